Background: an optimization exercise with open tools, aiming at small area. Do not read the settings as production practice. At most, simulation tests tie the RTL to the original design; equivalence was not proved. The runs stand in the order in which they began. Some may have run side by side, so a run need not build on the results above it, and the first need not be the original design. Not every run is shown, and edits may drop behaviour that the tests do not exercise. Only the layout flow was run in runs 1, 2 and 13 to 17; the RTL was not checked for function there. Power and IR drop assume default switching activity.

[flow/config.mk]
export PLATFORM = sky130hd
export DESIGN_NAME = apb_slave
export DESIGN_NICKNAME = apb_slave
export VERILOG_FILES = /design/flow/design.v
export SDC_FILE = /design/flow/constraint.sdc
export NUM_CORES = 4
export LEC_CHECK = 0
export CAP_MARGIN = 20
export CORE_MARGIN = 2
export CORE_UTILIZATION = 40
export SLEW_MARGIN = 20
[flow/constraint.sdc]
create_clock -name core_clock -period 5.0 [get_ports {PCLK}]
set_input_delay 1.0000 -clock core_clock [delete_from_list [all_inputs] [get_ports {PCLK}]]
set_output_delay 1.0000 -clock core_clock [all_outputs]
set_load 0.01 [all_outputs]
[flow/design.v]
`timescale 1ns / 1ps
module apb_slave (
    input wire PCLK,         
    input wire PRESETn,      
    input wire PSEL,         
    input wire PENABLE,      
    input wire PWRITE,       
    input wire [31:0] PADDR,  
    input wire [31:0] PWDATA,  
    output reg [31:0] PRDATA,  
    output reg PREADY        
);
    reg [31:0] mem [0:15];   
    always @(posedge PCLK or negedge PRESETn) begin
        if (~PRESETn)
            PREADY <= 0;
        else
            PREADY <= 1;   
    end
    always @(posedge PCLK) begin
        if (PSEL && PENABLE) begin
            if (PWRITE) begin
                mem[PADDR[3:0]] <= PWDATA;  
            end else begin
                PRDATA <= mem[PADDR[3:0]];  
            end
        end
    end
endmodule
[flow/run.sh]
#!/bin/bash
# synth_recipe.tcl (not shown) runs the flow's synth.tcl, then flattens the netlist and writes it again
# the make line also repeats each setting of config.mk as NAME=value (left out here)
make -C /OpenROAD-flow-scripts/flow DESIGN_CONFIG=/design/flow/config.mk WORK_HOME=/design/flow/orfs CLKGATE_MAP_FILE= SYNTH_SCRIPT=/design/flow/synth_recipe.tcl finish
==> flow_summary.yaml, run 1 <==
sta:
  finalCriticalPeriod_ns: 3.07
  tightest_slew_ns: 0.962
  slew_headroom: 0.358
  fin_tns_setup_ns: 0
  setup_ws_ns: 1.93
  period_share: 0.614
  setup_viol: 0
  skew_ns: 0.0220
  final-hold-violation-count: 0
  fmax_mhz: 326
  slew_viol_final: 0
  rsz0062_at_grt: "no"
setup_path:
  crit_fanout: 20
  reg2reg_from: "mem[11][26]$_DFFE_PP_"
  start_kind: "primary input"
  rr_worst_depth: 3
  cp_slowest_cell: "clkdlybuf4s50_1"
  timing.rr.end: "PRDATA[26]$_DFFE_PP_"
  critical_path.max_stage_delay_ns: 0.87
  path_class: "primary input to register"
  r2r_slack_ns: 3.40
  cp-startpoint: "PADDR[3]"
  end_kind: "register"
  crit_chain: "clkdlybuf4s50_1, nand2_1, nor2_4, buf_4"
  critPathArrivalTime_ns: 3.37
  cp.required_ns: 5.30
  endpoint: "mem[14][1]$_DFFE_PP_"
place:
  io_buffer_count: 73
  gp_congestion: 0.686
  place_ws_ns: 1.24
  dp_hpwl_um: 23200
detailed_routing:
  drtAntennaViolNets: 0
  m1WireLength_um: 18200
  avgRoutedWirePerCell_um: 24.9
  wl_met3_um: 2640
  via_per_inst: 5.34
  wl_met2_um: 20300
  top_layer: "met4"
  wirelength_um: 41800
  drt-initial-drc-count: 851
  drc: 0
  vias: 8972
  drt_first_pass_iters: 5
grt:
  grt_max_degree: 110
  grt_pass1_vias: 9479
  antenna_found_initial: 0
  grt.total_usage: 0.162
  grt_overflow: 0
  grt_pass1_wl_um: 62700
power_and_ir_drop:
  irDropWorstVdd_mv: 0.289
  p_leak_nw: 7.44
  fin_total_pwr_mw: 9.67
  power.density_nw_per_um2: 405
clock_network:
  ctsHtreeMaxLevel: 2
  cts_sinks: 545
  clockBufferDepth: 3
  clk_pin_slew_ns: 0.06
  cts-resized-gates: 0
  cts_buffers: 55
  clk_latency_ns: 0.62
  holdBufCountCts: 0
  post-cts-setup-buffers: 0
  tritoncts: "yes"
  cts_root_buf: "clkbuf_16"
logic_synthesis:
  yosysUniqueCellTypes: 20
  ys_ff_latch: 545
  syn_avg_cell_area_sq_um: 23.9
  syn-cell-area_sq_um: 20200
  yosysTopAreaCell: "edfxtp_1"
  ys_top_cells_by_area: "edfxtp_1, mux4_2, a22oi_1"
  syn_inst: 847
  ys_warn_count: 1
  seq_area_frac_synth: 0.808
  synth_fp_nets: 916
  synth_top_cell_area_share: 0.807
layout:
  syn_to_final_growth_pct: 17.8
  drive_gt1_frac: 0.258
  nets: 1030
  final_common_cell: "edfxtp_1"
  num_antenna_cells: 0
  layout_common_cells: "edfxtp_1, mux4_2, clkdlybuf4s50_1, a22oi_1, clkbuf_16"
floorplan:
  chipWidth_um: 229
  core.rowCount: 82
  fp.dieH_um: 229
  io_pins: 102
  die_area_sq_um: 52400
  core_area_sq_um: 50100
  start_util: 0.404
outcome:
  status: "complete, no violations"
worst_hold_path:
  min_path_type: "primary input to asynchronous set/reset pin"
job:
  drv_cap: 0
[logic make-up (layout without fill, tap and decap cells)]
logic type	Yosys count	after routing	share of synthesized area
buffers and inverters	47	207	0.0126
other	1	1	0.000185
muxes	128	128	0.142
DFF	545	545	0.808
AOI/OAI and AO/OA	64	64	0.0237
and+or+nand+nor	62	62	0.0132
[worst max-delay path, delay by kind of cell]
family	cells	cell delay, ns
simple gates	2	1.15
buf+inv	2	1.20
[worst min path at each step]
stage / from / cells after the start / endpoint / slack, ns
after detailed placement: mem[14][31]$_DFFE_PP_ / 3 / PRDATA[31]$_DFFE_PP_ / 0.74
after global placement: mem[12][31]$_DFFE_PP_ / 3 / PRDATA[31]$_DFFE_PP_ / 0.73
final: PRESETn / 1 / PREADY$_DFF_PN0_ / 0.52
after floorplan: PRESETn / 0 / PREADY$_DFF_PN0_ / 0.70
after CTS: PRESETn / 1 / PREADY$_DFF_PN0_ / 0.49
after global routing: PRESETn / 1 / PREADY$_DFF_PN0_ / 0.49
[sequential cells by signal (all words and copies together), names as in the netlist]
register	count
PREADY	1
PRDATA	32
mem	512
[layout make-up]
type                            count  area [sq um]
Sequential cell                   545         16400
Timing Repair Buffer              104          1030
Clock buffer                       66          1420
Fill cell                        4146         26200
Multi-Input combinational cell    255          3770
Tap cell                          672           841
Clock inverter                     37           438
[cells in the mapped netlist]
master    instances
edfxtp_1        544
mux4_2          128
a22oi_1          64
nand2_1          34
clkbuf_1         25
nor2_1           14
buf_2            12
buf_6             8
nor3_1            4
nand2b_1          2
nand3b_1          2
nor2b_1           2
and2_1            1
and3_1            1
buf_1             1
buf_4             1
conb_1            1
dfrtp_1           1
nand3_1           1
or3b_1            1
[metrics by stage]
| step | cell area, sq um | hold WS [ns] | cells | utilization |
|---|---|---|---|---|
| 3_5_place_dp | 22000 | 0.744 | 1576 | 0.439 |
| 4_1_cts | 23900 | 0.486 | 1679 | 0.477 |
| 2_1_floorplan | 20200 | 0.704 | 847 | - |
| 6_report | 23900 | 0.523 | 1679 | 0.477 |
| 5_1_grt | 23900 | 0.486 | 1679 | 0.477 |
| 3_3_place_gp | 22000 | 0.733 | 1576 | 0.439 |
[power by group]
group          switching [mW]  total (mW)  internal, mW
Sequential            0.00741        5.08          5.07
Clock                    1.71        4.21          2.50
Combinational           0.222       0.386         0.163
Total                    1.94        9.67          7.73
[per-layer routing]
layer | GRT usage | vias up
met1 | 0.227 | 4807
met3 | 0.0391 | 54
met5 | 0 | -
li1 | - | 3868
met4 | 0.0331 | 0
met2 | 0.262 | 243
==> run 2, diff against run 1 <==
==> flow/design.v (replaced) <==
`timescale 1ns / 1ps
module apb_slave (
    input wire PCLK,
    input wire PRESETn,
    input wire PSEL,
    input wire PENABLE,
    input wire PWRITE,
    input wire [31:0] PADDR,
    input wire [31:0] PWDATA,
    output wire [31:0] PRDATA,
    output reg PREADY
);
    reg [31:0] mem [0:15];
    reg [3:0] raddr;
    always @(posedge PCLK or negedge PRESETn) begin
        if (~PRESETn)
            PREADY <= 0;
        else
            PREADY <= 1;
    end
    always @(posedge PCLK) begin
        raddr <= PADDR[3:0];
        if (PSEL && PENABLE && PWRITE)
            mem[PADDR[3:0]] <= PWDATA;
    end
    assign PRDATA = mem[raddr];
endmodule
==> flow_summary.yaml, run 2 <==
outcome:
  status: "complete, no violations"
sta:
  final-hold-violation-count: 0
  tightest_slew_ns: 1.09
  slew_viol_final: 0
  period_share: 0.848
  setup_viol: 0
  rsz0062_at_grt: "no"
  setup_ws_ns: 0.758
  fmax_mhz: 236
  worst_hold_slack_ns: 0.561
  finalCriticalPeriod_ns: 4.24
  slew_headroom: 0.271
  fin_tns_setup_ns: 0
detailed_routing:
  via_per_inst: 5.49
  drt_first_pass_iters: 5
  drtAntennaViolNets: 0
  avgRoutedWirePerCell_um: 25.7
  drc: 0
  wirelength_um: 40500
  drt-initial-drc-count: 917
  vias: 8633
logic_synthesis:
  synth_top_cell_area_share: 0.796
  yosysTopAreaCell: "edfxtp_1"
  ys_ff_latch: 517
  yosys.area_share.simple: 0.0134
  synth_fp_nets: 882
  synthAdderAreaFrac: 0
  synth_mux_area_frac: 0.149
  yosysMostFrequentCell: "edfxtp_1"
  async_flop_share: 0.00193
  ys_warn_count: 1
  ys_top_cells_by_area: "edfxtp_1, mux4_2, a22oi_1"
  syn_avg_cell_area_sq_um: 23.8
  synth_edf_count: 512
  seq_area_frac_synth: 0.802
  ys.flop_type: "edfxtp_1"
  synth_common_cells: "edfxtp_1, mux4_2, a22oi_1, nand2_1, clkbuf_1"
  synth_top_family_by_area: "multiplexers"
  syn-cell-area_sq_um: 19300
  syn_inst: 813
  synth_compound_area_frac: 0.0249
  synth_xor_area_frac: 0
  yosysUniqueCellTypes: 20
setup_path:
  crit_fanout: 32
  cp_slowest_cell: "dfxtp_4"
  path_delay_family: "buffers and inverters"
  crit_chain: "buf_12, mux4_2, a22oi_1, nand2_1, clkdlybuf4s50_1"
  critical_path.max_stage_delay_ns: 0.83
  cp.required_ns: 4.00
  end_kind: "primary output"
  start_kind: "register"
  path_class: "register to primary output"
  critPathArrivalTime_ns: 3.24
  crit_buf_inv: 2
clock_network:
  cts_root_buf: "clkbuf_16"
  cts-resized-gates: 0
  holdBufCountCts: 0
  clk_pin_slew_ns: 0.06
  cts_sinks: 517
  clockBufferDepth: 3
  tritoncts: "yes"
  cts_buffers: 51
  post-cts-setup-buffers: 0
  ctsHtreeMaxLevel: 2
floorplan:
  io_pins: 102
  die_area_sq_um: 50000
  chipWidth_um: 224
  core_area_sq_um: 47600
  start_util: 0.405
  core.rowCount: 80
  fp.dieH_um: 224
place:
  place_ws_ns: 1.32
  post-place-cells: 1486
  gp_congestion: 0.688
  dp_hpwl_um: 20300
  io_buffer_count: 73
power_and_ir_drop:
  p_clk_frac: 0.396
  power.density_nw_per_um2: 385
  p_leak_nw: 6.96
  seqPwrFrac: 0.555
  irDropWorstVdd_mv: 0.224
  switching_share: 0.202
  power.internal_mw: 6.92
  power.share.combinational: 0.050
  p_switching_mw: 1.75
grt:
  grt_max_degree: 129
  grt_pass1_vias: 8975
  grt_pass1_wl_um: 59300
  antenna_found_initial: 2
  grt_overflow: 0
  grt.total_usage: 0.165
job:
  drv_cap: 0
layout:
  largest_reg_flops: 512
  syn_to_final_growth_pct: 16.6
  nets: 993
  layout_common_cells: "edfxtp_1, mux4_2, clkdlybuf4s50_1, a22oi_1, clkbuf_16"
  drive_gt1_frac: 0.248
  instances_no_fill: 1573
  final_common_cell: "edfxtp_1"
  num_antenna_cells: 0
worst_hold_path:
  min_path_type: "primary input to asynchronous set/reset pin"
==> run 2: cell types whose count changed in the layout (fill, tap and decap cells not counted), sizes merged, moves of 2 or more <==
| cell | before | now |
|---|---|---|
| edfxtp | 544 | 512 |
| bufinv | 9 | 0 |
| clkinv | 24 | 18 |
| buf | 32 | 28 |
| dfxtp | 0 | 4 |
| inv | 4 | 0 |
| clkbuf | 67 | 69 |
| clkdlybuf4s50 | 71 | 73 |
==> run 2: logic make-up after synthesis <==
group	count (synthesis)
buf+inv	43
other cells	1
compound gates	64
flops	517
mux	128
simple gates	60
==> run 2: cell type report <==
cell class | count | area, sq um
Fill cell | 3842 | 25100
Sequential cell | 517 | 15500
Multi-Input combinational cell | 253 | 3760
Clock buffer | 69 | 1390
Timing Repair Buffer | 101 | 1040
Tap cell | 615 | 769
Clock inverter | 18 | 75.1
==> run 2: worst max-delay path by stage <==
| stage | startpoint | end | cells past startpoint | slack (ns) |
|---|---|---|---|---|
| floorplan | PWRITE | mem[0][0]$_DFFE_PP_ | 3 | 0.64 |
| global placement | register | PRDATA[1] | 5 | 1.31 |
| detailed placement | register | PRDATA[22] | 5 | 1.32 |
| CTS | register | PRDATA[22] | 5 | 0.68 |
| global route | register | PRDATA[22] | 5 | 0.57 |
| finish | register | PRDATA[22] | 5 | 0.76 |
==> run 2: stage by stage <==
stage               area, sq um  power [mW]   util
floorplan                 19300        5.12      -
global placement          21100        5.34  0.442
detailed placement        21100        5.34  0.442
CTS                       22500        8.77  0.473
global route              22500        8.95  0.473
finish                    22500        8.67  0.473
==> run 2: metal layers <==
metal,global-route usage,vias to the layer above,share of wire
met4,0.0452,4,0.019
met5,0,-,0.00054
met3,0.0278,63,0.049
met2,0.259,214,0.47
li1,-,3714,-
met1,0.240,4638,0.46
==> run 2: power by group through the flow <==
stage          Clock (mW)  Combinational (mW)  Sequential, mW
2_1_floorplan           0               0.227            4.89
3_3_place_gp            0               0.434            4.90
3_5_place_dp            0               0.439            4.90
4_1_cts              3.52               0.441            4.81
5_1_grt              3.67               0.465            4.81
6_report             3.43               0.431            4.81
==> run 3, diff against run 2 <==
==> flow/design.v (replaced) <==
`timescale 1ns / 1ps
module apb_bit (
    input wire clk,
    input wire we,
    input wire web,
    input wire d,
    output reg q
);
    always @(posedge clk)
        q <= (q & web) | (d & we);
endmodule
module apb_aoi3 (
    input wire a0, input wire s0,
    input wire a1, input wire s1,
    input wire a2, input wire s2,
    output wire y
);
    assign y = ~((a0 & s0) | (a1 & s1) | (a2 & s2));
endmodule
module apb_nand2 (
    input wire a, input wire s,
    output wire y
);
    assign y = ~(a & s);
endmodule
module apb_nand6 (
    input wire [5:0] x,
    output wire y
);
    assign y = ~&x;
endmodule
module apb_slave (
    input wire PCLK,
    input wire PRESETn,
    input wire PSEL,
    input wire PENABLE,
    input wire PWRITE,
    input wire [31:0] PADDR,
    input wire [31:0] PWDATA,
    output wire [31:0] PRDATA,
    output reg PREADY
);
    reg [3:0] raddr;
    wire [15:0] we;
    wire [15:0] web;
    wire [15:0] sel;
    wire [31:0] q [0:15];
    always @(posedge PCLK or negedge PRESETn) begin
        if (~PRESETn)
            PREADY <= 0;
        else
            PREADY <= 1;
    end
    always @(posedge PCLK)
        raddr <= PADDR[3:0];
    wire wr = PSEL & PENABLE & PWRITE;
    genvar w, b;
    generate
        for (w = 0; w < 16; w = w + 1) begin : word
            assign we[w] = wr & (PADDR[3:0] == w);
            assign web[w] = ~we[w];
            assign sel[w] = (raddr == w);
            for (b = 0; b < 32; b = b + 1) begin : bits
                apb_bit u (.clk(PCLK), .we(we[w]), .web(web[w]), .d(PWDATA[b]), .q(q[w][b]));
            end
        end
        for (b = 0; b < 32; b = b + 1) begin : rd
            wire [5:0] x;
            apb_aoi3 g0 (.a0(q[0][b]),  .s0(sel[0]),  .a1(q[1][b]),  .s1(sel[1]),  .a2(q[2][b]),  .s2(sel[2]),  .y(x[0]));
            apb_aoi3 g1 (.a0(q[3][b]),  .s0(sel[3]),  .a1(q[4][b]),  .s1(sel[4]),  .a2(q[5][b]),  .s2(sel[5]),  .y(x[1]));
            apb_aoi3 g2 (.a0(q[6][b]),  .s0(sel[6]),  .a1(q[7][b]),  .s1(sel[7]),  .a2(q[8][b]),  .s2(sel[8]),  .y(x[2]));
            apb_aoi3 g3 (.a0(q[9][b]),  .s0(sel[9]),  .a1(q[10][b]), .s1(sel[10]), .a2(q[11][b]), .s2(sel[11]), .y(x[3]));
            apb_aoi3 g4 (.a0(q[12][b]), .s0(sel[12]), .a1(q[13][b]), .s1(sel[13]), .a2(q[14][b]), .s2(sel[14]), .y(x[4]));
            apb_nand2 g5 (.a(q[15][b]), .s(sel[15]), .y(x[5]));
            apb_nand6 g6 (.x(x), .y(PRDATA[b]));
        end
    endgenerate
endmodule
--- a/flow/config.mk
+++ b/flow/config.mk
@@ -11 +11,3 @@
 export SLEW_MARGIN = 20
+export SYNTH_HIERARCHICAL = 1
+export SYNTH_MINIMUM_KEEP_SIZE = 0
==> flow_summary.yaml, run 3 <==
floorplan:
  chipWidth_um: 213
  die_area_sq_um: 45200
  io_pins: 102
  core.rowCount: 76
  core_area_sq_um: 43100
  start_util: 0.405
  fp.dieH_um: 213
logic_synthesis:
  ys.flop_type: "dfxtp_1"
  syn_inst: 1362
  seq_area_frac_synth: 0.594
  async_flop_share: 0.00193
  synth_common_cells: "dfxtp_1, a22o_1, a222oi_1, nand2_1, nand3_1"
  synth_fp_nets: 1431
  ys_top_cells_by_area: "dfxtp_1, a22o_1, a222oi_1"
  ys_ff_latch: 517
  syn_avg_cell_area_sq_um: 12.8
  ys_warn_count: 8
  synth_top_family_by_area: "compound AO/OA/AOI/OAI gates"
  synth_mux_area_frac: 0
  synth_top_cell_area_share: 0.593
  synth_xor_area_frac: 0
  synth_edf_count: 0
  yosys.area_share.simple: 0.0546
  yosysMostFrequentCell: "dfxtp_1"
  yosysUniqueCellTypes: 24
  synth_compound_area_frac: 0.349
  yosysTopAreaCell: "dfxtp_1"
  synthAdderAreaFrac: 0
  syn-cell-area_sq_um: 17400
job:
  drv_cap: 0
detailed_routing:
  drc: 0
  wirelength_um: 59400
  via_per_inst: 6.66
  avgRoutedWirePerCell_um: 27.5
  drt-initial-drc-count: 2063
  drtAntennaViolNets: 0
  drt_first_pass_iters: 11
  vias: 14390
setup_path:
  crit_fanout: 18
  cp.required_ns: 4.00
  path_delay_family: "simple AND/OR/NAND/NOR gates"
  start_kind: "register"
  path_class: "register to primary output"
  crit_buf_inv: 2
  critPathArrivalTime_ns: 3.50
  cp_slowest_cell: "nor2_4"
  end_kind: "primary output"
  crit_chain: "nand2b_1, nor2_4, buf_4, a222oi_1, and4_1, nand3_1, clkdlybuf4s50_1"
  critical_path.max_stage_delay_ns: 0.61
sta:
  slew_viol_final: 0
  rsz0062_at_grt: "no"
  setup_viol: 0
  fmax_mhz: 222
  slew_headroom: 0.172
  finalCriticalPeriod_ns: 4.50
  tightest_slew_ns: 1.24
  period_share: 0.899
  fin_tns_setup_ns: 0
  final-hold-violation-count: 0
  skew_ns: 0
grt:
  grt_pass1_wl_um: 88500
  grt_overflow: 0
  antenna_found_initial: 1
  grt_pass1_vias: 14259
  grt_max_degree: 33
  grt.total_usage: 0.259
clock_network:
  cts_sinks: 517
  tritoncts: "yes"
  ctsHtreeMaxLevel: 2
  clk_latency_ns: 0.60
  clockBufferDepth: 3
  cts-resized-gates: 0
  holdBufCountCts: 0
  post-cts-setup-buffers: 0
  cts_root_buf: "clkbuf_16"
  cts_buffers: 52
  clk_pin_slew_ns: 0.06
layout:
  largest_reg_flops: 512
  syn_to_final_growth_pct: 22.9
  layout_common_cells: "dfxtp_1, a22o_1, a222oi_1, clkdlybuf4s50_1, clkbuf_16"
  instances_no_fill: 2162
  final_common_cell: "dfxtp_1"
  drive_gt1_frac: 0.115
  design_area_sq_um: 21400
  nets: 1604
place:
  placed_area_sq_um: 19500
  io_buffer_count: 73
  dp_hpwl_um: 33400
  gp_congestion: 0.783
  post-place-cells: 2066
power_and_ir_drop:
  power.density_nw_per_um2: 483
  irDropWorstVdd_mv: 0.268
  p_leak_nw: 8.00
worst_hold_path:
  min_path_type: "register to register"
outcome:
  status: "complete, no violations"
-- run 3: path summary, 6_finish.rpt --
| kind | startpoint | end | slack [ns] | depth (start not counted) |
|---|---|---|---|---|
| min in group asynchronous | PRESETn | PREADY$_DFF_PN0_ | 0.54 | 1 |
| max | raddr[0]$_DFF_P_ | PRDATA[1] | 0.50 | 7 |
| min | word[14].bits[27].u.q$_DFF_P_ | word[14].bits[27].u.q$_DFF_P_ | 0.48 | 1 |
| max in group asynchronous | PRESETn | PREADY$_DFF_PN0_ | 4.36 | 1 |
| min reg2reg | word[14].bits[27].u.q$_DFF_P_ | word[14].bits[27].u.q$_DFF_P_ | 0.48 | 1 |
| max reg2reg | word[9].bits[5].u.q$_DFF_P_ | word[9].bits[5].u.q$_DFF_P_ | 4.33 | 1 |
-- run 3: cell type report --
cell class	instances	area (sq um)
diodes	1	2.50
fillers	3787	21700
well taps	585	732
multi-input cells	839	7250
repair buffers	125	1130
clock buffers	72	1540
clock inverters	23	398
flip-flops and latches	517	10400
-- run 3: report_power, final --
group	total [mW]	switching [mW]	internal [mW]
registers	5.00	0.307	4.69
clock network	4.36	1.69	2.67
logic	0.983	0.362	0.620
total	10.3	2.35	7.98
-- run 3: metrics by stage --
stage / hold WS [ns] / setup slack [ns] / total power, mW / util
final: 0.483 / 0.504 / 10.3 / 0.497
after global routing: 0.495 / 0.439 / 10.7 / 0.497
after CTS: 0.486 / 0.546 / 10.4 / 0.497
after detailed placement: 0.470 / 1.20 / 6.05 / 0.452
after global placement: 0.465 / 1.23 / 6.00 / 0.452
after floorplan: 0.455 / 0.832 / 5.65 / -
-- run 3: kinds of logic (layout without fill, tap and decap cells) --
group,Yosys count,in the layout
AOI/OAI and AO/OA,672,672
DFF,517,517
and+or+nand+nor,166,166
buffers and inverters,6,220
other,1,2
-- run 3: metal layers --
metal,vias up,part of all wire,GRT usage
li1,6304,-,-
met3,139,0.083,0.0509
met5,-,0,0
met2,679,0.46,0.416
met4,0,0.033,0.0996
met1,7268,0.43,0.345
-- run 3: per-module statistics from Yosys, one instance, submodules excluded --
| module | times used | area, sq um | cells inside | flops+latches |
|---|---|---|---|---|
| apb_slave | 1 | 529 | 82 | 5 |
| apb_bit | 512 | 28.8 | 2 | 1 |
| apb_nand6 | 32 | 13.8 | 2 | 0 |
| apb_aoi3 | 160 | 10.0 | 1 | 0 |
| apb_nand2 | 32 | 3.75 | 1 | 0 |
==> run 4, diff against run 3 <==
--- a/flow/config.mk
+++ b/flow/config.mk
@@ -10,2 +10,4 @@
 export CORE_UTILIZATION = 40
+export CTS_BUF_LIST = sky130_fd_sc_hd__clkbuf_8
+export CTS_CLUSTER_SIZE = 30
 export SLEW_MARGIN = 20
==> flow_summary.yaml, run 4 <==
detailed_routing:
  wirelength_um: 59600
  vias: 14604
  drtAntennaViolNets: 0
  drt_first_pass_iters: 11
  via_per_inst: 6.58
  drt-initial-drc-count: 2081
  avgRoutedWirePerCell_um: 26.9
  drc: 0
logic_synthesis:
  ys_top_cells_by_area: "dfxtp_1, a22o_1, a222oi_1"
  seq_area_frac_synth: 0.594
  ys_warn_count: 8
  synth_top_cell_area_share: 0.593
  async_flop_share: 0.00193
  yosysUniqueCellTypes: 24
  synth_fp_nets: 1431
  synth_edf_count: 0
  yosysTopAreaCell: "dfxtp_1"
  synth_common_cells: "dfxtp_1, a22o_1, a222oi_1, nand2_1, nand3_1"
  ys.flop_type: "dfxtp_1"
  ys_ff_latch: 517
  syn-cell-area_sq_um: 17400
  syn_inst: 1362
  syn_avg_cell_area_sq_um: 12.8
  yosysMostFrequentCell: "dfxtp_1"
grt:
  grt_pass1_vias: 14602
  grt_max_degree: 33
  grt.total_usage: 0.262
  grt_pass1_wl_um: 89500
  antenna_found_initial: 1
  grt_overflow: 0
sta:
  tightest_slew_ns: 1.24
  rsz0062_at_grt: "no"
  skew_ns: 0
  slew_headroom: 0.173
  slew_viol_final: 0
  setup_viol: 0
  period_share: 0.904
  finalCriticalPeriod_ns: 4.52
  fin_tns_setup_ns: 0
  final-hold-violation-count: 0
  fmax_mhz: 221
layout:
  drive_gt1_frac: 0.134
  nets: 1636
  design_area_sq_um: 21300
  final_common_cell: "dfxtp_1"
  largest_reg_flops: 512
  layout_common_cells: "dfxtp_1, a22o_1, a222oi_1, clkbuf_8, clkdlybuf4s50_1"
  syn_to_final_growth_pct: 22.1
setup_path:
  cp.required_ns: 4.00
  crit_fanout: 18
  critPathArrivalTime_ns: 3.52
  cp_slowest_cell: "nor2_4"
  end_kind: "primary output"
  crit_buf_inv: 2
  start_kind: "register"
  crit_chain: "nand2b_1, nor2_4, buf_4, a222oi_1, and4_1, nand3_1, clkdlybuf4s50_1"
  path_class: "register to primary output"
  path_delay_family: "simple AND/OR/NAND/NOR gates"
  critical_path.max_stage_delay_ns: 0.61
power_and_ir_drop:
  power.share.combinational: 0.100
  p_clk_frac: 0.392
  seqPwrFrac: 0.509
  p_switching_mw: 2.38
  switching_share: 0.242
  power.density_nw_per_um2: 462
  power.internal_mw: 7.45
  p_leak_nw: 8.07
  irDropWorstVdd_mv: 0.218
place:
  io_buffer_count: 73
  placed_area_sq_um: 19500
  dp_hpwl_um: 33400
  gp_congestion: 0.783
clock_network:
  clk_latency_ns: 0.64
  ctsHtreeMaxLevel: 3
  clk_pin_slew_ns: 0.06
  cts_buffers: 84
  tritoncts: "yes"
  holdBufCountCts: 0
  post-cts-setup-buffers: 0
  cts_sinks: 517
  cts-resized-gates: 0
  clockBufferDepth: 3
  cts_root_buf: "clkbuf_8"
floorplan:
  chipWidth_um: 213
  core.rowCount: 76
  start_util: 0.405
  io_pins: 102
  die_area_sq_um: 45200
  core_area_sq_um: 43100
  fp.dieH_um: 213
outcome:
  status: "complete, no violations"
job:
  drv_cap: 0
worst_hold_path:
  min_path_type: "register to register"
[run 4: cell counts after synthesis]
Identical to the previous run, type by type.
[run 4: path summary, 6_finish.rpt]
| path | startpoint | depth (start not counted) | slack, ns | end |
|---|---|---|---|---|
| setup / recovery | raddr[0]$_DFF_P_ | 7 | 0.48 | PRDATA[1] |
| hold / removal | word[15].bits[12].u.q$_DFF_P_ | 1 | 0.48 | word[15].bits[12].u.q$_DFF_P_ |
| setup reg to reg | word[9].bits[5].u.q$_DFF_P_ | 1 | 4.33 | word[9].bits[5].u.q$_DFF_P_ |
| min in group asynchronous | PRESETn | 1 | 0.49 | PREADY$_DFF_PN0_ |
| max in group asynchronous | PRESETn | 1 | 4.41 | PREADY$_DFF_PN0_ |
| hold reg to reg | word[15].bits[12].u.q$_DFF_P_ | 1 | 0.48 | word[15].bits[12].u.q$_DFF_P_ |
[run 4: logic make-up (layout without fill, tap and decap cells)]
logic type | Yosys count | in the layout | synth area share
AOI/OAI and AO/OA | 672 | 672 | 0.349
buffers and inverters | 6 | 278 | 0.00172
DFF | 517 | 517 | 0.594
other | 1 | 2 | 0.000215
and+or+nand+nor | 166 | 166 | 0.0546
[run 4: layout make-up]
| cell class | count | area, sq um |
|---|---|---|
| diodes | 1 | 2.50 |
| clock buffers | 113 | 1560 |
| clock inverters | 40 | 246 |
| fillers | 3826 | 21800 |
| multi-input cells | 839 | 7250 |
| flip-flops and latches | 517 | 10400 |
| well taps | 585 | 732 |
| repair buffers | 125 | 1130 |
[run 4: layer usage]
| layer | track usage | vias to the layer above | share of wire |
|---|---|---|---|
| met5 | 0 | - | 0 |
| met4 | 0.106 | 0 | 0.034 |
| met3 | 0.0525 | 148 | 0.087 |
| met2 | 0.418 | 756 | 0.46 |
| met1 | 0.348 | 7306 | 0.42 |
| li1 | - | 6394 | - |
[run 4: power by group through the flow]
stage | combinational, mW | clock (mW) | sequential (mW)
after floorplan | 0.663 | 0 | 4.99
final | 0.982 | 3.85 | 5.00
after detailed placement | 0.981 | 0 | 5.07
after global routing | 1.06 | 4.10 | 5.05
after CTS | 0.984 | 3.91 | 4.99
after global placement | 0.956 | 0 | 5.05
[run 4: metrics by stage]
stage / setup WS (ns) / instances / power, mW / utilization / hold slack [ns]
4_1_cts: 0.494 / 2219 / 9.88 / 0.494 / 0.458
2_1_floorplan: 0.832 / 1362 / 5.65 / - / 0.455
5_1_grt: 0.388 / 2220 / 10.2 / 0.494 / 0.467
3_3_place_gp: 1.23 / 2066 / 6.00 / 0.452 / 0.465
3_5_place_dp: 1.20 / 2066 / 6.05 / 0.452 / 0.470
6_report: 0.480 / 2220 / 9.83 / 0.494 / 0.483
[run 4: per-module statistics from Yosys (local to each module, per instance)]
module,cell area [sq um],flip-flops and latches,times used,cells
apb_bit,28.8,1,512,2
apb_aoi3,10.0,0,160,1
apb_nand6,13.8,0,32,2
apb_slave,529,5,1,82
apb_nand2,3.75,0,32,1
==> run 5, diff against run 4 <==
--- a/flow/config.mk
+++ b/flow/config.mk
@@ -10,4 +10,3 @@
 export CORE_UTILIZATION = 40
-export CTS_BUF_LIST = sky130_fd_sc_hd__clkbuf_8
-export CTS_CLUSTER_SIZE = 30
+export CTS_BUF_LIST = sky130_fd_sc_hd__clkbuf_4
 export SLEW_MARGIN = 20
==> flow_summary.yaml, run 5 <==
outcome:
  status: "complete, no violations"
setup_path:
  cp-startpoint: "raddr[0]$_DFF_P_"
  crit_chain: "nand2b_1, nor2_4, buf_4, a222oi_1, and4_1, nand3_1, clkdlybuf4s50_1"
  start_kind: "register"
  path_delay_family: "simple AND/OR/NAND/NOR gates"
  critical_path.max_stage_delay_ns: 0.61
  end_kind: "primary output"
  path_class: "register to primary output"
  reg2reg_from: "word[9].bits[5].u.q$_DFF_P_"
  cp.required_ns: 4.00
  crit_buf_inv: 2
  critPathArrivalTime_ns: 3.83
  cp_slowest_cell: "nor2_4"
  crit_fanout: 18
power_and_ir_drop:
  p_leak_nw: 8.06
  fin_total_pwr_mw: 9.74
  irDropWorstVdd_mv: 0.238
  power.density_nw_per_um2: 459
detailed_routing:
  drc: 0
  drt_first_pass_iters: 9
  via_per_inst: 6.49
  avgRoutedWirePerCell_um: 26.1
  drt-initial-drc-count: 2115
  drtAntennaViolNets: 0
  wirelength_um: 60100
  vias: 14940
clock_network:
  clk_pin_slew_ns: 0.06
  ctsHtreeMaxLevel: 4
  cts_root_buf: "clkbuf_4"
  clk_latency_ns: 0.96
  holdBufCountCts: 0
  post-cts-setup-buffers: 0
  cts-resized-gates: 0
  cts_buffers: 136
  clockBufferDepth: 3
  tritoncts: "yes"
  cts_sinks: 517
sta:
  fin_tns_setup_ns: 0
  tightest_slew_ns: 1.23
  setup_viol: 0
  slew_headroom: 0.181
  rsz0062_at_grt: "no"
  skew_ns: 0
  final-hold-violation-count: 0
  finalCriticalPeriod_ns: 4.83
  period_share: 0.965
  slew_viol_final: 0
  fmax_mhz: 207
logic_synthesis:
  synth_xor_area_frac: 0
  synth_top_cell_area_share: 0.593
  synth_mux_area_frac: 0
  synthAdderAreaFrac: 0
  yosys.area_share.simple: 0.0546
  ys_warn_count: 8
  ys_ff_latch: 517
  synth_fp_nets: 1431
  synth_compound_area_frac: 0.349
  syn_inst: 1362
  syn-cell-area_sq_um: 17400
  ys.flop_type: "dfxtp_1"
  syn_avg_cell_area_sq_um: 12.8
  synth_edf_count: 0
  yosysMostFrequentCell: "dfxtp_1"
  seq_area_frac_synth: 0.594
  yosysTopAreaCell: "dfxtp_1"
  synth_top_family_by_area: "compound AO/OA/AOI/OAI gates"
  synth_common_cells: "dfxtp_1, a22o_1, a222oi_1, nand2_1, nand3_1"
  ys_top_cells_by_area: "dfxtp_1, a22o_1, a222oi_1"
  yosysUniqueCellTypes: 24
  async_flop_share: 0.00193
grt:
  grt_max_degree: 33
  antenna_found_initial: 2
  grt_pass1_wl_um: 90200
  grt_overflow: 0
  grt_pass1_vias: 15048
  grt.total_usage: 0.267
layout:
  design_area_sq_um: 21200
  nets: 1688
  layout_common_cells: "dfxtp_1, a22o_1, clkbuf_4, a222oi_1, clkdlybuf4s50_1"
  syn_to_final_growth_pct: 21.7
  final_common_cell: "dfxtp_1"
  nFillCells: 3906
  largest_reg_flops: 512
  drive_gt1_frac: 0.175
  final_util: 0.492
floorplan:
  core_area_sq_um: 43100
  core.rowCount: 76
  io_pins: 102
  die_area_sq_um: 45200
  fp.dieH_um: 213
  chipWidth_um: 213
  start_util: 0.405
job:
  drv_cap: 0
place:
  dp_hpwl_um: 33400
  gp_congestion: 0.783
  io_buffer_count: 73
  placed_area_sq_um: 19500
worst_hold_path:
  min_path_type: "primary input to asynchronous set/reset pin"
## run 5: cell types whose count changed in the layout (fill, tap and decap cells not counted), sizes merged
cell	change
clkbuf	+78
clkinvlp	+2
clkinv	+18
bufinv	+3
diode	+5
inv	-25
## run 5: per-module statistics from Yosys, one instance, submodules excluded
module / area (sq um) / copies in the design / cells inside
apb_aoi3: 10.0 / 160 / 1
apb_bit: 28.8 / 512 / 2
apb_nand2: 3.75 / 32 / 1
apb_nand6: 13.8 / 32 / 2
apb_slave: 529 / 1 / 82
## run 5: cell type report
class / count / area (sq um) / share of cell area
flip-flops and latches: 517 / 10400 / 0.488
multi-input cells: 839 / 7250 / 0.342
clock buffers: 191 / 1430 / 0.0676
repair buffers: 125 / 1130 / 0.0534
well taps: 585 / 732 / 0.0345
clock inverters: 38 / 292 / 0.0137
diodes: 6 / 15.0 / 0.000708
## run 5: cells by family (layout without fill, tap and decap cells)
| group | Yosys count | after routing |
|---|---|---|
| flops | 517 | 517 |
| compound gates | 672 | 672 |
| other cells | 1 | 7 |
| buf+inv | 6 | 354 |
| simple gates | 166 | 166 |
## run 5: where the power goes
group	switching, mW	internal, mW	total (mW)
Clock	1.75	2.02	3.76
Sequential	0.305	4.69	5.00
Combinational	0.362	0.620	0.982
## run 5: final timing paths
kind / to / slack, ns / depth (start not counted)
hold reg to reg: word[15].bits[3].u.q$_DFF_P_ / 0.48 / 1
setup / recovery: PRDATA[1] / 0.17 / 7
hold / removal: PREADY$_DFF_PN0_ / 0.19 / 1
min in group core_clock: word[15].bits[3].u.q$_DFF_P_ / 0.48 / 1
max in group asynchronous: PREADY$_DFF_PN0_ / 4.71 / 1
setup reg to reg: word[9].bits[5].u.q$_DFF_P_ / 4.33 / 1
## run 5: metal layers
layer | up-vias | track usage | share of wire
met3 | 119 | 0.0619 | 0.088
li1 | 6552 | - | -
met5 | - | 0 | 0
met4 | 0 | 0.120 | 0.026
met1 | 7471 | 0.346 | 0.42
met2 | 798 | 0.423 | 0.46
## run 5: metrics by stage
step	instances	hold WS, ns	setup WS, ns
after floorplan	1362	0.455	0.832
after global placement	2066	0.465	1.23
after detailed placement	2066	0.470	1.20
after CTS	2295	0.111	0.171
after global routing	2299	0.125	0.0843
final	2301	0.189	0.175
==> run 6, diff against run 5 <==
--- a/flow/config.mk
+++ b/flow/config.mk
@@ -11,2 +11,4 @@
 export CTS_BUF_LIST = sky130_fd_sc_hd__clkbuf_4
+export CTS_CLUSTER_DIAMETER = 40
+export CTS_CLUSTER_SIZE = 10
 export SLEW_MARGIN = 20
==> flow_summary.yaml, run 6 <==
layout:
  instances_no_fill: 2181
  nets: 1623
  syn_to_final_growth_pct: 17.2
  largest_reg_flops: 512
  ff_latch_area_sq_um: 10400
  drive_gt1_frac: 0.124
  layout_common_cells: "dfxtp_1, a22o_1, a222oi_1, clkbuf_4, clkdlybuf4s50_1"
  multi_input_area_sq_um: 7250
  final_common_cell: "dfxtp_1"
  design_area_sq_um: 20400
  nFillCells: 3894
logic_synthesis:
  synth_edf_count: 0
  synth_common_cells: "dfxtp_1, a22o_1, a222oi_1, nand2_1, nand3_1"
  ys_top_cells_by_area: "dfxtp_1, a22o_1, a222oi_1"
  ys_ff_latch: 517
  ys.flop_type: "dfxtp_1"
  ys_warn_count: 8
  yosysMostFrequentCell: "dfxtp_1"
  async_flop_share: 0.00193
  syn_avg_cell_area_sq_um: 12.8
  seq_area_frac_synth: 0.594
  yosysUniqueCellTypes: 24
  syn-cell-area_sq_um: 17400
  yosysTopAreaCell: "dfxtp_1"
  synth_top_cell_area_share: 0.593
  syn_inst: 1362
  synth_fp_nets: 1431
sta:
  period_share: 0.937
  final-hold-violation-count: 0
  slew_viol_final: 0
  slew_headroom: 0.184
  setup_viol: 0
  fin_tns_setup_ns: 0
  fmax_mhz: 213
  setup_ws_ns: 0.313
  rsz0062_at_grt: "no"
  tightest_slew_ns: 1.22
  skew_ns: 0
  finalCriticalPeriod_ns: 4.69
detailed_routing:
  drt-initial-drc-count: 1972
  drt_first_pass_iters: 9
  drtAntennaViolNets: 0
  via_per_inst: 6.64
  avgRoutedWirePerCell_um: 27.1
  drc: 0
  vias: 14484
  wirelength_um: 59200
setup_path:
  start_kind: "register"
  crit_chain: "nand2b_1, nor2_4, buf_4, a222oi_1, and4_1, nand3_1, clkdlybuf4s50_1"
  critPathArrivalTime_ns: 3.69
  path_delay_family: "simple AND/OR/NAND/NOR gates"
  path_class: "register to primary output"
  end_kind: "primary output"
  cp_slowest_cell: "nor2_4"
  cp.required_ns: 4.00
  crit_buf_inv: 2
  crit_fanout: 18
  critical_path.max_stage_delay_ns: 0.62
clock_network:
  tritoncts: "yes"
  clockBufferDepth: 3
  clk_latency_ns: 0.77
  post-cts-setup-buffers: 0
  holdBufCountCts: 0
  cts_sinks: 517
  cts_buffers: 71
  cts_root_buf: "clkbuf_4"
  ctsHtreeMaxLevel: 3
  clk_pin_slew_ns: 0.11
  cts-resized-gates: 0
place:
  place_ws_ns: 1.20
  io_buffer_count: 73
  placed_area_sq_um: 19500
  post-place-cells: 2066
  gp_congestion: 0.783
  dp_hpwl_um: 33400
grt:
  grt_max_degree: 33
  antenna_found_initial: 2
  grt.total_usage: 0.259
  grt_pass1_wl_um: 88400
  grt_pass1_vias: 14332
  grt_overflow: 0
power_and_ir_drop:
  power.density_nw_per_um2: 421
  p_leak_nw: 7.57
  irDropWorstVdd_mv: 0.214
  fin_total_pwr_mw: 8.60
floorplan:
  chipWidth_um: 213
  core_area_sq_um: 43100
  io_pins: 102
  core.rowCount: 76
  fp.dieH_um: 213
  start_util: 0.405
  die_area_sq_um: 45200
outcome:
  status: "complete, no violations"
job:
  drv_cap: 0
worst_hold_path:
  min_path_type: "primary input to asynchronous set/reset pin"
-- run 6: changes by cell type in the layout (fill, tap and decap cells not counted) --
cell / before / now
bufinv_16: 5 / 6
clkbuf_4: 191 / 83
clkinv_1: 20 / 7
clkinv_2: 4 / 5
clkinv_4: 1 / 3
clkinvlp_4: 2 / 3
diode_2: 6 / 2
inv_2: 6 / 3
inv_6: 0 / 3
-- run 6: path summary, 6_finish.rpt --
kind                                              from                     endpoint  slack [ns]  cells after the start
min in group core_clock    word[5].bits[5].u.q$_DFF_P_  word[5].bits[5].u.q$_DFF_P_        0.49                      1
min                                            PRESETn             PREADY$_DFF_PN0_        0.34                      1
max                                   raddr[0]$_DFF_P_                    PRDATA[1]        0.31                      7
max in group asynchronous                      PRESETn             PREADY$_DFF_PN0_        4.57                      1
max reg2reg                word[9].bits[5].u.q$_DFF_P_  word[9].bits[5].u.q$_DFF_P_        4.32                      1
min reg2reg                word[5].bits[5].u.q$_DFF_P_  word[5].bits[5].u.q$_DFF_P_        0.49                      1
-- run 6: cell families (layout without fill, tap and decap cells) --
kind of cell           count (synthesis)  count (layout)  synth area share
DFF                                  517             517             0.594
and+or+nand+nor                      166             166            0.0546
other                                  1               3          0.000215
AOI/OAI and AO/OA                    672             672             0.349
buffers and inverters                  6             238           0.00172
-- run 6: metal layers --
metal  vias to the layer above  track usage  part of all wire
li1                       6362            -                 -
met1                      7271        0.346              0.43
met2                       693        0.412              0.46
met3                       158       0.0513             0.082
met4                         0        0.102             0.035
met5                         -            0                 0
-- run 6: power breakdown --
group	internal, mW	switching, mW	total, mW
logic	0.620	0.361	0.981
registers	4.69	0.304	4.99
clock network	1.12	1.50	2.63
-- run 6: metrics by stage --
stage / utilization / hold WS (ns)
CTS: 0.474 / 0.271
global placement: 0.452 / 0.465
floorplan: - / 0.455
global route: 0.474 / 0.296
detailed placement: 0.452 / 0.470
finish: 0.474 / 0.339
-- run 6: final cells by class --
| class | instances | area share |
|---|---|---|
| sequential | 517 | 0.507 |
| clock buffer | 83 | 0.0305 |
| timing repair buffer | 125 | 0.0555 |
| antenna | 2 | 0.000245 |
| tap | 585 | 0.0358 |
| clock inverter | 30 | 0.0156 |
| multi-input combinational | 839 | 0.355 |
-- run 6: per-module statistics from Yosys, one instance, submodules excluded --
module     cell area, sq um  times used  cells inside
apb_bit                28.8         512             2
apb_nand2              3.75          32             1
apb_aoi3               10.0         160             1
apb_nand6              13.8          32             2
apb_slave               529           1            82
==> run 7, diff against run 6 <==
--- a/flow/config.mk
+++ b/flow/config.mk
@@ -10,5 +10,5 @@
 export CORE_UTILIZATION = 40
-export CTS_BUF_LIST = sky130_fd_sc_hd__clkbuf_4
-export CTS_CLUSTER_DIAMETER = 40
-export CTS_CLUSTER_SIZE = 10
+export CTS_BUF_LIST = sky130_fd_sc_hd__clkbuf_8
+export CTS_CLUSTER_DIAMETER = 50
+export CTS_CLUSTER_SIZE = 20
 export SLEW_MARGIN = 20
==> flow_summary.yaml, run 7 <==
layout:
  final_common_cell: "dfxtp_1"
  drive_gt1_frac: 0.105
  multi_input_area_sq_um: 7250
  syn_to_final_growth_pct: 17.0
  nFillCells: 3904
  ff_latch_area_sq_um: 10400
  layout_common_cells: "dfxtp_1, a22o_1, a222oi_1, clkdlybuf4s50_1, buf_4"
  nets: 1595
  design_area_sq_um: 20400
  largest_reg_flops: 512
grt:
  antenna_found_initial: 1
  grt_max_degree: 33
  grt_overflow: 0
  grt_pass1_wl_um: 88000
  grt.total_usage: 0.258
  grt_pass1_vias: 14130
sta:
  slew_headroom: 0.175
  skew_ns: 0
  setup_viol: 0
  period_share: 0.908
  slew_viol_final: 0
  finalCriticalPeriod_ns: 4.54
  tightest_slew_ns: 1.23
  fmax_mhz: 220
  fin_tns_setup_ns: 0
  final-hold-violation-count: 0
  worst_hold_slack_ns: 0.476
  rsz0062_at_grt: "no"
floorplan:
  core.rowCount: 76
  io_pins: 102
  die_area_sq_um: 45200
  start_util: 0.405
  core_area_sq_um: 43100
  fp.dieH_um: 213
  chipWidth_um: 213
logic_synthesis:
  synth_common_cells: "dfxtp_1, a22o_1, a222oi_1, nand2_1, nand3_1"
  seq_area_frac_synth: 0.594
  yosysUniqueCellTypes: 24
  synth_edf_count: 0
  syn-cell-area_sq_um: 17400
  ys_warn_count: 8
  syn_avg_cell_area_sq_um: 12.8
  synth_top_cell_area_share: 0.593
  syn_inst: 1362
  yosysMostFrequentCell: "dfxtp_1"
  synth_fp_nets: 1431
  async_flop_share: 0.00193
  ys_top_cells_by_area: "dfxtp_1, a22o_1, a222oi_1"
  ys.flop_type: "dfxtp_1"
  yosysTopAreaCell: "dfxtp_1"
  ys_ff_latch: 517
setup_path:
  reg2reg_from: "word[9].bits[5].u.q$_DFF_P_"
  cp_slowest_cell: "nor2_4"
  path_class: "register to primary output"
  crit_fanout: 19
  crit_chain: "nand2b_1, nor2_4, buf_4, a222oi_1, and4_1, nand3_1, clkdlybuf4s50_1"
  critPathArrivalTime_ns: 3.54
  end_kind: "primary output"
  critical_path.max_stage_delay_ns: 0.76
  rr_worst_depth: 1
  start_kind: "register"
  r2r_slack_ns: 4.32
  cp.required_ns: 4.00
  timing.rr.end: "word[9].bits[5].u.q$_DFF_P_"
  path_delay_family: "simple AND/OR/NAND/NOR gates"
  crit_buf_inv: 2
power_and_ir_drop:
  irDropWorstVdd_mv: 0.238
  p_leak_nw: 7.51
  power.density_nw_per_um2: 418
  fin_total_pwr_mw: 8.53
detailed_routing:
  drtAntennaViolNets: 0
  vias: 14309
  via_per_inst: 6.68
  avgRoutedWirePerCell_um: 27.4
  drc: 0
  drt-initial-drc-count: 2121
  wirelength_um: 58800
  drt_first_pass_iters: 8
place:
  gp_congestion: 0.783
  placed_area_sq_um: 19500
  dp_hpwl_um: 33400
  io_buffer_count: 73
clock_network:
  ctsHtreeMaxLevel: 2
  cts_buffers: 43
  post-cts-setup-buffers: 0
  tritoncts: "yes"
  clk_pin_slew_ns: 0.11
  clockBufferDepth: 3
  holdBufCountCts: 0
  clk_latency_ns: 0.65
  cts-resized-gates: 0
  cts_root_buf: "clkbuf_8"
  cts_sinks: 517
worst_hold_path:
  min_path_type: "primary input to asynchronous set/reset pin"
job:
  drv_cap: 0
outcome:
  status: "complete, no violations"
[run 7: cell types whose count changed in the layout (fill, tap and decap cells not counted), moves of 5 or more]
cell / change
bufinv_16: -6
clkbuf_4: -83
clkbuf_8: +45
clkinv_1: -7
clkinv_2: -5
inv_6: +6
inv_8: +8
[run 7: cells by family (layout without fill, tap and decap cells)]
logic type	Yosys count	in the layout	share of synthesized area
and+or+nand+nor	166	166	0.0546
DFF	517	517	0.594
AOI/OAI and AO/OA	672	672	0.349
buffers and inverters	6	201	0.00172
other	1	2	0.000215
[run 7: cell type report]
class	instances	share of cell area
flip-flops and latches	517	0.508
multi-input cells	839	0.356
repair buffers	125	0.0556
well taps	585	0.0359
clock buffers	45	0.0304
clock inverters	31	0.0148
diodes	1	0.000123
[run 7: how the worst max path moves through the flow]
stage                           startpoint  depth (start not counted)         end  slack [ns]
after floorplan           raddr[1]$_DFF_P_                          3   PRDATA[0]        0.83
after detailed placement  raddr[0]$_DFF_P_                          7   PRDATA[1]        1.20
after CTS                 raddr[0]$_DFF_P_                          7   PRDATA[1]        0.48
after global placement    raddr[0]$_DFF_P_                          7   PRDATA[1]        1.23
after global routing      raddr[0]$_DFF_P_                          7   PRDATA[1]        0.37
final                     raddr[0]$_DFF_P_                          7  PRDATA[24]        0.46
[run 7: per-stage QoR]
stage	std cells	setup WS, ns	util
3_3_place_gp	2066	1.23	0.452
3_5_place_dp	2066	1.20	0.452
2_1_floorplan	1362	0.832	-
4_1_cts	2142	0.476	0.473
5_1_grt	2143	0.370	0.473
6_report	2143	0.462	0.473
[run 7: power breakdown]
group | internal, mW | switching, mW
clock network | 0.947 | 1.62
registers | 4.69 | 0.305
logic | 0.620 | 0.361
total | 6.25 | 2.28
[run 7: per-layer routing]
metal	up-vias	global-route usage	part of all wire
met5	-	0	0
met4	0	0.0933	0.032
met3	126	0.0522	0.087
met2	703	0.413	0.46
met1	7200	0.345	0.42
li1	6280	-	-
[run 7: per-module statistics from Yosys, one instance, submodules excluded]
module / flip-flops and latches / times used
apb_bit: 1 / 512
apb_aoi3: 0 / 160
apb_nand2: 0 / 32
apb_nand6: 0 / 32
apb_slave: 5 / 1
==> run 8, diff against run 7 <==
--- a/flow/config.mk
+++ b/flow/config.mk
@@ -10,5 +10,5 @@
 export CORE_UTILIZATION = 40
-export CTS_BUF_LIST = sky130_fd_sc_hd__clkbuf_8
-export CTS_CLUSTER_DIAMETER = 50
-export CTS_CLUSTER_SIZE = 20
+export CTS_BUF_LIST = sky130_fd_sc_hd__clkbuf_16
+export CTS_CLUSTER_DIAMETER = 80
+export CTS_CLUSTER_SIZE = 40
 export SLEW_MARGIN = 20
==> flow_summary.yaml, run 8 <==
outcome:
  status: "complete, no violations"
setup_path:
  crit_chain: "nand2b_1, nor2_4, buf_4, a222oi_1, and4_1, nand3_1, clkdlybuf4s50_1"
  path_class: "register to primary output"
  cp_slowest_cell: "nor2_4"
  critical_path.max_stage_delay_ns: 0.61
  critPathArrivalTime_ns: 3.51
  crit_buf_inv: 2
  path_delay_family: "simple AND/OR/NAND/NOR gates"
  cp.required_ns: 4.00
  crit_fanout: 18
  end_kind: "primary output"
  start_kind: "register"
logic_synthesis:
  syn_inst: 1362
  synth_fp_nets: 1431
  synth_edf_count: 0
  syn_avg_cell_area_sq_um: 12.8
  ys.flop_type: "dfxtp_1"
  ys_top_cells_by_area: "dfxtp_1, a22o_1, a222oi_1"
  yosysMostFrequentCell: "dfxtp_1"
  synth_top_cell_area_share: 0.593
  syn-cell-area_sq_um: 17400
  yosysUniqueCellTypes: 24
  seq_area_frac_synth: 0.594
  yosysTopAreaCell: "dfxtp_1"
  ys_warn_count: 8
  async_flop_share: 0.00193
  ys_ff_latch: 517
  synth_common_cells: "dfxtp_1, a22o_1, a222oi_1, nand2_1, nand3_1"
sta:
  period_share: 0.903
  setup_viol: 0
  fin_tns_setup_ns: 0
  slew_viol_final: 0
  fmax_mhz: 222
  finalCriticalPeriod_ns: 4.51
  final-hold-violation-count: 0
  skew_ns: 0
  rsz0062_at_grt: "no"
  slew_headroom: 0.170
  tightest_slew_ns: 1.24
detailed_routing:
  vias: 14215
  drt_first_pass_iters: 9
  drc: 0
  drtAntennaViolNets: 0
  via_per_inst: 6.71
  avgRoutedWirePerCell_um: 27.5
  drt-initial-drc-count: 2026
  wirelength_um: 58300
layout:
  largest_reg_flops: 512
  nets: 1580
  final_common_cell: "dfxtp_1"
  ff_latch_area_sq_um: 10400
  syn_to_final_growth_pct: 17.9
  final_util: 0.477
  drive_gt1_frac: 0.0926
  num_antenna_cells: 0
  nFillCells: 3855
  layout_common_cells: "dfxtp_1, a22o_1, a222oi_1, clkdlybuf4s50_1, buf_4"
  multi_input_area_sq_um: 7250
grt:
  antenna_found_initial: 0
  grt.total_usage: 0.254
  grt_max_degree: 35
  grt_overflow: 0
  grt_pass1_vias: 13994
  grt_pass1_wl_um: 87300
clock_network:
  cts_sinks: 517
  cts_buffers: 28
  cts-resized-gates: 0
  holdBufCountCts: 0
  tritoncts: "yes"
  cts_root_buf: "clkbuf_16"
  ctsHtreeMaxLevel: 1
  clk_latency_ns: 0.60
  post-cts-setup-buffers: 0
  clk_pin_slew_ns: 0.11
  clockBufferDepth: 3
floorplan:
  die_area_sq_um: 45200
  fp.dieH_um: 213
  start_util: 0.405
  io_pins: 102
  chipWidth_um: 213
  core_area_sq_um: 43100
  core.rowCount: 76
place:
  io_buffer_count: 73
  gp_congestion: 0.783
  dp_hpwl_um: 33400
power_and_ir_drop:
  irDropWorstVdd_mv: 0.270
  p_leak_nw: 7.55
  power.density_nw_per_um2: 429
job:
  drv_cap: 0
worst_hold_path:
  min_path_type: "register to register"
run 8: cell counts after synthesis:
Identical to the previous run, type by type.
run 8: layout make-up:
class | instances | area share
clock buffer | 29 | 0.0353
multi-input combinational | 839 | 0.353
sequential | 517 | 0.504
clock inverter | 23 | 0.0170
tap | 585 | 0.0356
timing repair buffer | 125 | 0.0552
run 8: routing by layer:
metal  vias to the layer above  part of all wire  global-route usage
li1                       6248                 -                   -
met3                       106             0.083              0.0382
met4                         0             0.027              0.0745
met2                       698              0.47               0.416
met1                      7163              0.42               0.347
met5                         -                 0                   0
run 8: final timing paths:
path	end	from	slack (ns)	depth (start not counted)
worst max-delay path	PRDATA[1]	raddr[0]$_DFF_P_	0.49	7
max in group asynchronous	PREADY$_DFF_PN0_	PRESETn	4.38	1
worst max register to register	word[9].bits[5].u.q$_DFF_P_	word[9].bits[5].u.q$_DFF_P_	4.33	1
min in group asynchronous	PREADY$_DFF_PN0_	PRESETn	0.53	1
worst min-delay path	word[11].bits[31].u.q$_DFF_P_	word[11].bits[31].u.q$_DFF_P_	0.49	1
worst min register to register	word[11].bits[31].u.q$_DFF_P_	word[11].bits[31].u.q$_DFF_P_	0.49	1
run 8: per-module statistics from Yosys, one instance, submodules excluded:
module	flip-flops and latches	cell area [sq um]
apb_aoi3	0	10.0
apb_bit	1	28.8
apb_nand2	0	3.75
apb_nand6	0	13.8
apb_slave	5	529
run 8: cell families after synthesis:
| group | count (synthesis) | synth area share |
|---|---|---|
| AOI/OAI and AO/OA | 672 | 0.349 |
| DFF | 517 | 0.594 |
| and+or+nand+nor | 166 | 0.0546 |
| buffers and inverters | 6 | 0.00172 |
| other | 1 | 0.000215 |
run 8: stage by stage:
step	std cells	hold WS [ns]	instance area, sq um	setup slack, ns	power, mW
6_report	2118	0.494	20500	0.487	8.81
5_1_grt	2118	0.506	20500	0.423	9.14
4_1_cts	2118	0.495	20500	0.525	8.85
3_5_place_dp	2066	0.470	19500	1.20	6.05
3_3_place_gp	2066	0.465	19500	1.23	6.00
2_1_floorplan	1362	0.455	17400	0.832	5.65
run 8: where the power goes:
group	total, mW	switching, mW	internal, mW
Combinational	0.982	0.361	0.620
Clock	2.84	1.64	1.20
Sequential	4.99	0.303	4.69
==> run 9, diff against run 8 <==
==> flow/flow/run.sh (new file) <==
#!/bin/bash
# Own layout flow: the standard synthesis and layout, with
#  - port buffers of the smallest buffer cell (every port still gets one),
#  - clock tree of clkbuf_8 leaf clusters without dummy balancing loads.
# Each step's full output goes to a log of its own in this folder.
set -euo pipefail
bash standard.sh synth > synth.log 2>&1
CTS="-sink_clustering_enable -repair_clock_nets -dont_use_dummy_load -buf_list sky130_fd_sc_hd__clkbuf_8 -sink_clustering_size 20 -sink_clustering_max_diameter 50"
bash standard.sh \
  "BUFFER_PORTS_ARGS=-buffer_cell sky130_fd_sc_hd__buf_1" \
  "CTS_ARGS=$CTS" \
  finish > layout.log 2>&1
==> flow/standard.sh (new file) <==
#!/bin/bash
# synth_recipe.tcl (not shown) runs the flow's synth.tcl, then flattens the netlist and writes it again
# the make line also repeats each setting of config.mk as NAME=value (left out here)
make -C /OpenROAD-flow-scripts/flow DESIGN_CONFIG=/design/flow/config.mk WORK_HOME=/design/flow/orfs CLKGATE_MAP_FILE= SYNTH_SCRIPT=/design/flow/synth_recipe.tcl "${@:-finish}"
--- a/flow/config.mk
+++ b/flow/config.mk
@@ -10,5 +10,3 @@
 export CORE_UTILIZATION = 40
-export CTS_BUF_LIST = sky130_fd_sc_hd__clkbuf_16
-export CTS_CLUSTER_DIAMETER = 80
-export CTS_CLUSTER_SIZE = 40
+export GPL_TIMING_DRIVEN = 0
 export SLEW_MARGIN = 20
removed: flow/run.sh
==> flow_summary.yaml, run 9 <==
outcome:
  status: "complete, no violations"
setup_path:
  critical_path.max_stage_delay_ns: 0.75
  crit_fanout: 9
  critPathArrivalTime_ns: 3.11
  cp.required_ns: 4.00
  crit_chain: "nand2_1, nor3_2, buf_4, buf_4, a222oi_1, nand3_1, buf_1"
  cp_slowest_cell: "nor3_2"
  path_class: "register to primary output"
  end_kind: "primary output"
  start_kind: "register"
  critPathMostFrequentCell: "buf_4"
grt:
  grt_overflow: 0
  grtUsageMet1: 0.346
  grt.total_usage: 0.263
  gr-usage-met2: 0.433
  grt_busiest_layer: "met2"
  grt_pass1_wl_um: 91000
  grt_use_met3: 0.0488
  antenna_found_initial: 1
  grt_max_degree: 23
  grt_pass1_vias: 14612
clock_network:
  cts_root_buf: "clkbuf_8"
  cts_sinks: 517
  ctsHtreeMaxLevel: 2
  post-cts-setup-buffers: 0
  clockBufferDepth: 3
  clk_latency_ns: 0.61
  tritoncts: "yes"
  cts_buffers: 45
  clk_pin_slew_ns: 0.08
  cts-resized-gates: 0
  holdBufCountCts: 0
logic_synthesis:
  synth_edf_count: 0
  synth_fp_nets: 1431
  ys_warn_count: 8
  syn_inst: 1362
  ys_top_cells_by_area: "dfxtp_1, a22o_1, a222oi_1"
  yosysMostFrequentCell: "dfxtp_1"
  async_flop_share: 0.00193
  synth_common_cells: "dfxtp_1, a22o_1, a222oi_1, nand2_1, nand3_1"
  yosysTopAreaCell: "dfxtp_1"
  seq_area_frac_synth: 0.594
  syn-cell-area_sq_um: 17400
  ys.flop_type: "dfxtp_1"
  ys_ff_latch: 517
  syn_avg_cell_area_sq_um: 12.8
  synth_top_cell_area_share: 0.593
  yosysUniqueCellTypes: 24
sta:
  slew_viol_final: 0
  fmax_mhz: 243
  final-hold-violation-count: 0
  rsz0062_at_grt: "no"
  setup_ws_ns: 0.891
  setup_viol: 0
  tightest_slew_ns: 0.889
  finalCriticalPeriod_ns: 4.11
  slew_headroom: 0.404
  period_share: 0.822
  skew_ns: 0
detailed_routing:
  vias: 14533
  drt-initial-drc-count: 1904
  drtAntennaViolNets: 0
  wirelength_um: 60000
  drt_first_pass_iters: 7
  drc: 0
  via_per_inst: 6.75
  avgRoutedWirePerCell_um: 27.8
layout:
  syn_to_final_growth_pct: 18.3
  multi_input_area_sq_um: 7270
  largest_reg_flops: 512
  final_common_cell: "dfxtp_1"
  layout_common_cells: "dfxtp_1, a22o_1, a222oi_1, buf_1, buf_4"
  nets: 1639
  nFillCells: 3802
  ff_latch_area_sq_um: 10400
  instances_no_fill: 2154
  drive_gt1_frac: 0.121
power_and_ir_drop:
  power.density_nw_per_um2: 391
  p_leak_nw: 7.66
  irDropWorstVdd_mv: 0.201
floorplan:
  start_util: 0.405
  io_pins: 102
  die_area_sq_um: 45200
  core.rowCount: 76
  chipWidth_um: 213
  core_area_sq_um: 43100
  fp.dieH_um: 213
place:
  dp_hpwl_um: 40800
  post-place-cells: 2108
  place_ws_ns: 1.56
  io_buffer_count: 73
  gp_congestion: 0.794
job:
  drv_cap: 0
worst_hold_path:
  min_path_type: "primary input to asynchronous set/reset pin"
[run 9: final cells by class]
| type | count | share of cell area |
|---|---|---|
| flip-flops and latches | 517 | 0.502 |
| plain buffers | 6 | 0.00146 |
| well taps | 585 | 0.0355 |
| clock buffers | 45 | 0.0300 |
| multi-input cells | 839 | 0.353 |
| diodes | 1 | 0.000121 |
| repair buffers | 161 | 0.0781 |
[run 9: logic make-up after synthesis]
group | share of synthesized area
flip-flops | 0.594
AO/OA/AOI/OAI | 0.349
buffers and inverters | 0.00172
AND/OR/NAND/NOR | 0.0546
other | 0.000215
[run 9: stage by stage]
| step | area (sq um) | setup TNS (ns) | power, mW | hold WS (ns) | utilization |
|---|---|---|---|---|---|
| after detailed placement | 20000 | 0 | 6.00 | 0.470 | 0.464 |
| after floorplan | 17400 | 0 | 5.65 | 0.455 | - |
| after CTS | 20600 | 0 | 8.11 | 0.0847 | 0.479 |
| after global routing | 20600 | 0 | 8.39 | 0.0882 | 0.479 |
| after global placement | 18400 | -321.79 | 5.91 | 0.465 | 0.428 |
| final | 20600 | 0 | 8.06 | 0.128 | 0.479 |
[run 9: worst paths after layout]
check	slack [ns]	start	end	cells past startpoint
max	0.89	raddr[1]$_DFF_P_	PRDATA[29]	7
min	0.13	PRESETn	PREADY$_DFF_PN0_	1
max reg2reg	4.32	word[7].bits[15].u.q$_DFF_P_	word[7].bits[15].u.q$_DFF_P_	1
min reg2reg	0.48	word[2].bits[26].u.q$_DFF_P_	word[2].bits[26].u.q$_DFF_P_	1
max in group asynchronous	4.77	PRESETn	PREADY$_DFF_PN0_	1
min in group core_clock	0.48	word[2].bits[26].u.q$_DFF_P_	word[2].bits[26].u.q$_DFF_P_	1
[run 9: power by group]
| group | internal [mW] | leakage, nW | switching (mW) | total [mW] |
|---|---|---|---|---|
| clock | 0.805 | 0.324 | 1.33 | 2.14 |
| sequential | 4.69 | 4.27 | 0.308 | 4.99 |
| combinational | 0.562 | 3.07 | 0.368 | 0.930 |
[run 9: worst max-delay path, delay by kind of cell, from the launching register on]
| family | cells | cell delay, ns |
|---|---|---|
| and+or+nand+nor | 3 | 1.15 |
| buffers and inverters | 3 | 0.71 |
| DFF | 1 | 0.49 |
| AOI/OAI and AO/OA | 1 | 0.13 |
[run 9: per-module statistics from Yosys, one instance, submodules excluded]
module     area [sq um]  cells inside  flops+latches  times used
apb_nand2          3.75             1              0          32
apb_slave           529            82              5           1
apb_nand6          13.8             2              0          32
apb_aoi3           10.0             1              0         160
apb_bit            28.8             2              1         512
[run 9: routing by layer]
metal  wire [um]  up-vias  share of wire
met4        1940        0          0.032
met3        4440      140          0.074
met5           0        -              0
met2       28200      655           0.47
li1            -     6331              -
met1       25400     7407           0.42
==> run 10, diff against run 9 <==
==> flow/run.sh (new file) <==
#!/bin/bash
# synth_recipe.tcl (not shown) runs the flow's synth.tcl, then flattens the netlist and writes it again
# the make line also repeats each setting of config.mk as NAME=value (left out here)
make -C /OpenROAD-flow-scripts/flow DESIGN_CONFIG=/design/flow/config.mk WORK_HOME=/design/flow/orfs CLKGATE_MAP_FILE= SYNTH_SCRIPT=/design/flow/synth_recipe.tcl finish
--- a/flow/config.mk
+++ b/flow/config.mk
@@ -10,2 +10,5 @@
 export CORE_UTILIZATION = 40
+export CTS_BUF_LIST = sky130_fd_sc_hd__clkbuf_8
+export CTS_CLUSTER_DIAMETER = 50
+export CTS_CLUSTER_SIZE = 20
 export GPL_TIMING_DRIVEN = 0
removed: flow/flow/run.sh
removed: flow/standard.sh
==> flow_summary.yaml, run 10 <==
outcome:
  status: "complete, no violations"
logic_synthesis:
  synth_top_cell_area_share: 0.593
  ys.flop_type: "dfxtp_1"
  syn_avg_cell_area_sq_um: 12.8
  synth_edf_count: 0
  synthAdderAreaFrac: 0
  ys_warn_count: 8
  synth_common_cells: "dfxtp_1, a22o_1, a222oi_1, nand2_1, nand3_1"
  seq_area_frac_synth: 0.594
  yosysUniqueCellTypes: 24
  synth_compound_area_frac: 0.349
  async_flop_share: 0.00193
  yosysTopAreaCell: "dfxtp_1"
  synth_xor_area_frac: 0
  ys_ff_latch: 517
  synth_mux_area_frac: 0
  ys_top_cells_by_area: "dfxtp_1, a22o_1, a222oi_1"
  syn_inst: 1362
  synth_top_family_by_area: "compound AO/OA/AOI/OAI gates"
  synth_fp_nets: 1431
  yosys.area_share.simple: 0.0546
  syn-cell-area_sq_um: 17400
  yosysMostFrequentCell: "dfxtp_1"
setup_path:
  end_kind: "primary output"
  cp_slowest_cell: "nor3_2"
  critPathMostFrequentCell: "buf_4"
  crit_fanout: 8
  crit_chain: "nand2b_1, nor3_2, buf_4, buf_4, buf_4, a222oi_1, and4_1, nand3_1, clkdlybuf4s50_1"
  start_kind: "register"
  critical_path.max_stage_delay_ns: 0.59
  critPathArrivalTime_ns: 3.79
  path_class: "register to primary output"
  cp.required_ns: 4.00
place:
  placed_area_sq_um: 20400
  post-place-cells: 2107
  gp_congestion: 0.797
  io_buffer_count: 73
  dp_hpwl_um: 40400
detailed_routing:
  drc: 0
  wl_met3_um: 4620
  m1WireLength_um: 25500
  via_per_inst: 6.71
  drt_first_pass_iters: 8
  vias: 14694
  wirelength_um: 60300
  top_layer: "met4"
  wl_met2_um: 28300
  avgRoutedWirePerCell_um: 27.5
  drtAntennaViolNets: 0
  drt-initial-drc-count: 1978
sta:
  setup_viol: 0
  final-hold-violation-count: 0
  tightest_slew_ns: 0.934
  worst_hold_slack_ns: 0.463
  skew_ns: 0
  finalCriticalPeriod_ns: 4.79
  rsz0062_at_grt: "no"
  slew_viol_final: 0
  slew_headroom: 0.374
  period_share: 0.959
  fmax_mhz: 209
clock_network:
  cts-resized-gates: 0
  clk_pin_slew_ns: 0.11
  clk_latency_ns: 0.66
  tritoncts: "yes"
  holdBufCountCts: 0
  cts_sinks: 517
  cts_buffers: 45
  post-cts-setup-buffers: 0
  cts_root_buf: "clkbuf_8"
  ctsHtreeMaxLevel: 2
  clockBufferDepth: 3
floorplan:
  io_pins: 102
  die_area_sq_um: 45200
  core.rowCount: 76
  core_area_sq_um: 43100
  start_util: 0.405
  fp.dieH_um: 213
  chipWidth_um: 213
layout:
  drive_gt1_frac: 0.137
  largest_reg_flops: 512
  final_util: 0.498
  multi_input_area_sq_um: 7270
  nFillCells: 3737
  design_area_sq_um: 21400
  final_common_cell: "dfxtp_1"
  ff_latch_area_sq_um: 10400
  syn_to_final_growth_pct: 23.1
  nets: 1638
  instances_no_fill: 2190
  layout_common_cells: "dfxtp_1, a22o_1, a222oi_1, clkdlybuf4s50_1, clkbuf_8"
grt:
  grt_overflow: 0
  grt_max_degree: 24
  antenna_found_initial: 1
  grt.total_usage: 0.266
  grt_pass1_vias: 14580
  grt_pass1_wl_um: 92100
job:
  drv_cap: 0
power_and_ir_drop:
  p_leak_nw: 8.03
  power.density_nw_per_um2: 408
  fin_total_pwr_mw: 8.75
  irDropWorstVdd_mv: 0.162
worst_hold_path:
  min_path_type: "primary input to asynchronous set/reset pin"
-- run 10: cell counts after synthesis --
No cell type changed its count.
-- run 10: cell type report --
type	count	area share
sequential	517	0.483
multi-input combinational	839	0.339
timing repair buffer	160	0.0937
tap	585	0.0341
clock buffer	48	0.0308
clock inverter	34	0.0180
buffer	6	0.00140
antenna	1	0.000117
-- run 10: worst paths after layout --
check | from | end | slack [ns] | cells after the start
setup / recovery | raddr[3]$_DFF_P_ | PRDATA[28] | 0.21 | 9
setup reg to reg | word[9].bits[15].u.q$_DFF_P_ | word[9].bits[15].u.q$_DFF_P_ | 4.31 | 1
hold reg to reg | word[1].bits[18].u.q$_DFF_P_ | word[1].bits[18].u.q$_DFF_P_ | 0.49 | 1
min in group core_clock | word[1].bits[18].u.q$_DFF_P_ | word[1].bits[18].u.q$_DFF_P_ | 0.49 | 1
max in group asynchronous | PRESETn | PREADY$_DFF_PN0_ | 4.44 | 1
hold / removal | PRESETn | PREADY$_DFF_PN0_ | 0.46 | 1
-- run 10: report_power, final --
| group | internal, mW | total (mW) | leakage, nW | switching [mW] |
|---|---|---|---|---|
| combinational | 0.635 | 1.00 | 3.23 | 0.368 |
| clock | 1.14 | 2.76 | 0.537 | 1.62 |
| sequential | 4.69 | 4.99 | 4.27 | 0.305 |
| total | 6.46 | 8.75 | 8.03 | 2.29 |
-- run 10: worst max-delay path, delay by kind of cell, from the launching register on --
family	cells	cell delay, ns
AND/OR/NAND/NOR	4	1.31
buffers and inverters	4	1.21
flip-flops	1	0.50
AO/OA/AOI/OAI	1	0.13
-- run 10: layer usage --
layer  global-route usage  up-vias
li1                     -     6375
met1                0.355     7469
met2                0.437      724
met3               0.0369      126
met4                0.103        0
met5                    0        -
-- run 10: per-stage QoR --
step / setup TNS [ns] / setup WS, ns
finish: 0 / 0.207
global route: 0 / 0.115
CTS: 0 / 0.277
detailed placement: 0 / 1.00
global placement: -395.36 / -3.85
floorplan: 0 / 0.832
-- run 10: modules after synthesis (local to each module, per instance) --
module,times used,flip-flops and latches,area [sq um],cells inside
apb_aoi3,160,0,10.0,1
apb_nand2,32,0,3.75,1
apb_bit,512,1,28.8,2
apb_slave,1,5,529,82
apb_nand6,32,0,13.8,2
-- run 10: cells by family (layout without fill, tap and decap cells) --
kind of cell	count (synthesis)	count (layout)
AOI/OAI and AO/OA	672	672
buffers and inverters	6	248
and+or+nand+nor	166	166
DFF	517	517
other	1	2
==> run 11, diff against run 10 <==
==> flow/flow/run.sh (new file) <==
#!/bin/bash
# Own layout flow: the standard synthesis and layout, with
#  - port buffers of the smallest buffer cell (every port still gets one),
#  - clock tree of clkbuf_8 leaf clusters without dummy balancing loads.
# Each step's full output goes to a log of its own in this folder.
set -euo pipefail
bash standard.sh synth > synth.log 2>&1
CTS="-sink_clustering_enable -repair_clock_nets -dont_use_dummy_load -buf_list sky130_fd_sc_hd__clkbuf_8 -sink_clustering_size 20 -sink_clustering_max_diameter 50"
bash standard.sh \
  "BUFFER_PORTS_ARGS=-buffer_cell sky130_fd_sc_hd__buf_1" \
  "CTS_ARGS=$CTS" \
  finish > layout.log 2>&1
==> flow/standard.sh (new file) <==
#!/bin/bash
# synth_recipe.tcl (not shown) runs the flow's synth.tcl, then flattens the netlist and writes it again
# the make line also repeats each setting of config.mk as NAME=value (left out here)
make -C /OpenROAD-flow-scripts/flow DESIGN_CONFIG=/design/flow/config.mk WORK_HOME=/design/flow/orfs CLKGATE_MAP_FILE= SYNTH_SCRIPT=/design/flow/synth_recipe.tcl "${@:-finish}"
--- a/flow/config.mk
+++ b/flow/config.mk
@@ -10,6 +10,2 @@
 export CORE_UTILIZATION = 40
-export CTS_BUF_LIST = sky130_fd_sc_hd__clkbuf_8
-export CTS_CLUSTER_DIAMETER = 50
-export CTS_CLUSTER_SIZE = 20
-export GPL_TIMING_DRIVEN = 0
 export SLEW_MARGIN = 20
removed: flow/run.sh
==> flow_summary.yaml, run 11 <==
sta:
  tightest_slew_ns: 1.17
  fin_tns_setup_ns: 0
  slew_headroom: 0.218
  setup_ws_ns: 0.731
  slew_viol_final: 0
  final-hold-violation-count: 0
  skew_ns: 0
  rsz0062_at_grt: "no"
  fmax_mhz: 234
  period_share: 0.854
  setup_viol: 0
  finalCriticalPeriod_ns: 4.27
setup_path:
  reg2reg_from: "word[0].bits[0].u.q$_DFF_P_"
  start_kind: "register"
  rr_worst_depth: 1
  cp-startpoint: "raddr[2]$_DFF_P_"
  timing.rr.end: "word[0].bits[0].u.q$_DFF_P_"
  crit_chain: "nand2_1, nor3_2, buf_12, a222oi_1, and4_1, nand3_1, buf_1"
  cp.required_ns: 4.00
  critical_path.max_stage_delay_ns: 0.81
  cp_slowest_cell: "nor3_2"
  r2r_slack_ns: 4.34
  critPathArrivalTime_ns: 3.27
  path_class: "register to primary output"
  end_kind: "primary output"
  endpoint: "PRDATA[7]"
  crit_fanout: 24
place:
  gp_congestion: 0.816
  place_ws_ns: 1.43
  post-place-cells: 2062
  io_buffer_count: 73
  dp_hpwl_um: 33600
floorplan:
  core.rowCount: 76
  die_area_sq_um: 45200
  start_util: 0.405
  chipWidth_um: 213
  io_pins: 102
  fp.dieH_um: 213
  core_area_sq_um: 43100
logic_synthesis:
  yosysTopAreaCell: "dfxtp_1"
  synth_fp_nets: 1431
  yosysMostFrequentCell: "dfxtp_1"
  seq_area_frac_synth: 0.594
  ys_ff_latch: 517
  ys_top_cells_by_area: "dfxtp_1, a22o_1, a222oi_1"
  syn-cell-area_sq_um: 17400
  yosysUniqueCellTypes: 24
  ys_warn_count: 8
  synth_top_cell_area_share: 0.593
  syn_avg_cell_area_sq_um: 12.8
  synth_edf_count: 0
  async_flop_share: 0.00193
  synth_common_cells: "dfxtp_1, a22o_1, a222oi_1, nand2_1, nand3_1"
  ys.flop_type: "dfxtp_1"
  syn_inst: 1362
layout:
  drive_gt1_frac: 0.0894
  instances_no_fill: 2107
  num_antenna_cells: 0
  layout_common_cells: "dfxtp_1, a22o_1, a222oi_1, buf_1, buf_4"
  final_common_cell: "dfxtp_1"
  nets: 1593
  syn_to_final_growth_pct: 12.7
  largest_reg_flops: 512
grt:
  grt_max_degree: 33
  grt_pass1_wl_um: 89000
  grt.total_usage: 0.262
  antenna_found_initial: 0
  grt_pass1_vias: 13893
  grt_overflow: 0
power_and_ir_drop:
  irDropWorstVdd_mv: 0.219
  power.density_nw_per_um2: 408
  p_leak_nw: 7.16
clock_network:
  cts_sinks: 517
  clk_pin_slew_ns: 0.10
  cts-resized-gates: 0
  ctsHtreeMaxLevel: 2
  tritoncts: "yes"
  clockBufferDepth: 3
  post-cts-setup-buffers: 0
  cts_buffers: 44
  holdBufCountCts: 0
  cts_root_buf: "clkbuf_8"
  clk_latency_ns: 0.61
detailed_routing:
  vias: 14444
  drc: 0
  drt-initial-drc-count: 1986
  avgRoutedWirePerCell_um: 28.5
  drtAntennaViolNets: 0
  wirelength_um: 60000
  drt_first_pass_iters: 10
  via_per_inst: 6.86
job:
  drv_cap: 0
worst_hold_path:
  min_path_type: "primary input to asynchronous set/reset pin"
outcome:
  status: "complete, no violations"
run 11: cell counts after synthesis:
Identical to the previous run, type by type.
run 11: cells by family after synthesis:
family,count (synthesis),share of synthesized area
DFF,517,0.594
other,1,0.000215
buffers and inverters,6,0.00172
and+or+nand+nor,166,0.0546
AOI/OAI and AO/OA,672,0.349
run 11: routing by layer:
metal | part of all wire | track usage
met1 | 0.43 | 0.360
met2 | 0.45 | 0.422
met3 | 0.093 | 0.0475
met4 | 0.022 | 0.0719
met5 | 0 | 0
run 11: modules after synthesis (local to each module, per instance):
module,cells inside,copies in the design,flip-flops and latches,area [sq um]
apb_aoi3,1,160,0,10.0
apb_bit,2,512,1,28.8
apb_nand2,1,32,0,3.75
apb_nand6,2,32,0,13.8
apb_slave,82,1,5,529
run 11: worst min-delay path by stage:
stage	cells past startpoint	slack, ns	start	endpoint
6_report	1	0.09	PRESETn	PREADY$_DFF_PN0_
3_5_place_dp	1	0.47	word[12].bits[7].u.q$_DFF_P_	word[12].bits[7].u.q$_DFF_P_
4_1_cts	1	0.07	PRESETn	PREADY$_DFF_PN0_
2_1_floorplan	1	0.46	word[0].bits[0].u.q$_DFF_P_	word[0].bits[0].u.q$_DFF_P_
5_1_grt	1	0.08	PRESETn	PREADY$_DFF_PN0_
3_3_place_gp	1	0.46	word[6].bits[21].u.q$_DFF_P_	word[6].bits[21].u.q$_DFF_P_
run 11: final cells by class:
class | count | area, sq um
Multi-Input combinational cell | 839 | 7250
Clock buffer | 44 | 606
Sequential cell | 517 | 10400
Tap cell | 585 | 732
Fill cell | 3948 | 23400
Timing Repair Buffer | 122 | 687
run 11: critical path: cells and delay by family, from the launching register on:
| family | cells | cell delay (ns) |
|---|---|---|
| simple gates | 4 | 1.53 |
| flops | 1 | 0.51 |
| buf+inv | 2 | 0.45 |
| compound gates | 1 | 0.14 |
run 11: power by group:
| part | switching [mW] | total, mW | internal [mW] |
|---|---|---|---|
| combinational | 0.365 | 0.910 | 0.545 |
| clock | 1.32 | 2.10 | 0.788 |
| sequential | 0.304 | 4.99 | 4.69 |
| total | 1.98 | 8.00 | 6.02 |
run 11: per-stage QoR:
stage	cell area [sq um]	hold slack [ns]	util	power, mW
6_report	19600	0.0943	0.456	8.00
5_1_grt	19600	0.0764	0.456	8.34
4_1_cts	19600	0.0653	0.455	8.04
3_5_place_dp	19000	0.470	0.441	5.97
3_3_place_gp	19000	0.465	0.441	5.93
2_1_floorplan	17400	0.455	-	5.65
==> run 12, diff against run 11 <==
--- a/flow/config.mk
+++ b/flow/config.mk
@@ -9,3 +9,4 @@
 export CORE_MARGIN = 2
-export CORE_UTILIZATION = 40
+export CORE_UTILIZATION = 65
+export PLACE_DENSITY = 0.75
 export SLEW_MARGIN = 20
==> flow_summary.yaml, run 12 <==
outcome:
  status: "complete, no violations"
sta:
  slew_viol_final: 0
  fmax_mhz: 236
  final-hold-violation-count: 0
  rsz0062_at_grt: "no"
  skew_ns: 0
  fin_tns_setup_ns: 0
  setup_viol: 0
  setup_ws_ns: 0.755
  finalCriticalPeriod_ns: 4.25
  period_share: 0.849
  tightest_slew_ns: 1.29
  slew_headroom: 0.136
clock_network:
  ctsHtreeMaxLevel: 2
  tritoncts: "yes"
  cts_sinks: 517
  cts_root_buf: "clkbuf_8"
  clk_latency_ns: 0.57
  clk_pin_slew_ns: 0.08
  clockBufferDepth: 3
  post-cts-setup-buffers: 0
  cts_buffers: 40
  holdBufCountCts: 0
  cts-resized-gates: 0
detailed_routing:
  avgRoutedWirePerCell_um: 31.2
  via_per_inst: 8.07
  drt_first_pass_iters: 7
  vias: 14913
  drtAntennaViolNets: 0
  wirelength_um: 57600
  drc: 0
  drt-initial-drc-count: 2532
floorplan:
  die_area_sq_um: 28100
  io_pins: 102
  core_area_sq_um: 26200
  start_util: 0.665
  fp.dieH_um: 168
  chipWidth_um: 168
  core.rowCount: 59
layout:
  nets: 1584
  nFillCells: 1934
  layout_common_cells: "dfxtp_1, a22o_1, a222oi_1, buf_1, nand2_1"
  drive_gt1_frac: 0.0813
  largest_reg_flops: 512
  ff_latch_area_sq_um: 10400
  design_area_sq_um: 19300
  final_common_cell: "dfxtp_1"
  multi_input_area_sq_um: 7250
  syn_to_final_growth_pct: 10.5
logic_synthesis:
  synth_top_cell_area_share: 0.593
  ys_warn_count: 8
  seq_area_frac_synth: 0.594
  synth_common_cells: "dfxtp_1, a22o_1, a222oi_1, nand2_1, nand3_1"
  ys.flop_type: "dfxtp_1"
  ys_ff_latch: 517
  ys_top_cells_by_area: "dfxtp_1, a22o_1, a222oi_1"
  synth_fp_nets: 1431
  yosysUniqueCellTypes: 24
  syn_inst: 1362
  syn-cell-area_sq_um: 17400
  synth_edf_count: 0
  async_flop_share: 0.00193
  yosysTopAreaCell: "dfxtp_1"
  syn_avg_cell_area_sq_um: 12.8
  yosysMostFrequentCell: "dfxtp_1"
power_and_ir_drop:
  p_leak_nw: 7.10
  irDropWorstVdd_mv: 0.300
  power.density_nw_per_um2: 409
setup_path:
  critPathArrivalTime_ns: 3.25
  crit_chain: "nand2b_1, nor2_4, a222oi_1, and4_1, nand3_1, buf_1"
  cp.required_ns: 4.00
  critical_path.max_stage_delay_ns: 1.00
  cp_slowest_cell: "nor2_4"
  start_kind: "register"
  r2r_slack_ns: 4.32
  path_class: "register to primary output"
  crit_fanout: 32
  end_kind: "primary output"
grt:
  antenna_found_initial: 1
  grt_pass1_vias: 14351
  grt_max_degree: 33
  grt.total_usage: 0.398
  grt_overflow: 0
  grt_pass1_wl_um: 86000
worst_hold_path:
  min_path_type: "primary input to asynchronous set/reset pin"
place:
  place_ws_ns: 1.47
  gp_congestion: 0.808
  placed_area_sq_um: 18600
  io_buffer_count: 73
  dp_hpwl_um: 29500
job:
  drv_cap: 0
==> run 12: cell counts after synthesis <==
No cell type changed its count.
==> run 12: cells by family after synthesis <==
family          count (synthesis)  synth area share
simple gates                  166            0.0546
compound gates                672             0.349
buf+inv                         6           0.00172
other cells                     1          0.000215
flops                         517             0.594
==> run 12: path summary, 6_finish.rpt <==
check | from | to | cells after the start
max reg2reg | word[3].bits[0].u.q$_DFF_P_ | word[3].bits[0].u.q$_DFF_P_ | 1
max | raddr[1]$_DFF_P_ | PRDATA[1] | 6
min reg2reg | word[10].bits[19].u.q$_DFF_P_ | word[10].bits[19].u.q$_DFF_P_ | 1
min | PRESETn | PREADY$_DFF_PN0_ | 1
min in group core_clock | word[10].bits[19].u.q$_DFF_P_ | word[10].bits[19].u.q$_DFF_P_ | 1
max in group asynchronous | PRESETn | PREADY$_DFF_PN0_ | 1
==> run 12: critical path, delay by kind of cell, from the launching register on <==
kind	cells	cell delay [ns]
AOI/OAI and AO/OA	1	0.27
buffers and inverters	1	0.19
DFF	1	0.51
and+or+nand+nor	4	1.73
==> run 12: routing by layer <==
| layer | global-route usage | part of all wire | wire, um |
|---|---|---|---|
| met1 | 0.535 | 0.38 | 22100 |
| met2 | 0.616 | 0.44 | 25400 |
| met3 | 0.0891 | 0.13 | 7670 |
| met4 | 0.185 | 0.043 | 2450 |
| met5 | 0 | 0 | 0 |
==> run 12: per-stage QoR <==
step | total power [mW] | hold WS, ns | util | std cells
floorplan | 5.65 | 0.455 | - | 1362
global placement | 5.91 | 0.465 | 0.710 | 1804
detailed placement | 5.97 | 0.470 | 0.710 | 1804
CTS | 7.86 | 0.161 | 0.731 | 1844
global route | 8.16 | 0.164 | 0.735 | 1848
finish | 7.87 | 0.182 | 0.735 | 1849
==> run 12: area by class of cell <==
type	instances	share of cell area
clock buffers	40	0.0286
flip-flops and latches	517	0.538
diodes	1	0.000130
repair buffers	117	0.0350
multi-input cells	839	0.377
well taps	335	0.0218
==> run 12: Yosys stat by module (local to each module, per instance) <==
module     area [sq um]  flops+latches  copies in the design
apb_nand2          3.75              0                    32
apb_bit            28.8              1                   512
apb_nand6          13.8              0                    32
apb_aoi3           10.0              0                   160
apb_slave           529              5                     1
==> run 12: report_power, final <==
group          internal (mW)  leakage (nW)  total, mW  switching (mW)
Clock                  0.720         0.288       1.97            1.25
Sequential              4.69          4.27       5.00           0.314
Combinational          0.544          2.55      0.908           0.364
==> run 13, diff against run 12 <==
--- a/flow/design.v
+++ b/flow/design.v
@@ -20,12 +20,24 @@
 module apb_nand2 (
-    input wire a, input wire s,
+    input wire a, input wire b,
     output wire y
 );
-    assign y = ~(a & s);
+    assign y = ~(a & b);
 endmodule
-module apb_nand6 (
-    input wire [5:0] x,
+module apb_and3 (
+    input wire a, input wire b, input wire c,
     output wire y
 );
-    assign y = ~&x;
+    assign y = a & b & c;
+endmodule
+module apb_nand4 (
+    input wire a, input wire b, input wire c, input wire d,
+    output wire y
+);
+    assign y = ~(a & b & c & d);
+endmodule
+module apb_inv (
+    input wire a,
+    output wire y
+);
+    assign y = ~a;
 endmodule
@@ -46,2 +58,3 @@
     wire [15:0] sel;
+    wire [15:0] seln;
     wire [31:0] q [0:15];
@@ -56,8 +69,16 @@
     wire wr = PSEL & PENABLE & PWRITE;
-    genvar w, b;
+    wire [3:0] wlo, whi, rlo, rhi;
+    genvar i, w, b;
     generate
+        for (i = 0; i < 4; i = i + 1) begin : pre
+            assign wlo[i] = wr & (PADDR[1:0] == i);
+            assign whi[i] = (PADDR[3:2] == i);
+            assign rlo[i] = (raddr[1:0] == i);
+            assign rhi[i] = (raddr[3:2] == i);
+        end
         for (w = 0; w < 16; w = w + 1) begin : word
-            assign we[w] = wr & (PADDR[3:0] == w);
-            assign web[w] = ~we[w];
-            assign sel[w] = (raddr == w);
+            apb_nand2 wn (.a(whi[w / 4]), .b(wlo[w % 4]), .y(web[w]));
+            apb_inv   wi (.a(web[w]), .y(we[w]));
+            apb_nand2 rn (.a(rhi[w / 4]), .b(rlo[w % 4]), .y(seln[w]));
+            apb_inv   ri (.a(seln[w]), .y(sel[w]));
             for (b = 0; b < 32; b = b + 1) begin : bits
@@ -68,2 +89,3 @@
             wire [5:0] x;
+            wire x012;
             apb_aoi3 g0 (.a0(q[0][b]),  .s0(sel[0]),  .a1(q[1][b]),  .s1(sel[1]),  .a2(q[2][b]),  .s2(sel[2]),  .y(x[0]));
@@ -73,4 +95,5 @@
             apb_aoi3 g4 (.a0(q[12][b]), .s0(sel[12]), .a1(q[13][b]), .s1(sel[13]), .a2(q[14][b]), .s2(sel[14]), .y(x[4]));
-            apb_nand2 g5 (.a(q[15][b]), .s(sel[15]), .y(x[5]));
-            apb_nand6 g6 (.x(x), .y(PRDATA[b]));
+            apb_nand2 g5 (.a(q[15][b]), .b(sel[15]), .y(x[5]));
+            apb_and3  g6 (.a(x[0]), .b(x[1]), .c(x[2]), .y(x012));
+            apb_nand4 g7 (.a(x012), .b(x[3]), .c(x[4]), .d(x[5]), .y(PRDATA[b]));
         end
==> flow_summary.yaml, run 13 <==
sta:
  rsz0062_at_grt: "no"
  fmax_mhz: 239
  tightest_slew_ns: 1.23
  final-hold-violation-count: 0
  slew_viol_final: 0
  setup_viol: 0
  skew_ns: 0
  fin_tns_setup_ns: 0
  slew_headroom: 0.180
  finalCriticalPeriod_ns: 4.18
  period_share: 0.835
setup_path:
  crit_cells: 7
  r2r_slack_ns: 4.31
  crit_fanout: 17
  timing.rr.end: "word[4].bits[23].u.q$_DFF_P_"
  critical_path.max_stage_delay_ns: 0.62
  critPathArrivalTime_ns: 3.18
  cp_slowest_cell: "clkinv_1"
  start_kind: "register"
  crit_buf_inv: 3
  crit_chain: "and2_1, nand2_1, clkinv_1, buf_4, a222oi_1, nand4_1, buf_1"
  cp.required_ns: 4.00
  end_kind: "primary output"
  path_delay_family: "buffers and inverters"
  rr_worst_depth: 1
  reg2reg_from: "word[4].bits[23].u.q$_DFF_P_"
  path_class: "register to primary output"
floorplan:
  fp.dieH_um: 167
  io_pins: 102
  chipWidth_um: 167
  start_util: 0.663
  die_area_sq_um: 28000
  core_area_sq_um: 26100
  core.rowCount: 59
layout:
  design_area_sq_um: 18900
  syn_to_final_growth_pct: 9.19
  drive_gt1_frac: 0.0588
  num_antenna_cells: 0
  nFillCells: 1928
  nets: 1601
  instances_no_fill: 1865
  layout_common_cells: "dfxtp_1, a22o_1, a222oi_1, buf_1, nand2_1"
  largest_reg_flops: 512
  final_common_cell: "dfxtp_1"
logic_synthesis:
  synth_xor_area_frac: 0
  ys_ff_latch: 517
  yosys.area_share.simple: 0.0431
  synth_mux_area_frac: 0
  syn_inst: 1369
  synth_compound_area_frac: 0.351
  async_flop_share: 0.00193
  syn-cell-area_sq_um: 17300
  ys.flop_type: "dfxtp_1"
  yosysUniqueCellTypes: 15
  synth_fp_nets: 1438
  synth_top_family_by_area: "compound AO/OA/AOI/OAI gates"
  synth_common_cells: "dfxtp_1, a22o_1, a222oi_1, nand2_1"
  seq_area_frac_synth: 0.598
  synth_top_cell_area_share: 0.597
  synthAdderAreaFrac: 0
  syn_avg_cell_area_sq_um: 12.6
  yosysMostFrequentCell: "dfxtp_1"
  yosysTopAreaCell: "dfxtp_1"
  ys_top_cells_by_area: "dfxtp_1, a22o_1, a222oi_1"
  ys_warn_count: 8
  synth_edf_count: 0
detailed_routing:
  avgRoutedWirePerCell_um: 30.2
  drt-initial-drc-count: 2417
  wirelength_um: 56300
  drtAntennaViolNets: 0
  vias: 14656
  via_per_inst: 7.86
  drc: 0
  drt_first_pass_iters: 21
grt:
  gr-usage-met2: 0.640
  grt_busiest_layer: "met2"
  grtUsageMet1: 0.500
  grt_max_degree: 34
  grt.total_usage: 0.390
  grt_use_met3: 0.0823
  grt_pass1_wl_um: 84500
  grt_pass1_vias: 14162
  antenna_found_initial: 0
  grt_overflow: 0
clock_network:
  post-cts-setup-buffers: 0
  clk_pin_slew_ns: 0.10
  cts_buffers: 38
  cts-resized-gates: 0
  clockBufferDepth: 3
  clk_latency_ns: 0.55
  tritoncts: "yes"
  cts_root_buf: "clkbuf_8"
  ctsHtreeMaxLevel: 2
  cts_sinks: 517
  holdBufCountCts: 0
power_and_ir_drop:
  power.density_nw_per_um2: 414
  irDropWorstVdd_mv: 0.318
  p_leak_nw: 7.32
place:
  gp_congestion: 0.812
  post-place-cells: 1827
  dp_hpwl_um: 29900
  io_buffer_count: 73
  placed_area_sq_um: 18400
worst_hold_path:
  min_path_type: "primary input to asynchronous set/reset pin"
outcome:
  status: "complete, no violations"
job:
  drv_cap: 0
[run 13: layer usage]
metal	routed length [um]	vias to the layer above	share of wire
met5	0	-	0
met4	2450	0	0.044
met3	6360	189	0.11
met2	26000	997	0.46
met1	21500	7276	0.38
li1	-	6194	-
[run 13: worst max path at each step]
stage | from | to | slack (ns)
floorplan | PWRITE | word[0].bits[0].u.q$_DFF_P_ | 2.20
global placement | raddr[3]$_DFF_P_ | PRDATA[19] | 1.58
detailed placement | raddr[3]$_DFF_P_ | PRDATA[10] | 1.55
CTS | raddr[3]$_DFF_P_ | PRDATA[10] | 0.94
global route | raddr[3]$_DFF_P_ | PRDATA[10] | 0.79
finish | raddr[3]$_DFF_P_ | PRDATA[10] | 0.82
[run 13: layout make-up]
cell class                 instances  area, sq um  share of cell area
clock buffer                      38          523              0.0277
inverter                          33          124             0.00655
multi-input combinational        819         6840               0.362
timing repair buffer             123          649              0.0343
sequential                       517        10400               0.548
tap                              335          419              0.0222
[run 13: logic make-up after synthesis]
group | count (synthesis)
flip-flops | 517
other | 1
AND/OR/NAND/NOR | 146
buffers and inverters | 33
AO/OA/AOI/OAI | 672
[run 13: Yosys stat by module, one instance, submodules excluded]
module / flops+latches / times used
apb_slave: 5 / 1
apb_bit: 1 / 512
apb_aoi3: 0 / 160
apb_and3: 0 / 32
apb_nand4: 0 / 32
apb_inv: 0 / 32
apb_nand2: 0 / 64
[run 13: per-stage QoR]
stage,util,power [mW],hold slack [ns],setup slack (ns)
after floorplan,-,5.64,0.455,2.20
after global placement,0.703,5.89,0.465,1.58
after detailed placement,0.703,5.94,0.470,1.55
after CTS,0.723,7.80,0.193,0.942
after global routing,0.723,8.09,0.189,0.789
final,0.723,7.82,0.205,0.823
[run 13: report_power, final]
| part | switching [mW] | internal, mW | total (mW) |
|---|---|---|---|
| Sequential | 0.311 | 4.69 | 5.00 |
| Clock | 1.25 | 0.687 | 1.94 |
| Combinational | 0.351 | 0.536 | 0.887 |
==> run 14, diff against run 13 <==
--- a/flow/config.mk
+++ b/flow/config.mk
@@ -10,2 +10,3 @@
 export CORE_UTILIZATION = 65
+export GPL_TIMING_DRIVEN = 0
 export PLACE_DENSITY = 0.75
==> flow_summary.yaml, run 14 <==
logic_synthesis:
  synth_common_cells: "dfxtp_1, a22o_1, a222oi_1, nand2_1"
  yosysMostFrequentCell: "dfxtp_1"
  seq_area_frac_synth: 0.598
  synth_edf_count: 0
  synth_top_cell_area_share: 0.597
  ys.flop_type: "dfxtp_1"
  syn_inst: 1369
  ys_warn_count: 8
  syn_avg_cell_area_sq_um: 12.6
  ys_top_cells_by_area: "dfxtp_1, a22o_1, a222oi_1"
  yosysUniqueCellTypes: 15
  synth_fp_nets: 1438
  ys_ff_latch: 517
  syn-cell-area_sq_um: 17300
  async_flop_share: 0.00193
  yosysTopAreaCell: "dfxtp_1"
sta:
  rsz0062_at_grt: "no"
  slew_viol_final: 0
  final-hold-violation-count: 0
  skew_ns: 0
  tightest_slew_ns: 0.888
  finalCriticalPeriod_ns: 3.81
  worst_hold_slack_ns: 0.171
  setup_ws_ns: 1.19
  setup_viol: 0
  period_share: 0.762
  fmax_mhz: 262
  slew_headroom: 0.407
  fin_tns_setup_ns: 0
setup_path:
  path_class: "register to primary output"
  endpoint: "PRDATA[18]"
  r2r_slack_ns: 4.31
  end_kind: "primary output"
  rr_worst_depth: 1
  crit_fanout: 32
  start_kind: "register"
  cp.required_ns: 4.00
  reg2reg_from: "word[13].bits[15].u.q$_DFF_P_"
  critPathArrivalTime_ns: 2.81
  timing.rr.end: "word[13].bits[15].u.q$_DFF_P_"
  cp-startpoint: "raddr[1]$_DFF_P_"
clock_network:
  cts_sinks: 517
  tritoncts: "yes"
  clockBufferDepth: 3
  holdBufCountCts: 0
  clk_latency_ns: 0.58
  ctsHtreeMaxLevel: 2
  cts_root_buf: "clkbuf_8"
  clk_pin_slew_ns: 0.09
  cts_buffers: 39
  cts-resized-gates: 0
  post-cts-setup-buffers: 0
layout:
  final_common_cell: "dfxtp_1"
  nets: 1583
  instances_no_fill: 1848
  largest_reg_flops: 512
  layout_common_cells: "dfxtp_1, a22o_1, a222oi_1, buf_1, nand2_1"
  drive_gt1_frac: 0.0794
  design_area_sq_um: 19300
  syn_to_final_growth_pct: 11.7
power_and_ir_drop:
  switching_share: 0.243
  seqPwrFrac: 0.638
  p_switching_mw: 1.90
  p_leak_nw: 7.39
  irDropWorstVdd_mv: 0.312
  power.density_nw_per_um2: 405
  power.internal_mw: 5.93
  p_clk_frac: 0.248
  power.share.combinational: 0.115
floorplan:
  core_area_sq_um: 26100
  start_util: 0.663
  fp.dieH_um: 167
  chipWidth_um: 167
  core.rowCount: 59
  die_area_sq_um: 28000
  io_pins: 102
outcome:
  status: "complete, no violations"
place:
  io_buffer_count: 73
  placed_area_sq_um: 18800
  place_ws_ns: 1.45
  gp_congestion: 0.780
  dp_hpwl_um: 32500
  post-place-cells: 1808
detailed_routing:
  wirelength_um: 56000
  drt_first_pass_iters: 19
  vias: 14655
  drt-initial-drc-count: 2179
  drc: 0
  drtAntennaViolNets: 0
  avgRoutedWirePerCell_um: 30.3
  via_per_inst: 7.93
grt:
  grt_max_degree: 33
  grt_overflow: 0
  grt_pass1_vias: 14089
  grt_pass1_wl_um: 84300
  grt.total_usage: 0.391
  antenna_found_initial: 2
job:
  drv_cap: 0
worst_hold_path:
  min_path_type: "primary input to asynchronous set/reset pin"
-- run 14: final cells by class --
cell class	count	area, sq um
multi-input combinational	819	6880
inverter	33	124
sequential	517	10400
fill	1823	6790
clock buffer	39	537
tap	335	419
antenna	1	2.50
timing repair buffer	104	1030
-- run 14: cells by family after synthesis --
| logic type | count (synthesis) | synth area share |
|---|---|---|
| AOI/OAI and AO/OA | 672 | 0.351 |
| DFF | 517 | 0.598 |
| and+or+nand+nor | 146 | 0.0431 |
| buffers and inverters | 33 | 0.00715 |
| other | 1 | 0.000217 |
-- run 14: per-stage QoR --
stage / power, mW / utilization
2_1_floorplan: 5.64 / -
3_3_place_gp: 5.87 / 0.689
3_5_place_dp: 5.96 / 0.720
4_1_cts: 7.83 / 0.740
5_1_grt: 8.12 / 0.740
6_report: 7.84 / 0.740
-- run 14: worst min path at each step --
stage                                        startpoint                             to
after floorplan             word[0].bits[0].u.q$_DFF_P_    word[0].bits[0].u.q$_DFF_P_
after global placement    word[12].bits[18].u.q$_DFF_P_  word[12].bits[18].u.q$_DFF_P_
after detailed placement    word[3].bits[4].u.q$_DFF_P_    word[3].bits[4].u.q$_DFF_P_
after CTS                                       PRESETn               PREADY$_DFF_PN0_
after global routing                            PRESETn               PREADY$_DFF_PN0_
final                                           PRESETn               PREADY$_DFF_PN0_
-- run 14: worst max-delay path, cell delays in order (launching register included) --
cell and delay, ns:
dfxtp_1 0.37, nor2b_1 0.29, nand2_1 0.14, inv_2 0.56, a222oi_1 0.25, and3_1 0.27, nand4_1 0.12, buf_1 0.19
-- run 14: routing by layer --
| layer | part of all wire | track usage | vias to the layer above |
|---|---|---|---|
| li1 | - | - | 6156 |
| met1 | 0.38 | 0.506 | 7249 |
| met2 | 0.46 | 0.620 | 1042 |
| met3 | 0.12 | 0.0882 | 206 |
| met4 | 0.047 | 0.199 | 2 |
| met5 | 0.00023 | 0 | - |
-- run 14: modules after synthesis (local to each module, per instance) --
| module | area (sq um) | cells inside |
|---|---|---|
| apb_inv | 3.75 | 1 |
| apb_nand4 | 6.26 | 1 |
| apb_nand2 | 3.75 | 1 |
| apb_bit | 28.8 | 2 |
| apb_aoi3 | 10.0 | 1 |
| apb_slave | 219 | 25 |
| apb_and3 | 6.26 | 1 |
-- run 14: power groups by stage --
stage,clock (mW),combinational (mW),sequential (mW)
after global placement,0,0.833,5.04
after floorplan,0,0.654,4.99
after CTS,1.95,0.891,4.98
after global routing,2.10,0.967,5.05
final,1.94,0.897,5.00
after detailed placement,0,0.887,5.07
==> run 15, diff against run 14 <==
--- a/flow/flow/run.sh
+++ b/flow/flow/run.sh
@@ -7,3 +7,3 @@
 bash standard.sh synth > synth.log 2>&1
-CTS="-sink_clustering_enable -repair_clock_nets -dont_use_dummy_load -buf_list sky130_fd_sc_hd__clkbuf_8 -sink_clustering_size 20 -sink_clustering_max_diameter 50"
+CTS="-sink_clustering_enable -repair_clock_nets -dont_use_dummy_load -buf_list sky130_fd_sc_hd__clkbuf_8 -sink_clustering_size 16 -sink_clustering_max_diameter 40"
 bash standard.sh \
--- a/flow/config.mk
+++ b/flow/config.mk
@@ -10,3 +10,2 @@
 export CORE_UTILIZATION = 65
-export GPL_TIMING_DRIVEN = 0
 export PLACE_DENSITY = 0.75
==> flow_summary.yaml, run 15 <==
outcome:
  status: "complete, no violations"
floorplan:
  core.rowCount: 59
  fp.dieH_um: 167
  chipWidth_um: 167
  io_pins: 102
  core_area_sq_um: 26100
  start_util: 0.663
  die_area_sq_um: 28000
layout:
  instances_no_fill: 1878
  nFillCells: 1897
  largest_reg_flops: 512
  ff_latch_area_sq_um: 10400
  layout_common_cells: "dfxtp_1, a22o_1, a222oi_1, buf_1, nand2_1"
  multi_input_area_sq_um: 6840
  drive_gt1_frac: 0.0668
  nets: 1614
  num_antenna_cells: 0
  final_common_cell: "dfxtp_1"
  syn_to_final_growth_pct: 10.3
setup_path:
  crit_fanout: 17
  path_class: "register to primary output"
  start_kind: "register"
  cp.required_ns: 4.00
  end_kind: "primary output"
  critPathArrivalTime_ns: 3.27
grt:
  grt.total_usage: 0.393
  grt_pass1_wl_um: 85300
  grt_max_degree: 34
  antenna_found_initial: 0
  grt_overflow: 0
  grt_pass1_vias: 14427
clock_network:
  cts_buffers: 50
  clk_pin_slew_ns: 0.07
  cts_sinks: 517
  clk_latency_ns: 0.60
  clockBufferDepth: 3
  tritoncts: "yes"
  cts_root_buf: "clkbuf_8"
  post-cts-setup-buffers: 0
  holdBufCountCts: 0
  ctsHtreeMaxLevel: 2
  cts-resized-gates: 0
logic_synthesis:
  syn_avg_cell_area_sq_um: 12.6
  synth_edf_count: 0
  yosysMostFrequentCell: "dfxtp_1"
  ys_warn_count: 8
  async_flop_share: 0.00193
  synth_fp_nets: 1438
  synth_top_cell_area_share: 0.597
  synth_common_cells: "dfxtp_1, a22o_1, a222oi_1, nand2_1"
  yosysUniqueCellTypes: 15
  ys_ff_latch: 517
  ys.flop_type: "dfxtp_1"
  syn-cell-area_sq_um: 17300
  yosysTopAreaCell: "dfxtp_1"
  seq_area_frac_synth: 0.598
  syn_inst: 1369
  ys_top_cells_by_area: "dfxtp_1, a22o_1, a222oi_1"
detailed_routing:
  drt-initial-drc-count: 2323
  vias: 14872
  wirelength_um: 56700
  via_per_inst: 7.92
  drc: 0
  avgRoutedWirePerCell_um: 30.2
  drt_first_pass_iters: 19
  drtAntennaViolNets: 0
power_and_ir_drop:
  seqPwrFrac: 0.618
  power.share.combinational: 0.110
  power.density_nw_per_um2: 424
  p_leak_nw: 7.42
  irDropWorstVdd_mv: 0.305
  p_switching_mw: 1.98
  p_clk_frac: 0.272
  power.internal_mw: 6.11
  switching_share: 0.245
place:
  gp_congestion: 0.812
  post-place-cells: 1827
  io_buffer_count: 73
  dp_hpwl_um: 29900
sta:
  fmax_mhz: 234
  skew_ns: 0
  period_share: 0.854
  finalCriticalPeriod_ns: 4.27
  setup_viol: 0
  fin_tns_setup_ns: 0
  rsz0062_at_grt: "no"
  tightest_slew_ns: 1.18
  slew_viol_final: 0
  slew_headroom: 0.210
  final-hold-violation-count: 0
job:
  drv_cap: 0
worst_hold_path:
  min_path_type: "primary input to asynchronous set/reset pin"
[run 15: cell counts after synthesis]
No cell type changed its count.
[run 15: modules after synthesis (local to each module, per instance)]
module     flip-flops and latches  area (sq um)  cells inside
apb_nand4                       0          6.26             1
apb_inv                         0          3.75             1
apb_and3                        0          6.26             1
apb_aoi3                        0          10.0             1
apb_bit                         1          28.8             2
apb_slave                       5           219            25
apb_nand2                       0          3.75             1
[run 15: kinds of logic (layout without fill, tap and decap cells)]
| group | Yosys count | in the layout | synth area share |
|---|---|---|---|
| and+or+nand+nor | 146 | 146 | 0.0431 |
| AOI/OAI and AO/OA | 672 | 672 | 0.351 |
| DFF | 517 | 517 | 0.598 |
| other | 1 | 1 | 0.000217 |
| buffers and inverters | 33 | 207 | 0.00715 |
[run 15: metal layers]
| metal | wire, um | track usage |
|---|---|---|
| met4 | 2640 | 0.198 |
| met5 | 0 | 0 |
| met1 | 21700 | 0.506 |
| met3 | 6350 | 0.0789 |
| met2 | 26000 | 0.634 |
[run 15: area by class of cell]
class                      count  area share
tap                          335      0.0219
sequential                   517       0.542
multi-input combinational    819       0.358
timing repair buffer         124      0.0354
inverter                      33     0.00649
clock buffer                  50      0.0360
[run 15: worst max-delay path, stage by stage (launching register included)]
cell	delay, ns
dfxtp_1	0.33
and2_1	0.20
nand2_1	0.08
clkinv_1	0.62
buf_4	0.52
a222oi_1	0.47
nand4_1	0.27
buf_1	0.20
[run 15: power by group through the flow]
stage,clock network (mW),registers [mW],logic [mW]
floorplan,0,4.99,0.654
global placement,0,5.05,0.844
detailed placement,0,5.07,0.875
CTS,2.20,4.98,0.878
global route,2.36,5.05,0.956
finish,2.20,5.00,0.887
[run 15: through the flow]
step	hold WS (ns)	util	total power, mW	worst slack, ns	area, sq um
finish	0.184	0.731	8.09	0.729	19100
global route	0.178	0.731	8.37	0.785	19100
CTS	0.176	0.730	8.06	0.929	19100
detailed placement	0.470	0.703	5.94	1.55	18400
global placement	0.465	0.703	5.89	1.58	18400
floorplan	0.455	-	5.64	2.20	17300
[run 15: worst paths after layout]
check	startpoint	to	slack, ns	depth (start not counted)
setup / recovery	raddr[3]$_DFF_P_	PRDATA[10]	0.73	7
hold reg to reg	word[15].bits[31].u.q$_DFF_P_	word[15].bits[31].u.q$_DFF_P_	0.48	1
min in group core_clock	word[15].bits[31].u.q$_DFF_P_	word[15].bits[31].u.q$_DFF_P_	0.48	1
hold / removal	PRESETn	PREADY$_DFF_PN0_	0.18	1
max in group asynchronous	PRESETn	PREADY$_DFF_PN0_	4.72	1
setup reg to reg	word[11].bits[22].u.q$_DFF_P_	word[11].bits[22].u.q$_DFF_P_	4.32	1
==> run 16, diff against run 15 <==
--- a/flow/flow/run.sh
+++ b/flow/flow/run.sh
@@ -7,3 +7,3 @@
 bash standard.sh synth > synth.log 2>&1
-CTS="-sink_clustering_enable -repair_clock_nets -dont_use_dummy_load -buf_list sky130_fd_sc_hd__clkbuf_8 -sink_clustering_size 16 -sink_clustering_max_diameter 40"
+CTS="-sink_clustering_enable -repair_clock_nets -dont_use_dummy_load -buf_list sky130_fd_sc_hd__clkbuf_8 -sink_clustering_size 20 -sink_clustering_max_diameter 50"
 bash standard.sh \
--- a/flow/config.mk
+++ b/flow/config.mk
@@ -7,3 +7,3 @@
 export LEC_CHECK = 0
-export CAP_MARGIN = 20
+export CAP_MARGIN = 0
 export CORE_MARGIN = 2
@@ -11,3 +11,3 @@
 export PLACE_DENSITY = 0.75
-export SLEW_MARGIN = 20
+export SLEW_MARGIN = 0
 export SYNTH_HIERARCHICAL = 1
==> flow_summary.yaml, run 16 <==
floorplan:
  fp.dieH_um: 167
  io_pins: 102
  core_area_sq_um: 26100
  chipWidth_um: 167
  core.rowCount: 59
  die_area_sq_um: 28000
  start_util: 0.663
grt:
  grt_max_degree: 34
  grt_pass1_vias: 14162
  grt.total_usage: 0.390
  grt_pass1_wl_um: 84500
  antenna_found_initial: 0
  grt_overflow: 0
sta:
  period_share: 0.834
  tightest_slew_ns: 1.26
  skew_ns: 0
  setup_ws_ns: 0.831
  rsz0062_at_grt: "no"
  fin_tns_setup_ns: 0
  setup_viol: 0
  fmax_mhz: 240
  worst_hold_slack_ns: 0.206
  slew_viol_final: 0
  slew_headroom: 0.157
  final-hold-violation-count: 0
  finalCriticalPeriod_ns: 4.17
job:
  drv_cap: 0
setup_path:
  path_class: "register to primary output"
  crit_fanout: 17
  cp.required_ns: 4.00
  critical_path.max_stage_delay_ns: 0.62
  r2r_slack_ns: 4.31
  critPathArrivalTime_ns: 3.17
  start_kind: "register"
  cp_slowest_cell: "clkinv_1"
  end_kind: "primary output"
  crit_chain: "and2_1, nand2_1, clkinv_1, buf_4, a222oi_1, nand4_1, buf_1"
logic_synthesis:
  syn_inst: 1369
  seq_area_frac_synth: 0.598
  synth_top_cell_area_share: 0.597
  yosysTopAreaCell: "dfxtp_1"
  async_flop_share: 0.00193
  synth_edf_count: 0
  syn-cell-area_sq_um: 17300
  ys_top_cells_by_area: "dfxtp_1, a22o_1, a222oi_1"
  syn_avg_cell_area_sq_um: 12.6
  synth_common_cells: "dfxtp_1, a22o_1, a222oi_1, nand2_1"
  ys_ff_latch: 517
  ys_warn_count: 8
  yosysUniqueCellTypes: 15
  synth_fp_nets: 1438
  ys.flop_type: "dfxtp_1"
  yosysMostFrequentCell: "dfxtp_1"
power_and_ir_drop:
  power.density_nw_per_um2: 413
  irDropWorstVdd_mv: 0.319
  p_leak_nw: 7.33
layout:
  syn_to_final_growth_pct: 9.19
  nFillCells: 1928
  nets: 1601
  layout_common_cells: "dfxtp_1, a22o_1, a222oi_1, buf_1, nand2_1"
  num_antenna_cells: 0
  drive_gt1_frac: 0.0588
  final_common_cell: "dfxtp_1"
  largest_reg_flops: 512
  final_util: 0.723
place:
  place_ws_ns: 1.55
  gp_congestion: 0.812
  io_buffer_count: 73
  dp_hpwl_um: 29900
worst_hold_path:
  min_path_type: "primary input to asynchronous set/reset pin"
clock_network:
  clockBufferDepth: 3
  clk_latency_ns: 0.55
  cts_buffers: 38
  ctsHtreeMaxLevel: 2
  cts_sinks: 517
  cts_root_buf: "clkbuf_8"
  tritoncts: "yes"
  holdBufCountCts: 0
  post-cts-setup-buffers: 0
  cts-resized-gates: 0
  clk_pin_slew_ns: 0.10
detailed_routing:
  via_per_inst: 7.86
  drtAntennaViolNets: 0
  vias: 14666
  avgRoutedWirePerCell_um: 30.2
  drt_first_pass_iters: 19
  drt-initial-drc-count: 2416
  drc: 0
  wirelength_um: 56300
outcome:
  status: "complete, no violations"
[run 16: cell types whose count changed in the layout (fill, tap and decap cells not counted)]
cell | before | now
buf_16 | 1 | 0
clkbuf_8 | 50 | 38
clkinv_1 | 3 | 2
inv_1 | 30 | 31
[run 16: cell families after synthesis]
family	count (synthesis)	synth area share
other	1	0.000217
AO/OA/AOI/OAI	672	0.351
buffers and inverters	33	0.00715
AND/OR/NAND/NOR	146	0.0431
flip-flops	517	0.598
[run 16: cell type report]
type	count	area [sq um]	share of cell area
clock buffers	38	523	0.0277
repair buffers	123	649	0.0343
well taps	335	419	0.0222
inverters	33	124	0.00655
flip-flops and latches	517	10400	0.548
multi-input cells	819	6840	0.362
[run 16: modules after synthesis (local to each module, per instance)]
| module | cells | copies in the design | cell area [sq um] |
|---|---|---|---|
| apb_aoi3 | 1 | 160 | 10.0 |
| apb_nand2 | 1 | 64 | 3.75 |
| apb_and3 | 1 | 32 | 6.26 |
| apb_inv | 1 | 32 | 3.75 |
| apb_nand4 | 1 | 32 | 6.26 |
| apb_slave | 25 | 1 | 219 |
| apb_bit | 2 | 512 | 28.8 |
[run 16: per-layer routing]
layer  global-route usage  part of all wire  vias up
li1                     -                 -     6192
met1                0.500              0.38     7261
met2                0.640              0.46     1017
met3               0.0823              0.11      196
met4                0.172             0.045        0
met5                    0                 0        -
[run 16: worst max-delay path, delay by kind of cell (launching register included)]
family          cells  cell delay, ns
simple gates        3            0.53
buf+inv             3            1.34
compound gates      1            0.39
flops               1            0.34
[run 16: worst paths after layout]
check / cells after the start / end / startpoint
max: 7 / PRDATA[10] / raddr[3]$_DFF_P_
min: 1 / PREADY$_DFF_PN0_ / PRESETn
max reg2reg: 1 / word[5].bits[2].u.q$_DFF_P_ / word[5].bits[2].u.q$_DFF_P_
min reg2reg: 1 / word[10].bits[1].u.q$_DFF_P_ / word[10].bits[1].u.q$_DFF_P_
max in group asynchronous: 1 / PREADY$_DFF_PN0_ / PRESETn
min in group core_clock: 1 / word[10].bits[1].u.q$_DFF_P_ / word[10].bits[1].u.q$_DFF_P_
[run 16: report_power, final]
group          leakage, nW  internal (mW)  switching, mW  total [mW]
combinational         2.79          0.536          0.351       0.887
sequential            4.27           4.69          0.311        5.00
clock                0.273          0.687           1.25        1.93
[run 16: stage by stage]
step	instance area, sq um	instances	power [mW]
2_1_floorplan	17300	1369	5.64
3_3_place_gp	18400	1827	5.89
3_5_place_dp	18400	1827	5.94
4_1_cts	18900	1865	7.80
5_1_grt	18900	1865	8.09
6_report	18900	1865	7.82
==> run 17, diff against run 16 <==
--- a/flow/config.mk
+++ b/flow/config.mk
@@ -10,2 +10,3 @@
 export CORE_UTILIZATION = 65
+export GPL_TIMING_DRIVEN = 0
 export PLACE_DENSITY = 0.75
==> flow_summary.yaml, run 17 <==
outcome:
  status: "complete, but fails checks"
  check.faults: "capacitance limit, slew limit"
layout:
  design_area_sq_um: 18900
  drive_gt1_frac: 0.0575
  final_common_cell: "dfxtp_1"
  syn_to_final_growth_pct: 9.44
  largest_reg_flops: 512
  nets: 1566
  layout_common_cells: "dfxtp_1, a22o_1, a222oi_1, buf_1, nand2_1"
  instances_no_fill: 1831
logic_synthesis:
  synthAdderAreaFrac: 0
  yosys.area_share.simple: 0.0431
  yosysUniqueCellTypes: 15
  ys.flop_type: "dfxtp_1"
  syn_inst: 1369
  synth_mux_area_frac: 0
  synth_xor_area_frac: 0
  yosysTopAreaCell: "dfxtp_1"
  syn_avg_cell_area_sq_um: 12.6
  synth_top_family_by_area: "compound AO/OA/AOI/OAI gates"
  yosysMostFrequentCell: "dfxtp_1"
  synth_edf_count: 0
  synth_top_cell_area_share: 0.597
  ys_warn_count: 8
  seq_area_frac_synth: 0.598
  ys_ff_latch: 517
  ys_top_cells_by_area: "dfxtp_1, a22o_1, a222oi_1"
  synth_fp_nets: 1438
  synth_compound_area_frac: 0.351
  async_flop_share: 0.00193
  synth_common_cells: "dfxtp_1, a22o_1, a222oi_1, nand2_1"
  syn-cell-area_sq_um: 17300
clock_network:
  ctsHtreeMaxLevel: 2
  post-cts-setup-buffers: 0
  clk_latency_ns: 0.56
  tritoncts: "yes"
  cts_root_buf: "clkbuf_8"
  clockBufferDepth: 3
  cts-resized-gates: 0
  clk_pin_slew_ns: 0.10
  cts_sinks: 517
  cts_buffers: 38
  holdBufCountCts: 0
sta:
  finalCriticalPeriod_ns: 4.29
  slew_viol_final: 66
  worst_hold_slack_ns: 0.172
  period_share: 0.858
  setup_viol: 0
  final-hold-violation-count: 0
  setup_ws_ns: 0.710
  rsz0062_at_grt: "no"
  slew_headroom: -0.0266
  fin_tns_setup_ns: 0
  tightest_slew_ns: 1.54
  fmax_mhz: 233
  skew_ns: 0
detailed_routing:
  drc: 0
  drt_first_pass_iters: 19
  avgRoutedWirePerCell_um: 30.1
  drt-initial-drc-count: 2350
  wirelength_um: 55000
  via_per_inst: 7.90
  vias: 14467
  drtAntennaViolNets: 0
worst_hold_path:
  min_path_type: "primary input to asynchronous set/reset pin"
power_and_ir_drop:
  power.share.combinational: 0.113
  power.density_nw_per_um2: 413
  power.internal_mw: 5.91
  switching_share: 0.244
  p_leak_nw: 7.22
  irDropWorstVdd_mv: 0.291
  seqPwrFrac: 0.639
  p_switching_mw: 1.91
  p_clk_frac: 0.248
setup_path:
  critical_path.max_stage_delay_ns: 1.03
  critPathArrivalTime_ns: 3.29
  crit_chain: "nor2b_1, nand2_1, inv_1, a222oi_1, and3_1, nand4_1, buf_1"
  path_delay_family: "buffers and inverters"
  path_class: "register to primary output"
  rr_worst_depth: 1
  start_kind: "register"
  endpoint: "PRDATA[10]"
  crit_fanout: 32
  cp.required_ns: 4.00
  reg2reg_from: "word[10].bits[24].u.q$_DFF_P_"
  crit_buf_inv: 2
  r2r_slack_ns: 4.32
  crit_cells: 7
  cp_slowest_cell: "inv_1"
  cp-startpoint: "raddr[1]$_DFF_P_"
  end_kind: "primary output"
  timing.rr.end: "word[10].bits[24].u.q$_DFF_P_"
floorplan:
  io_pins: 102
  chipWidth_um: 167
  die_area_sq_um: 28000
  start_util: 0.663
  core.rowCount: 59
  core_area_sq_um: 26100
  fp.dieH_um: 167
job:
  drv_cap: 3
grt:
  grt_pass1_vias: 13917
  antenna_found_initial: 2
  grt.total_usage: 0.382
  grt_overflow: 0
  grt_max_degree: 34
  grt_pass1_wl_um: 83000
place:
  placed_area_sq_um: 18200
  gp_congestion: 0.780
  dp_hpwl_um: 27900
  io_buffer_count: 73
  place_ws_ns: 0.822
  post-place-cells: 1784
[run 17: cell counts after synthesis]
Identical to the previous run, type by type.
[run 17: power groups by stage]
stage	sequential [mW]	clock, mW	combinational, mW
after detailed placement	5.07	0	0.871
after CTS	4.98	1.94	0.873
after global placement	5.04	0	0.833
after global routing	5.05	2.09	0.956
after floorplan	4.99	0	0.654
final	4.99	1.94	0.886
[run 17: cells by family after synthesis]
family,Yosys count
other,1
AND/OR/NAND/NOR,146
buffers and inverters,33
AO/OA/AOI/OAI,672
flip-flops,517
[run 17: worst min-delay path by stage]
| stage | slack [ns] | endpoint | cells after the start | start |
|---|---|---|---|---|
| floorplan | 0.46 | word[0].bits[0].u.q$_DFF_P_ | 1 | word[0].bits[0].u.q$_DFF_P_ |
| global placement | 0.47 | word[12].bits[18].u.q$_DFF_P_ | 1 | word[12].bits[18].u.q$_DFF_P_ |
| detailed placement | 0.47 | word[0].bits[0].u.q$_DFF_P_ | 1 | word[0].bits[0].u.q$_DFF_P_ |
| CTS | 0.16 | PREADY$_DFF_PN0_ | 1 | PRESETn |
| global route | 0.16 | PREADY$_DFF_PN0_ | 1 | PRESETn |
| finish | 0.17 | PREADY$_DFF_PN0_ | 1 | PRESETn |
[run 17: layer usage]
metal  wire, um  part of all wire  up-vias  track usage
met5         13           0.00024        -            0
met4       2200             0.040        2        0.168
met3       6250              0.11      183       0.0775
met2      24900              0.45      987        0.610
met1      21600              0.39     7182        0.505
li1           -                 -     6113            -
[run 17: final cells by class]
class | instances | area (sq um)
Fill cell | 1885 | 7180
Sequential cell | 517 | 10400
Tap cell | 335 | 419
Clock buffer | 38 | 523
Multi-Input combinational cell | 819 | 6880
Inverter | 33 | 124
Antenna cell | 1 | 2.50
Timing Repair Buffer | 88 | 649
[run 17: Yosys stat by module, one instance, submodules excluded]
module / flops+latches / cells inside / area (sq um) / copies in the design
apb_bit: 1 / 2 / 28.8 / 512
apb_nand4: 0 / 1 / 6.26 / 32
apb_slave: 5 / 25 / 219 / 1
apb_aoi3: 0 / 1 / 10.0 / 160
apb_nand2: 0 / 1 / 3.75 / 64
apb_and3: 0 / 1 / 6.26 / 32
apb_inv: 0 / 1 / 3.75 / 32
[run 17: through the flow]
step	util	total power, mW
finish	0.725	7.82
global route	0.725	8.10
CTS	0.717	7.80
detailed placement	0.697	5.94
global placement	0.689	5.87
floorplan	-	5.64
==> run 18, diff against run 17 <==
--- a/flow/design.v
+++ b/flow/design.v
@@ -55,6 +55,6 @@
     reg [3:0] raddr;
-    wire [15:0] we;
-    wire [15:0] web;
-    wire [15:0] sel;
-    wire [15:0] seln;
+    wire [31:0] we;
+    wire [31:0] web;
+    wire [31:0] sel;
+    wire [31:0] seln;
     wire [31:0] q [0:15];
@@ -79,8 +79,10 @@
         for (w = 0; w < 16; w = w + 1) begin : word
-            apb_nand2 wn (.a(whi[w / 4]), .b(wlo[w % 4]), .y(web[w]));
-            apb_inv   wi (.a(web[w]), .y(we[w]));
-            apb_nand2 rn (.a(rhi[w / 4]), .b(rlo[w % 4]), .y(seln[w]));
-            apb_inv   ri (.a(seln[w]), .y(sel[w]));
+            for (i = 0; i < 2; i = i + 1) begin : half
+                apb_nand2 wn (.a(whi[w / 4]), .b(wlo[w % 4]), .y(web[i*16 + w]));
+                apb_inv   wi (.a(web[i*16 + w]), .y(we[i*16 + w]));
+                apb_nand2 rn (.a(rhi[w / 4]), .b(rlo[w % 4]), .y(seln[i*16 + w]));
+                apb_inv   ri (.a(seln[i*16 + w]), .y(sel[i*16 + w]));
+            end
             for (b = 0; b < 32; b = b + 1) begin : bits
-                apb_bit u (.clk(PCLK), .we(we[w]), .web(web[w]), .d(PWDATA[b]), .q(q[w][b]));
+                apb_bit u (.clk(PCLK), .we(we[(b / 16)*16 + w]), .web(web[(b / 16)*16 + w]), .d(PWDATA[b]), .q(q[w][b]));
             end
@@ -90,8 +92,8 @@
             wire x012;
-            apb_aoi3 g0 (.a0(q[0][b]),  .s0(sel[0]),  .a1(q[1][b]),  .s1(sel[1]),  .a2(q[2][b]),  .s2(sel[2]),  .y(x[0]));
-            apb_aoi3 g1 (.a0(q[3][b]),  .s0(sel[3]),  .a1(q[4][b]),  .s1(sel[4]),  .a2(q[5][b]),  .s2(sel[5]),  .y(x[1]));
-            apb_aoi3 g2 (.a0(q[6][b]),  .s0(sel[6]),  .a1(q[7][b]),  .s1(sel[7]),  .a2(q[8][b]),  .s2(sel[8]),  .y(x[2]));
-            apb_aoi3 g3 (.a0(q[9][b]),  .s0(sel[9]),  .a1(q[10][b]), .s1(sel[10]), .a2(q[11][b]), .s2(sel[11]), .y(x[3]));
-            apb_aoi3 g4 (.a0(q[12][b]), .s0(sel[12]), .a1(q[13][b]), .s1(sel[13]), .a2(q[14][b]), .s2(sel[14]), .y(x[4]));
-            apb_nand2 g5 (.a(q[15][b]), .b(sel[15]), .y(x[5]));
+            apb_aoi3 g0 (.a0(q[0][b]),  .s0(sel[(b / 16)*16 + 0]),  .a1(q[1][b]),  .s1(sel[(b / 16)*16 + 1]),  .a2(q[2][b]),  .s2(sel[(b / 16)*16 + 2]),  .y(x[0]));
+            apb_aoi3 g1 (.a0(q[3][b]),  .s0(sel[(b / 16)*16 + 3]),  .a1(q[4][b]),  .s1(sel[(b / 16)*16 + 4]),  .a2(q[5][b]),  .s2(sel[(b / 16)*16 + 5]),  .y(x[1]));
+            apb_aoi3 g2 (.a0(q[6][b]),  .s0(sel[(b / 16)*16 + 6]),  .a1(q[7][b]),  .s1(sel[(b / 16)*16 + 7]),  .a2(q[8][b]),  .s2(sel[(b / 16)*16 + 8]),  .y(x[2]));
+            apb_aoi3 g3 (.a0(q[9][b]),  .s0(sel[(b / 16)*16 + 9]),  .a1(q[10][b]), .s1(sel[(b / 16)*16 + 10]), .a2(q[11][b]), .s2(sel[(b / 16)*16 + 11]), .y(x[3]));
+            apb_aoi3 g4 (.a0(q[12][b]), .s0(sel[(b / 16)*16 + 12]), .a1(q[13][b]), .s1(sel[(b / 16)*16 + 13]), .a2(q[14][b]), .s2(sel[(b / 16)*16 + 14]), .y(x[4]));
+            apb_nand2 g5 (.a(q[15][b]), .b(sel[(b / 16)*16 + 15]), .y(x[5]));
             apb_and3  g6 (.a(x[0]), .b(x[1]), .c(x[2]), .y(x012));
--- a/flow/config.mk
+++ b/flow/config.mk
@@ -7,8 +7,7 @@
 export LEC_CHECK = 0
-export CAP_MARGIN = 0
+export CAP_MARGIN = 20
 export CORE_MARGIN = 2
 export CORE_UTILIZATION = 65
-export GPL_TIMING_DRIVEN = 0
 export PLACE_DENSITY = 0.75
-export SLEW_MARGIN = 0
+export SLEW_MARGIN = 20
 export SYNTH_HIERARCHICAL = 1
==> flow_summary.yaml, run 18 <==
job:
  drv_cap: 0
logic_synthesis:
  seq_area_frac_synth: 0.590
  synth_top_cell_area_share: 0.588
  syn_avg_cell_area_sq_um: 12.3
  syn_inst: 1433
  yosysUniqueCellTypes: 15
  ys_ff_latch: 517
  ys_top_cells_by_area: "dfxtp_1, a22o_1, a222oi_1"
  synth_edf_count: 0
  synth_fp_nets: 1502
  yosysTopAreaCell: "dfxtp_1"
  ys_warn_count: 8
  synth_common_cells: "dfxtp_1, a22o_1, a222oi_1, nand2_1, inv_1"
  syn-cell-area_sq_um: 17600
  yosysMostFrequentCell: "dfxtp_1"
  async_flop_share: 0.00193
  ys.flop_type: "dfxtp_1"
grt:
  gr-usage-met2: 0.466
  grt_use_met3: 0.0698
  grtUsageMet1: 0.523
  antenna_found_initial: 0
  grt_overflow: 0
  grt_pass1_vias: 13042
  grt_pass1_wl_um: 74900
  grt.total_usage: 0.333
  grt_busiest_layer: "met1"
  grt_max_degree: 21
sta:
  setup_viol: 0
  fin_tns_setup_ns: 0
  finalCriticalPeriod_ns: 4.04
  final-hold-violation-count: 0
  rsz0062_at_grt: "no"
  tightest_slew_ns: 0.972
  slew_headroom: 0.352
  fmax_mhz: 248
  period_share: 0.807
  slew_viol_final: 0
  skew_ns: 0
detailed_routing:
  via_per_inst: 7.40
  wirelength_um: 49100
  avgRoutedWirePerCell_um: 25.8
  vias: 14072
  drt-initial-drc-count: 2054
  drc: 0
  drt_first_pass_iters: 10
  drtAntennaViolNets: 0
layout:
  largest_reg_flops: 512
  instances_no_fill: 1901
  drive_gt1_frac: 0.0359
  nets: 1631
  layout_common_cells: "dfxtp_1, a22o_1, a222oi_1, nand2_1, buf_1"
  syn_to_final_growth_pct: 7.65
  final_common_cell: "dfxtp_1"
  num_antenna_cells: 0
  final_util: 0.707
power_and_ir_drop:
  irDropWorstVdd_mv: 0.321
  p_clk_frac: 0.246
  p_leak_nw: 7.50
  power.share.combinational: 0.117
  power.internal_mw: 5.90
  p_switching_mw: 1.92
  power.density_nw_per_um2: 414
  fin_total_pwr_mw: 7.83
  seqPwrFrac: 0.637
  switching_share: 0.246
floorplan:
  chipWidth_um: 168
  core_area_sq_um: 26700
  fp.dieH_um: 168
  io_pins: 102
  core.rowCount: 60
  die_area_sq_um: 28300
  start_util: 0.657
setup_path:
  end_kind: "primary output"
  cp.required_ns: 4.00
  reg2reg_from: "word[12].bits[3].u.q$_DFF_P_"
  path_class: "register to primary output"
  critPathArrivalTime_ns: 3.04
  start_kind: "register"
  cp-startpoint: "raddr[0]$_DFF_P_"
  crit_fanout: 16
clock_network:
  clk_pin_slew_ns: 0.08
  cts_buffers: 38
  clockBufferDepth: 3
  cts_root_buf: "clkbuf_8"
  cts-resized-gates: 0
  tritoncts: "yes"
  clk_latency_ns: 0.57
  ctsHtreeMaxLevel: 2
  post-cts-setup-buffers: 0
  cts_sinks: 517
  holdBufCountCts: 0
outcome:
  status: "complete, no violations"
worst_hold_path:
  min_path_type: "primary input to asynchronous set/reset pin"
place:
  post-place-cells: 1863
  io_buffer_count: 73
  dp_hpwl_um: 30900
  gp_congestion: 0.824
==> run 18: cell types whose count changed in the layout (fill, tap and decap cells not counted), moves of 5 or more <==
cell     before  now
buf_12        5    0
buf_16       10    0
buf_4         0   16
inv_1        14   65
inv_2        15    0
nand2_1      48   96
nand2_2      16    0
==> run 18: cell families (layout without fill, tap and decap cells) <==
| group | Yosys count | count (layout) | share of synthesized area |
|---|---|---|---|
| DFF | 517 | 517 | 0.590 |
| and+or+nand+nor | 178 | 178 | 0.0494 |
| AOI/OAI and AO/OA | 672 | 672 | 0.347 |
| other | 1 | 1 | 0.000214 |
| buffers and inverters | 65 | 192 | 0.0139 |
==> run 18: worst paths after layout <==
kind | end | slack, ns | cells after the start
hold / removal | PREADY$_DFF_PN0_ | 0.17 | 1
setup reg to reg | word[12].bits[3].u.q$_DFF_P_ | 4.31 | 1
setup / recovery | PRDATA[21] | 0.96 | 7
min in group core_clock | word[10].bits[8].u.q$_DFF_P_ | 0.49 | 1
max in group asynchronous | PREADY$_DFF_PN0_ | 4.74 | 1
hold reg to reg | word[10].bits[8].u.q$_DFF_P_ | 0.49 | 1
==> run 18: layout make-up <==
cell class              count  area [sq um]
multi-input cells         851          6960
inverters                  65           244
fillers                  2011          7830
well taps                 341           427
flip-flops and latches    517         10400
repair buffers             89           394
clock buffers              38           523
==> run 18: stage by stage <==
stage / area (sq um) / hold slack (ns) / setup slack (ns)
after floorplan: 17600 / 0.455 / 2.47
after global placement: 18400 / 0.465 / 1.57
after detailed placement: 18400 / 0.470 / 1.52
after CTS: 18900 / 0.154 / 1.07
after global routing: 18900 / 0.150 / 0.857
final: 18900 / 0.169 / 0.964
==> run 18: per-module statistics from Yosys (local to each module, per instance) <==
module / times used / cells inside / flops+latches / cell area [sq um]
apb_aoi3: 160 / 1 / 0 / 10.0
apb_slave: 1 / 25 / 5 / 219
apb_inv: 64 / 1 / 0 / 3.75
apb_and3: 32 / 1 / 0 / 6.26
apb_nand2: 96 / 1 / 0 / 3.75
apb_bit: 512 / 2 / 1 / 28.8
apb_nand4: 32 / 1 / 0 / 6.26
==> run 18: critical path, cell delays in order, from the launching register on <==
cell,delay (ns)
dfxtp_1,0.38
nor2b_1,0.62
nand2_1,0.10
inv_1,0.47
a222oi_1,0.29
and3_1,0.29
nand4_1,0.12
buf_1,0.17
==> run 18: per-layer routing <==
metal	vias to the layer above	wire length, um
met5	-	93
li1	6282	-
met1	7015	22600
met3	66	4980
met2	707	20600
met4	2	839
==> run 18: power groups by stage <==
stage                     Clock [mW]  Combinational [mW]  Sequential (mW)
after floorplan                    0               0.660             4.99
after global placement             0               0.868             5.04
after detailed placement           0               0.902             5.06
after CTS                       1.94               0.904             4.98
after global routing            2.10               0.983             5.05
final                           1.93               0.915             4.99
==> run 19, diff against run 18 <==
--- a/flow/config.mk
+++ b/flow/config.mk
@@ -10,2 +10,3 @@
 export CORE_UTILIZATION = 65
+export GPL_TIMING_DRIVEN = 0
 export PLACE_DENSITY = 0.75
==> flow_summary.yaml, run 19 <==
logic_synthesis:
  synth_top_cell_area_share: 0.588
  async_flop_share: 0.00193
  syn-cell-area_sq_um: 17600
  syn_avg_cell_area_sq_um: 12.3
  yosysTopAreaCell: "dfxtp_1"
  seq_area_frac_synth: 0.590
  ys_ff_latch: 517
  ys.flop_type: "dfxtp_1"
  synth_fp_nets: 1502
  ys_warn_count: 8
  synth_common_cells: "dfxtp_1, a22o_1, a222oi_1, nand2_1, inv_1"
  synth_edf_count: 0
  yosysUniqueCellTypes: 15
  ys_top_cells_by_area: "dfxtp_1, a22o_1, a222oi_1"
  yosysMostFrequentCell: "dfxtp_1"
  syn_inst: 1433
clock_network:
  tritoncts: "yes"
  cts_buffers: 37
  clk_latency_ns: 0.55
  cts_root_buf: "clkbuf_8"
  clk_pin_slew_ns: 0.09
  cts_sinks: 517
  post-cts-setup-buffers: 0
  holdBufCountCts: 0
  ctsHtreeMaxLevel: 2
  cts-resized-gates: 0
  clockBufferDepth: 3
grt:
  antenna_found_initial: 0
  grt_overflow: 0
  grt_pass1_vias: 13273
  grt_max_degree: 21
  grt.total_usage: 0.339
  grt_pass1_wl_um: 76200
detailed_routing:
  wirelength_um: 49300
  drt-initial-drc-count: 1901
  drtAntennaViolNets: 0
  avgRoutedWirePerCell_um: 26.1
  via_per_inst: 7.42
  vias: 13984
  drt_first_pass_iters: 8
  drc: 0
floorplan:
  core.rowCount: 60
  start_util: 0.657
  die_area_sq_um: 28300
  chipWidth_um: 168
  fp.dieH_um: 168
  io_pins: 102
  core_area_sq_um: 26700
layout:
  syn_to_final_growth_pct: 6.92
  drive_gt1_frac: 0.0259
  layout_common_cells: "dfxtp_1, a22o_1, a222oi_1, nand2_1, buf_1"
  num_antenna_cells: 0
  design_area_sq_um: 18800
  nets: 1614
  largest_reg_flops: 512
  final_common_cell: "dfxtp_1"
setup_path:
  cp.required_ns: 4.00
  critical_path.max_stage_delay_ns: 0.59
  end_kind: "primary output"
  crit_chain: "nor2b_1, nand2_1, inv_1, a222oi_1, and3_1, nand4_1, buf_1"
  start_kind: "register"
  path_class: "register to primary output"
  crit_buf_inv: 2
  cp_slowest_cell: "nor2b_1"
  path_delay_family: "simple AND/OR/NAND/NOR gates"
  critPathArrivalTime_ns: 2.97
  crit_fanout: 16
power_and_ir_drop:
  fin_total_pwr_mw: 7.79
  irDropWorstVdd_mv: 0.268
  p_leak_nw: 7.42
  power.density_nw_per_um2: 415
sta:
  final-hold-violation-count: 0
  rsz0062_at_grt: "no"
  finalCriticalPeriod_ns: 3.97
  period_share: 0.795
  slew_headroom: 0.350
  setup_viol: 0
  slew_viol_final: 0
  fmax_mhz: 252
  skew_ns: 0
  worst_hold_slack_ns: 0.188
  tightest_slew_ns: 0.975
  fin_tns_setup_ns: 0
worst_hold_path:
  min_path_type: "primary input to asynchronous set/reset pin"
place:
  io_buffer_count: 73
  placed_area_sq_um: 18300
  dp_hpwl_um: 31100
  gp_congestion: 0.835
outcome:
  status: "complete, no violations"
job:
  drv_cap: 0
[run 19: changes by cell type in the layout (fill, tap and decap cells not counted)]
cell | previous run | this run
clkbuf_8 | 38 | 37
nor3_2 | 1 | 2
nor3_1 | 1 | 0
buf_4 | 16 | 0
[run 19: where the power goes]
group | internal (mW) | switching (mW)
Clock | 0.669 | 1.22
Sequential | 4.69 | 0.304
Combinational | 0.531 | 0.381
[run 19: layer usage]
| layer | up-vias | routed length (um) | track usage |
|---|---|---|---|
| met1 | 7000 | 22400 | 0.528 |
| met5 | - | 0 | 0 |
| met4 | 0 | 681 | 0.0645 |
| met3 | 64 | 5300 | 0.0701 |
| met2 | 677 | 20900 | 0.488 |
| li1 | 6243 | - | - |
[run 19: logic make-up (layout without fill, tap and decap cells)]
| family | after synthesis | count (layout) | share of synthesized area |
|---|---|---|---|
| DFF | 517 | 517 | 0.590 |
| other | 1 | 1 | 0.000214 |
| and+or+nand+nor | 178 | 178 | 0.0494 |
| AOI/OAI and AO/OA | 672 | 672 | 0.347 |
| buffers and inverters | 65 | 175 | 0.0139 |
[run 19: worst paths after layout]
kind | from | end | slack [ns] | depth (start not counted)
worst max-delay path | raddr[0]$_DFF_P_ | PRDATA[22] | 1.03 | 7
worst min-delay path | PRESETn | PREADY$_DFF_PN0_ | 0.19 | 1
worst max register to register | word[5].bits[16].u.q$_DFF_P_ | word[5].bits[16].u.q$_DFF_P_ | 4.32 | 1
max in group asynchronous | PRESETn | PREADY$_DFF_PN0_ | 4.72 | 1
worst min register to register | word[10].bits[16].u.q$_DFF_P_ | word[10].bits[16].u.q$_DFF_P_ | 0.49 | 1
min in group core_clock | word[10].bits[16].u.q$_DFF_P_ | word[10].bits[16].u.q$_DFF_P_ | 0.49 | 1
[run 19: per-stage QoR]
step                      utilization  setup slack (ns)  instances
after floorplan                     -              2.47       1433
after global placement          0.683              1.04       1847
after detailed placement        0.683              1.11       1847
after CTS                       0.702              1.08       1884
after global routing            0.702             0.857       1884
final                           0.702              1.03       1884
[run 19: modules after synthesis (local to each module, per instance)]
module,flip-flops and latches,times used,cells inside
apb_nand4,0,32,1
apb_inv,0,64,1
apb_bit,1,512,2
apb_nand2,0,96,1
apb_and3,0,32,1
apb_slave,5,1,25
apb_aoi3,0,160,1
[run 19: cell type report]
class | instances | area, sq um
sequential | 517 | 10400
multi-input combinational | 851 | 6960
fill | 2085 | 7960
inverter | 65 | 244
clock buffer | 37 | 509
tap | 341 | 427
timing repair buffer | 73 | 274
==> run 20, diff against run 19 <==
--- a/flow/config.mk
+++ b/flow/config.mk
@@ -9,5 +9,5 @@
 export CORE_MARGIN = 2
-export CORE_UTILIZATION = 65
+export CORE_UTILIZATION = 80
 export GPL_TIMING_DRIVEN = 0
-export PLACE_DENSITY = 0.75
+export PLACE_DENSITY = 0.88
 export SLEW_MARGIN = 20
==> flow_summary.yaml, run 20 <==
outcome:
  status: "complete, no violations"
logic_synthesis:
  synth_xor_area_frac: 0
  ys_ff_latch: 517
  synth_top_cell_area_share: 0.588
  ys.flop_type: "dfxtp_1"
  synth_fp_nets: 1502
  syn_avg_cell_area_sq_um: 12.3
  async_flop_share: 0.00193
  yosysUniqueCellTypes: 15
  synth_mux_area_frac: 0
  seq_area_frac_synth: 0.590
  synth_edf_count: 0
  synth_top_family_by_area: "compound AO/OA/AOI/OAI gates"
  yosysTopAreaCell: "dfxtp_1"
  synth_common_cells: "dfxtp_1, a22o_1, a222oi_1, nand2_1, inv_1"
  synth_compound_area_frac: 0.347
  syn_inst: 1433
  synthAdderAreaFrac: 0
  syn-cell-area_sq_um: 17600
  ys_top_cells_by_area: "dfxtp_1, a22o_1, a222oi_1"
  ys_warn_count: 8
  yosysMostFrequentCell: "dfxtp_1"
  yosys.area_share.simple: 0.0494
layout:
  nets: 1614
  final_common_cell: "dfxtp_1"
  largest_reg_flops: 512
  multi_input_area_sq_um: 6960
  nFillCells: 1140
  syn_to_final_growth_pct: 6.49
  design_area_sq_um: 18700
  ff_latch_area_sq_um: 10400
  drive_gt1_frac: 0.0259
  num_antenna_cells: 0
  layout_common_cells: "dfxtp_1, a22o_1, a222oi_1, nand2_1, buf_1"
detailed_routing:
  avgRoutedWirePerCell_um: 26.9
  wirelength_um: 49100
  vias: 14715
  via_per_inst: 8.07
  drt-initial-drc-count: 2718
  drtAntennaViolNets: 0
  drc: 0
  drt_first_pass_iters: 11
floorplan:
  core_area_sq_um: 21700
  fp.dieH_um: 152
  die_area_sq_um: 23100
  core.rowCount: 54
  chipWidth_um: 152
  start_util: 0.809
  io_pins: 102
setup_path:
  crit_buf_inv: 2
  rr_worst_depth: 1
  cp-startpoint: "raddr[0]$_DFF_P_"
  critical_path.max_stage_delay_ns: 0.64
  path_class: "register to primary output"
  crit_cells: 7
  cp.required_ns: 4.00
  timing.rr.end: "word[8].bits[4].u.q$_DFF_P_"
  endpoint: "PRDATA[22]"
  path_delay_family: "simple AND/OR/NAND/NOR gates"
  cp_slowest_cell: "nor2b_1"
  r2r_slack_ns: 4.28
  critPathArrivalTime_ns: 3.02
  crit_fanout: 16
  start_kind: "register"
  crit_chain: "nor2b_1, nand2_1, inv_1, a222oi_1, and3_1, nand4_1, buf_1"
  end_kind: "primary output"
  reg2reg_from: "word[8].bits[4].u.q$_DFF_P_"
clock_network:
  cts_sinks: 517
  clk_latency_ns: 0.55
  cts_buffers: 37
  post-cts-setup-buffers: 0
  clockBufferDepth: 3
  clk_pin_slew_ns: 0.10
  ctsHtreeMaxLevel: 2
  cts_root_buf: "clkbuf_8"
  tritoncts: "yes"
  cts-resized-gates: 0
  holdBufCountCts: 0
grt:
  grt_pass1_vias: 13778
  grt_pass1_wl_um: 76300
  grt_max_degree: 21
  antenna_found_initial: 0
  grt.total_usage: 0.405
  grt_overflow: 0
sta:
  finalCriticalPeriod_ns: 4.02
  fmax_mhz: 248
  rsz0062_at_grt: "no"
  fin_tns_setup_ns: 0
  period_share: 0.805
  setup_viol: 0
  slew_viol_final: 0
  skew_ns: 0
  slew_headroom: 0.372
  final-hold-violation-count: 0
  tightest_slew_ns: 0.942
power_and_ir_drop:
  seqPwrFrac: 0.640
  p_clk_frac: 0.241
  irDropWorstVdd_mv: 0.322
  p_switching_mw: 1.94
  power.density_nw_per_um2: 419
  power.share.combinational: 0.118
  switching_share: 0.247
  power.internal_mw: 5.89
  p_leak_nw: 7.42
place:
  placed_area_sq_um: 18200
  dp_hpwl_um: 31300
  io_buffer_count: 73
  gp_congestion: 0.877
job:
  drv_cap: 0
worst_hold_path:
  min_path_type: "primary input to asynchronous set/reset pin"
## run 20: routing by layer
metal  GRT usage  up-vias  wire length [um]
li1            -     6254                 -
met1       0.600     7201             19100
met2       0.592     1152             21600
met3       0.121      108              7340
met4      0.0961        0              1030
met5           0        -                 0
## run 20: logic make-up (layout without fill, tap and decap cells)
family | count (synthesis) | count (layout)
AOI/OAI and AO/OA | 672 | 672
buffers and inverters | 65 | 175
DFF | 517 | 517
other | 1 | 1
and+or+nand+nor | 178 | 178
## run 20: metrics by stage
| step | power (mW) | setup WS, ns | utilization | hold WS, ns | instances |
|---|---|---|---|---|---|
| final | 7.82 | 0.976 | 0.862 | 0.166 | 1823 |
| after global routing | 8.06 | 0.777 | 0.862 | 0.149 | 1823 |
| after CTS | 7.78 | 1.14 | 0.862 | 0.158 | 1823 |
| after detailed placement | 5.98 | 1.27 | 0.838 | 0.470 | 1786 |
| after global placement | 5.89 | 1.08 | 0.838 | 0.466 | 1786 |
| after floorplan | 5.65 | 2.47 | - | 0.455 | 1433 |
## run 20: power by group through the flow
stage | Sequential [mW] | Combinational, mW | Clock [mW]
after floorplan | 4.99 | 0.660 | 0
after global placement | 5.04 | 0.852 | 0
after detailed placement | 5.08 | 0.901 | 0
after CTS | 5.00 | 0.908 | 1.87
after global routing | 5.06 | 0.991 | 2.01
final | 5.01 | 0.927 | 1.89
## run 20: final cells by class
class                           count  share of cell area
Timing Repair Buffer               73              0.0147
Tap cell                          280              0.0187
Multi-Input combinational cell    851               0.372
Sequential cell                   517               0.554
Inverter                           65              0.0131
Clock buffer                       37              0.0272
## run 20: how the worst min path moves through the flow
| stage | endpoint | slack (ns) | cells after the start |
|---|---|---|---|
| finish | PREADY$_DFF_PN0_ | 0.17 | 1 |
| global route | PREADY$_DFF_PN0_ | 0.15 | 1 |
| detailed placement | word[0].bits[18].u.q$_DFF_P_ | 0.47 | 1 |
| CTS | PREADY$_DFF_PN0_ | 0.16 | 1 |
| global placement | word[3].bits[3].u.q$_DFF_P_ | 0.47 | 1 |
| floorplan | word[0].bits[0].u.q$_DFF_P_ | 0.46 | 1 |
## run 20: Yosys stat by module, one instance, submodules excluded, excerpt
module / cells inside / cell area, sq um / copies in the design / flops+latches
apb_slave: 25 / 219 / 1 / 5
apb_bit: 2 / 28.8 / 512 / 1
apb_aoi3: 1 / 10.0 / 160 / 0
apb_nand4: 1 / 6.26 / 32 / 0
apb_and3: 1 / 6.26 / 32 / 0
apb_inv: 1 / 3.75 / 64 / 0
==> run 21, diff against run 20 <==
--- a/flow/flow/run.sh
+++ b/flow/flow/run.sh
@@ -7,3 +7,3 @@
 bash standard.sh synth > synth.log 2>&1
-CTS="-sink_clustering_enable -repair_clock_nets -dont_use_dummy_load -buf_list sky130_fd_sc_hd__clkbuf_8 -sink_clustering_size 20 -sink_clustering_max_diameter 50"
+CTS="-sink_clustering_enable -repair_clock_nets -dont_use_dummy_load -buf_list sky130_fd_sc_hd__clkbuf_8 -sink_clustering_size 20 -sink_clustering_max_diameter 45"
 bash standard.sh \
--- a/flow/config.mk
+++ b/flow/config.mk
@@ -9,5 +9,5 @@
 export CORE_MARGIN = 2
-export CORE_UTILIZATION = 80
+export CORE_UTILIZATION = 65
 export GPL_TIMING_DRIVEN = 0
-export PLACE_DENSITY = 0.88
+export PLACE_DENSITY = 0.75
 export SLEW_MARGIN = 20
==> flow_summary.yaml, run 21 <==
clock_network:
  tritoncts: "yes"
  cts_root_buf: "clkbuf_8"
  post-cts-setup-buffers: 0
  ctsHtreeMaxLevel: 2
  clk_latency_ns: 0.56
  cts-resized-gates: 0
  cts_sinks: 517
  holdBufCountCts: 0
  cts_buffers: 44
  clk_pin_slew_ns: 0.09
  clockBufferDepth: 3
sta:
  final-hold-violation-count: 0
  slew_viol_final: 0
  rsz0062_at_grt: "no"
  finalCriticalPeriod_ns: 4.02
  tightest_slew_ns: 0.972
  setup_viol: 0
  slew_headroom: 0.352
  period_share: 0.805
  skew_ns: 0
  fmax_mhz: 248
  fin_tns_setup_ns: 0
  worst_hold_slack_ns: 0.165
setup_path:
  crit_chain: "nor2b_1, nand2_1, inv_1, a222oi_1, and3_1, nand4_1, buf_1"
  cp.required_ns: 4.00
  crit_buf_inv: 2
  r2r_slack_ns: 4.32
  crit_cells: 7
  start_kind: "register"
  reg2reg_from: "word[14].bits[11].u.q$_DFF_P_"
  rr_worst_depth: 1
  critPathArrivalTime_ns: 3.02
  cp_slowest_cell: "nor2b_1"
  path_delay_family: "simple AND/OR/NAND/NOR gates"
  end_kind: "primary output"
  timing.rr.end: "word[14].bits[11].u.q$_DFF_P_"
  path_class: "register to primary output"
  critical_path.max_stage_delay_ns: 0.57
  crit_fanout: 16
logic_synthesis:
  synth_common_cells: "dfxtp_1, a22o_1, a222oi_1, nand2_1, inv_1"
  yosysTopAreaCell: "dfxtp_1"
  ys_top_cells_by_area: "dfxtp_1, a22o_1, a222oi_1"
  ys.flop_type: "dfxtp_1"
  syn-cell-area_sq_um: 17600
  synth_fp_nets: 1502
  yosysUniqueCellTypes: 15
  ys_ff_latch: 517
  syn_avg_cell_area_sq_um: 12.3
  syn_inst: 1433
  synth_top_cell_area_share: 0.588
  async_flop_share: 0.00193
  yosysMostFrequentCell: "dfxtp_1"
  synth_edf_count: 0
  ys_warn_count: 8
  seq_area_frac_synth: 0.590
layout:
  syn_to_final_growth_pct: 7.47
  layout_common_cells: "dfxtp_1, a22o_1, a222oi_1, nand2_1, buf_1"
  final_common_cell: "dfxtp_1"
  largest_reg_flops: 512
  drive_gt1_frac: 0.0303
  num_antenna_cells: 0
  nets: 1621
  final_util: 0.706
grt:
  grt_pass1_wl_um: 76400
  grt_max_degree: 21
  grt_overflow: 0
  grt.total_usage: 0.339
  grt_pass1_vias: 13369
  antenna_found_initial: 0
power_and_ir_drop:
  fin_total_pwr_mw: 7.95
  irDropWorstVdd_mv: 0.335
  p_leak_nw: 7.48
  power.density_nw_per_um2: 421
detailed_routing:
  drt_first_pass_iters: 9
  via_per_inst: 7.45
  drt-initial-drc-count: 1947
  vias: 14089
  wirelength_um: 49400
  avgRoutedWirePerCell_um: 26.1
  drtAntennaViolNets: 0
  drc: 0
worst_hold_path:
  min_path_type: "primary input to asynchronous set/reset pin"
outcome:
  status: "complete, no violations"
floorplan:
  fp.dieH_um: 168
  core_area_sq_um: 26700
  die_area_sq_um: 28300
  io_pins: 102
  core.rowCount: 60
  chipWidth_um: 168
  start_util: 0.657
place:
  io_buffer_count: 73
  dp_hpwl_um: 31100
  gp_congestion: 0.835
job:
  drv_cap: 0
run 21: cell count changes in the layout (fill, tap and decap cells not counted):
cell and delta:
clkbuf_8 +7
run 21: area by class of cell:
class / count / area (sq um)
Timing Repair Buffer: 73 / 274
Inverter: 65 / 244
Tap cell: 341 / 427
Clock buffer: 44 / 606
Sequential cell: 517 / 10400
Fill cell: 2068 / 7860
Multi-Input combinational cell: 851 / 6960
run 21: how the worst max path moves through the flow:
stage                      from                       endpoint  slack [ns]
6_report       raddr[0]$_DFF_P_                     PRDATA[22]        0.98
5_1_grt        raddr[2]$_DFF_P_                     PRDATA[22]        0.86
4_1_cts        raddr[2]$_DFF_P_                     PRDATA[22]        1.07
2_1_floorplan            PWRITE    word[0].bits[0].u.q$_DFF_P_        2.47
3_5_place_dp             PWRITE  word[12].bits[25].u.q$_DFF_P_        1.11
3_3_place_gp               PSEL  word[12].bits[28].u.q$_DFF_P_        1.04
run 21: Yosys stat by module, one instance, submodules excluded:
| module | flops+latches | times used | cells inside | area, sq um |
|---|---|---|---|---|
| apb_and3 | 0 | 32 | 1 | 6.26 |
| apb_aoi3 | 0 | 160 | 1 | 10.0 |
| apb_bit | 1 | 512 | 2 | 28.8 |
| apb_inv | 0 | 64 | 1 | 3.75 |
| apb_nand2 | 0 | 96 | 1 | 3.75 |
| apb_nand4 | 0 | 32 | 1 | 6.26 |
| apb_slave | 5 | 1 | 25 | 219 |
run 21: metrics by stage:
step | worst slack, ns | cells | cell area, sq um
final | 0.976 | 1891 | 18900
after detailed placement | 1.11 | 1847 | 18300
after global placement | 1.04 | 1847 | 18300
after floorplan | 2.47 | 1433 | 17600
after global routing | 0.859 | 1891 | 18900
after CTS | 1.07 | 1891 | 18900
run 21: power breakdown:
group,internal [mW],switching [mW],leakage (nW),total (mW)
Sequential,4.69,0.303,4.27,4.99
Clock,0.788,1.26,0.316,2.05
Combinational,0.531,0.381,2.89,0.913
run 21: cell families (layout without fill, tap and decap cells):
group | after synthesis | in the layout | share of synthesized area
flops | 517 | 517 | 0.590
simple gates | 178 | 178 | 0.0494
other cells | 1 | 1 | 0.000214
compound gates | 672 | 672 | 0.347
buf+inv | 65 | 182 | 0.0139
run 21: routing by layer:
layer	GRT usage	share of wire	vias to the layer above
li1	-	-	6261
met1	0.525	0.45	7018
met2	0.489	0.43	729
met3	0.0705	0.11	79
met4	0.0716	0.017	2
met5	0.0139	0.0010	-
==> run 22, diff against run 21 <==
--- a/flow/flow/run.sh
+++ b/flow/flow/run.sh
@@ -7,3 +7,3 @@
 bash standard.sh synth > synth.log 2>&1
-CTS="-sink_clustering_enable -repair_clock_nets -dont_use_dummy_load -buf_list sky130_fd_sc_hd__clkbuf_8 -sink_clustering_size 20 -sink_clustering_max_diameter 45"
+CTS="-sink_clustering_enable -repair_clock_nets -dont_use_dummy_load -buf_list {sky130_fd_sc_hd__clkbuf_4 sky130_fd_sc_hd__clkbuf_8} -sink_clustering_size 20 -sink_clustering_max_diameter 50"
 bash standard.sh \
==> flow_summary.yaml, run 22 <==
outcome:
  status: "complete, no violations"
layout:
  largest_reg_flops: 512
  syn_to_final_growth_pct: 6.92
  layout_common_cells: "dfxtp_1, a22o_1, a222oi_1, nand2_1, buf_1"
  nFillCells: 2085
  drive_gt1_frac: 0.0259
  instances_no_fill: 1884
  final_common_cell: "dfxtp_1"
  nets: 1614
  num_antenna_cells: 0
logic_synthesis:
  yosysUniqueCellTypes: 15
  syn-cell-area_sq_um: 17600
  synth_top_cell_area_share: 0.588
  ys_ff_latch: 517
  yosysMostFrequentCell: "dfxtp_1"
  synth_common_cells: "dfxtp_1, a22o_1, a222oi_1, nand2_1, inv_1"
  yosysTopAreaCell: "dfxtp_1"
  ys_warn_count: 8
  syn_inst: 1433
  async_flop_share: 0.00193
  ys.flop_type: "dfxtp_1"
  syn_avg_cell_area_sq_um: 12.3
  seq_area_frac_synth: 0.590
  synth_fp_nets: 1502
  synth_edf_count: 0
  ys_top_cells_by_area: "dfxtp_1, a22o_1, a222oi_1"
detailed_routing:
  drt_first_pass_iters: 8
  avgRoutedWirePerCell_um: 26.1
  drc: 0
  wirelength_um: 49300
  vias: 13984
  drt-initial-drc-count: 1901
  via_per_inst: 7.42
  drtAntennaViolNets: 0
sta:
  setup_viol: 0
  worst_hold_slack_ns: 0.188
  skew_ns: 0
  fmax_mhz: 252
  tightest_slew_ns: 0.975
  finalCriticalPeriod_ns: 3.97
  slew_viol_final: 0
  final-hold-violation-count: 0
  rsz0062_at_grt: "no"
  period_share: 0.795
  slew_headroom: 0.350
  fin_tns_setup_ns: 0
setup_path:
  rr_worst_depth: 1
  path_class: "register to primary output"
  end_kind: "primary output"
  r2r_slack_ns: 4.32
  crit_chain: "nor2b_1, nand2_1, inv_1, a222oi_1, and3_1, nand4_1, buf_1"
  critical_path.max_stage_delay_ns: 0.59
  critPathArrivalTime_ns: 2.97
  cp_slowest_cell: "nor2b_1"
  reg2reg_from: "word[5].bits[16].u.q$_DFF_P_"
  cp.required_ns: 4.00
  start_kind: "register"
  crit_fanout: 16
  timing.rr.end: "word[5].bits[16].u.q$_DFF_P_"
floorplan:
  core.rowCount: 60
  die_area_sq_um: 28300
  core_area_sq_um: 26700
  chipWidth_um: 168
  fp.dieH_um: 168
  io_pins: 102
  start_util: 0.657
grt:
  grt_overflow: 0
  grt.total_usage: 0.339
  antenna_found_initial: 0
  grt_max_degree: 21
  grt_pass1_vias: 13273
  grt_pass1_wl_um: 76200
worst_hold_path:
  min_path_type: "primary input to asynchronous set/reset pin"
power_and_ir_drop:
  power.density_nw_per_um2: 415
  irDropWorstVdd_mv: 0.268
  p_leak_nw: 7.42
clock_network:
  clockBufferDepth: 3
  holdBufCountCts: 0
  cts_root_buf: "clkbuf_8"
  post-cts-setup-buffers: 0
  tritoncts: "yes"
  cts_buffers: 37
  clk_pin_slew_ns: 0.09
  ctsHtreeMaxLevel: 2
  clk_latency_ns: 0.55
  cts_sinks: 517
  cts-resized-gates: 0
job:
  drv_cap: 0
place:
  dp_hpwl_um: 31100
  io_buffer_count: 73
  post-place-cells: 1847
  gp_congestion: 0.835
-- run 22: cells by family after synthesis --
group | share of synthesized area
AO/OA/AOI/OAI | 0.347
buffers and inverters | 0.0139
flip-flops | 0.590
other | 0.000214
AND/OR/NAND/NOR | 0.0494
-- run 22: Yosys stat by module, one instance, submodules excluded --
module	area, sq um	flops+latches	times used	cells
apb_inv	3.75	0	64	1
apb_bit	28.8	1	512	2
apb_nand4	6.26	0	32	1
apb_and3	6.26	0	32	1
apb_aoi3	10.0	0	160	1
apb_nand2	3.75	0	96	1
apb_slave	219	5	1	25
-- run 22: stage by stage --
stage               cell area (sq um)  utilization  setup slack, ns  power [mW]
floorplan                       17600            -             2.47        5.65
global placement                18300        0.683             1.04        5.91
detailed placement              18300        0.683             1.11        5.97
CTS                             18800        0.702             1.08        7.80
global route                    18800        0.702            0.857        8.10
finish                          18800        0.702             1.03        7.79
-- run 22: cell type report --
cell class | count | area, sq um | share of cell area
Timing Repair Buffer | 73 | 274 | 0.0146
Multi-Input combinational cell | 851 | 6960 | 0.371
Tap cell | 341 | 427 | 0.0227
Inverter | 65 | 244 | 0.0130
Clock buffer | 37 | 509 | 0.0271
Sequential cell | 517 | 10400 | 0.552
-- run 22: report_power, final --
part           switching, mW  internal, mW  leakage [nW]  total (mW)
registers              0.304          4.69          4.27        4.99
logic                  0.381         0.531          2.89       0.912
clock network           1.22         0.669         0.266        1.89
-- run 22: worst max-delay path by stage --
stage	start	end	slack, ns	cells past startpoint
floorplan	PWRITE	word[0].bits[0].u.q$_DFF_P_	2.47	5
global placement	PSEL	word[12].bits[28].u.q$_DFF_P_	1.04	6
detailed placement	PWRITE	word[12].bits[25].u.q$_DFF_P_	1.11	6
CTS	raddr[2]$_DFF_P_	PRDATA[22]	1.08	7
global route	raddr[2]$_DFF_P_	PRDATA[22]	0.86	7
finish	raddr[0]$_DFF_P_	PRDATA[22]	1.03	7
-- run 22: per-layer routing --
metal,vias to the layer above,part of all wire,track usage
met2,677,0.42,0.488
met3,64,0.11,0.0701
met4,0,0.014,0.0645
li1,6243,-,-
met1,7000,0.45,0.528
met5,-,0,0
-- run 22: critical path: cells and delay by family (launching register included) --
kind	cells	cell delay (ns)
simple gates	4	1.18
buf+inv	2	0.64
flops	1	0.36
compound gates	1	0.25
==> run 23, diff against run 22 <==
--- a/flow/flow/run.sh
+++ b/flow/flow/run.sh
@@ -7,3 +7,3 @@
 bash standard.sh synth > synth.log 2>&1
-CTS="-sink_clustering_enable -repair_clock_nets -dont_use_dummy_load -buf_list {sky130_fd_sc_hd__clkbuf_4 sky130_fd_sc_hd__clkbuf_8} -sink_clustering_size 20 -sink_clustering_max_diameter 50"
+CTS="-sink_clustering_enable -repair_clock_nets -dont_use_dummy_load -buf_list sky130_fd_sc_hd__clkbuf_8 -sink_clustering_size 18 -sink_clustering_max_diameter 60"
 bash standard.sh \
==> flow_summary.yaml, run 23 <==
layout:
  num_antenna_cells: 0
  nFillCells: 2088
  ff_latch_area_sq_um: 10400
  largest_reg_flops: 512
  layout_common_cells: "dfxtp_1, a22o_1, a222oi_1, nand2_1, buf_1"
  final_common_cell: "dfxtp_1"
  multi_input_area_sq_um: 6960
  nets: 1613
  drive_gt1_frac: 0.0253
  syn_to_final_growth_pct: 6.84
floorplan:
  core_area_sq_um: 26700
  core.rowCount: 60
  start_util: 0.657
  die_area_sq_um: 28300
  chipWidth_um: 168
  fp.dieH_um: 168
  io_pins: 102
detailed_routing:
  drc: 0
  wirelength_um: 49300
  drtAntennaViolNets: 0
  drt_first_pass_iters: 9
  avgRoutedWirePerCell_um: 26.2
  vias: 14021
  via_per_inst: 7.45
  drt-initial-drc-count: 2028
setup_path:
  r2r_slack_ns: 4.31
  path_class: "register to primary output"
  endpoint: "PRDATA[22]"
  reg2reg_from: "word[1].bits[10].u.q$_DFF_P_"
  critPathArrivalTime_ns: 3.01
  rr_worst_depth: 1
  end_kind: "primary output"
  crit_fanout: 16
  cp.required_ns: 4.00
  start_kind: "register"
  cp-startpoint: "raddr[0]$_DFF_P_"
  timing.rr.end: "word[1].bits[10].u.q$_DFF_P_"
logic_synthesis:
  syn_inst: 1433
  ys.flop_type: "dfxtp_1"
  ys_warn_count: 8
  syn_avg_cell_area_sq_um: 12.3
  synth_fp_nets: 1502
  async_flop_share: 0.00193
  syn-cell-area_sq_um: 17600
  synth_common_cells: "dfxtp_1, a22o_1, a222oi_1, nand2_1, inv_1"
  yosysMostFrequentCell: "dfxtp_1"
  synth_top_cell_area_share: 0.588
  yosysUniqueCellTypes: 15
  yosysTopAreaCell: "dfxtp_1"
  synth_edf_count: 0
  seq_area_frac_synth: 0.590
  ys_top_cells_by_area: "dfxtp_1, a22o_1, a222oi_1"
  ys_ff_latch: 517
place:
  gp_congestion: 0.835
  io_buffer_count: 73
  dp_hpwl_um: 31100
clock_network:
  cts_root_buf: "clkbuf_8"
  post-cts-setup-buffers: 0
  cts_sinks: 517
  ctsHtreeMaxLevel: 2
  clk_latency_ns: 0.56
  cts_buffers: 36
  holdBufCountCts: 0
  clockBufferDepth: 3
  clk_pin_slew_ns: 0.10
  cts-resized-gates: 0
  tritoncts: "yes"
sta:
  rsz0062_at_grt: "no"
  fin_tns_setup_ns: 0
  tightest_slew_ns: 0.971
  fmax_mhz: 249
  final-hold-violation-count: 0
  finalCriticalPeriod_ns: 4.01
  setup_viol: 0
  skew_ns: 0
  slew_viol_final: 0
  slew_headroom: 0.352
  period_share: 0.803
power_and_ir_drop:
  irDropWorstVdd_mv: 0.306
  p_leak_nw: 7.42
  power.density_nw_per_um2: 415
  fin_total_pwr_mw: 7.78
grt:
  grt_overflow: 0
  grt_max_degree: 19
  grt_pass1_wl_um: 76300
  grt.total_usage: 0.338
  antenna_found_initial: 0
  grt_pass1_vias: 13246
job:
  drv_cap: 0
worst_hold_path:
  min_path_type: "primary input to asynchronous set/reset pin"
outcome:
  status: "complete, no violations"
[run 23: worst max-delay path: stages, from the launching register on]
cell,delay (ns)
dfxtp_1,0.36
nor2b_1,0.61
nand2_1,0.13
inv_1,0.46
a222oi_1,0.27
and3_1,0.27
nand4_1,0.19
buf_1,0.17
[run 23: how the worst min path moves through the flow]
stage,start,endpoint,cells past startpoint
floorplan,word[0].bits[0].u.q$_DFF_P_,word[0].bits[0].u.q$_DFF_P_,1
global placement,word[12].bits[12].u.q$_DFF_P_,word[12].bits[12].u.q$_DFF_P_,1
detailed placement,word[12].bits[0].u.q$_DFF_P_,word[12].bits[0].u.q$_DFF_P_,1
CTS,PRESETn,PREADY$_DFF_PN0_,1
global route,PRESETn,PREADY$_DFF_PN0_,1
finish,PRESETn,PREADY$_DFF_PN0_,1
[run 23: power by group]
part	switching, mW	internal (mW)	leakage, nW
clock network	1.22	0.653	0.259
logic	0.382	0.531	2.89
registers	0.305	4.69	4.27
[run 23: per-stage QoR]
stage	instance area, sq um	util	worst slack (ns)	cells	hold slack, ns
after floorplan	17600	-	2.47	1433	0.455
after global placement	18300	0.683	1.04	1847	0.465
after detailed placement	18300	0.683	1.11	1847	0.470
after CTS	18800	0.702	1.11	1883	0.162
after global routing	18800	0.702	0.881	1883	0.150
final	18800	0.702	0.987	1883	0.172
[run 23: kinds of logic after synthesis]
kind of cell | after synthesis | synth area share
AOI/OAI and AO/OA | 672 | 0.347
DFF | 517 | 0.590
and+or+nand+nor | 178 | 0.0494
buffers and inverters | 65 | 0.0139
other | 1 | 0.000214
[run 23: area by class of cell]
class | instances | share of cell area
tap | 341 | 0.0227
inverter | 65 | 0.0130
multi-input combinational | 851 | 0.371
sequential | 517 | 0.552
clock buffer | 36 | 0.0264
timing repair buffer | 73 | 0.0146
[run 23: metal layers]
layer | vias to the layer above | global-route usage | share of wire
li1 | 6244 | - | -
met1 | 7007 | 0.523 | 0.45
met2 | 718 | 0.492 | 0.43
met3 | 52 | 0.0686 | 0.11
met4 | 0 | 0.0630 | 0.012
met5 | - | 0 | 0
[run 23: per-module statistics from Yosys (local to each module, per instance)]
| module | cells | times used |
|---|---|---|
| apb_bit | 2 | 512 |
| apb_and3 | 1 | 32 |
| apb_inv | 1 | 64 |
| apb_nand4 | 1 | 32 |
| apb_aoi3 | 1 | 160 |
| apb_nand2 | 1 | 96 |
| apb_slave | 25 | 1 |
==> run 24, diff against run 23 <==
--- a/flow/design.v
+++ b/flow/design.v
@@ -37,2 +37,8 @@
 endmodule
+module apb_nor2 (
+    input wire a, input wire b,
+    output wire y
+);
+    assign y = ~(a | b);
+endmodule
 module apb_inv (
@@ -58,3 +64,2 @@
     wire [31:0] sel;
-    wire [31:0] seln;
     wire [31:0] q [0:15];
@@ -69,3 +74,3 @@
     wire wr = PSEL & PENABLE & PWRITE;
-    wire [3:0] wlo, whi, rlo, rhi;
+    wire [3:0] wlo, whi, rlon, rhin;
     genvar i, w, b;
@@ -75,4 +80,4 @@
             assign whi[i] = (PADDR[3:2] == i);
-            assign rlo[i] = (raddr[1:0] == i);
-            assign rhi[i] = (raddr[3:2] == i);
+            assign rlon[i] = (raddr[1:0] != i);
+            assign rhin[i] = (raddr[3:2] != i);
         end
@@ -82,4 +87,3 @@
                 apb_inv   wi (.a(web[i*16 + w]), .y(we[i*16 + w]));
-                apb_nand2 rn (.a(rhi[w / 4]), .b(rlo[w % 4]), .y(seln[i*16 + w]));
-                apb_inv   ri (.a(seln[i*16 + w]), .y(sel[i*16 + w]));
+                apb_nor2  rn (.a(rhin[w / 4]), .b(rlon[w % 4]), .y(sel[i*16 + w]));
             end
==> flow_summary.yaml, run 24 <==
clock_network:
  cts_sinks: 517
  holdBufCountCts: 0
  clk_pin_slew_ns: 0.11
  cts_root_buf: "clkbuf_8"
  clockBufferDepth: 3
  tritoncts: "yes"
  clk_latency_ns: 0.57
  cts-resized-gates: 0
  cts_buffers: 36
  post-cts-setup-buffers: 0
  ctsHtreeMaxLevel: 2
logic_synthesis:
  ys_top_cells_by_area: "dfxtp_1, a22o_1, a222oi_1"
  syn-cell-area_sq_um: 17400
  syn_avg_cell_area_sq_um: 12.4
  ys_ff_latch: 517
  synth_fp_nets: 1470
  yosysUniqueCellTypes: 17
  async_flop_share: 0.00193
  yosysTopAreaCell: "dfxtp_1"
  synth_common_cells: "dfxtp_1, a22o_1, a222oi_1, nand2_1, nor2_1"
  yosysMostFrequentCell: "dfxtp_1"
  synth_top_cell_area_share: 0.592
  syn_inst: 1401
  seq_area_frac_synth: 0.594
  ys_warn_count: 8
  synth_edf_count: 0
  ys.flop_type: "dfxtp_1"
power_and_ir_drop:
  irDropWorstVdd_mv: 0.291
  power.density_nw_per_um2: 416
  switching_share: 0.247
  p_clk_frac: 0.241
  p_switching_mw: 1.92
  power.internal_mw: 5.87
  p_leak_nw: 7.15
  seqPwrFrac: 0.640
  power.share.combinational: 0.119
  fin_total_pwr_mw: 7.79
sta:
  final-hold-violation-count: 0
  rsz0062_at_grt: "no"
  setup_viol: 0
  slew_viol_final: 0
  fmax_mhz: 231
  skew_ns: 0
  slew_headroom: 0.236
  finalCriticalPeriod_ns: 4.32
  fin_tns_setup_ns: 0
  tightest_slew_ns: 1.14
  period_share: 0.865
detailed_routing:
  via_per_inst: 7.65
  drt_first_pass_iters: 9
  drc: 0
  avgRoutedWirePerCell_um: 27.9
  drtAntennaViolNets: 0
  drt-initial-drc-count: 2022
  wirelength_um: 51700
  vias: 14166
setup_path:
  end_kind: "primary output"
  cp-startpoint: "raddr[0]$_DFF_P_"
  path_class: "register to primary output"
  r2r_slack_ns: 4.32
  critPathArrivalTime_ns: 3.32
  endpoint: "PRDATA[26]"
  reg2reg_from: "word[12].bits[10].u.q$_DFF_P_"
  start_kind: "register"
  rr_worst_depth: 1
  timing.rr.end: "word[12].bits[10].u.q$_DFF_P_"
  crit_fanout: 16
  cp.required_ns: 4.00
floorplan:
  die_area_sq_um: 28200
  start_util: 0.665
  fp.dieH_um: 168
  core_area_sq_um: 26200
  core.rowCount: 59
  chipWidth_um: 168
  io_pins: 102
layout:
  final_util: 0.715
  syn_to_final_growth_pct: 7.45
  nets: 1585
  largest_reg_flops: 512
  nFillCells: 1978
  layout_common_cells: "dfxtp_1, a22o_1, a222oi_1, buf_1, nand2_1"
  instances_no_fill: 1851
  final_common_cell: "dfxtp_1"
  drive_gt1_frac: 0.0449
grt:
  grt_pass1_wl_um: 79200
  grt_pass1_vias: 13615
  antenna_found_initial: 2
  grt_max_degree: 19
  grt_overflow: 0
  grt.total_usage: 0.357
place:
  post-place-cells: 1811
  io_buffer_count: 73
  dp_hpwl_um: 31600
  gp_congestion: 0.872
outcome:
  status: "complete, no violations"
worst_hold_path:
  min_path_type: "primary input to asynchronous set/reset pin"
job:
  drv_cap: 0
## run 24: cell types whose count changed after synthesis
cell and change:
nand2_1 -30, nor2b_1 -4, and2_1 -2, or2_1 +2, nand2b_1 +4, inv_1 -32
nor2_1 +30
## run 24: modules after synthesis (local to each module, per instance)
| module | cells | area, sq um | times used | flops+latches |
|---|---|---|---|---|
| apb_and3 | 1 | 6.26 | 32 | 0 |
| apb_aoi3 | 1 | 10.0 | 160 | 0 |
| apb_bit | 2 | 28.8 | 512 | 1 |
| apb_inv | 1 | 3.75 | 32 | 0 |
| apb_nand2 | 1 | 3.75 | 64 | 0 |
| apb_nand4 | 1 | 6.26 | 32 | 0 |
| apb_nor2 | 1 | 3.75 | 32 | 0 |
| apb_slave | 25 | 219 | 1 | 5 |
## run 24: how the worst min path moves through the flow
stage                                            start  slack, ns                           end
after CTS                                      PRESETn       0.15              PREADY$_DFF_PN0_
after floorplan            word[0].bits[0].u.q$_DFF_P_       0.46   word[0].bits[0].u.q$_DFF_P_
after detailed placement  word[0].bits[17].u.q$_DFF_P_       0.47  word[0].bits[17].u.q$_DFF_P_
after global placement     word[3].bits[4].u.q$_DFF_P_       0.47   word[3].bits[4].u.q$_DFF_P_
final                                          PRESETn       0.17              PREADY$_DFF_PN0_
after global routing                           PRESETn       0.15              PREADY$_DFF_PN0_
## run 24: logic make-up after synthesis
| logic type | Yosys count | share of synthesized area |
|---|---|---|
| and+or+nand+nor | 178 | 0.0497 |
| buffers and inverters | 33 | 0.00710 |
| AOI/OAI and AO/OA | 672 | 0.349 |
| other | 1 | 0.000215 |
| DFF | 517 | 0.594 |
## run 24: layout make-up
type	count	area [sq um]	share of cell area
antenna	2	5.00	0.000267
tap	335	419	0.0224
timing repair buffer	77	312	0.0166
inverter	33	124	0.00661
sequential	517	10400	0.553
multi-input combinational	851	7020	0.375
clock buffer	36	495	0.0264
## run 24: power by group through the flow
stage,clock network [mW],registers [mW],logic [mW]
CTS,1.89,4.98,0.914
floorplan,0,4.99,0.658
global placement,0,5.05,0.875
finish,1.88,4.99,0.924
detailed placement,0,5.07,0.914
global route,2.05,5.05,0.991
## run 24: worst max-delay path, stage by stage, from the launching register on
cell and delay, ns:
dfxtp_1 0.34, nand2b_1 0.42, nor2_1 0.97, a222oi_1 0.40, and3_1 0.36, nand4_1 0.10, buf_1 0.18
## run 24: per-layer routing
metal,share of wire,wire length [um],global-route usage,vias up
met3,0.090,4670,0.0491,138
met5,0,0,0,-
met4,0.054,2800,0.186,0
met2,0.46,23700,0.564,796
li1,-,-,-,6201
met1,0.40,20600,0.483,7031
## run 24: through the flow
step	hold WS, ns	cell area (sq um)	setup slack (ns)
2_1_floorplan	0.455	17400	2.34
3_3_place_gp	0.465	18100	0.923
3_5_place_dp	0.470	18200	1.22
4_1_cts	0.149	18700	0.699
5_1_grt	0.151	18700	0.631
6_report	0.171	18700	0.676

[what the ideal ports hide]
No port has a modelled driver above. Below, the same layouts with a new extraction and two added sets of constraints.
Step 1 sets driving cells, clkbuf_16 on the clock port and buf_2 on the other inputs (assumed; they add their load-dependent delay and slew).
Step 2 adds t to the input delays and takes it off the output delays; t is the mean of the earliest and latest rising clock arrival at the registers after step 1. Input paths then give back, and output paths get back, about the clock's delay inside the block.
Slacks: no drivers / after step 1 / after step 2; pairs: no drivers / after step 1.
| run | t, ns | slack for setup (ns) | hold slack, ns | clock arrival spread, ns |
|---|---|---|---|---|
| run 1 | 0.665 | 1.932 / 1.963 / 1.299 | 0.523 / 0.491 / 0.750 | 0.024 / 0.025 |
| run 2 | 0.625 | 0.758 / 0.706 / 1.331 | 0.561 / 0.533 / 1.158 | 0.018 / 0.017 |
| run 3 | 0.659 | 0.504 / 0.446 / 1.105 | 0.483 / 0.483 / 0.483 | 0.016 / 0.016 |
| run 4 | 0.687 | 0.480 / 0.427 / 1.114 | 0.483 / 0.471 / 0.483 | 0.029 / 0.028 |
| run 5 | 1.008 | 0.175 / 0.116 / 1.124 | 0.189 / 0.161 / 0.482 | 0.049 / 0.048 |
| run 6 | 0.809 | 0.313 / 0.259 / 1.068 | 0.339 / 0.315 / 0.490 | 0.054 / 0.054 |
| run 7 | 0.699 | 0.462 / 0.406 / 1.105 | 0.476 / 0.450 / 0.494 | 0.054 / 0.054 |
| run 8 | 0.650 | 0.487 / 0.431 / 1.081 | 0.494 / 0.494 / 0.494 | 0.042 / 0.042 |
| run 9 | 0.679 | 0.891 / 0.838 / 1.517 | 0.128 / 0.097 / 0.484 | 0.098 / 0.098 |
| run 10 | 0.701 | 0.207 / 0.153 / 0.854 | 0.463 / 0.436 / 0.492 | 0.045 / 0.045 |
| run 11 | 0.682 | 0.731 / 0.675 / 1.357 | 0.094 / 0.064 / 0.485 | 0.096 / 0.096 |
| run 12 | 0.610 | 0.755 / 0.705 / 1.315 | 0.182 / 0.157 / 0.483 | 0.078 / 0.078 |
| run 13 | 0.615 | 0.823 / 0.776 / 1.391 | 0.205 / 0.182 / 0.490 | 0.057 / 0.057 |
| run 14 | 0.619 | 1.190 / 1.139 / 1.268 | 0.171 / 0.144 / 0.489 | 0.044 / 0.044 |
| run 15 | 0.641 | 0.729 / 0.678 / 1.318 | 0.184 / 0.156 / 0.484 | 0.052 / 0.053 |
| run 16 | 0.617 | 0.831 / 0.784 / 1.400 | 0.206 / 0.183 / 0.490 | 0.061 / 0.061 |
| run 17 | 0.615 | 0.710 / 0.662 / 0.679 | 0.172 / 0.149 / 0.491 | 0.047 / 0.047 |
| run 18 | 0.617 | 0.964 / 0.918 / 1.368 | 0.169 / 0.148 / 0.486 | 0.047 / 0.047 |
| run 19 | 0.607 | 1.025 / 0.975 / 1.004 | 0.188 / 0.161 / 0.488 | 0.060 / 0.059 |
| run 20 | 0.609 | 0.976 / 0.927 / 0.887 | 0.166 / 0.140 / 0.490 | 0.035 / 0.036 |
| run 21 | 0.617 | 0.976 / 0.925 / 1.012 | 0.165 / 0.138 / 0.485 | 0.082 / 0.082 |
| run 22 | 0.607 | 1.025 / 0.975 / 1.004 | 0.188 / 0.161 / 0.488 | 0.060 / 0.059 |
| run 23 | 0.598 | 0.987 / 0.938 / 0.992 | 0.172 / 0.147 / 0.493 | 0.040 / 0.040 |
| run 24 | 0.601 | 0.676 / 0.630 / 0.994 | 0.171 / 0.149 / 0.489 | 0.039 / 0.039 |
The setup slack of run 1, which loses most, moves by +0.031 ns with the drivers and by -0.633 ns with both steps.
